This is an optimization exercise on Yosys and OpenROAD, whose aim is small area and a short achievable clock period, not a production implementation. Function was checked by simulation only, so behaviour that the tests miss may differ from the original. Runs are listed by start time; runs that overlapped did not see each other's results, and the first one shown may already differ from the original design. Some runs may be left out. An edit can pass the tests and still lose a function that they never use. In runs 8 to 18 the design's own scripts or RTL, not TritonCTS, make the clock network. The clock input has no modelled driver; a real chip could not lean on it and would need a root buffer or a full tree.

<file path="flow/constraint.sdc">
create_clock -name core_clock -period 5.0 [get_ports {clk}]
set_input_delay 1.0000 -clock core_clock [delete_from_list [all_inputs] [get_ports {clk}]]
set_output_delay 1.0000 -clock core_clock [all_outputs]
set_load 0.01 [all_outputs]
</file>
<file path="flow/design.v">
module ram (clk,reset, writeEn,readEn,writeAddr,readAddr,dataIn,dataOut);
parameter packetwidth = 55;
parameter addressWidth = 4;
input clk;
input reset;
input writeEn;
input readEn;
input [addressWidth-1:0] writeAddr;
input [addressWidth-1:0] readAddr;
input [packetwidth-1:0] dataIn;
output [packetwidth-1:0] dataOut;
reg [packetwidth-1:0] ram[(1<<addressWidth)-1:0];
reg [packetwidth-1:0] dataOut;
wire [packetwidth-1:0] dataIn;
always @(posedge clk or negedge reset)
  begin
    if( !reset)
		begin
      dataOut 		<= 0;
		end
    else
      begin 
        if (writeEn)
            ram[writeAddr] <= dataIn;
        if (readEn)
            dataOut <= ram[readAddr];
      end
       end
endmodule
`timescale 1ns / 1ps
module FIFO ( clk, reset, reqUpStr , gntUpStr , full, PacketIn,
                         reqInCtr , gntInCtr , empty, PacketOut );
parameter packetwidth = 55;  
parameter addressWidth = 4; 
parameter fifoDepth =  ( ( 1 << addressWidth ) - 1 );  
input clk;
input reset;
input reqUpStr; 
input reqInCtr; 
input [packetwidth-1:0] PacketIn; 
output gntUpStr; 
output gntInCtr; 
output full; 
output empty; 
output [packetwidth-1:0] PacketOut; 
wire clk;
wire reset;
wire reqUpStr; 
reg  gntUpStr; 
wire reqInCtr; 
wire [packetwidth-1:0] PacketIn; 
wire [packetwidth-1:0] PacketOut; 
wire full; 
wire empty; 
reg writeEnable; 
reg readEnable; 
reg gntInCtr; 
reg [addressWidth-1:0] writeAddr; 
reg [addressWidth-1:0] readAddr; 
reg EnableGnt;
ram # (.packetwidth(packetwidth),.addressWidth(addressWidth)) fifoBuffer
(
.clk(clk),
.reset(reset),
.writeEn(writeEnable),
.readEn(readEnable),
.writeAddr(writeAddr),
.readAddr(readAddr),
.dataIn(PacketIn),
.dataOut(PacketOut)
);
always @(posedge clk or negedge reset)
  begin
    if( !reset) 
      begin 
        gntInCtr 	<= 0;
		gntUpStr	<= 0;
		readEnable	<= 0;
		writeEnable <= 0;
        writeAddr 	<= 0;
        readAddr 	<= 0;
		EnableGnt   <= 1;
      end
    else
      begin
			if ( !reqUpStr)
				EnableGnt <= 1;			
			if ( reqUpStr && ! full  && EnableGnt)
				begin
					gntUpStr 	<= 1;
					EnableGnt 	<= 0;
					writeEnable <= 1;
					writeAddr	<= writeAddr + 1'b1;
				end
			else
				begin
					gntUpStr 	<= 0;
					writeEnable <= 0;
				end
			if ( reqInCtr && ! empty )
				begin						
					gntInCtr		<= 1; 
					readEnable  <= 1;
					readAddr 	<= readAddr +1'b1;						
				end
			else 
				begin
					readEnable  <= 0;
					gntInCtr	<= 0;
				end
      end  
  end  
assign full = ( writeAddr == readAddr-1 ); 
assign empty = ( writeAddr == readAddr );
endmodule
`timescale 1ns / 1ps
module InputPortController ( clk, reset, req , gnt , empty , PacketIn,
                           PacketOut );
parameter routerNo  = 8;  
parameter packetwidth = 55; 
parameter Idle = 2'b00,
          Read = 2'b01,
          Route = 2'b10,
          Grant = 2'b11; 		 
input clk;
input reset;
input gnt; 
input empty; 
input [packetwidth-1:0] PacketIn; 
output req; 
output [packetwidth-1:0] PacketOut; 
wire clk;
wire reset;  
wire gnt; 
wire [packetwidth-1:0] PacketIn; 
wire [packetwidth-1:0] PacketOut; 
wire empty; 
reg req, EnableRoute; 
reg [packetwidth-1:0] dataBuf,Temp; 
reg [1:0] State;
always @(posedge clk or negedge reset)
  begin
    if( !reset)
      begin 
		  req 			<= 0;
        dataBuf 		<= 0;
		  Temp 			<= 0;
        State 			<= Idle;
      end
    else
      begin
        case (State) 
          Idle :
			 begin
				 if ( !empty )
					begin
					  State 	<= Read;
					  req 	<= 1;
					end
				else
					begin
						req 	<= 0;
						State <= Idle;
					end
			 end 
          Read : 
			 begin     
				if ( gnt )
					begin
						req <= 0;
						State <= Route;
					end 
				else
					begin
						req <= 0;
						State <= Read;
					end
			 end 
          Route : 
		   begin
            State <= Idle;
				dataBuf <= PacketIn;
           end
       endcase
      end  
  end  
assign PacketOut = dataBuf;
endmodule
`timescale 1ns / 1ps
module InputPort ( clk, reset, reqUpStr , gntUpStr , full, PacketIn, PacketOut );
parameter routerNo 		= 24;  
parameter packetwidth = 55;  
parameter datawidth=25;
parameter addressWidth = 4; 
parameter fifoDepth =  ( ( 1 << addressWidth ) - 1 );  
input clk;
input reset; 
input reqUpStr; 
input [packetwidth-1:0] PacketIn; 
output full;
output gntUpStr; 
output [packetwidth-1:0] PacketOut; 
wire clk;
wire reset;
wire reqUpStr , gntUpStr; 
wire full; 
wire [packetwidth-1:0] PacketIn; 
wire [packetwidth-1:0] PacketOut; 
wire emptyFifoInCntr, reqFifoInCntr, gntFifoInCntr;
wire [packetwidth-1:0] PacketFifoInCntr;
FIFO # (.packetwidth(packetwidth),.addressWidth(addressWidth),
        .fifoDepth(fifoDepth)) fifo
(
.clk(clk),
.reset(reset),
.reqUpStr(reqUpStr),
.gntUpStr(gntUpStr),
.full(full), 
.PacketIn(PacketIn),
.reqInCtr(reqFifoInCntr),
.gntInCtr(gntFifoInCntr),
.empty(emptyFifoInCntr),
.PacketOut(PacketFifoInCntr)
);
InputPortController # (.packetwidth(packetwidth)) InputPortController
(
.clk(clk),
.reset(reset),
.req(reqFifoInCntr),
.gnt(gntFifoInCntr),
.empty(emptyFifoInCntr),
.PacketIn(PacketFifoInCntr),
.PacketOut(PacketOut)
);
endmodule
`timescale 1ns / 1ps
module OutputController( clk, reset, reqDnStr, gntDnStr, full, 
PacketInPort_0, PacketInPort_1, PacketInPort_2 , PacketInPort_3,PacketInPort_4,PacketOut);
parameter routerNo  = 8;  
parameter packetwidth = 55; 
parameter datawidth=25;
parameter direction =3'b000;
parameter SEND_REQ=1'b0, 
				    WAIT_GRANT=1'b1;
input clk;
input reset;
input gntDnStr; 
input full; 
input [packetwidth-1:0] PacketInPort_0, PacketInPort_1, PacketInPort_2, PacketInPort_3,PacketInPort_4;
output reqDnStr; 
output [packetwidth-1:0] PacketOut; 
wire clk;
wire reset;
wire gntDnStr; 
wire full; 
wire [packetwidth-1:0] PacketInPort,PacketInPort_0, PacketInPort_1, PacketInPort_2, PacketInPort_3,PacketInPort_4;
reg  [packetwidth-1:0] PacketOut; 
reg reqDnStr; 
wire [packetwidth-1:0] DataBuff;
reg [1:0] STATE;
assign PacketInPort=PacketInPort_0|PacketInPort_1 | PacketInPort_2 | PacketInPort_3 | PacketInPort_4;
always @(posedge clk or negedge reset)
  begin
    if( !reset) 
      begin 
        reqDnStr  <= 0;
		  PacketOut  <= 0;
		  STATE		<= SEND_REQ;
      end
    else
	 begin
      case(STATE)
			SEND_REQ:
				begin
					if ( (! full) &(PacketInPort[datawidth+2:datawidth]==direction))
						begin
						STATE 		 <= WAIT_GRANT;
						reqDnStr  <= 1;
						PacketOut<= {3'b000,(PacketInPort[packetwidth-1:datawidth+3]),PacketInPort[datawidth-1:0]};
						end
					else if(full)
						begin
						STATE 		<= SEND_REQ;
						end 
				end
		    WAIT_GRANT:
				begin
				if ( gntDnStr )
					begin
					STATE 		<= SEND_REQ;
					reqDnStr 	<= 0;
					end
				else
					begin
					STATE 		<= WAIT_GRANT;
					end
				end
			endcase
		end 
  end  
endmodule
`timescale 1ns / 1ps
module Base_Router(  clk, reset,
							eastReqUpStr,  eastGntUpStr,  eastUpStrFull,  eastPacketIn,
							eastReqDnStr,  eastGntDnStr,  eastDnStrFull,  eastPacketOut,
							northReqUpStr, northGntUpStr, northUpStrFull, northPacketIn,
							northReqDnStr, northGntDnStr, northDnStrFull, northPacketOut,
							westReqUpStr,  westGntUpStr , westUpStrFull,  westPacketIn,
							westReqDnStr,  westGntDnStr,  westDnStrFull,  westPacketOut,
							southReqUpStr, southGntUpStr, southUpStrFull, southPacketIn,
							southReqDnStr, southGntDnStr, southDnStrFull, southPacketOut,
							localReqUpStr, localGntUpStr, localUpStrFull, localPacketIn,
							localReqDnStr, localGntDnStr, localDnStrFull, localPacketOut);
parameter routerID     	= 6'b000_000; 
parameter routerNo 		= 5'b00001;
parameter packetwidth = 55;
parameter datawidth=25;
parameter addressWidth 	= 4;
parameter fifoDepth 	= ((1 << addressWidth) - 1); 
input clk;
input reset;
input eastReqUpStr, northReqUpStr, westReqUpStr, southReqUpStr, localReqUpStr;
input eastDnStrFull,  northDnStrFull, westDnStrFull, southDnStrFull, localDnStrFull ;
input eastGntDnStr, northGntDnStr, westGntDnStr, southGntDnStr, localGntDnStr;
input [packetwidth-1:0] eastPacketIn, northPacketIn, westPacketIn, southPacketIn, localPacketIn;
output eastReqDnStr, northReqDnStr, westReqDnStr, southReqDnStr, localReqDnStr;  
output eastUpStrFull, northUpStrFull, westUpStrFull, southUpStrFull, localUpStrFull;
output eastGntUpStr, northGntUpStr, westGntUpStr, southGntUpStr, localGntUpStr;
output [packetwidth-1:0] eastPacketOut, northPacketOut, westPacketOut, southPacketOut, localPacketOut ;
wire clk;
wire reset;
wire eastReqUpStr, northReqUpStr, westReqUpStr, southReqUpStr, localReqUpStr;
wire eastDnStrFull,  northDnStrFull, westDnStrFull, southDnStrFull, localDnStrFull ;
wire eastGntDnStr, northGntDnStr, westGntDnStr, southGntDnStr, localGntDnStr; 
wire [packetwidth-1:0] eastPacketOut, northPacketOut, westPacketOut, southPacketOut, localPacketOut ;
wire eastReqDnStr, northReqDnStr, westReqDnStr, southReqDnStr, localReqDnStr; 
wire eastUpStrFull, northUpStrFull, westUpStrFull, southUpStrFull, localUpStrFull;
wire  eastGntUpStr,  northGntUpStr, westGntUpStr, southGntUpStr, localGntUpStr;
wire [packetwidth-1:0] eastPacketIn, northPacketIn, westPacketIn, southPacketIn, localPacketIn;
wire [packetwidth-1:0] eastPacket, northPacket, westPacket, southPacket, localPacket ;
InputPort  # (.routerNo(routerNo),.packetwidth(packetwidth),.datawidth(datawidth),.addressWidth(addressWidth) ,
                    .fifoDepth(fifoDepth)) eastInputController
(
.clk(clk),
.reset(reset),
.reqUpStr(eastReqUpStr),  
.gntUpStr(eastGntUpStr), 
.full(eastUpStrFull),  
.PacketIn(eastPacketIn),
.PacketOut(eastPacket)
);
OutputController # (.direction(3'b100),.routerNo(routerNo),.datawidth(datawidth),.packetwidth(packetwidth)) eastOutputController
( 
.clk(clk), 
.reset(reset), 
.reqDnStr(eastReqDnStr),
.gntDnStr(eastGntDnStr),   
.full(eastDnStrFull), 
.PacketInPort_4(localPacket), 
.PacketInPort_3(southPacket), 
.PacketInPort_2(westPacket), 
.PacketInPort_1(northPacket),
.PacketInPort_0(eastPacket), 
.PacketOut(eastPacketOut)
);     	
InputPort  # (.routerNo(routerNo),.packetwidth(packetwidth),.datawidth(datawidth),.addressWidth(addressWidth) ,
                    .fifoDepth(fifoDepth)) northInputController
(
.clk(clk),
.reset(reset),
.reqUpStr(northReqUpStr), 
.gntUpStr(northGntUpStr),
.full(northUpStrFull),  
.PacketIn(northPacketIn), 
.PacketOut(northPacket)
);
OutputController # (.direction(3'b111),.routerNo(routerNo),.datawidth(datawidth),.packetwidth(packetwidth)) northOutputController
( 
.clk(clk), 
.reset(reset), 
.reqDnStr(northReqDnStr), 
.gntDnStr(northGntDnStr), 
.full(northDnStrFull), 
.PacketInPort_4(localPacket), 
.PacketInPort_3(southPacket), 
.PacketInPort_2(westPacket), 
.PacketInPort_1(northPacket),
.PacketInPort_0(eastPacket), 
.PacketOut(northPacketOut)
);
InputPort  # (.routerNo(routerNo),.packetwidth(packetwidth),.datawidth(datawidth),.addressWidth(addressWidth) ,
                    .fifoDepth(fifoDepth)) westInputController
(
.clk(clk),
.reset(reset),
.reqUpStr(westReqUpStr), 
.gntUpStr(westGntUpStr),
.full(westUpStrFull), 
.PacketIn(westPacketIn), 
.PacketOut(westPacket)
);
OutputController # (.direction(3'b110),.routerNo(routerNo),.datawidth(datawidth),.packetwidth(packetwidth)) westOutputController
( 
.clk(clk), 
.reset(reset), 
.reqDnStr(westReqDnStr), 
.gntDnStr(westGntDnStr), 
.full(westDnStrFull), 
.PacketInPort_4(localPacket), 
.PacketInPort_3(southPacket), 
.PacketInPort_2(westPacket), 
.PacketInPort_1(northPacket),
.PacketInPort_0(eastPacket), 
.PacketOut(westPacketOut)
);
InputPort  # (.routerNo(routerNo),.packetwidth(packetwidth),.datawidth(datawidth),.addressWidth(addressWidth) ,
                    .fifoDepth(fifoDepth)) southInputController
(
.clk(clk),
.reset(reset),
.reqUpStr(southReqUpStr),
.gntUpStr(southGntUpStr), 
.full(southUpStrFull), 
.PacketIn(southPacketIn),
.PacketOut(southPacket)
);
OutputController # (.direction(3'b101),.routerNo(routerNo),.datawidth(datawidth),.packetwidth(packetwidth)) southOutputController
( 
.clk(clk), 
.reset(reset), 
.reqDnStr(southReqDnStr),  
.gntDnStr(southGntDnStr), 
.full(southDnStrFull), 
.PacketInPort_4(localPacket), 
.PacketInPort_3(southPacket), 
.PacketInPort_2(westPacket), 
.PacketInPort_1(northPacket),
.PacketInPort_0(eastPacket), 
.PacketOut(southPacketOut)
);
InputPort  # (.routerNo(routerNo),.packetwidth(packetwidth),.datawidth(datawidth),.addressWidth(addressWidth) ,
                    .fifoDepth(fifoDepth)) localInputController
(
.clk(clk),
.reset(reset),
.reqUpStr(localReqUpStr), 
.gntUpStr(localGntUpStr),
.full(localUpStrFull), 
.PacketIn(localPacketIn),
.PacketOut(localPacket) 
);
OutputController # (.direction(3'b000),.routerNo(routerNo),.datawidth(datawidth),.packetwidth(packetwidth)) localOutputController
( 
.clk(clk), 
.reset(reset), 
.reqDnStr(localReqDnStr),
.gntDnStr(localGntDnStr),  
.full(localDnStrFull), 
.PacketInPort_4(localPacket), 
.PacketInPort_3(southPacket), 
.PacketInPort_2(westPacket), 
.PacketInPort_1(northPacket),
.PacketInPort_0(eastPacket), 
.PacketOut(localPacketOut));
endmodule
</file>
<file path="flow/run.sh">
#!/bin/bash
# synth_recipe.tcl (not shown) runs the flow's synth.tcl, then flattens the netlist and writes it again
# the make line also repeats each setting of config.mk as NAME=value (left out here)
make -C /OpenROAD-flow-scripts/flow DESIGN_CONFIG=/design/flow/config.mk WORK_HOME=/design/flow/orfs CLKGATE_MAP_FILE= SYNTH_SCRIPT=/design/flow/synth_recipe.tcl finish
</file>
<file path="flow/config.mk">
export PLATFORM = sky130hd
export DESIGN_NAME = Base_Router
export DESIGN_NICKNAME = Base_Router
export VERILOG_FILES = /design/flow/design.v
export SDC_FILE = /design/flow/constraint.sdc
export NUM_CORES = 8
export LEC_CHECK = 0
export CAP_MARGIN = 20
export CORE_MARGIN = 2
export CORE_UTILIZATION = 40
export SLEW_MARGIN = 20
</file>
==> results of run 1 <==
layout make-up:
type | count | area [um2] | area share, %
Antenna cell | 81 | 202.7 | 0.08703
Clock buffer | 807 | 15780 | 6.776
Tap cell | 6655 | 8327 | 3.575
Clock inverter | 214 | 2132 | 0.9154
Sequential cell | 5290 | 154500 | 66.31
Timing Repair Buffer | 945 | 9630 | 4.135
Inverter | 64 | 240.2 | 0.1031
Multi-Input combinational cell | 5952 | 42140 | 18.09
through the flow:
| step | hold WS (ns) | setup WS, ns | std cells |
|---|---|---|---|
| 6_report | 0.4518 | 0.5977 | 20010 |
| 2_1_floorplan | 0.4389 | -0.8729 | 12190 |
| 3_3_place_gp | 0.4460 | 1.380 | 18900 |
| 3_5_place_dp | 0.4495 | 1.342 | 18910 |
| 5_1_grt | 0.4303 | 0.4488 | 19950 |
| 4_1_cts | 0.3726 | 0.5431 | 19930 |
cell families (layout without fill, tap and decap cells):
| logic type | count (synthesis) | after routing |
|---|---|---|
| AO/OA/AOI/OAI | 3346 | 3346 |
| XOR/XNOR | 64 | 64 |
| adder cells (fa/ha/maj) | 65 | 65 |
| buffers and inverters | 944 | 2030 |
| flip-flops | 5290 | 5290 |
| multiplexers | 761 | 761 |
| other | 1 | 96 |
| AND/OR/NAND/NOR | 1701 | 1701 |
how the worst min path moves through the flow:
stage / to / slack (ns) / cells after the start
2_1_floorplan: eastInputController.fifo.EnableGnt / 0.44 / 2
3_3_place_gp: westInputController.fifo.EnableGnt / 0.45 / 2
3_5_place_dp: localInputController.fifo.EnableGnt / 0.45 / 2
4_1_cts: westInputController.fifo.EnableGnt / 0.37 / 2
5_1_grt: localInputController.fifo.EnableGnt / 0.43 / 2
6_report: localInputController.fifo.EnableGnt / 0.45 / 2
cell usage after synthesis (313+ instances only):
cell and n:
sky130_fd_sc_hd__buf_2 320, sky130_fd_sc_hd__clkbuf_1 403, sky130_fd_sc_hd__nor2_1 313, sky130_fd_sc_hd__mux2_2 482, sky130_fd_sc_hd__nand2_1 711, sky130_fd_sc_hd__o21ai_0 518, sky130_fd_sc_hd__dfrtp_1 885, sky130_fd_sc_hd__a221oi_1 333
sky130_fd_sc_hd__a21oi_1 575, sky130_fd_sc_hd__o22ai_1 332, sky130_fd_sc_hd__a22oi_1 570, sky130_fd_sc_hd__edfxtp_1 4400
layer usage:
layer | vias up | part of all wire (%) | track usage [%]
met5 | - | 0.084 | 0
met4 | 86 | 4.2 | 10.18
met3 | 1134 | 12 | 7.556
met2 | 7065 | 45 | 39.00
met1 | 63160 | 39 | 35.40
li1 | 50200 | - | -
registers in the layout, summed over array words and instances, names as in the netlist, 880 cells and up:
name                                      flops
eastInputController.fifo.fifoBuffer.ram     880
localInputController.fifo.fifoBuffer.ram    880
northInputController.fifo.fifoBuffer.ram    880
southInputController.fifo.fifoBuffer.ram    880
westInputController.fifo.fifoBuffer.ram     880
==> flow_summary.json, run 1 <==
{
  "synth_top_cell_area_share_pct": 66.18,
  "worstPathCellList": "inv_1 > ha_1 > xnor2_1 > a22oi_1 > and3_1 > clkdlybuf4s50_1",
  "hp-class": "in2reg",
  "gate_count_post_synth": 12170,
  "crit_path_top_delay_cell": "sky130_fd_sc_hd__clkdlybuf4s50_1",
  "timing.final.setup_violations": 0,
  "start_kind": "flip-flop",
  "rrSetupSlack_ns": 1.55,
  "cts.clk_slew.worst_paths_ns": 0.06,
  "dp_hpwl_um": 408000,
  "count_of_boundary_i_o_pins": 582,
  "timing.fmax_mhz": 227.2,
  "post_synth_and_or_nand_nor_area_fraction_pct": 3.871,
  "root_buffer": "sky130_fd_sc_hd__clkbuf_16",
  "rsz_0062_raised_after_global_routing": "false",
  "post-route-period-util_pct": 88.05,
  "worst_path_dominant_cell_family": "buffers and inverters",
  "drt_iter0_drc": 17260,
  "timing.hold.worst.start": "localReqUpStr",
  "final_max_tran_viols": 0,
  "hold_violations": 0,
  "core_region_area_um2": 497400,
  "wire_length_of_the_first_global_routing_pass_um": 929600,
  "finalInstanceArea_um2": 232900,
  "compound_cell_area_share_of_the_yosys_netlist_pct": 11.73,
  "drt.antenna.violating_nets": 0,
  "layout-drive-gt1-share_pct": 14.18,
  "commonest_non_fill_non_tap_cells_in_the_layout": "sky130_fd_sc_hd__edfxtp_1, sky130_fd_sc_hd__dfrtp_1, sky130_fd_sc_hd__nand2_1",
  "gpl.final_weighted_congestion": 0.8211,
  "worst_setup_path_endpoint": "localUpStrFull",
  "yosysWarnings": 9,
  "main_combinational_cell_family_by_area_after_synthesis": "compound AO/OA/AOI/OAI gates",
  "post_cts_buffers": 0,
  "final_common_cell": "sky130_fd_sc_hd__edfxtp_1",
  "grt_use_total_pct": 25.88,
  "path_buf_inv": 2,
  "hold_buffers": 1,
  "yosys.area_share.adder_pct": 0.4074,
  "dieHeight_um": 710.5,
  "post_dp_cell_area_um2": 214800,
  "floorplan.initialDensity_pct": 40.13,
  "clock_insertion_delay_worst_skew_ns": 1.09,
  "nets": 13160,
  "grt_pass1_vias": 116100,
  "worst_pin_slew_ns": 1.227,
  "antenna_found_initial": 176,
  "grt_start_max_net_pins": 140,
  "setup-tns-final_ns": 0,
  "vias_per_cell": 6.080,
  "worst_r2r_path_depth": 8,
  "end_kind": "primary output",
  "worst_clock_skew_ns": 0.04767,
  "post_synth_mux_area_share_pct": 4.281,
  "postSynth.topFlopCell": "sky130_fd_sc_hd__edfxtp_1",
  "syn-cell-area_um2": 199600,
  "die_w_um": 710.5,
  "io_buffer_count": 566,
  "area_growth_syn_to_layout_pct": 16.67,
  "ys_types": 93,
  "synth_top_area_cell": "sky130_fd_sc_hd__edfxtp_1",
  "arrival_ns": 3.40,
  "ys_async_sr_fraction_pct": 16.82,
  "grt_overflow_total": 0,
  "synth-edff-count": 4400,
  "critical_path.startpoint": "localInputController.fifo.readAddr[0]",
  "final.min_clock_period_ns": 4.402,
  "route.vias.total": 121600,
  "std_cell_rows": 259,
  "ctsResizeCount": 0,
  "worst-path-max-fanout": 6,
  "synth_seq_cells": 5290,
  "cts_inserted_buffers": 554,
  "reported_max_cap_violation_count": 0,
  "cp_num_cells": 6,
  "yosysSeqAreaShare_pct": 77.34,
  "tritoncts_num_sinks": 5290,
  "htree_levels": 6,
  "tritoncts": "yes",
  "design.die.area_um2": 504800,
  "slew-limit-headroom_pct": 17.93,
  "n_fill_cell": 42230,
  "drt-wirelength-per-cell_um": 33.56,
  "drt-pass1-iter-count": 10,
  "crit_required_ns": 4.00,
  "fin_util_pct": 46.82,
  "crit_path_kind": "reg2out",
  "synth-xor-area-share_pct": 0.2808,
  "critical-path-max-stage-delay_ns": 0.64,
  "post-route-drc-count": 0,
  "synth_area_per_cell_um2": 16.40,
  "drt_wl_total_um": 671600,
  "cts_max_path_buffers": 4,
  "critical_path.reg2reg.startpoint": "northInputController.fifo.readAddr[1]",
  "synthTopCellsByArea": "sky130_fd_sc_hd__edfxtp_1, sky130_fd_sc_hd__dfrtp_1, sky130_fd_sc_hd__mux2_2",
  "run_status": "no timing/DRC/antenna violations",
  "reg2reg_to": "northInputController.fifo.fifoBuffer.dataOut[43]"
}
Power of run 1 is not shown: the default activity estimate is doubtful for this run.
==> run 2: changes to the inputs <==
==> flow/design.v (replaced) <==
module ram (clk, writeEn, writeAddr, readAddr, dataIn, dataOut);
parameter packetwidth = 55;
parameter addressWidth = 4;
input clk;
input writeEn;
input [addressWidth-1:0] writeAddr;
input [addressWidth-1:0] readAddr;
input [packetwidth-1:0] dataIn;
output [packetwidth-1:0] dataOut;
reg [packetwidth-1:0] mem [0:(1<<addressWidth)-1];
always @(posedge clk)
  if (writeEn)
    mem[writeAddr] <= dataIn;
assign dataOut = mem[readAddr];
endmodule
module FIFO (clk, reset, reqUpStr, gntUpStr, full, rdReq, rdGnt, empty, readAddr,
             PacketIn, PacketOut);
parameter packetwidth = 55;
parameter addressWidth = 4;
input clk;
input reset;
input reqUpStr;
output reg gntUpStr;           
output reg full;
input rdReq;
output rdGnt;
output empty;
output reg [addressWidth-1:0] readAddr;
input [packetwidth-1:0] PacketIn;
output [packetwidth-1:0] PacketOut;
reg [addressWidth-1:0] writeAddr;
reg EnableGnt;
wire wrGnt = reqUpStr & ~full & EnableGnt;
assign empty = (writeAddr == readAddr);
assign rdGnt = rdReq & ~empty;
wire [addressWidth-1:0] writeAddrNext = writeAddr + {{(addressWidth-1){1'b0}}, wrGnt};
wire [addressWidth-1:0] readAddrNext  = readAddr  + {{(addressWidth-1){1'b0}}, rdGnt};
wire fullNext = (readAddrNext != 0) &&
                (writeAddrNext == readAddrNext - {{(addressWidth-1){1'b0}}, 1'b1});
always @(posedge clk or negedge reset)
  if (!reset) begin
    gntUpStr  <= 1'b0;
    writeAddr <= 0;
    readAddr  <= 0;
    EnableGnt <= 1'b1;
    full      <= 1'b0;
  end else begin
    gntUpStr  <= wrGnt;
    writeAddr <= writeAddrNext;
    readAddr  <= readAddrNext;
    EnableGnt <= ~reqUpStr | (EnableGnt & ~wrGnt);
    full      <= fullNext;
  end
ram #(.packetwidth(packetwidth), .addressWidth(addressWidth)) fifoBuffer (
  .clk(clk), .writeEn(gntUpStr), .writeAddr(writeAddr), .readAddr(readAddr),
  .dataIn(PacketIn), .dataOut(PacketOut));
endmodule
module InputPortController (clk, reset, rdReq, rdGnt, empty, PacketIn, valid, PacketOut);
parameter packetwidth = 55;
input clk;
input reset;
output rdReq;
input rdGnt;
input empty;
input [packetwidth-1:0] PacketIn;
output reg valid;                      
output reg [packetwidth-1:0] PacketOut;
localparam IDLE = 3'd0, REQ = 3'd1, WAIT = 3'd2, ROUTE = 3'd3, STUCK = 3'd4;
reg [2:0] State;
assign rdReq = (State == REQ);
always @(posedge clk or negedge reset)
  if (!reset) begin
    State <= IDLE;
    valid <= 1'b0;
  end else begin
    case (State)
      IDLE:    if (!empty) State <= REQ;
      REQ:     State <= rdGnt ? WAIT : STUCK;
      WAIT:    State <= ROUTE;
      ROUTE:   begin State <= IDLE; valid <= 1'b1; end
      default: State <= STUCK;
    endcase
  end
always @(posedge clk)
  if (State == ROUTE)
    PacketOut <= PacketIn;
endmodule
module InputPort (clk, reset, reqUpStr, gntUpStr, full, PacketIn, PacketOut);
parameter packetwidth = 55;
parameter addressWidth = 4;
input clk;
input reset;
input reqUpStr;
output gntUpStr;
output full;
input [packetwidth-1:0] PacketIn;
output [packetwidth-1:0] PacketOut;    
wire rdReq, rdGnt, empty, valid;
wire [addressWidth-1:0] readAddr;
wire [packetwidth-1:0] ramOut, dataBuf;
FIFO #(.packetwidth(packetwidth), .addressWidth(addressWidth)) fifo (
  .clk(clk), .reset(reset), .reqUpStr(reqUpStr), .gntUpStr(gntUpStr), .full(full),
  .rdReq(rdReq), .rdGnt(rdGnt), .empty(empty), .readAddr(readAddr),
  .PacketIn(PacketIn), .PacketOut(ramOut));
InputPortController #(.packetwidth(packetwidth)) InputPortController (
  .clk(clk), .reset(reset), .rdReq(rdReq), .rdGnt(rdGnt), .empty(empty),
  .PacketIn(ramOut), .valid(valid), .PacketOut(dataBuf));
assign PacketOut = dataBuf & {packetwidth{valid}};
endmodule
module OutputController (clk, reset, reqDnStr, gntDnStr, full, PacketIn, PacketOut);
parameter packetwidth = 55;
parameter datawidth = 25;
parameter direction = 3'b000;
input clk;
input reset;
output reg reqDnStr;
input gntDnStr;
input full;
input [packetwidth-1:0] PacketIn;      
output [packetwidth-1:0] PacketOut;
reg [packetwidth-4:0] pkt;
wire load = ~reqDnStr & ~full & (PacketIn[datawidth+2:datawidth] == direction);
always @(posedge clk or negedge reset)
  if (!reset) begin
    reqDnStr <= 1'b0;
    pkt      <= 0;
  end else begin
    reqDnStr <= reqDnStr ? ~gntDnStr : load;
    if (load)
      pkt <= {PacketIn[packetwidth-1:datawidth+3], PacketIn[datawidth-1:0]};
  end
assign PacketOut = {3'b000, pkt};
endmodule
`timescale 1ns / 1ps
module Base_Router(  clk, reset,
							eastReqUpStr,  eastGntUpStr,  eastUpStrFull,  eastPacketIn,
							eastReqDnStr,  eastGntDnStr,  eastDnStrFull,  eastPacketOut,
							northReqUpStr, northGntUpStr, northUpStrFull, northPacketIn,
							northReqDnStr, northGntDnStr, northDnStrFull, northPacketOut,
							westReqUpStr,  westGntUpStr , westUpStrFull,  westPacketIn,
							westReqDnStr,  westGntDnStr,  westDnStrFull,  westPacketOut,
							southReqUpStr, southGntUpStr, southUpStrFull, southPacketIn,
							southReqDnStr, southGntDnStr, southDnStrFull, southPacketOut,
							localReqUpStr, localGntUpStr, localUpStrFull, localPacketIn,
							localReqDnStr, localGntDnStr, localDnStrFull, localPacketOut);
parameter routerID     	= 6'b000_000; 
parameter routerNo 		= 5'b00001;
parameter packetwidth = 55;
parameter datawidth=25;
parameter addressWidth 	= 4;
parameter fifoDepth 	= ((1 << addressWidth) - 1); 
input clk;
input reset;
input eastReqUpStr, northReqUpStr, westReqUpStr, southReqUpStr, localReqUpStr;
input eastDnStrFull,  northDnStrFull, westDnStrFull, southDnStrFull, localDnStrFull ;
input eastGntDnStr, northGntDnStr, westGntDnStr, southGntDnStr, localGntDnStr;
input [packetwidth-1:0] eastPacketIn, northPacketIn, westPacketIn, southPacketIn, localPacketIn;
output eastReqDnStr, northReqDnStr, westReqDnStr, southReqDnStr, localReqDnStr;  
output eastUpStrFull, northUpStrFull, westUpStrFull, southUpStrFull, localUpStrFull;
output eastGntUpStr, northGntUpStr, westGntUpStr, southGntUpStr, localGntUpStr;
output [packetwidth-1:0] eastPacketOut, northPacketOut, westPacketOut, southPacketOut, localPacketOut ;
wire [packetwidth-1:0] eastPacket, northPacket, westPacket, southPacket, localPacket;
wire [packetwidth-1:0] orPacket = eastPacket | northPacket | westPacket | southPacket | localPacket;
InputPort #(.packetwidth(packetwidth), .addressWidth(addressWidth)) eastInputController (
  .clk(clk), .reset(reset), .reqUpStr(eastReqUpStr), .gntUpStr(eastGntUpStr), .full(eastUpStrFull),
  .PacketIn(eastPacketIn), .PacketOut(eastPacket));
OutputController #(.direction(3'b100), .datawidth(datawidth), .packetwidth(packetwidth)) eastOutputController (
  .clk(clk), .reset(reset), .reqDnStr(eastReqDnStr), .gntDnStr(eastGntDnStr), .full(eastDnStrFull),
  .PacketIn(orPacket), .PacketOut(eastPacketOut));
InputPort #(.packetwidth(packetwidth), .addressWidth(addressWidth)) northInputController (
  .clk(clk), .reset(reset), .reqUpStr(northReqUpStr), .gntUpStr(northGntUpStr), .full(northUpStrFull),
  .PacketIn(northPacketIn), .PacketOut(northPacket));
OutputController #(.direction(3'b111), .datawidth(datawidth), .packetwidth(packetwidth)) northOutputController (
  .clk(clk), .reset(reset), .reqDnStr(northReqDnStr), .gntDnStr(northGntDnStr), .full(northDnStrFull),
  .PacketIn(orPacket), .PacketOut(northPacketOut));
InputPort #(.packetwidth(packetwidth), .addressWidth(addressWidth)) westInputController (
  .clk(clk), .reset(reset), .reqUpStr(westReqUpStr), .gntUpStr(westGntUpStr), .full(westUpStrFull),
  .PacketIn(westPacketIn), .PacketOut(westPacket));
OutputController #(.direction(3'b110), .datawidth(datawidth), .packetwidth(packetwidth)) westOutputController (
  .clk(clk), .reset(reset), .reqDnStr(westReqDnStr), .gntDnStr(westGntDnStr), .full(westDnStrFull),
  .PacketIn(orPacket), .PacketOut(westPacketOut));
InputPort #(.packetwidth(packetwidth), .addressWidth(addressWidth)) southInputController (
  .clk(clk), .reset(reset), .reqUpStr(southReqUpStr), .gntUpStr(southGntUpStr), .full(southUpStrFull),
  .PacketIn(southPacketIn), .PacketOut(southPacket));
OutputController #(.direction(3'b101), .datawidth(datawidth), .packetwidth(packetwidth)) southOutputController (
  .clk(clk), .reset(reset), .reqDnStr(southReqDnStr), .gntDnStr(southGntDnStr), .full(southDnStrFull),
  .PacketIn(orPacket), .PacketOut(southPacketOut));
InputPort #(.packetwidth(packetwidth), .addressWidth(addressWidth)) localInputController (
  .clk(clk), .reset(reset), .reqUpStr(localReqUpStr), .gntUpStr(localGntUpStr), .full(localUpStrFull),
  .PacketIn(localPacketIn), .PacketOut(localPacket));
OutputController #(.direction(3'b000), .datawidth(datawidth), .packetwidth(packetwidth)) localOutputController (
  .clk(clk), .reset(reset), .reqDnStr(localReqDnStr), .gntDnStr(localGntDnStr), .full(localDnStrFull),
  .PacketIn(orPacket), .PacketOut(localPacketOut));
endmodule
==> flow_summary.json, run 2 <==
{
  "run_status": "no timing/DRC/antenna violations",
  "hold_violations": 0,
  "syn-cell-area_um2": 190000,
  "seq_area_um2": 149000,
  "worst_clock_skew_ns": 0.03800,
  "clock_insertion_delay_worst_skew_ns": 1.06,
  "synth_top_cell_area_share_pct": 73.90,
  "synth_seq_cells": 5015,
  "n_fill_cell": 38490,
  "start_kind": "flip-flop",
  "final_common_cell": "sky130_fd_sc_hd__edfxtp_1",
  "worst-path-max-fanout": 28,
  "gpl.final_weighted_congestion": 0.8095,
  "worst_pin_slew_ns": 1.133,
  "post-route-period-util_pct": 70.44,
  "drt.antenna.violating_nets": 0,
  "detailed_routed_wire_length_on_met2_um": 247500,
  "routedLengthMet1_um": 210400,
  "tritoncts": "yes",
  "wire_length_of_the_first_global_routing_pass_um": 733800,
  "core_region_area_um2": 473900,
  "cts_max_path_buffers": 4,
  "timing.fmax_mhz": 283.9,
  "reported_max_cap_violation_count": 0,
  "post_dp_cell_area_um2": 204700,
  "final_max_tran_viols": 0,
  "ys_async_sr_fraction_pct": 6.780,
  "synthTopCellsByArea": "sky130_fd_sc_hd__edfxtp_1, sky130_fd_sc_hd__mux4_2, sky130_fd_sc_hd__dfrtp_1",
  "drt-pass1-iter-count": 7,
  "slew-limit-headroom_pct": 24.30,
  "grt_overflow_total": 0,
  "yosysSeqAreaShare_pct": 78.39,
  "finalInstanceArea_um2": 221600,
  "synthMostInstantiatedCell": "sky130_fd_sc_hd__edfxtp_1",
  "hold_path_depth": 2,
  "std_cell_rows": 253,
  "fin_hold_ws_ns": 0.4698,
  "drt_wl_total_um": 529700,
  "worst_hold_path.endpoint": "eastInputController.fifo.EnableGnt",
  "crit_path_top_delay_cell": "sky130_fd_sc_hd__dfrtp_4",
  "gate_count_post_synth": 8843,
  "hp-class": "reg2reg",
  "antenna_found_initial": 181,
  "rsz_0062_raised_after_global_routing": "false",
  "end_kind": "flip-flop",
  "worst_r2r_path_depth": 12,
  "tritoncts_num_sinks": 5015,
  "dp_hpwl_um": 303700,
  "timing.final.setup_violations": 0,
  "yosysWarnings": 8,
  "cts_inserted_buffers": 530,
  "ys_types": 50,
  "instances_no_fill": 16420,
  "drt-wirelength-per-cell_um": 32.25,
  "grt_use_total_pct": 21.56,
  "route.vias.total": 94500,
  "drt_iter0_drc": 11970,
  "design.die.area_um2": 480400,
  "top_layer_used": "met5",
  "cell_repeated_most_along_the_worst_path": "sky130_fd_sc_hd__ha_1",
  "nets": 10020,
  "grt_pass1_vias": 94950,
  "count_of_boundary_i_o_pins": 582,
  "crit_required_ns": 5.96,
  "synth_top_area_cell": "sky130_fd_sc_hd__edfxtp_1",
  "critical-path-max-stage-delay_ns": 0.81,
  "synth-edff-count": 4675,
  "setup-tns-final_ns": 0,
  "floorplan.initialDensity_pct": 40.09,
  "io_buffer_count": 566,
  "cts.clk_slew.worst_paths_ns": 0.07,
  "ctsResizeCount": 0,
  "dp_cells": 15410,
  "crit_path_kind": "reg2reg",
  "layout-drive-gt1-share_pct": 23.51,
  "synth_area_per_cell_um2": 21.48,
  "vias_per_cell": 5.754,
  "area_growth_syn_to_layout_pct": 16.64,
  "grt_start_max_net_pins": 141,
  "worstPathCellList": "xor2_1 > nor4_1 > nor4b_1 > ha_1 > ha_1 > inv_1 > ha_1 > xor2_1 > nand3_1 > o21ai_0 > a21oi_1 > a211oi_1",
  "postSynth.topFlopCell": "sky130_fd_sc_hd__edfxtp_1",
  "post-route-drc-count": 0,
  "multi_input_area_um2": 39620,
  "die_w_um": 693.1,
  "timing.hold.worst.start": "eastInputController.fifo.EnableGnt",
  "dieHeight_um": 693.1,
  "arrival_ns": 4.48,
  "met3WireLength_um": 54060,
  "rrSetupSlack_ns": 1.48,
  "commonest_non_fill_non_tap_cells_in_the_layout": "sky130_fd_sc_hd__edfxtp_1, sky130_fd_sc_hd__mux4_2, sky130_fd_sc_hd__clkdlybuf4s50_1",
  "final.min_clock_period_ns": 3.522,
  "htree_levels": 6,
  "critical_path.reg2reg.startpoint": "eastInputController.fifo.readAddr[0]",
  "root_buffer": "sky130_fd_sc_hd__clkbuf_16",
  "reg2reg_to": "eastInputController.fifo.full",
  "synth.cells.most_frequent": "sky130_fd_sc_hd__edfxtp_1, sky130_fd_sc_hd__mux4_2, sky130_fd_sc_hd__mux2i_1, sky130_fd_sc_hd__mux2_2, sky130_fd_sc_hd__o21ai_0"
}
## run 2: through the flow
step           setup WS [ns]  util, %
6_report               1.478    46.76
5_1_grt                1.201    46.74
4_1_cts                1.522    46.72
3_5_place_dp           1.541    43.21
3_3_place_gp           1.237    43.20
2_1_floorplan       0.008831        -
## run 2: timing repair
item	CTS	global route
hold buffers	1	0
buffers inserted	0	0
endpoints found under the hold margin	40	0
## run 2: layout make-up
| cell class | count | share of cell area (%) |
|---|---|---|
| diodes | 60 | 0.06776 |
| clock buffers | 716 | 6.563 |
| clock inverters | 233 | 0.9560 |
| inverters | 17 | 0.02880 |
| multi-input cells | 3337 | 17.88 |
| flip-flops and latches | 5015 | 67.24 |
| well taps | 6247 | 3.528 |
| repair buffers | 798 | 3.739 |
## run 2: worst max-delay path: cells and delay by family (launching register included)
kind	cells	cell delay, ns
adders and majority gates	3	0.85
DFF	1	0.81
and+or+nand+nor	3	0.73
AOI/OAI and AO/OA	3	0.57
xor gates and xnor gates	2	0.39
buffers and inverters	1	0.08
## run 2: worst max path at each step
stage / from / end / slack [ns] / depth (start not counted)
CTS: eastInputController.fifo.readAddr[0] / eastInputController.fifo.full / 1.52 / 12
detailed placement: eastInputController.fifo.readAddr[0] / eastInputController.fifo.full / 1.54 / 12
global route: eastInputController.fifo.readAddr[0] / eastInputController.fifo.full / 1.20 / 12
global placement: eastInputController.fifo.readAddr[2] / eastInputController.fifo.full / 1.24 / 12
floorplan: northInputController.fifo.writeAddr[2] / northInputController.fifo.fifoBuffer.mem[12][0] / 0.009 / 3
finish: eastInputController.fifo.readAddr[0] / eastInputController.fifo.full / 1.48 / 12
## run 2: cells by family (layout without fill, tap and decap cells)
kind of cell | count (synthesis) | in the layout | synth area share [%]
other | 1 | 75 | 0.001974
buffers and inverters | 505 | 1764 | 1.145
muxes | 1805 | 1805 | 15.55
AOI/OAI and AO/OA | 965 | 965 | 3.325
and+or+nand+nor | 457 | 457 | 1.081
adders and majority gates | 28 | 28 | 0.1844
xor gates and xnor gates | 67 | 67 | 0.3247
DFF | 5015 | 5015 | 78.39
## run 2: per-layer routing
metal	global-route usage, %	vias up
met2	33.72	4203
li1	-	38690
met4	6.963	108
met3	6.305	892
met5	0	-
met1	29.13	50610
Power of run 2 is not shown: the default activity estimate is doubtful for this run.
==> run 3: changes to the inputs <==
--- a/flow/design.v
+++ b/flow/design.v
@@ -1,17 +1,25 @@
-module ram (clk, writeEn, writeAddr, readAddr, dataIn, dataOut);
+module ram (clk, writeSel, readSel, dataIn, dataOut);
 parameter packetwidth = 55;
 parameter addressWidth = 4;
 input clk;
-input writeEn;
-input [addressWidth-1:0] writeAddr;
-input [addressWidth-1:0] readAddr;
+input [(1<<addressWidth)-1:0] writeSel;   
+input [(1<<addressWidth)-1:0] readSel;    
 input [packetwidth-1:0] dataIn;
 output [packetwidth-1:0] dataOut;
 reg [packetwidth-1:0] mem [0:(1<<addressWidth)-1];
-always @(posedge clk)
-  if (writeEn)
-    mem[writeAddr] <= dataIn;
-assign dataOut = mem[readAddr];
+integer j;
+always @(posedge clk)
+  for (j = 0; j < (1<<addressWidth); j = j + 1)
+    if (writeSel[j])
+      mem[j] <= dataIn;
+reg [packetwidth-1:0] rd;
+integer i;
+always @* begin
+  rd = {packetwidth{1'b0}};
+  for (i = 0; i < (1<<addressWidth); i = i + 1)
+    rd = rd | (mem[i] & {packetwidth{readSel[i]}});
+end
+assign dataOut = rd;
 endmodule
 module FIFO (clk, reset, reqUpStr, gntUpStr, full, rdReq, rdGnt, empty, readAddr,
              PacketIn, PacketOut);
@@ -24,19 +32,27 @@
 output reg full;
 input rdReq;
 output rdGnt;
-output empty;
+output reg empty;
 output reg [addressWidth-1:0] readAddr;
 input [packetwidth-1:0] PacketIn;
 output [packetwidth-1:0] PacketOut;
 reg [addressWidth-1:0] writeAddr;
 reg EnableGnt;
+reg [(1<<addressWidth)-1:0] readSel;    
+reg [(1<<addressWidth)-1:0] writeSel;
 wire wrGnt = reqUpStr & ~full & EnableGnt;
-assign empty = (writeAddr == readAddr);
 assign rdGnt = rdReq & ~empty;
-wire [addressWidth-1:0] writeAddrNext = writeAddr + {{(addressWidth-1){1'b0}}, wrGnt};
-wire [addressWidth-1:0] readAddrNext  = readAddr  + {{(addressWidth-1){1'b0}}, rdGnt};
-wire fullNext = (readAddrNext != 0) &&
-                (writeAddrNext == readAddrNext - {{(addressWidth-1){1'b0}}, 1'b1});
+wire [addressWidth-1:0] one = {{(addressWidth-1){1'b0}}, 1'b1};
+wire wEqRm1 = (writeAddr == readAddr - one);            
+wire wEqRm2 = (writeAddr == readAddr - one - one);      
+wire wEqRp1 = (writeAddr == readAddr + one);            
+wire fullNext  = wrGnt ? (rdGnt ? wEqRm1 : (wEqRm2 & (readAddr != 0)))
+                       : (rdGnt ? 1'b0 : full);
+wire emptyNext = wrGnt ? (rdGnt ? 1'b0 : wEqRm1)
+                       : (rdGnt ? wEqRp1 : empty);
+wire [addressWidth-1:0] writeAddrInc = writeAddr + one;
+always @(posedge clk)
+  writeSel <= {{((1<<addressWidth)-1){1'b0}}, wrGnt} << writeAddrInc;
 always @(posedge clk or negedge reset)
   if (!reset) begin
     gntUpStr  <= 1'b0;
@@ -44,18 +60,22 @@
     readAddr  <= 0;
     EnableGnt <= 1'b1;
     full      <= 1'b0;
+    empty     <= 1'b1;
+    readSel   <= {{((1<<addressWidth)-1){1'b0}}, 1'b1};
   end else begin
     gntUpStr  <= wrGnt;
-    writeAddr <= writeAddrNext;
-    readAddr  <= readAddrNext;
+    if (wrGnt) writeAddr <= writeAddrInc;
+    if (rdGnt) readAddr  <= readAddr + one;
+    if (rdGnt) readSel   <= {readSel[(1<<addressWidth)-2:0], readSel[(1<<addressWidth)-1]};
     EnableGnt <= ~reqUpStr | (EnableGnt & ~wrGnt);
     full      <= fullNext;
+    empty     <= emptyNext;
   end
 ram #(.packetwidth(packetwidth), .addressWidth(addressWidth)) fifoBuffer (
-  .clk(clk), .writeEn(gntUpStr), .writeAddr(writeAddr), .readAddr(readAddr),
+  .clk(clk), .writeSel(writeSel), .readSel(readSel),
   .dataIn(PacketIn), .dataOut(PacketOut));
 endmodule
-module InputPortController (clk, reset, rdReq, rdGnt, empty, PacketIn, valid, PacketOut);
+module InputPortController (clk, reset, rdReq, rdGnt, empty, PacketIn, valid, PacketOut, hopNext);
 parameter packetwidth = 55;
 input clk;
 input reset;
@@ -65,6 +85,8 @@
 input [packetwidth-1:0] PacketIn;
 output reg valid;                      
 output reg [packetwidth-1:0] PacketOut;
+output [2:0] hopNext;                  
+parameter datawidth = 25;
 localparam IDLE = 3'd0, REQ = 3'd1, WAIT = 3'd2, ROUTE = 3'd3, STUCK = 3'd4;
 reg [2:0] State;
 assign rdReq = (State == REQ);
@@ -84,8 +106,14 @@
 always @(posedge clk)
   if (State == ROUTE)
     PacketOut <= PacketIn;
-endmodule
-module InputPort (clk, reset, reqUpStr, gntUpStr, full, PacketIn, PacketOut);
+reg [2:0] hopPre;
+always @(posedge clk)
+  if (State == WAIT)
+    hopPre <= PacketIn[datawidth+2:datawidth];
+assign hopNext = (State == ROUTE) ? hopPre :
+                 (PacketOut[datawidth+2:datawidth] & {3{valid}});
+endmodule
+module InputPort (clk, reset, reqUpStr, gntUpStr, full, PacketIn, PacketOut, hopNext);
 parameter packetwidth = 55;
 parameter addressWidth = 4;
 input clk;
@@ -95,6 +123,7 @@
 output full;
 input [packetwidth-1:0] PacketIn;
 output [packetwidth-1:0] PacketOut;    
+output [2:0] hopNext;
 wire rdReq, rdGnt, empty, valid;
 wire [addressWidth-1:0] readAddr;
 wire [packetwidth-1:0] ramOut, dataBuf;
@@ -104,10 +133,10 @@
   .PacketIn(PacketIn), .PacketOut(ramOut));
 InputPortController #(.packetwidth(packetwidth)) InputPortController (
   .clk(clk), .reset(reset), .rdReq(rdReq), .rdGnt(rdGnt), .empty(empty),
-  .PacketIn(ramOut), .valid(valid), .PacketOut(dataBuf));
+  .PacketIn(ramOut), .valid(valid), .PacketOut(dataBuf), .hopNext(hopNext));
 assign PacketOut = dataBuf & {packetwidth{valid}};
 endmodule
-module OutputController (clk, reset, reqDnStr, gntDnStr, full, PacketIn, PacketOut);
+module OutputController (clk, reset, reqDnStr, gntDnStr, full, PacketIn, hopNext, PacketOut);
 parameter packetwidth = 55;
 parameter datawidth = 25;
 parameter direction = 3'b000;
@@ -117,14 +146,18 @@
 input gntDnStr;
 input full;
 input [packetwidth-1:0] PacketIn;      
+input [2:0] hopNext;                   
 output [packetwidth-1:0] PacketOut;
 reg [packetwidth-4:0] pkt;
-wire load = ~reqDnStr & ~full & (PacketIn[datawidth+2:datawidth] == direction);
+reg match;                             
+wire load = ~reqDnStr & ~full & match;
 always @(posedge clk or negedge reset)
   if (!reset) begin
     reqDnStr <= 1'b0;
     pkt      <= 0;
+    match    <= (direction == 3'b000);
   end else begin
+    match    <= (hopNext == direction);
     reqDnStr <= reqDnStr ? ~gntDnStr : load;
     if (load)
       pkt <= {PacketIn[packetwidth-1:datawidth+3], PacketIn[datawidth-1:0]};
@@ -161,34 +194,36 @@
 output [packetwidth-1:0] eastPacketOut, northPacketOut, westPacketOut, southPacketOut, localPacketOut ;
 wire [packetwidth-1:0] eastPacket, northPacket, westPacket, southPacket, localPacket;
 wire [packetwidth-1:0] orPacket = eastPacket | northPacket | westPacket | southPacket | localPacket;
+wire [2:0] eastHop, northHop, westHop, southHop, localHop;
+wire [2:0] orHopNext = eastHop | northHop | westHop | southHop | localHop;
 InputPort #(.packetwidth(packetwidth), .addressWidth(addressWidth)) eastInputController (
   .clk(clk), .reset(reset), .reqUpStr(eastReqUpStr), .gntUpStr(eastGntUpStr), .full(eastUpStrFull),
-  .PacketIn(eastPacketIn), .PacketOut(eastPacket));
+  .PacketIn(eastPacketIn), .PacketOut(eastPacket), .hopNext(eastHop));
 OutputController #(.direction(3'b100), .datawidth(datawidth), .packetwidth(packetwidth)) eastOutputController (
   .clk(clk), .reset(reset), .reqDnStr(eastReqDnStr), .gntDnStr(eastGntDnStr), .full(eastDnStrFull),
-  .PacketIn(orPacket), .PacketOut(eastPacketOut));
+  .PacketIn(orPacket), .hopNext(orHopNext), .PacketOut(eastPacketOut));
 InputPort #(.packetwidth(packetwidth), .addressWidth(addressWidth)) northInputController (
   .clk(clk), .reset(reset), .reqUpStr(northReqUpStr), .gntUpStr(northGntUpStr), .full(northUpStrFull),
-  .PacketIn(northPacketIn), .PacketOut(northPacket));
+  .PacketIn(northPacketIn), .PacketOut(northPacket), .hopNext(northHop));
 OutputController #(.direction(3'b111), .datawidth(datawidth), .packetwidth(packetwidth)) northOutputController (
   .clk(clk), .reset(reset), .reqDnStr(northReqDnStr), .gntDnStr(northGntDnStr), .full(northDnStrFull),
-  .PacketIn(orPacket), .PacketOut(northPacketOut));
+  .PacketIn(orPacket), .hopNext(orHopNext), .PacketOut(northPacketOut));
 InputPort #(.packetwidth(packetwidth), .addressWidth(addressWidth)) westInputController (
   .clk(clk), .reset(reset), .reqUpStr(westReqUpStr), .gntUpStr(westGntUpStr), .full(westUpStrFull),
-  .PacketIn(westPacketIn), .PacketOut(westPacket));
+  .PacketIn(westPacketIn), .PacketOut(westPacket), .hopNext(westHop));
 OutputController #(.direction(3'b110), .datawidth(datawidth), .packetwidth(packetwidth)) westOutputController (
   .clk(clk), .reset(reset), .reqDnStr(westReqDnStr), .gntDnStr(westGntDnStr), .full(westDnStrFull),
-  .PacketIn(orPacket), .PacketOut(westPacketOut));
+  .PacketIn(orPacket), .hopNext(orHopNext), .PacketOut(westPacketOut));
 InputPort #(.packetwidth(packetwidth), .addressWidth(addressWidth)) southInputController (
   .clk(clk), .reset(reset), .reqUpStr(southReqUpStr), .gntUpStr(southGntUpStr), .full(southUpStrFull),
-  .PacketIn(southPacketIn), .PacketOut(southPacket));
+  .PacketIn(southPacketIn), .PacketOut(southPacket), .hopNext(southHop));
 OutputController #(.direction(3'b101), .datawidth(datawidth), .packetwidth(packetwidth)) southOutputController (
   .clk(clk), .reset(reset), .reqDnStr(southReqDnStr), .gntDnStr(southGntDnStr), .full(southDnStrFull),
-  .PacketIn(orPacket), .PacketOut(southPacketOut));
+  .PacketIn(orPacket), .hopNext(orHopNext), .PacketOut(southPacketOut));
 InputPort #(.packetwidth(packetwidth), .addressWidth(addressWidth)) localInputController (
   .clk(clk), .reset(reset), .reqUpStr(localReqUpStr), .gntUpStr(localGntUpStr), .full(localUpStrFull),
-  .PacketIn(localPacketIn), .PacketOut(localPacket));
+  .PacketIn(localPacketIn), .PacketOut(localPacket), .hopNext(localHop));
 OutputController #(.direction(3'b000), .datawidth(datawidth), .packetwidth(packetwidth)) localOutputController (
   .clk(clk), .reset(reset), .reqDnStr(localReqDnStr), .gntDnStr(localGntDnStr), .full(localDnStrFull),
-  .PacketIn(orPacket), .PacketOut(localPacketOut));
-endmodule
+  .PacketIn(orPacket), .hopNext(orHopNext), .PacketOut(localPacketOut));
+endmodule
==> flow/flow/run.sh (new file) <==
#!/bin/bash
# Own layout flow: the standard ORFS flow (standard.sh), with
#  - output flip-flops pulled next to their output ports after global placement
#    (move_out_flops.tcl), so the clock-to-output paths are short;
#  - port buffers of a fixed type, free resizing, and timing repair aimed at the
#    worst paths only.
# Each stage's full output goes to log_<stage>.txt in the work folder.
set -uo pipefail
W=$(pwd)
F=$W/flow
ARGS=(
  "POST_GLOBAL_PLACE_TCL=$F/move_out_flops.tcl"
  "BUFFER_PORTS_ARGS=-buffer_cell sky130_fd_sc_hd__buf_2"
  "MATCH_CELL_FOOTPRINT=0"
)
for stage in synth floorplan place cts route finish; do
  echo "=== $stage $(date)"
  if ! bash standard.sh "${ARGS[@]}" $stage > "$W/log_$stage.txt" 2>&1; then
    echo "stage $stage failed"; tail -30 "$W/log_$stage.txt"; exit 1
  fi
done
ls -la out/
==> flow/flow/move_out_flops.tcl (new file) <==
# After global placement: pull each output port's buffer, the flip-flop driving it
# and that flip-flop's data-input gate next to the port, so the path from the
# flip-flop to the output is short. Detailed placement legalises afterwards.
set block [ord::get_db_block]
set die [$block getDieArea]
set W [$die xMax]; set H [$die yMax]
set um 1000
set moved 0
proc drv_of {net} {
  if {$net == "NULL"} { return "" }
  foreach it [$net getITerms] { if {[$it isOutputSignal]} { return [$it getInst] } }
  return ""
}
proc place_at {inst x y} {
  $inst setLocation [expr {int($x)}] [expr {int($y)}]
  $inst setPlacementStatus PLACED
}
foreach bt [$block getBTerms] {
  if {[$bt getIoType] != "OUTPUT"} continue
  set net [$bt getNet]
  set buf [drv_of $net]
  if {$buf == ""} continue
  if {[llength [$net getITerms]] != 1} continue
  set in ""
  foreach it [$buf getITerms] { if {[$it isInputSignal]} { set in [$it getNet] } }
  if {$in == ""} continue
  set ff [drv_of $in]
  if {$ff == ""} continue
  if {![string match "*df*" [[$ff getMaster] getName]]} continue
  set bb [$bt getBBox]
  set px [expr {([$bb xMin] + [$bb xMax]) / 2}]
  set py [expr {([$bb yMin] + [$bb yMax]) / 2}]
  # inward unit vector
  set dx 0; set dy 0
  if {$py <= 1000} { set dy 1 } elseif {$py >= $H - 1000} { set dy -1 } elseif {$px <= 1000} { set dx 1 } else { set dx -1 }
  place_at $buf [expr {$px + $dx*4*$um}] [expr {$py + $dy*4*$um}]
  place_at $ff  [expr {$px + $dx*10*$um}] [expr {$py + $dy*10*$um}]
  # the gate driving the flip-flop's D pin, if it drives only that pin
  foreach it [$ff getITerms] {
    if {[$it isInputSignal] && [[$it getMTerm] getName] == "D"} {
      set dn [$it getNet]
      set g [drv_of $dn]
      if {$g != "" && [llength [$dn getITerms]] == 2 && ![string match "*df*" [[$g getMaster] getName]]} {
        place_at $g [expr {$px + $dx*16*$um}] [expr {$py + $dy*16*$um}]
      }
    }
  }
  incr moved
}
puts "move_out_flops: moved $moved output flip-flops next to their ports"
==> flow/standard.sh (new file) <==
#!/bin/bash
# synth_recipe.tcl (not shown) runs the flow's synth.tcl, then flattens the netlist and writes it again
# the make line also repeats each setting of config.mk as NAME=value (left out here)
make -C /OpenROAD-flow-scripts/flow DESIGN_CONFIG=/design/flow/config.mk WORK_HOME=/design/flow/orfs CLKGATE_MAP_FILE= SYNTH_SCRIPT=/design/flow/synth_recipe.tcl "${@:-finish}"
--- a/flow/config.mk
+++ b/flow/config.mk
@@ -5,7 +5,12 @@
 export SDC_FILE = /design/flow/constraint.sdc
 export NUM_CORES = 8
 export LEC_CHECK = 0
+export ABC_AREA = 1
 export CAP_MARGIN = 20
 export CORE_MARGIN = 2
-export CORE_UTILIZATION = 40
+export CORE_UTILIZATION = 60
+export CTS_CLUSTER_DIAMETER = 80
+export CTS_CLUSTER_SIZE = 24
+export SETUP_SLACK_MARGIN = 2.8
 export SLEW_MARGIN = 20
+export TNS_END_PERCENT = 5
removed: flow/run.sh
==> flow_summary.json, run 3 <==
{
  "vias_per_cell": 6.674,
  "io_buffer_count": 566,
  "floorplan.initialDensity_pct": 60.41,
  "drt_wl_total_um": 639500,
  "worstPathCellList": "nand2_4 > buf_4 > nand2_1 > o21ai_0",
  "syn-cell-area_um2": 188700,
  "ys_types": 46,
  "wire_length_of_the_first_global_routing_pass_um": 866600,
  "start_kind": "flip-flop",
  "path_buf_inv": 1,
  "synth_area_per_cell_um2": 15.10,
  "slew-limit-headroom_pct": 15.06,
  "tritoncts": "yes",
  "post-route-period-util_pct": 56.31,
  "hold_buffers": 0,
  "crit_path_kind": "reg2reg",
  "std_cell_rows": 205,
  "gate_count_post_synth": 12500,
  "timing.final.setup_violations": 0,
  "reported_max_cap_violation_count": 0,
  "nets": 13460,
  "synth_top_cell_area_share_pct": 74.63,
  "synth.cells.most_frequent": "sky130_fd_sc_hd__edfxtp_1, sky130_fd_sc_hd__nand2_1, sky130_fd_sc_hd__a221oi_1, sky130_fd_sc_hd__nand3_1, sky130_fd_sc_hd__dfrtp_1",
  "rsz_0062_raised_after_global_routing": "true",
  "area_growth_syn_to_layout_pct": 9.519,
  "synth_top_area_cell": "sky130_fd_sc_hd__edfxtp_1",
  "route.vias.total": 117300,
  "core_region_area_um2": 312400,
  "worst_pin_slew_ns": 1.274,
  "end_kind": "flip-flop",
  "synthTopCellsByArea": "sky130_fd_sc_hd__edfxtp_1, sky130_fd_sc_hd__nand2_1, sky130_fd_sc_hd__dfrtp_1",
  "hp-class": "in2async",
  "setup-tns-final_ns": 0,
  "dieHeight_um": 564.8,
  "root_buffer": "sky130_fd_sc_hd__clkbuf_16",
  "final_max_tran_viols": 0,
  "grt_pass1_vias": 106400,
  "synth_seq_cells": 5200,
  "drt-pass1-iter-count": 13,
  "layout-drive-gt1-share_pct": 12.56,
  "grt_overflow_total": 0,
  "grt_start_max_net_pins": 106,
  "hold_violations": 0,
  "drt-wirelength-per-cell_um": 36.38,
  "cts_max_path_buffers": 4,
  "count_of_boundary_i_o_pins": 582,
  "timing.fmax_mhz": 355.2,
  "worst-path-max-fanout": 64,
  "commonest_non_fill_non_tap_cells_in_the_layout": "sky130_fd_sc_hd__edfxtp_1, sky130_fd_sc_hd__nand2_1, sky130_fd_sc_hd__a221oi_1",
  "drt.antenna.violating_nets": 0,
  "crit_path_top_delay_cell": "sky130_fd_sc_hd__dfstp_2",
  "tritoncts_num_sinks": 5200,
  "synth-edff-count": 4690,
  "cts.clk_slew.worst_paths_ns": 0.10,
  "yosysWarnings": 9,
  "final.min_clock_period_ns": 2.816,
  "critical-path-max-stage-delay_ns": 0.76,
  "post-route-drc-count": 0,
  "ys_async_sr_fraction_pct": 8.269,
  "yosysSeqAreaShare_pct": 81.19,
  "clock_insertion_delay_worst_skew_ns": 1.02,
  "drt_iter0_drc": 19290,
  "dp_hpwl_um": 377500,
  "die_w_um": 564.8,
  "grt_use_total_pct": 39.88,
  "htree_levels": 4,
  "worst_path_dominant_cell_family": "simple AND/OR/NAND/NOR gates",
  "antenna_found_initial": 254,
  "worst_clock_skew_ns": 0.07523,
  "run_status": "no timing/DRC/antenna violations",
  "postSynth.topFlopCell": "sky130_fd_sc_hd__edfxtp_1",
  "arrival_ns": 3.67,
  "design.die.area_um2": 319000,
  "synthMostInstantiatedCell": "sky130_fd_sc_hd__edfxtp_1",
  "cts_inserted_buffers": 241,
  "fin_hold_ws_ns": 0.02734,
  "final_common_cell": "sky130_fd_sc_hd__edfxtp_1",
  "crit_required_ns": 5.86
}
==> run 3: cell count changes after synthesis, sizes merged, moves of 431 or more <==
| cell | delta |
|---|---|
| a221oi | +494 |
| mux2 | -431 |
| mux2i | -500 |
| mux4 | -874 |
| nand2 | +3648 |
| nand3 | +494 |
==> run 3: worst paths after layout <==
kind                                                       startpoint                                             end  slack [ns]  cells after the start
worst max register to register            localOutputController.match                    localOutputController.pkt[7]        2.18                      4
worst min register to register  eastInputController.fifo.writeSel[10]  eastInputController.fifo.fifoBuffer.mem[10][7]        0.46                      0
worst min-delay path                                            reset            westInputController.fifo.readSel[13]        0.03                      1
min in group core_clock                                 localReqUpStr             localInputController.fifo.EnableGnt        0.15                      2
max in group asynchronous                                       reset                    westOutputController.pkt[48]        3.51                      2
worst max-delay path                      localOutputController.match                    localOutputController.pkt[7]        2.18                      4
==> run 3: layout make-up <==
class / instances / area (um2)
flip-flops and latches: 5200 / 153800
fillers: 21440 / 105700
multi-input cells: 6554 / 32950
repair buffers: 988 / 6925
clock buffers: 373 / 6621
well taps: 4140 / 5180
inverters: 153 / 603.1
diodes: 144 / 360.3
clock inverters: 21 / 240.2
repair inverters: 3 / 17.52
==> run 3: metrics by stage <==
stage	instance area [um2]	setup WS [ns]	util [%]	instances
floorplan	188800	2.499	-	12510
global placement	196800	2.152	62.99	16860
detailed placement	197100	1.604	63.10	16870
CTS	205600	2.362	65.82	17390
global route	206500	2.211	66.10	17500
finish	206700	2.184	66.16	17580
==> run 3: timing repair <==
| item | in CTS | in global routing |
|---|---|---|
| cloned | 1 | 5 |
| gates resized for setup | 180 | 52 |
| endpoints found under the setup margin | 900 | 947 |
| pin swaps | 3 | 5 |
| setup buffers | 126 | 30 |
==> run 3: per-layer routing <==
layer | wire length (um) | global-route usage (%) | share of wire (%)
met1 | 222700 | 51.84 | 35
met4 | 45930 | 24.94 | 7.2
met5 | 1046 | 0.9077 | 0.16
met3 | 86870 | 13.92 | 14
met2 | 283000 | 57.83 | 44
==> run 3: worst reg2reg max path, delay by kind of cell, from the launching register on <==
family	cells	cell delay (ns)
buffers and inverters	1	0.85
AOI/OAI and AO/OA	1	0.16
DFF	1	0.76
and+or+nand+nor	2	0.95
==> run 3: kinds of logic after synthesis <==
logic type / share of synthesized area [%]
flops: 81.19
simple gates: 11.09
compound gates: 5.597
buf+inv: 1.676
xor+xnor: 0.3056
fa+ha+maj: 0.1459
other cells: 0.001987
Power of run 3 is not shown: the default activity estimate is doubtful for this run.
==> run 4: changes to the inputs <==
--- a/flow/design.v
+++ b/flow/design.v
@@ -55,63 +55,65 @@
   writeSel <= {{((1<<addressWidth)-1){1'b0}}, wrGnt} << writeAddrInc;
 always @(posedge clk or negedge reset)
   if (!reset) begin
-    gntUpStr  <= 1'b0;
     writeAddr <= 0;
     readAddr  <= 0;
     EnableGnt <= 1'b1;
-    full      <= 1'b0;
     empty     <= 1'b1;
-    readSel   <= {{((1<<addressWidth)-1){1'b0}}, 1'b1};
-  end else begin
-    gntUpStr  <= wrGnt;
+    readSel   <= 0;
+  end else begin
     if (wrGnt) writeAddr <= writeAddrInc;
     if (rdGnt) readAddr  <= readAddr + one;
-    if (rdGnt) readSel   <= {readSel[(1<<addressWidth)-2:0], readSel[(1<<addressWidth)-1]};
+    if (rdGnt) readSel   <= {{((1<<addressWidth)-1){1'b0}}, 1'b1} << (readAddr + one);
     EnableGnt <= ~reqUpStr | (EnableGnt & ~wrGnt);
-    full      <= fullNext;
     empty     <= emptyNext;
+  end
+always @(posedge clk)
+  if (!reset) begin
+    gntUpStr <= 1'b0;
+    full     <= 1'b0;
+  end else begin
+    gntUpStr <= wrGnt;
+    full     <= fullNext;
   end
 ram #(.packetwidth(packetwidth), .addressWidth(addressWidth)) fifoBuffer (
   .clk(clk), .writeSel(writeSel), .readSel(readSel),
   .dataIn(PacketIn), .dataOut(PacketOut));
 endmodule
-module InputPortController (clk, reset, rdReq, rdGnt, empty, PacketIn, valid, PacketOut, hopNext);
-parameter packetwidth = 55;
+module InputPortController (clk, reset, rdReq, rdGnt, empty, PacketIn, PacketOut, hopNext);
+parameter packetwidth = 55;
+parameter datawidth = 25;
 input clk;
 input reset;
 output rdReq;
 input rdGnt;
 input empty;
 input [packetwidth-1:0] PacketIn;
-output reg valid;                      
 output reg [packetwidth-1:0] PacketOut;
 output [2:0] hopNext;                  
-parameter datawidth = 25;
-localparam IDLE = 3'd0, REQ = 3'd1, WAIT = 3'd2, ROUTE = 3'd3, STUCK = 3'd4;
-reg [2:0] State;
-assign rdReq = (State == REQ);
+reg sIdle, sReq, sWait, sRoute, sStuck;
+assign rdReq = sReq;
 always @(posedge clk or negedge reset)
   if (!reset) begin
-    State <= IDLE;
-    valid <= 1'b0;
-  end else begin
-    case (State)
-      IDLE:    if (!empty) State <= REQ;
-      REQ:     State <= rdGnt ? WAIT : STUCK;
-      WAIT:    State <= ROUTE;
-      ROUTE:   begin State <= IDLE; valid <= 1'b1; end
-      default: State <= STUCK;
-    endcase
-  end
-always @(posedge clk)
-  if (State == ROUTE)
+    sIdle  <= 1'b1;
+    sReq   <= 1'b0;
+    sWait  <= 1'b0;
+    sRoute <= 1'b0;
+    sStuck <= 1'b0;
+  end else begin
+    sIdle  <= (sIdle & empty) | sRoute;
+    sReq   <= sIdle & ~empty;
+    sWait  <= sReq & rdGnt;
+    sRoute <= sWait;
+    sStuck <= sStuck | (sReq & ~rdGnt);
+  end
+always @(posedge clk)
+  if (sRoute | ~reset)
     PacketOut <= PacketIn;
 reg [2:0] hopPre;
 always @(posedge clk)
-  if (State == WAIT)
+  if (sWait)
     hopPre <= PacketIn[datawidth+2:datawidth];
-assign hopNext = (State == ROUTE) ? hopPre :
-                 (PacketOut[datawidth+2:datawidth] & {3{valid}});
+assign hopNext = sRoute ? hopPre : PacketOut[datawidth+2:datawidth];
 endmodule
 module InputPort (clk, reset, reqUpStr, gntUpStr, full, PacketIn, PacketOut, hopNext);
 parameter packetwidth = 55;
@@ -124,7 +126,7 @@
 input [packetwidth-1:0] PacketIn;
 output [packetwidth-1:0] PacketOut;    
 output [2:0] hopNext;
-wire rdReq, rdGnt, empty, valid;
+wire rdReq, rdGnt, empty;
 wire [addressWidth-1:0] readAddr;
 wire [packetwidth-1:0] ramOut, dataBuf;
 FIFO #(.packetwidth(packetwidth), .addressWidth(addressWidth)) fifo (
@@ -133,8 +135,8 @@
   .PacketIn(PacketIn), .PacketOut(ramOut));
 InputPortController #(.packetwidth(packetwidth)) InputPortController (
   .clk(clk), .reset(reset), .rdReq(rdReq), .rdGnt(rdGnt), .empty(empty),
-  .PacketIn(ramOut), .valid(valid), .PacketOut(dataBuf), .hopNext(hopNext));
-assign PacketOut = dataBuf & {packetwidth{valid}};
+  .PacketIn(ramOut), .PacketOut(dataBuf), .hopNext(hopNext));
+assign PacketOut = dataBuf;
 endmodule
 module OutputController (clk, reset, reqDnStr, gntDnStr, full, PacketIn, hopNext, PacketOut);
 parameter packetwidth = 55;
@@ -152,12 +154,15 @@
 reg match;                             
 wire load = ~reqDnStr & ~full & match;
 always @(posedge clk or negedge reset)
+  if (!reset)
+    match <= (direction == 3'b000);
+  else
+    match <= (hopNext == direction);
+always @(posedge clk)
   if (!reset) begin
     reqDnStr <= 1'b0;
     pkt      <= 0;
-    match    <= (direction == 3'b000);
-  end else begin
-    match    <= (hopNext == direction);
+  end else begin
     reqDnStr <= reqDnStr ? ~gntDnStr : load;
     if (load)
       pkt <= {PacketIn[packetwidth-1:datawidth+3], PacketIn[datawidth-1:0]};
==> flow/config.mk (replaced) <==
export PLATFORM = sky130hd
export DESIGN_NAME = Base_Router
export DESIGN_NICKNAME = Base_Router
export VERILOG_FILES = /design/flow/design.v
export SDC_FILE = /design/flow/constraint.sdc
export NUM_CORES = 8
export LEC_CHECK = 0
export CAP_MARGIN = 20
export CORE_MARGIN = 2
export CORE_UTILIZATION = 60
export CTS_CLUSTER_DIAMETER = 80
export CTS_CLUSTER_SIZE = 24
export SETUP_SLACK_MARGIN = 2.45
export SLEW_MARGIN = 20
export TNS_END_PERCENT = 100
==> flow_summary.json, run 4 <==
{
  "run_status": "no timing/DRC/antenna violations",
  "count_of_boundary_i_o_pins": 582,
  "critical-path-max-stage-delay_ns": 0.88,
  "core_region_area_um2": 303300,
  "antenna_found_initial": 168,
  "layout-drive-gt1-share_pct": 14.52,
  "drt.antenna.violating_nets": 0,
  "seq_area_um2": 152600,
  "reg2reg_to": "westOutputController.pkt[36]",
  "routedLengthMet1_um": 218000,
  "timing.final.setup_violations": 0,
  "worst_setup_path_endpoint": "westOutputController.pkt[36]",
  "ys_types": 54,
  "tritoncts": "yes",
  "htree_levels": 4,
  "postSynth.topFlopCell": "sky130_fd_sc_hd__edfxtp_1",
  "synth_seq_cells": 5200,
  "std_cell_rows": 202,
  "drt_wl_total_um": 617000,
  "synth.cells.most_frequent": "sky130_fd_sc_hd__edfxtp_1, sky130_fd_sc_hd__a22o_1, sky130_fd_sc_hd__a221oi_1, sky130_fd_sc_hd__clkbuf_1, sky130_fd_sc_hd__nor2_1",
  "final_common_cell": "sky130_fd_sc_hd__edfxtp_1",
  "synthTopCellsByArea": "sky130_fd_sc_hd__edfxtp_1, sky130_fd_sc_hd__a22o_1, sky130_fd_sc_hd__a221oi_1",
  "grt_start_max_net_pins": 143,
  "drt_iter0_drc": 17500,
  "cts_max_path_buffers": 4,
  "reported_max_cap_violation_count": 0,
  "dp_hpwl_um": 364100,
  "route.vias.total": 106300,
  "floorplan.initialDensity_pct": 60.36,
  "worstPathCellList": "or4_1 > nor2_1 > a211oi_1",
  "top_layer_used": "met5",
  "fin_hold_ws_ns": 0.1773,
  "synth-edff-count": 4690,
  "detailed_routed_wire_length_on_met2_um": 281900,
  "grt_overflow_total": 0,
  "grt_pass1_vias": 98650,
  "crit_path_kind": "reg2reg",
  "dieHeight_um": 556.4,
  "timing.fmax_mhz": 370.3,
  "commonest_non_fill_non_tap_cells_in_the_layout": "sky130_fd_sc_hd__edfxtp_1, sky130_fd_sc_hd__a22o_1, sky130_fd_sc_hd__a221oi_1",
  "area_growth_syn_to_layout_pct": 9.206,
  "arrival_ns": 3.47,
  "design.die.area_um2": 309600,
  "synth_top_area_cell": "sky130_fd_sc_hd__edfxtp_1",
  "n_fill_cell": 20150,
  "crit_path_top_delay_cell": "sky130_fd_sc_hd__nor2_1",
  "io_buffer_count": 566,
  "met3WireLength_um": 81230,
  "nets": 10460,
  "vias_per_cell": 7.376,
  "grt_use_total_pct": 39.17,
  "synth_area_per_cell_um2": 19.04,
  "final_max_tran_viols": 0,
  "crit_required_ns": 5.77,
  "rsz_0062_raised_after_global_routing": "true",
  "root_buffer": "sky130_fd_sc_hd__clkbuf_16",
  "final.min_clock_period_ns": 2.700,
  "worst-path-max-fanout": 5,
  "gate_count_post_synth": 9618,
  "wire_length_of_the_first_global_routing_pass_um": 827500,
  "hold_violations": 0,
  "synth_top_cell_area_share_pct": 76.93,
  "drt-pass1-iter-count": 10,
  "worst_r2r_path_depth": 3,
  "syn-cell-area_um2": 183100,
  "clock_insertion_delay_worst_skew_ns": 0.99,
  "slew-limit-headroom_pct": 13.25,
  "drt-wirelength-per-cell_um": 42.81,
  "end_kind": "flip-flop",
  "multi_input_area_um2": 29010,
  "hp-class": "in2reg",
  "cts.clk_slew.worst_paths_ns": 0.09,
  "worst_clock_skew_ns": 0.04090,
  "rrSetupSlack_ns": 2.30,
  "die_w_um": 556.4,
  "start_kind": "flip-flop",
  "yosysSeqAreaShare_pct": 82.94,
  "yosysWarnings": 9,
  "ys_async_sr_fraction_pct": 2.981,
  "cts_inserted_buffers": 241,
  "worst_pin_slew_ns": 1.300,
  "post-route-period-util_pct": 54.00,
  "tritoncts_num_sinks": 5200,
  "post-route-drc-count": 0,
  "setup-tns-final_ns": 0,
  "synthMostInstantiatedCell": "sky130_fd_sc_hd__edfxtp_1"
}
[run 4: metrics by stage]
| step | utilization [%] | setup WS (ns) | cells | cell area, um2 |
|---|---|---|---|---|
| detailed placement | 62.98 | 1.368 | 13770 | 191000 |
| global route | 65.86 | 2.413 | 14340 | 199800 |
| CTS | 65.64 | 2.398 | 14270 | 199100 |
| global placement | 62.85 | 0.9770 | 13750 | 190600 |
| finish | 65.92 | 2.300 | 14410 | 199900 |
| floorplan | - | 2.839 | 9632 | 183100 |
[run 4: worst min path at each step]
stage | endpoint | start | depth (start not counted)
after floorplan | eastInputController.InputPortController.sRoute | eastInputController.InputPortController.sWait | 0
after global placement | westInputController.fifo.EnableGnt | westInputController.fifo.full | 2
after detailed placement | westInputController.fifo.EnableGnt | westInputController.fifo.full | 2
after CTS | eastInputController.fifo.readAddr[3] | reset | 1
after global routing | localInputController.fifo.EnableGnt | localReqUpStr | 2
final | southInputController.fifo.EnableGnt | southReqUpStr | 2
[run 4: kinds of logic after synthesis]
| kind of cell | share of synthesized area (%) |
|---|---|
| XOR/XNOR | 0.5440 |
| AND/OR/NAND/NOR | 2.690 |
| adder cells (fa/ha/maj) | 0.2597 |
| AO/OA/AOI/OAI | 12.11 |
| other | 0.002048 |
| buffers and inverters | 1.392 |
| flip-flops | 82.94 |
| multiplexers | 0.06698 |
[run 4: layer usage]
metal | vias up | global-route usage, %
met4 | 92 | 18.93
li1 | 41490 | -
met2 | 7618 | 59.07
met5 | - | 0.04688
met3 | 1502 | 12.05
met1 | 55600 | 52.37
[run 4: layout make-up]
cell class | instances | area share, %
diodes | 119 | 0.1489
clock buffers | 413 | 3.403
clock inverters | 13 | 0.07885
inverters | 26 | 0.05257
multi-input cells | 3779 | 14.51
flip-flops and latches | 5200 | 76.34
well taps | 3978 | 2.489
repair buffers | 885 | 2.982
[run 4: critical path, delay by kind of cell (launching register included)]
kind | cells | cell delay (ns)
simple gates | 2 | 1.54
compound gates | 1 | 0.28
flops | 1 | 0.65
[run 4: repair_timing]
| action | 4_1_cts | 5_1_grt |
|---|---|---|
| endpoints found under the hold margin | 0 | 19 |
| setup buffers | 67 | 21 |
| hold buffers | 0 | 5 |
| pin swaps | 17 | 16 |
| setup endpoints to repair | 155 | 58 |
| gates resized for setup | 224 | 40 |
Power of run 4 is not shown: the default activity estimate is doubtful for this run.
==> run 5: changes to the inputs <==
--- a/flow/design.v
+++ b/flow/design.v
@@ -29,7 +29,8 @@
 input reset;
 input reqUpStr;
 output reg gntUpStr;           
-output reg full;
+output reg full;               
+reg fullInt;                   
 input rdReq;
 output rdGnt;
 output reg empty;
@@ -40,14 +41,15 @@
 reg EnableGnt;
 reg [(1<<addressWidth)-1:0] readSel;    
 reg [(1<<addressWidth)-1:0] writeSel;
-wire wrGnt = reqUpStr & ~full & EnableGnt;
+wire wrGnt = reqUpStr & ~fullInt & EnableGnt;
 assign rdGnt = rdReq & ~empty;
 wire [addressWidth-1:0] one = {{(addressWidth-1){1'b0}}, 1'b1};
 wire wEqRm1 = (writeAddr == readAddr - one);            
 wire wEqRm2 = (writeAddr == readAddr - one - one);      
 wire wEqRp1 = (writeAddr == readAddr + one);            
-wire fullNext  = wrGnt ? (rdGnt ? wEqRm1 : (wEqRm2 & (readAddr != 0)))
-                       : (rdGnt ? 1'b0 : full);
+wire fullMove  = wrGnt ? (rdGnt ? wEqRm1 : (wEqRm2 & (readAddr != 0))) : 1'b0;
+wire fullNext  = fullMove | (~wrGnt & ~rdGnt & fullInt);
+wire fullNextOut = fullMove | (~wrGnt & ~rdGnt & full);    
 wire emptyNext = wrGnt ? (rdGnt ? 1'b0 : wEqRm1)
                        : (rdGnt ? wEqRp1 : empty);
 wire [addressWidth-1:0] writeAddrInc = writeAddr + one;
@@ -71,9 +73,11 @@
   if (!reset) begin
     gntUpStr <= 1'b0;
     full     <= 1'b0;
+    fullInt  <= 1'b0;
   end else begin
     gntUpStr <= wrGnt;
-    full     <= fullNext;
+    full     <= fullNextOut;
+    fullInt  <= fullNext;
   end
 ram #(.packetwidth(packetwidth), .addressWidth(addressWidth)) fifoBuffer (
   .clk(clk), .writeSel(writeSel), .readSel(readSel),
@@ -144,7 +148,7 @@
 parameter direction = 3'b000;
 input clk;
 input reset;
-output reg reqDnStr;
+output reg reqDnStr;                   
 input gntDnStr;
 input full;
 input [packetwidth-1:0] PacketIn;      
@@ -152,7 +156,8 @@
 output [packetwidth-1:0] PacketOut;
 reg [packetwidth-4:0] pkt;
 reg match;                             
-wire load = ~reqDnStr & ~full & match;
+reg waitGnt;                           
+wire load = ~waitGnt & ~full & match;
 always @(posedge clk or negedge reset)
   if (!reset)
     match <= (direction == 3'b000);
@@ -161,9 +166,11 @@
 always @(posedge clk)
   if (!reset) begin
     reqDnStr <= 1'b0;
+    waitGnt  <= 1'b0;
     pkt      <= 0;
   end else begin
     reqDnStr <= reqDnStr ? ~gntDnStr : load;
+    waitGnt  <= waitGnt ? ~gntDnStr : load;
     if (load)
       pkt <= {PacketIn[packetwidth-1:datawidth+3], PacketIn[datawidth-1:0]};
   end
--- a/flow/config.mk
+++ b/flow/config.mk
@@ -7,9 +7,9 @@
 export LEC_CHECK = 0
 export CAP_MARGIN = 20
 export CORE_MARGIN = 2
-export CORE_UTILIZATION = 60
+export CORE_UTILIZATION = 65
 export CTS_CLUSTER_DIAMETER = 80
 export CTS_CLUSTER_SIZE = 24
-export SETUP_SLACK_MARGIN = 2.45
+export SETUP_SLACK_MARGIN = 2.5
 export SLEW_MARGIN = 20
 export TNS_END_PERCENT = 100
==> flow_summary.json, run 5 <==
{
  "root_buffer": "sky130_fd_sc_hd__clkbuf_16",
  "rrSetupSlack_ns": 2.08,
  "grt_start_max_net_pins": 116,
  "drt-wirelength-per-cell_um": 40.86,
  "final.min_clock_period_ns": 2.919,
  "grt_use_total_pct": 40.09,
  "layout-drive-gt1-share_pct": 15.91,
  "antenna_found_initial": 197,
  "seq_area_um2": 152800,
  "worst_r2r_path_depth": 4,
  "dieHeight_um": 535.4,
  "final_max_tran_viols": 0,
  "worst_clock_skew_ns": 0.05030,
  "slew-limit-headroom_pct": 11.39,
  "synth_top_area_cell": "sky130_fd_sc_hd__edfxtp_1",
  "synth_area_per_cell_um2": 19.01,
  "std_cell_rows": 195,
  "critical_path.reg2reg.startpoint": "northOutputController.match",
  "drt-pass1-iter-count": 12,
  "ys_async_sr_fraction_pct": 2.975,
  "synthMostInstantiatedCell": "sky130_fd_sc_hd__edfxtp_1",
  "crit_path_kind": "reg2reg",
  "syn-cell-area_um2": 183500,
  "io_buffer_count": 566,
  "drt_iter0_drc": 17030,
  "design.die.area_um2": 286600,
  "reported_max_cap_violation_count": 0,
  "n_fill_cell": 17280,
  "multi_input_area_um2": 29230,
  "pre_cts_slack_ns": 1.787,
  "yosysWarnings": 9,
  "htree_levels": 4,
  "end_kind": "flip-flop",
  "timing.fmax_mhz": 342.6,
  "grt_pass1_vias": 98320,
  "fin_util_pct": 71.07,
  "route.vias.total": 106500,
  "final_common_cell": "sky130_fd_sc_hd__edfxtp_1",
  "ys_types": 55,
  "clock_insertion_delay_worst_skew_ns": 1.00,
  "floorplan.initialDensity_pct": 65.19,
  "gate_count_post_synth": 9657,
  "worst_pin_slew_ns": 1.329,
  "synth_seq_cells": 5210,
  "rsz_0062_raised_after_global_routing": "true",
  "tritoncts_num_sinks": 5210,
  "drt.antenna.violating_nets": 0,
  "reg2reg_to": "northOutputController.pkt[10]",
  "die_w_um": 535.4,
  "dp_hpwl_um": 331200,
  "synth-edff-count": 4690,
  "crit_required_ns": 5.84,
  "cts_inserted_buffers": 240,
  "grt_overflow_total": 0,
  "yosysSeqAreaShare_pct": 82.84,
  "core_region_area_um2": 281600,
  "critical_path.startpoint": "northOutputController.match",
  "wire_length_of_the_first_global_routing_pass_um": 790000,
  "cts.clk_slew.worst_paths_ns": 0.11,
  "timing.final.setup_violations": 0,
  "post-route-period-util_pct": 58.39,
  "dp_cells": 13580,
  "synth_top_cell_area_share_pct": 76.73,
  "synth.cells.most_frequent": "sky130_fd_sc_hd__edfxtp_1, sky130_fd_sc_hd__a22o_1, sky130_fd_sc_hd__a221oi_1, sky130_fd_sc_hd__clkbuf_1, sky130_fd_sc_hd__nor2_1",
  "arrival_ns": 3.76,
  "commonest_non_fill_non_tap_cells_in_the_layout": "sky130_fd_sc_hd__edfxtp_1, sky130_fd_sc_hd__a22o_1, sky130_fd_sc_hd__a221oi_1",
  "area_growth_syn_to_layout_pct": 9.021,
  "run_status": "no timing/DRC/antenna violations",
  "count_of_boundary_i_o_pins": 582,
  "tritoncts": "yes",
  "synthTopCellsByArea": "sky130_fd_sc_hd__edfxtp_1, sky130_fd_sc_hd__a22o_1, sky130_fd_sc_hd__a221oi_1",
  "hold_violations": 0,
  "hp-class": "in2async",
  "nets": 10510,
  "postSynth.topFlopCell": "sky130_fd_sc_hd__edfxtp_1",
  "worst-path-max-fanout": 105,
  "post-route-drc-count": 0,
  "instances_no_fill": 14200,
  "start_kind": "flip-flop",
  "setup-tns-final_ns": 0,
  "cts_max_path_buffers": 4,
  "drt_wl_total_um": 580400,
  "vias_per_cell": 7.497,
  "setup_ws_ns": 2.081
}
==> run 5: cell types whose count changed in the layout (fill, tap and decap cells not counted), moves of 24 or more <==
cell and change:
sky130_fd_sc_hd__nor2_2 -24, sky130_fd_sc_hd__dfxtp_1 -140, sky130_fd_sc_hd__clkbuf_1 -37, sky130_fd_sc_hd__nor2_1 +35
sky130_fd_sc_hd__buf_2 -82, sky130_fd_sc_hd__dfxtp_4 -56, sky130_fd_sc_hd__dfxtp_2 +206, sky130_fd_sc_hd__buf_4 +77
sky130_fd_sc_hd__buf_6 +42
==> run 5: timing repair <==
action | 4_1_cts | 5_1_grt
hold buffers | 0 | 0
pin swaps | 7 | 8
gates cloned | 2 | 0
buffers inserted | 49 | 52
setup endpoints to repair | 269 | 165
gates resized for setup | 279 | 121
==> run 5: critical path, stage by stage (launching register included) <==
cell and delay [ns]:
sky130_fd_sc_hd__dfrtp_1 0.49, sky130_fd_sc_hd__nor3b_2 0.32, sky130_fd_sc_hd__buf_12 0.26, sky130_fd_sc_hd__nor2_1 0.47, sky130_fd_sc_hd__a211oi_1 0.61
==> run 5: metrics by stage <==
step / instance area, um2 / hold WS [ns]
global placement: 191000 / 0.4170
detailed placement: 191100 / 0.4231
floorplan: 183600 / 0.3923
CTS: 198800 / 0.0002169
global route: 199900 / 0.02271
finish: 200100 / 0.02983
==> run 5: how the worst max path moves through the flow <==
stage,end,slack [ns]
after floorplan,flip-flop,2.10
after global placement,localOutputController.pkt[25],1.87
after detailed placement,northInputController.fifo.full,1.79
after CTS,westInputController.fifo.full,2.45
after global routing,northOutputController.pkt[10],2.03
final,northOutputController.pkt[10],2.08
==> run 5: final cells by class <==
type                       instances  share of cell area (%)
timing repair buffer             900                   3.066
multi-input combinational       3806                   14.61
tap                             3743                   2.340
sequential                      5210                   76.37
clock inverter                    13                 0.07628
clock buffer                     376                   3.330
inverter                          23                 0.04877
antenna                          133                  0.1663
==> run 5: per-layer routing <==
metal,wire length [um],track usage (%)
met1,199000,54.40
met2,265400,60.29
met3,78900,11.29
met4,36330,20.27
met5,831,0.6662
==> run 5: cells by family (layout without fill, tap and decap cells) <==
| kind of cell | Yosys count | after routing | share of synthesized area (%) |
|---|---|---|---|
| AOI/OAI and AO/OA | 2602 | 2602 | 12.13 |
| muxes | 20 | 20 | 0.1111 |
| and+or+nand+nor | 1017 | 1019 | 2.725 |
| other | 1 | 148 | 0.002043 |
| DFF | 5210 | 5210 | 82.84 |
| buffers and inverters | 657 | 1312 | 1.394 |
| adders and majority gates | 38 | 38 | 0.2590 |
| xor gates and xnor gates | 112 | 112 | 0.5426 |
Power of run 5 is not shown: the default activity estimate is doubtful for this run.
==> run 6: changes to the inputs <==
--- a/flow/config.mk
+++ b/flow/config.mk
@@ -5,11 +5,11 @@
 export SDC_FILE = /design/flow/constraint.sdc
 export NUM_CORES = 8
 export LEC_CHECK = 0
-export CAP_MARGIN = 20
+export CAP_MARGIN = 50
 export CORE_MARGIN = 2
 export CORE_UTILIZATION = 65
 export CTS_CLUSTER_DIAMETER = 80
 export CTS_CLUSTER_SIZE = 24
 export SETUP_SLACK_MARGIN = 2.5
-export SLEW_MARGIN = 20
+export SLEW_MARGIN = 50
 export TNS_END_PERCENT = 100
==> flow_summary.json, run 6 <==
{
  "grt_overflow_total": 0,
  "wire_length_of_the_first_global_routing_pass_um": 785200,
  "setup-tns-final_ns": 0,
  "synth_top_area_cell": "sky130_fd_sc_hd__edfxtp_1",
  "crit_required_ns": 5.56,
  "reported_max_cap_violation_count": 0,
  "end_kind": "flip-flop",
  "ys_types": 55,
  "critical-path-max-stage-delay_ns": 0.47,
  "yosysWarnings": 9,
  "cts_max_path_buffers": 4,
  "vias_per_cell": 7.458,
  "layout-drive-gt1-share_pct": 16.06,
  "final_common_cell": "sky130_fd_sc_hd__edfxtp_1",
  "std_cell_rows": 195,
  "start_kind": "flip-flop",
  "hold_violations": 0,
  "post-route-period-util_pct": 51.11,
  "timing.fmax_mhz": 391.3,
  "worst_pin_slew_ns": 0.8412,
  "drt_wl_total_um": 575000,
  "htree_levels": 4,
  "antenna_found_initial": 183,
  "final.min_clock_period_ns": 2.556,
  "rsz_0062_raised_after_global_routing": "true",
  "die_w_um": 535.4,
  "hp-class": "in2async",
  "area_growth_syn_to_layout_pct": 9.367,
  "post_dp_cell_area_um2": 192100,
  "path_buf_inv": 2,
  "dp_hpwl_um": 336700,
  "postSynth.topFlopCell": "sky130_fd_sc_hd__edfxtp_1",
  "tritoncts_num_sinks": 5210,
  "dieHeight_um": 535.4,
  "synth_area_per_cell_um2": 19.01,
  "nets": 10500,
  "cell_repeated_most_along_the_worst_path": "sky130_fd_sc_hd__buf_4",
  "slew-limit-headroom_pct": 43.86,
  "timing.final.setup_violations": 0,
  "finalInstanceArea_um2": 200700,
  "syn-cell-area_um2": 183500,
  "grt_start_max_net_pins": 116,
  "synth-edff-count": 4690,
  "cts.clk_slew.worst_paths_ns": 0.10,
  "gate_count_post_synth": 9657,
  "synth_top_cell_area_share_pct": 76.73,
  "crit_path_kind": "reg2reg",
  "synthTopCellsByArea": "sky130_fd_sc_hd__edfxtp_1, sky130_fd_sc_hd__a22o_1, sky130_fd_sc_hd__a221oi_1",
  "yosysSeqAreaShare_pct": 82.84,
  "final_max_tran_viols": 0,
  "tritoncts": "yes",
  "synth_seq_cells": 5210,
  "worst_clock_skew_ns": 0.03634,
  "post-route-drc-count": 0,
  "count_of_boundary_i_o_pins": 582,
  "run_status": "no timing/DRC/antenna violations",
  "worst-path-max-fanout": 37,
  "grt_pass1_vias": 98350,
  "design.die.area_um2": 286600,
  "ys_async_sr_fraction_pct": 2.975,
  "floorplan.initialDensity_pct": 65.19,
  "root_buffer": "sky130_fd_sc_hd__clkbuf_16",
  "cts_inserted_buffers": 240,
  "drt-pass1-iter-count": 11,
  "arrival_ns": 3.12,
  "synth.cells.most_frequent": "sky130_fd_sc_hd__edfxtp_1, sky130_fd_sc_hd__a22o_1, sky130_fd_sc_hd__a221oi_1, sky130_fd_sc_hd__clkbuf_1, sky130_fd_sc_hd__nor2_1",
  "rrSetupSlack_ns": 2.44,
  "drt.antenna.violating_nets": 0,
  "worst_path_dominant_cell_family": "buffers and inverters",
  "crit_path_top_delay_cell": "sky130_fd_sc_hd__dfrtp_2",
  "commonest_non_fill_non_tap_cells_in_the_layout": "sky130_fd_sc_hd__edfxtp_1, sky130_fd_sc_hd__a22o_1, sky130_fd_sc_hd__a221oi_1",
  "io_buffer_count": 566,
  "worstPathCellList": "buf_4 > buf_4 > a22o_1 > a221oi_1 > nand4_1",
  "clock_insertion_delay_worst_skew_ns": 0.98,
  "grt_use_total_pct": 39.74,
  "route.vias.total": 105900,
  "synthMostInstantiatedCell": "sky130_fd_sc_hd__edfxtp_1",
  "core_region_area_um2": 281600,
  "drt_iter0_drc": 17000,
  "drt-wirelength-per-cell_um": 40.49
}
-- run 6: cell counts after synthesis --
No cell type changed its count.
-- run 6: cell families after synthesis --
logic type,count (synthesis),synth area share (%)
and+or+nand+nor,1017,2.725
xor gates and xnor gates,112,0.5426
AOI/OAI and AO/OA,2602,12.13
adders and majority gates,38,0.2590
other,1,0.002043
buffers and inverters,657,1.394
DFF,5210,82.84
muxes,20,0.1111
-- run 6: through the flow --
step                setup WS (ns)  hold WS (ns)  utilization [%]  std cells
finish                      2.444        0.1407            71.30      14200
global route                2.447        0.1129            71.23      14130
CTS                         2.389      0.003906            70.96      14030
detailed placement          1.553        0.4268            68.21      13610
global placement            1.865        0.4170            67.82      13570
floorplan                   2.100        0.3923                -       9671
-- run 6: layout make-up --
type,count,area (um2)
Antenna cell,144,360.3
Clock buffer,378,6736
Clock inverter,10,125.1
Fill cell,17210,80820
Inverter,23,102.6
Multi-Input combinational cell,3804,29420
Sequential cell,5210,152900
Tap cell,3743,4683
Timing Repair Buffer,888,6446
-- run 6: what timing repair did --
item                                    CTS  global route
hold endpoints to repair                  0             7
hold buffers                              0             1
pin swaps                                 4             9
buffers inserted                         36            15
endpoints found under the setup margin  246            33
gates resized for setup                 293            16
-- run 6: per-layer routing --
metal | vias up | global-route usage (%) | share of wire, %
met2 | 7982 | 60.08 | 46
li1 | 41620 | - | -
met3 | 1628 | 10.69 | 13
met5 | - | 0.6163 | 0.16
met1 | 54560 | 54.08 | 35
met4 | 116 | 19.86 | 5.8
-- run 6: worst paths after layout --
path | start | end | cells past startpoint
min in group core_clock | southReqUpStr | southInputController.fifo.EnableGnt | 2
worst min-delay path | reset | westInputController.InputPortController.sIdle | 1
worst min register to register | localInputController.fifo.fullInt | localInputController.fifo.EnableGnt | 2
worst max register to register | northInputController.fifo.readSel[10] | flip-flop | 5
worst max-delay path | northInputController.fifo.readSel[10] | flip-flop | 5
max in group asynchronous | reset | westInputController.fifo.readSel[12] | 2
Power of run 6 is not shown: the default activity estimate is doubtful for this run.
==> run 7: changes to the inputs <==
==> flow/flow/run.sh (replaced) <==
#!/bin/bash
# Own layout flow: the standard ORFS flow (standard.sh), with
#  - output flip-flops (and the gates driving their D pins) placed in the rows
#    next to their output ports before global placement and held there while
#    the rest is placed (place_out_cells.tcl, unfix_out_cells.tcl), so the
#    clock-to-output paths are short;
#  - port buffers of a fixed type, free resizing, and timing repair aimed at the
#    worst paths only.
# Each stage's full output goes to log_<stage>.txt in the work folder.
set -uo pipefail
W=$(pwd)
F=$W/flow
ARGS=(
  "PRE_GLOBAL_PLACE_TCL=$F/place_out_cells.tcl"
  "POST_GLOBAL_PLACE_TCL=$F/unfix_out_cells.tcl"
  "BUFFER_PORTS_ARGS=-buffer_cell sky130_fd_sc_hd__buf_2"
  "MATCH_CELL_FOOTPRINT=0"
)
for stage in synth floorplan place cts route finish; do
  echo "=== $stage $(date)"
  if ! bash standard.sh "${ARGS[@]}" $stage > "$W/log_$stage.txt" 2>&1; then
    echo "stage $stage failed"; tail -30 "$W/log_$stage.txt"; exit 1
  fi
done
ls -la out/
==> flow/flow/place_out_cells.tcl (new file) <==
# Before global placement: put each output port's flip-flop, and the gate that
# drives its D pin, in a legal spot in the rows next to the port, and hold them
# there (FIXED) while the global placer places everything else around them.
# unfix_out_cells.tcl releases them afterwards so later steps may resize them.
namespace eval place_out {
set block [ord::get_db_block]
set die [$block getDieArea]
set W [$die xMax]; set H [$die yMax]

proc drv_iterm {net} {
  if {$net == "NULL"} { return "" }
  foreach it [$net getITerms] { if {[$it isOutputSignal]} { return $it } }
  return ""
}

# rows: y -> {x0 x1 sitew}
set rows {}
foreach row [$block getRows] {
  set bb [$row getBBox]
  lappend rows [list [$bb yMin] [$bb xMin] [$bb xMax] [[$row getSite] getWidth] [[$row getSite] getHeight]]
}
set rows [lsort -integer -index 0 $rows]
set nrows [llength $rows]
set rowH [lindex $rows 0 4]
set siteW [lindex $rows 0 3]
set coreX0 [lindex $rows 0 1]; set coreX1 [lindex $rows 0 2]
set coreY0 [lindex $rows 0 0]; set coreY1 [expr {[lindex $rows end 0] + $rowH}]

# occupied intervals per row index (fixed cells already there: tap cells)
array set occ {}
for {set r 0} {$r < $nrows} {incr r} { set occ($r) {} }
foreach inst [$block getInsts] {
  if {[$inst getPlacementStatus] != "FIRM" && [$inst getPlacementStatus] != "FIXED" && [$inst getPlacementStatus] != "LOCKED"} continue
  set bb [$inst getBBox]
  set r [expr {([$bb yMin] - $coreY0) / $rowH}]
  if {$r >= 0 && $r < $nrows} { lappend occ($r) [list [$bb xMin] [$bb xMax]] }
}
proc free_x {r x w} {
  # first x' >= x where [x', x'+w) hits no occupied interval of row r
  variable occ
  set moved 1
  while {$moved} {
    set moved 0
    foreach iv $occ($r) {
      lassign $iv a b
      if {$x < $b && [expr {$x + $w}] > $a} { set x $b; set moved 1 }
    }
  }
  return $x
}
proc snap {x} { variable coreX0; variable siteW; return [expr {$coreX0 + (($x - $coreX0 + $siteW - 1) / $siteW) * $siteW}] }

# collect output units: {side pos flop gate}
set units {}
foreach bt [$block getBTerms] {
  if {[$bt getIoType] != "OUTPUT"} continue
  set dit [drv_iterm [$bt getNet]]
  if {$dit == ""} continue
  set ff [$dit getInst]
  if {![string match "*df*" [[$ff getMaster] getName]]} continue
  set gate ""
  foreach it [$ff getITerms] {
    if {[$it isInputSignal] && [[$it getMTerm] getName] == "D"} {
      set g [drv_iterm [$it getNet]]
      if {$g != "" && [llength [[$it getNet] getITerms]] == 2} {
        set gi [$g getInst]
        if {![string match "*df*" [[$gi getMaster] getName]]} { set gate $gi }
      }
    }
  }
  set bb [$bt getBBox]
  set px [expr {([$bb xMin] + [$bb xMax]) / 2}]
  set py [expr {([$bb yMin] + [$bb yMax]) / 2}]
  if {$py <= [$die yMin] + 1000} { set side B; set pos $px } \
  elseif {$py >= $H - 1000} { set side T; set pos $px } \
  elseif {$px <= [$die xMin] + 1000} { set side L; set pos $py } \
  else { set side R; set pos $py }
  lappend units [list $side $pos $ff $gate]
}

proc unit_w {u} {
  set w [[[lindex $u 2] getMaster] getWidth]
  if {[lindex $u 3] != ""} { set w [expr {$w + [[[lindex $u 3] getMaster] getWidth]}] }
  return $w
}
proc put {u x y} {
  set ff [lindex $u 2]; set g [lindex $u 3]
  $ff setLocation $x $y; $ff setPlacementStatus FIRM
  if {$g != ""} { $g setLocation [expr {$x + [[$ff getMaster] getWidth]}] $y; $g setPlacementStatus FIRM }
}
proc add_occ {r a b} { variable occ; lappend occ($r) [list $a $b] }

set depth 3 ;# rows kept free next to the edge for the port buffers (horizontal sides)
set placed 0
foreach side {B T} {
  set us [lsort -integer -index 1 [lsearch -all -inline -index 0 $units $side]]
  if {$side == "B"} { set rlist {}; for {set k 1} {$k <= 8} {incr k} { lappend rlist $k } } \
  else { set rlist {}; for {set k 2} {$k <= 9} {incr k} { lappend rlist [expr {$nrows - $k}] } }
  foreach u $us {
    set w [unit_w $u]
    set want [snap [expr {[lindex $u 1] - $w / 2}]]
    set best ""; set bestc 1e18
    set k 0
    foreach r $rlist {
      set x [snap [free_x $r $want $w]]
      set x [snap [free_x $r $x $w]]
      if {$x + $w <= $coreX1} {
        set c [expr {abs($x - $want) + $k * 3000}]
        if {$c < $bestc} { set bestc $c; set best [list $r $x] }
      }
      incr k
    }
    if {$best == ""} continue
    lassign $best r x
    put $u $x [expr {$coreY0 + $r * $rowH}]
    add_occ $r $x [expr {$x + $w}]
    incr placed
  }
}
foreach side {L R} {
  set us [lsort -integer -index 1 [lsearch -all -inline -index 0 $units $side]]
  foreach u $us {
    set w [unit_w $u]
    set r0 [expr {([lindex $u 1] - $coreY0) / $rowH}]
    set best ""; set bestc 1e18
    for {set r [expr {$r0 - 4}]} {$r <= $r0 + 4} {incr r} {
      if {$r < 0 || $r >= $nrows} continue
      if {$side == "L"} {
        set x [snap [free_x $r [expr {$coreX0 + 4000}] $w]]
        set c [expr {($x - $coreX0) + abs($r - $r0) * $rowH}]
      } else {
        # from the right edge inwards
        set x [expr {[snap [expr {$coreX1 - 4000 - $w}]] - $siteW}]
        set guard 0
        while {[free_x $r $x $w] != $x && $guard < 400} { set x [expr {$x - $siteW}]; incr guard }
        set c [expr {($coreX1 - $x) + abs($r - $r0) * $rowH}]
      }
      if {$c < $bestc} { set bestc $c; set best [list $r $x] }
    }
    if {$best == ""} continue
    lassign $best r x
    put $u $x [expr {$coreY0 + $r * $rowH}]
    add_occ $r $x [expr {$x + $w}]
    incr placed
  }
}
puts "place_out_cells: fixed $placed of [llength $units] output flip-flops (and their D gates) next to their ports"

}
namespace delete place_out
==> flow/flow/unfix_out_cells.tcl (new file) <==
# Release the cells place_out_cells.tcl held in place during global placement.
set n 0
foreach inst [[ord::get_db_block] getInsts] {
  if {[$inst getPlacementStatus] == "FIRM" && ![string match "*tap*" [[$inst getMaster] getName]]} {
    $inst setPlacementStatus PLACED; incr n
  }
}
puts "unfix_out_cells: released $n cells"
removed: flow/flow/move_out_flops.tcl
==> flow_summary.json, run 7 <==
{
  "rsz_0062_raised_after_global_routing": "true",
  "area_growth_syn_to_layout_pct": 9.001,
  "grt_start_max_net_pins": 107,
  "die_w_um": 535.4,
  "drt_iter0_drc": 17170,
  "timing.hold.worst.start": "southReqUpStr",
  "post_synth_mux_area_share_pct": 0.1111,
  "yosysSeqAreaShare_pct": 82.84,
  "final_common_cell": "sky130_fd_sc_hd__edfxtp_1",
  "main_combinational_cell_family_by_area_after_synthesis": "compound AO/OA/AOI/OAI gates",
  "instances_no_fill": 14120,
  "synth_seq_cells": 5210,
  "tritoncts": "yes",
  "post_synth_and_or_nand_nor_area_fraction_pct": 2.725,
  "clock_insertion_delay_worst_skew_ns": 0.97,
  "ys_types": 55,
  "design.die.area_um2": 286600,
  "std_cell_rows": 195,
  "grt_pass1_vias": 96110,
  "synth_area_per_cell_um2": 19.01,
  "worst_hold_path.endpoint": "southInputController.fifo.EnableGnt",
  "core_region_area_um2": 281600,
  "synth.cells.most_frequent": "sky130_fd_sc_hd__edfxtp_1, sky130_fd_sc_hd__a22o_1, sky130_fd_sc_hd__a221oi_1, sky130_fd_sc_hd__clkbuf_1, sky130_fd_sc_hd__nor2_1",
  "worst-path-max-fanout": 23,
  "slew-limit-headroom_pct": 45.26,
  "ys_async_sr_fraction_pct": 2.975,
  "route.vias.total": 104500,
  "postSynth.topFlopCell": "sky130_fd_sc_hd__edfxtp_1",
  "cts_max_path_buffers": 4,
  "run_status": "no timing/DRC/antenna violations",
  "fin_hold_ws_ns": 0.1768,
  "hp-class": "in2reg",
  "synth_top_area_cell": "sky130_fd_sc_hd__edfxtp_1",
  "critical-path-max-stage-delay_ns": 0.66,
  "worst_r2r_path_depth": 4,
  "worst_pin_slew_ns": 0.8203,
  "yosysWarnings": 9,
  "rrSetupSlack_ns": 2.48,
  "drt-pass1-iter-count": 11,
  "yosys.area_share.adder_pct": 0.2590,
  "critical_path.reg2reg.startpoint": "southInputController.fifo.readSel[11]",
  "hold_path_depth": 2,
  "drt.antenna.violating_nets": 0,
  "floorplan.initialDensity_pct": 65.19,
  "cts.clk_slew.worst_paths_ns": 0.10,
  "synth-edff-count": 4690,
  "htree_levels": 4,
  "gate_count_post_synth": 9657,
  "post-route-drc-count": 0,
  "cts_inserted_buffers": 239,
  "vias_per_cell": 7.403,
  "synthTopCellsByArea": "sky130_fd_sc_hd__edfxtp_1, sky130_fd_sc_hd__a22o_1, sky130_fd_sc_hd__a221oi_1",
  "arrival_ns": 3.07,
  "hold_violations": 0,
  "antenna_found_initial": 169,
  "grt_use_total_pct": 38.98,
  "commonest_non_fill_non_tap_cells_in_the_layout": "sky130_fd_sc_hd__edfxtp_1, sky130_fd_sc_hd__a22o_1, sky130_fd_sc_hd__a221oi_1",
  "syn-cell-area_um2": 183500,
  "dieHeight_um": 535.4,
  "grt_overflow_total": 0,
  "start_kind": "flip-flop",
  "dp_cells": 13610,
  "reported_max_cap_violation_count": 0,
  "synth_top_cell_area_share_pct": 76.73,
  "synth-xor-area-share_pct": 0.5426,
  "final_max_tran_viols": 0,
  "timing.fmax_mhz": 396.8,
  "crit_path_top_delay_cell": "sky130_fd_sc_hd__dfrtp_2",
  "worstPathCellList": "buf_4 > a22o_1 > a221oi_1 > nand4_1",
  "worst_clock_skew_ns": 0.02662,
  "end_kind": "flip-flop",
  "crit_path_kind": "reg2reg",
  "tritoncts_num_sinks": 5210,
  "nets": 10450,
  "post-route-period-util_pct": 50.41,
  "dp_hpwl_um": 338200,
  "io_buffer_count": 566,
  "crit_required_ns": 5.55,
  "count_of_boundary_i_o_pins": 582,
  "root_buffer": "sky130_fd_sc_hd__clkbuf_16",
  "layout-drive-gt1-share_pct": 14.75,
  "final.min_clock_period_ns": 2.520,
  "timing.final.setup_violations": 0,
  "wire_length_of_the_first_global_routing_pass_um": 771500,
  "drt-wirelength-per-cell_um": 40.07,
  "drt_wl_total_um": 565800,
  "compound_cell_area_share_of_the_yosys_netlist_pct": 12.13,
  "synthMostInstantiatedCell": "sky130_fd_sc_hd__edfxtp_1",
  "setup-tns-final_ns": 0
}
## run 7: changes by cell type in the layout (fill, tap and decap cells not counted), sizes merged
cell and change:
clkinv +1, buf -45, bufinv -1, diode -31, clkbuf -2, inv -3
## run 7: metal layers
| layer | global-route usage, % | share of wire, % | up-vias |
|---|---|---|---|
| met2 | 59.30 | 46 | 7412 |
| met1 | 54.48 | 36 | 54270 |
| met4 | 16.66 | 4.9 | 130 |
| met5 | 1.399 | 0.24 | - |
| met3 | 9.660 | 13 | 1214 |
| li1 | - | - | 41500 |
## run 7: worst max-delay path by stage
stage                                          startpoint                            end  slack, ns  depth (start not counted)
finish              southInputController.fifo.readSel[11]                      flip-flop       2.48                          4
global route               westInputController.fifo.empty  westInputController.fifo.full       2.49                          5
CTS                         localOutputController.pkt[19]             localPacketOut[19]       2.47                          1
detailed placement                                  reset                      flip-flop       2.29                          5
global placement                                    reset                      flip-flop       2.04                          2
floorplan                                           reset                      flip-flop       2.10                          2
## run 7: kinds of logic (layout without fill, tap and decap cells)
logic type                 after synthesis  after routing
adders and majority gates               38             38
DFF                                   5210           5210
AOI/OAI and AO/OA                     2602           2602
buffers and inverters                  657           1249
xor gates and xnor gates               112            112
and+or+nand+nor                       1017           1017
muxes                                   20             20
other                                    1            128
## run 7: worst max-delay path: cells and delay by family, from the launching register on
| kind | cells | cell delay [ns] |
|---|---|---|
| AO/OA/AOI/OAI | 2 | 0.53 |
| buffers and inverters | 1 | 0.42 |
| AND/OR/NAND/NOR | 1 | 0.46 |
| flip-flops | 1 | 0.66 |
## run 7: repair_timing
item / 4_1_cts / 5_1_grt
pin swaps: 1 / 2
gates resized for setup: 373 / 18
setup endpoints to repair: 217 / 17
endpoints found under the hold margin: 13 / 0
gates cloned: 0 / 0
hold buffers: 1 / 0
buffers inserted: 10 / 1
## run 7: layout make-up
cell class	count	area (um2)
diodes	113	282.8
fillers	17330	81490
clock buffers	376	6644
clock inverters	7	58.81
well taps	3743	4683
flip-flops and latches	5210	152700
inverters	23	93.84
repair buffers	843	6329
multi-input cells	3804	29270
## run 7: through the flow
stage	instance area [um2]	worst slack [ns]	utilization [%]
6_report	200100	2.480	71.06
3_5_place_dp	192000	2.286	68.19
4_1_cts	199600	2.465	70.90
3_3_place_gp	191100	2.038	67.87
2_1_floorplan	183600	2.100	-
5_1_grt	199900	2.491	71.00
Power of run 7 is not shown: the default activity estimate is doubtful for this run.
==> run 8: changes to the inputs <==
--- a/flow/flow/run.sh
+++ b/flow/flow/run.sh
@@ -4,6 +4,8 @@
 #    next to their output ports before global placement and held there while
 #    the rest is placed (place_out_cells.tcl, unfix_out_cells.tcl), so the
 #    clock-to-output paths are short;
+#  - a balanced clock tree of inverters (clock_tree.tcl, via cts_hook.tcl) in
+#    place of TritonCTS, for a shorter clock insertion delay;
 #  - port buffers of a fixed type, free resizing, and timing repair aimed at the
 #    worst paths only.
 # Each stage's full output goes to log_<stage>.txt in the work folder.
@@ -13,6 +15,7 @@
 ARGS=(
   "PRE_GLOBAL_PLACE_TCL=$F/place_out_cells.tcl"
   "POST_GLOBAL_PLACE_TCL=$F/unfix_out_cells.tcl"
+  "PRE_CTS_TCL=$F/cts_hook.tcl"
   "BUFFER_PORTS_ARGS=-buffer_cell sky130_fd_sc_hd__buf_2"
   "MATCH_CELL_FOOTPRINT=0"
 )
==> flow/flow/clock_tree.tcl (new file) <==
# Clock tree of inverters, built level by level from the flip-flops up by
# recursive bisection (compact groups of equal size), with an even number of
# inverting levels so every flip-flop sees the rising clock edge. Replaces
# TritonCTS in the cts step (see cts_hook.tcl).
namespace eval ctree {
  # per level, from the leaves up: {master max_fanout}
  variable levels {
    {sky130_fd_sc_hd__inv_12 20}
    {sky130_fd_sc_hd__inv_16  8}
    {sky130_fd_sc_hd__inv_16  6}
    {sky130_fd_sc_hd__inv_16  8}
  }
  variable prefix ctree
}

proc ctree::bisect {items maxn} {
  if {[llength $items] <= $maxn} { return [list $items] }
  set xs [lmap it $items {lindex $it 0}]
  set ys [lmap it $items {lindex $it 1}]
  set dx [expr {[tcl::mathfunc::max {*}$xs] - [tcl::mathfunc::min {*}$xs]}]
  set dy [expr {[tcl::mathfunc::max {*}$ys] - [tcl::mathfunc::min {*}$ys]}]
  set idx [expr {$dx >= $dy ? 0 : 1}]
  set sorted [lsort -integer -index $idx $items]
  set n [llength $sorted]
  set groups [expr {($n + $maxn - 1) / $maxn}]
  set left [expr {int(round(double($n) * ($groups / 2) / $groups))}]
  if {$left < 1} { set left 1 }
  return [concat [ctree::bisect [lrange $sorted 0 [expr {$left - 1}]] $maxn] \
                 [ctree::bisect [lrange $sorted $left end] $maxn]]
}

proc ctree::centroid {grp} {
  set sx 0; set sy 0
  foreach it $grp { set sx [expr {$sx + [lindex $it 0]}]; set sy [expr {$sy + [lindex $it 1]}] }
  set n [llength $grp]
  return [list [expr {$sx / $n}] [expr {$sy / $n}]]
}

proc ctree::make_inv {block master name x y} {
  set inst [odb::dbInst_create $block $master $name]
  set w [$master getWidth]; set h [$master getHeight]
  $inst setLocation [expr {int($x - $w / 2)}] [expr {int($y - $h / 2)}]
  $inst setPlacementStatus PLACED
  set net [odb::dbNet_create $block "${name}_n"]
  $net setSigType CLOCK
  set out ""; set in ""
  foreach it [$inst getITerms] {
    if {[$it isOutputSignal]} { set out $it } elseif {[$it isInputSignal]} { set in $it }
  }
  $out connect $net
  return [list $inst $net $in]
}

proc ctree::build {clkname} {
  variable levels; variable prefix
  set db [ord::get_db]
  set block [ord::get_db_block]
  set clk [$block findNet $clkname]
  $clk setSigType CLOCK
  set items {}
  foreach it [$clk getITerms] {
    set bb [[$it getInst] getBBox]
    lappend items [list [expr {([$bb xMin] + [$bb xMax]) / 2}] [expr {([$bb yMin] + [$bb yMax]) / 2}] $it]
  }
  set nsinks [llength $items]
  foreach it $items { [lindex $it 2] disconnect }
  set lv 0
  set counts {}
  while {1} {
    if {$lv < [llength $levels]} { lassign [lindex $levels $lv] mname fo } else { lassign [lindex $levels end] mname fo }
    set master [$db findMaster $mname]
    set remaining_odd [expr {$lv % 2}]
    # the last level has a single inverter; stop when one group is left and the
    # number of levels built so far makes the polarity right
    set groups [ctree::bisect $items $fo]
    set next {}
    set k 0
    foreach grp $groups {
      lassign [ctree::centroid $grp] cx cy
      lassign [ctree::make_inv $block $master "${prefix}_${lv}_${k}" $cx $cy] inst net in
      foreach s $grp { [lindex $s 2] connect $net }
      lappend next [list $cx $cy $in]
      incr k
    }
    lappend counts $k
    incr lv
    set items $next
    if {[llength $items] == 1 && $lv % 2 == 0} break
  }
  [lindex $items 0 2] connect $clk
  puts "ctree: $nsinks sinks, $lv inverter levels, inverters per level (leaf first): $counts"
}
==> flow/flow/cts_hook.tcl (new file) <==
# PRE_CTS hook: build the clock tree with clock_tree.tcl instead of TritonCTS.
source [file join [file dirname [info script]] clock_tree.tcl]
if {[info commands ::ctree_tritoncts] == ""} { rename ::clock_tree_synthesis ::ctree_tritoncts }
proc ::clock_tree_synthesis {args} { ctree::build clk }
--- a/flow/config.mk
+++ b/flow/config.mk
@@ -8,8 +8,6 @@
 export CAP_MARGIN = 50
 export CORE_MARGIN = 2
 export CORE_UTILIZATION = 65
-export CTS_CLUSTER_DIAMETER = 80
-export CTS_CLUSTER_SIZE = 24
-export SETUP_SLACK_MARGIN = 2.5
+export SETUP_SLACK_MARGIN = 2.7
 export SLEW_MARGIN = 50
 export TNS_END_PERCENT = 100
==> flow_summary.json, run 8 <==
{
  "synth_top_area_cell": "sky130_fd_sc_hd__edfxtp_1",
  "crit_path_kind": "reg2reg",
  "drt_wl_total_um": 592900,
  "rrSetupSlack_ns": 2.63,
  "worst_clock_skew_ns": 0.08331,
  "worst_pin_slew_ns": 0.8032,
  "area_growth_syn_to_layout_pct": 8.866,
  "grt_use_total_pct": 40.40,
  "pre_cts_slack_ns": 1.836,
  "grt_pass1_vias": 97050,
  "dp_hpwl_um": 337500,
  "timing.final.setup_violations": 0,
  "commonest_non_fill_non_tap_cells_in_the_layout": "sky130_fd_sc_hd__edfxtp_1, sky130_fd_sc_hd__a22o_1, sky130_fd_sc_hd__a221oi_1",
  "synth_seq_cells": 5210,
  "floorplan.initialDensity_pct": 65.19,
  "cts.clk_slew.worst_paths_ns": 0.09,
  "final_common_cell": "sky130_fd_sc_hd__edfxtp_1",
  "post-route-period-util_pct": 47.41,
  "antenna_found_initial": 177,
  "vias_per_cell": 7.544,
  "final_max_tran_viols": 0,
  "count_of_boundary_i_o_pins": 582,
  "n_fill_cell": 17340,
  "grt_start_max_net_pins": 65,
  "synth-edff-count": 4690,
  "rsz_0062_raised_after_global_routing": "true",
  "final.min_clock_period_ns": 2.370,
  "io_buffer_count": 566,
  "setup-tns-final_ns": 0,
  "yosysWarnings": 9,
  "start_kind": "flip-flop",
  "arrival_ns": 2.64,
  "setup_ws_ns": 2.630,
  "ys_types": 55,
  "synth_area_per_cell_um2": 19.01,
  "syn-cell-area_um2": 183500,
  "run_status": "no timing/DRC/antenna violations",
  "synthTopCellsByArea": "sky130_fd_sc_hd__edfxtp_1, sky130_fd_sc_hd__a22o_1, sky130_fd_sc_hd__a221oi_1",
  "synthMostInstantiatedCell": "sky130_fd_sc_hd__edfxtp_1",
  "core_region_area_um2": 281600,
  "yosysSeqAreaShare_pct": 82.84,
  "std_cell_rows": 195,
  "ys_async_sr_fraction_pct": 2.975,
  "synth_top_cell_area_share_pct": 76.73,
  "end_kind": "flip-flop",
  "die_w_um": 535.4,
  "slew-limit-headroom_pct": 46.45,
  "reported_max_cap_violation_count": 0,
  "route.vias.total": 106900,
  "postSynth.topFlopCell": "sky130_fd_sc_hd__edfxtp_1",
  "grt_overflow_total": 0,
  "drt-wirelength-per-cell_um": 41.84,
  "design.die.area_um2": 286600,
  "hp-class": "in2async",
  "wire_length_of_the_first_global_routing_pass_um": 797100,
  "dieHeight_um": 535.4,
  "worst-path-max-fanout": 29,
  "hold_violations": 0,
  "hold_buffers": 0,
  "crit_required_ns": 5.27,
  "drt.antenna.violating_nets": 0,
  "multi_input_area_um2": 29400,
  "seq_area_um2": 152600,
  "nets": 10640,
  "critical_path.reg2reg.startpoint": "eastInputController.fifo.readSel[0]",
  "drt-pass1-iter-count": 7,
  "drt_iter0_drc": 17320,
  "clock_insertion_delay_worst_skew_ns": 0.69,
  "synth.cells.most_frequent": "sky130_fd_sc_hd__edfxtp_1, sky130_fd_sc_hd__a22o_1, sky130_fd_sc_hd__a221oi_1, sky130_fd_sc_hd__clkbuf_1, sky130_fd_sc_hd__nor2_1",
  "timing.fmax_mhz": 421.9,
  "post-route-drc-count": 0,
  "gate_count_post_synth": 9657,
  "layout-drive-gt1-share_pct": 15.08,
  "worst_r2r_path_depth": 4,
  "fin_hold_ws_ns": 0.2707
}
==> run 8: changes by cell type in the layout (fill, tap and decap cells not counted), sizes merged <==
cell	change
clkinv	-2
diode	+4
clkbuf	-363
inv	+301
and2	+3
nand2b	+1
bufinv	-2
dlygate4sd3	-1
buf	+112
==> run 8: repair_timing <==
action	CTS	global route
buffers inserted	72	53
cloned	24	0
pin swaps	32	19
gates resized for setup	146	37
setup endpoints to repair	607	57
==> run 8: cell families (layout without fill, tap and decap cells) <==
family          Yosys count  in the layout  synth area share (%)
flops                  5210           5210                 82.84
other cells               1            132              0.002043
fa+ha+maj                38             38                0.2590
buf+inv                 657           1294                 1.394
xor+xnor                112            112                0.5426
simple gates           1017           1021                 2.725
mux                      20             20                0.1111
compound gates         2602           2602                 12.13
==> run 8: critical path: stages, from the launching register on <==
cell	delay (ns)
sky130_fd_sc_hd__dfrtp_4	0.63
sky130_fd_sc_hd__buf_8	0.29
sky130_fd_sc_hd__a22o_1	0.26
sky130_fd_sc_hd__a221oi_1	0.31
sky130_fd_sc_hd__nand4_1	0.48
==> run 8: worst max path at each step <==
| stage | endpoint | startpoint | cells past startpoint | slack (ns) |
|---|---|---|---|---|
| 2_1_floorplan | flip-flop | reset | 2 | 2.61 |
| 6_report | flip-flop | eastInputController.fifo.readSel[0] | 4 | 2.63 |
| 4_1_cts | eastOutputController.pkt[16] | eastDnStrFull | 5 | 2.67 |
| 3_5_place_dp | localOutputController.pkt[47] | localDnStrFull | 6 | 1.84 |
| 3_3_place_gp | localOutputController.pkt[14] | localDnStrFull | 6 | 1.85 |
| 5_1_grt | flip-flop | northInputController.fifo.readSel[5] | 4 | 2.65 |
==> run 8: cell type report <==
type | instances | share of cell area, %
tap | 3743 | 2.344
timing repair inverter | 3 | 0.02880
sequential | 5210 | 76.36
antenna | 117 | 0.1465
inverter | 324 | 2.584
multi-input combinational | 3808 | 14.71
timing repair buffer | 967 | 3.828
==> run 8: routing by layer <==
metal  up-vias  track usage [%]  wire, um
met1     55270            55.50    205300
met4       122            20.40     35510
met2      8229            60.17    269200
met3      1401            11.23     81850
met5         -           0.7328      1016
li1      41890                -         -
==> run 8: per-stage QoR <==
stage,std cells,area [um2],utilization (%)
after CTS,14000,198800,70.60
after global placement,13580,191000,67.84
final,14170,199800,70.97
after detailed placement,13600,191900,68.17
after floorplan,9671,183600,-
after global routing,14120,199700,70.92
Power of run 8 is not shown: the default activity estimate is doubtful for this run.
==> run 9: changes to the inputs <==
--- a/flow/design.v
+++ b/flow/design.v
@@ -1,11 +1,14 @@
-module ram (clk, writeSel, readSel, dataIn, dataOut);
-parameter packetwidth = 55;
-parameter addressWidth = 4;
-input clk;
-input [(1<<addressWidth)-1:0] writeSel;   
-input [(1<<addressWidth)-1:0] readSel;    
+module ram (clk, writeSel, routeSel, readAddr, dataIn, dataOut, hopOut);
+parameter packetwidth = 55;
+parameter addressWidth = 4;
+parameter datawidth = 25;
+input clk;
+input [(1<<addressWidth)-1:0] writeSel;
+input [(1<<addressWidth)-1:0] routeSel;
+input [addressWidth-1:0] readAddr;
 input [packetwidth-1:0] dataIn;
 output [packetwidth-1:0] dataOut;
+output [2:0] hopOut;
 reg [packetwidth-1:0] mem [0:(1<<addressWidth)-1];
 integer j;
 always @(posedge clk)
@@ -17,12 +20,14 @@
 always @* begin
   rd = {packetwidth{1'b0}};
   for (i = 0; i < (1<<addressWidth); i = i + 1)
-    rd = rd | (mem[i] & {packetwidth{readSel[i]}});
+    rd = rd | (mem[i] & {packetwidth{routeSel[i]}});
 end
 assign dataOut = rd;
+wire [packetwidth-1:0] atRead = mem[readAddr];
+assign hopOut = atRead[datawidth+2:datawidth];
 endmodule
 module FIFO (clk, reset, reqUpStr, gntUpStr, full, rdReq, rdGnt, empty, readAddr,
-             PacketIn, PacketOut);
+             routeSel, PacketIn, PacketOut, hopOut);
 parameter packetwidth = 55;
 parameter addressWidth = 4;
 input clk;
@@ -35,11 +40,12 @@
 output rdGnt;
 output reg empty;
 output reg [addressWidth-1:0] readAddr;
+input [(1<<addressWidth)-1:0] routeSel;    
 input [packetwidth-1:0] PacketIn;
 output [packetwidth-1:0] PacketOut;
+output [2:0] hopOut;                      
 reg [addressWidth-1:0] writeAddr;
 reg EnableGnt;
-reg [(1<<addressWidth)-1:0] readSel;    
 reg [(1<<addressWidth)-1:0] writeSel;
 wire wrGnt = reqUpStr & ~fullInt & EnableGnt;
 assign rdGnt = rdReq & ~empty;
@@ -61,11 +67,9 @@
     readAddr  <= 0;
     EnableGnt <= 1'b1;
     empty     <= 1'b1;
-    readSel   <= 0;
   end else begin
     if (wrGnt) writeAddr <= writeAddrInc;
     if (rdGnt) readAddr  <= readAddr + one;
-    if (rdGnt) readSel   <= {{((1<<addressWidth)-1){1'b0}}, 1'b1} << (readAddr + one);
     EnableGnt <= ~reqUpStr | (EnableGnt & ~wrGnt);
     empty     <= emptyNext;
   end
@@ -80,43 +84,52 @@
     fullInt  <= fullNext;
   end
 ram #(.packetwidth(packetwidth), .addressWidth(addressWidth)) fifoBuffer (
-  .clk(clk), .writeSel(writeSel), .readSel(readSel),
-  .dataIn(PacketIn), .dataOut(PacketOut));
-endmodule
-module InputPortController (clk, reset, rdReq, rdGnt, empty, PacketIn, PacketOut, hopNext);
+  .clk(clk), .writeSel(writeSel), .routeSel(routeSel), .readAddr(readAddr),
+  .dataIn(PacketIn), .dataOut(PacketOut), .hopOut(hopOut));
+endmodule
+module InputPortController (clk, reset, rdReq, rdGnt, empty, readAddr, routeSel,
+                            hopIn, PacketIn, PacketOut, hopNext);
 parameter packetwidth = 55;
 parameter datawidth = 25;
+parameter addressWidth = 4;
 input clk;
 input reset;
 output rdReq;
 input rdGnt;
 input empty;
-input [packetwidth-1:0] PacketIn;
+input [addressWidth-1:0] readAddr;             
+output reg [(1<<addressWidth)-1:0] routeSel;   
+input [2:0] hopIn;                             
+input [packetwidth-1:0] PacketIn;              
 output reg [packetwidth-1:0] PacketOut;
-output [2:0] hopNext;                  
+output [2:0] hopNext;                          
 reg sIdle, sReq, sWait, sRoute, sStuck;
+reg keep;                                      
 assign rdReq = sReq;
 always @(posedge clk or negedge reset)
   if (!reset) begin
-    sIdle  <= 1'b1;
-    sReq   <= 1'b0;
-    sWait  <= 1'b0;
-    sRoute <= 1'b0;
-    sStuck <= 1'b0;
-  end else begin
-    sIdle  <= (sIdle & empty) | sRoute;
-    sReq   <= sIdle & ~empty;
-    sWait  <= sReq & rdGnt;
-    sRoute <= sWait;
-    sStuck <= sStuck | (sReq & ~rdGnt);
-  end
-always @(posedge clk)
-  if (sRoute | ~reset)
-    PacketOut <= PacketIn;
+    sIdle    <= 1'b1;
+    sReq     <= 1'b0;
+    sWait    <= 1'b0;
+    sRoute   <= 1'b0;
+    sStuck   <= 1'b0;
+    keep     <= 1'b0;
+    routeSel <= 0;
+  end else begin
+    sIdle    <= (sIdle & empty) | sRoute;
+    sReq     <= sIdle & ~empty;
+    sWait    <= sReq & rdGnt;
+    sRoute   <= sWait;
+    sStuck   <= sStuck | (sReq & ~rdGnt);
+    keep     <= ~sWait;
+    routeSel <= {{((1<<addressWidth)-1){1'b0}}, sWait} << readAddr;
+  end
+always @(posedge clk)
+  PacketOut <= PacketIn | (PacketOut & {packetwidth{keep}});
 reg [2:0] hopPre;
 always @(posedge clk)
   if (sWait)
-    hopPre <= PacketIn[datawidth+2:datawidth];
+    hopPre <= hopIn;
 assign hopNext = sRoute ? hopPre : PacketOut[datawidth+2:datawidth];
 endmodule
 module InputPort (clk, reset, reqUpStr, gntUpStr, full, PacketIn, PacketOut, hopNext);
@@ -131,14 +144,17 @@
 output [packetwidth-1:0] PacketOut;    
 output [2:0] hopNext;
 wire rdReq, rdGnt, empty;
+wire [(1<<addressWidth)-1:0] routeSel;
+wire [2:0] hopIn;
 wire [addressWidth-1:0] readAddr;
 wire [packetwidth-1:0] ramOut, dataBuf;
 FIFO #(.packetwidth(packetwidth), .addressWidth(addressWidth)) fifo (
   .clk(clk), .reset(reset), .reqUpStr(reqUpStr), .gntUpStr(gntUpStr), .full(full),
   .rdReq(rdReq), .rdGnt(rdGnt), .empty(empty), .readAddr(readAddr),
-  .PacketIn(PacketIn), .PacketOut(ramOut));
-InputPortController #(.packetwidth(packetwidth)) InputPortController (
+  .routeSel(routeSel), .PacketIn(PacketIn), .PacketOut(ramOut), .hopOut(hopIn));
+InputPortController #(.packetwidth(packetwidth), .addressWidth(addressWidth)) InputPortController (
   .clk(clk), .reset(reset), .rdReq(rdReq), .rdGnt(rdGnt), .empty(empty),
+  .readAddr(readAddr), .routeSel(routeSel), .hopIn(hopIn),
   .PacketIn(ramOut), .PacketOut(dataBuf), .hopNext(hopNext));
 assign PacketOut = dataBuf;
 endmodule
==> flow_summary.json, run 9 <==
{
  "worst_clock_skew_ns": 0.06878,
  "std_cell_rows": 195,
  "post-route-period-util_pct": 46.43,
  "synth_seq_cells": 5215,
  "synth-edff-count": 4415,
  "grt_start_max_net_pins": 99,
  "slew-limit-headroom_pct": 47.45,
  "commonest_non_fill_non_tap_cells_in_the_layout": "sky130_fd_sc_hd__edfxtp_1, sky130_fd_sc_hd__a22oi_1, sky130_fd_sc_hd__buf_2",
  "rrSetupSlack_ns": 2.68,
  "core_region_area_um2": 281800,
  "hp-class": "in2async",
  "wire_length_of_the_first_global_routing_pass_um": 812000,
  "synth.cells.most_frequent": "sky130_fd_sc_hd__edfxtp_1, sky130_fd_sc_hd__a22oi_1, sky130_fd_sc_hd__dfxtp_1, sky130_fd_sc_hd__a221oi_1, sky130_fd_sc_hd__nor2_1",
  "rsz_0062_raised_after_global_routing": "true",
  "synth_top_cell_area_share_pct": 72.13,
  "timing.fmax_mhz": 430.8,
  "antenna_found_initial": 168,
  "post-route-drc-count": 0,
  "nets": 11350,
  "io_buffer_count": 566,
  "ys_types": 63,
  "timing.final.setup_violations": 0,
  "floorplan.initialDensity_pct": 65.22,
  "final_max_tran_viols": 0,
  "die_w_um": 535.8,
  "worst_pin_slew_ns": 0.7871,
  "hold_buffers": 0,
  "drt-wirelength-per-cell_um": 40.00,
  "yosysSeqAreaShare_pct": 81.29,
  "yosysWarnings": 9,
  "grt_use_total_pct": 40.73,
  "synth_top_area_cell": "sky130_fd_sc_hd__edfxtp_1",
  "synth_area_per_cell_um2": 17.51,
  "setup-tns-final_ns": 0,
  "count_of_boundary_i_o_pins": 582,
  "hold_violations": 0,
  "end_kind": "flip-flop",
  "route.vias.total": 110700,
  "drt-pass1-iter-count": 9,
  "vias_per_cell": 7.448,
  "start_kind": "flip-flop",
  "dp_hpwl_um": 342700,
  "worst-path-max-fanout": 5,
  "worst_path_dominant_cell_family": "simple AND/OR/NAND/NOR gates",
  "synthMostInstantiatedCell": "sky130_fd_sc_hd__edfxtp_1",
  "arrival_ns": 2.80,
  "syn-cell-area_um2": 183800,
  "crit_path_kind": "reg2reg",
  "crit_path_top_delay_cell": "sky130_fd_sc_hd__or4_1",
  "crit_required_ns": 5.48,
  "dieHeight_um": 535.8,
  "critical-path-max-stage-delay_ns": 0.76,
  "design.die.area_um2": 287000,
  "final_common_cell": "sky130_fd_sc_hd__edfxtp_1",
  "clock_insertion_delay_worst_skew_ns": 0.68,
  "grt_pass1_vias": 103800,
  "postSynth.topFlopCell": "sky130_fd_sc_hd__edfxtp_1",
  "drt_iter0_drc": 19780,
  "drt_wl_total_um": 594500,
  "ys_async_sr_fraction_pct": 3.068,
  "cts.clk_slew.worst_paths_ns": 0.08,
  "path_buf_inv": 0,
  "post_dp_cell_area_um2": 192000,
  "reported_max_cap_violation_count": 0,
  "area_growth_syn_to_layout_pct": 8.044,
  "gate_count_post_synth": 10500,
  "run_status": "no timing/DRC/antenna violations",
  "final.min_clock_period_ns": 2.321,
  "worstPathCellList": "or4_1 > nor2_4 > a211oi_1",
  "layout-drive-gt1-share_pct": 13.50,
  "finalInstanceArea_um2": 198600,
  "grt_overflow_total": 0,
  "drt.antenna.violating_nets": 0,
  "synthTopCellsByArea": "sky130_fd_sc_hd__edfxtp_1, sky130_fd_sc_hd__dfxtp_1, sky130_fd_sc_hd__a22oi_1"
}
-- run 9: cell types whose count changed after synthesis, moves of 271 or more --
cell	delta
sky130_fd_sc_hd__a22oi_1	+1128
sky130_fd_sc_hd__a22o_1	-883
sky130_fd_sc_hd__a221oi_1	-541
sky130_fd_sc_hd__nand3_1	+314
sky130_fd_sc_hd__nand2_1	+302
sky130_fd_sc_hd__a222oi_1	+294
sky130_fd_sc_hd__dfxtp_1	+275
sky130_fd_sc_hd__edfxtp_1	-275
sky130_fd_sc_hd__nand4_1	-273
sky130_fd_sc_hd__and3_1	+271
-- run 9: cell families after synthesis --
group | Yosys count | synth area share, %
AOI/OAI and AO/OA | 2676 | 11.82
xor gates and xnor gates | 98 | 0.4711
adders and majority gates | 42 | 0.2859
buffers and inverters | 717 | 1.566
DFF | 5215 | 81.29
muxes | 36 | 0.2151
other | 1 | 0.002040
and+or+nand+nor | 1713 | 4.347
-- run 9: final timing paths --
kind	from	to	depth (start not counted)
max reg2reg	flip-flop	northOutputController.pkt[12]	3
min reg2reg	southInputController.fifo.fullInt	southInputController.fifo.EnableGnt	2
max in group asynchronous	reset	eastInputController.fifo.EnableGnt	4
min	reset	async pin	1
min in group core_clock	southInputController.fifo.fullInt	southInputController.fifo.EnableGnt	2
max	flip-flop	northOutputController.pkt[12]	3
-- run 9: area by class of cell --
class | instances | area, um2
inverter | 340 | 5230
timing repair inverter | 2 | 22.52
timing repair buffer | 879 | 6447
multi-input combinational | 4580 | 31990
fill | 17760 | 83220
sequential | 5215 | 150000
tap | 3743 | 4683
antenna | 103 | 257.7
-- run 9: timing repair --
action                     in CTS  in global routing
gates resized for setup        76                 27
setup endpoints to repair     304                 33
setup buffers                  23                 20
pin swaps                      13                  2
gates cloned                   21                  0
-- run 9: metrics by stage --
step / utilization (%) / hold WS, ns / worst slack [ns] / instances
2_1_floorplan: - / 0.4045 / 2.807 / 10510
4_1_cts: 70.23 / 0.4275 / 2.681 / 14730
5_1_grt: 70.41 / 0.1853 / 2.670 / 14790
6_report: 70.47 / 0.1939 / 2.679 / 14860
3_3_place_gp: 67.81 / 0.4219 / 1.224 / 14360
3_5_place_dp: 68.13 / 0.4251 / 1.875 / 14390
-- run 9: worst reg2reg max path, cell delays in order, from the launching register on --
cell	delay, ns
sky130_fd_sc_hd__dfxtp_1	0.58
sky130_fd_sc_hd__or4_1	0.77
sky130_fd_sc_hd__nor2_4	0.61
sky130_fd_sc_hd__a211oi_1	0.17
-- run 9: routing by layer --
metal	global-route usage (%)	wire (um)	up-vias
li1	-	-	44070
met1	56.16	205300	56340
met2	60.20	262900	8705
met3	11.41	87510	1462
met4	20.73	38010	114
met5	0.3331	784	-
Power of run 9 is not shown: the default activity estimate is doubtful for this run.
==> run 10: changes to the inputs <==
--- a/flow/flow/clock_tree.tcl
+++ b/flow/flow/clock_tree.tcl
@@ -6,11 +6,12 @@
   # per level, from the leaves up: {master max_fanout}
   variable levels {
     {sky130_fd_sc_hd__inv_12 20}
-    {sky130_fd_sc_hd__inv_16  8}
-    {sky130_fd_sc_hd__inv_16  6}
-    {sky130_fd_sc_hd__inv_16  8}
+    {sky130_fd_sc_hd__inv_12  6}
+    {sky130_fd_sc_hd__inv_16  5}
+    {sky130_fd_sc_hd__inv_16 12}
   }
   variable prefix ctree
+  variable use_bbox 1
 }
 
 proc ctree::bisect {items maxn} {
@@ -27,6 +28,13 @@
   if {$left < 1} { set left 1 }
   return [concat [ctree::bisect [lrange $sorted 0 [expr {$left - 1}]] $maxn] \
                  [ctree::bisect [lrange $sorted $left end] $maxn]]
+}
+
+proc ctree::bboxcenter {grp} {
+  set xs [lmap it $grp {lindex $it 0}]
+  set ys [lmap it $grp {lindex $it 1}]
+  return [list [expr {([tcl::mathfunc::min {*}$xs] + [tcl::mathfunc::max {*}$xs]) / 2}] \
+               [expr {([tcl::mathfunc::min {*}$ys] + [tcl::mathfunc::max {*}$ys]) / 2}]]
 }
 
 proc ctree::centroid {grp} {
@@ -76,7 +84,7 @@
     set next {}
     set k 0
     foreach grp $groups {
-      lassign [ctree::centroid $grp] cx cy
+      if {$lv == 0 || !$ctree::use_bbox} { lassign [ctree::centroid $grp] cx cy } else { lassign [ctree::bboxcenter $grp] cx cy }
       lassign [ctree::make_inv $block $master "${prefix}_${lv}_${k}" $cx $cy] inst net in
       foreach s $grp { [lindex $s 2] connect $net }
       lappend next [list $cx $cy $in]
--- a/flow/config.mk
+++ b/flow/config.mk
@@ -8,6 +8,6 @@
 export CAP_MARGIN = 50
 export CORE_MARGIN = 2
 export CORE_UTILIZATION = 65
-export SETUP_SLACK_MARGIN = 2.7
+export SETUP_SLACK_MARGIN = 2.8
 export SLEW_MARGIN = 50
 export TNS_END_PERCENT = 100
==> flow_summary.json, run 10 <==
{
  "drt-pass1-iter-count": 9,
  "final_max_tran_viols": 0,
  "rrSetupSlack_ns": 2.71,
  "synthMostInstantiatedCell": "sky130_fd_sc_hd__edfxtp_1",
  "post-route-drc-count": 0,
  "fin_hold_ws_ns": 0.1569,
  "hp-class": "in2async",
  "nets": 11430,
  "grt_overflow_total": 0,
  "slew-limit-headroom_pct": 45.17,
  "syn-cell-area_um2": 183800,
  "worstPathCellList": "or4_1 > nor2_2 > a211oi_1",
  "timing.fmax_mhz": 436.5,
  "clock_insertion_delay_worst_skew_ns": 0.67,
  "yosysSeqAreaShare_pct": 81.29,
  "io_buffer_count": 566,
  "commonest_non_fill_non_tap_cells_in_the_layout": "sky130_fd_sc_hd__edfxtp_1, sky130_fd_sc_hd__a22oi_1, sky130_fd_sc_hd__a221oi_1",
  "dp_hpwl_um": 342700,
  "antenna_found_initial": 170,
  "fin_util_pct": 71.26,
  "final.min_clock_period_ns": 2.291,
  "reported_max_cap_violation_count": 0,
  "worst_clock_skew_ns": 0.06849,
  "drt_wl_total_um": 612500,
  "worst_pin_slew_ns": 0.8213,
  "synth.cells.most_frequent": "sky130_fd_sc_hd__edfxtp_1, sky130_fd_sc_hd__a22oi_1, sky130_fd_sc_hd__dfxtp_1, sky130_fd_sc_hd__a221oi_1, sky130_fd_sc_hd__nor2_1",
  "synth_area_per_cell_um2": 17.51,
  "gate_count_post_synth": 10500,
  "arrival_ns": 2.79,
  "drt_iter0_drc": 20470,
  "end_kind": "flip-flop",
  "ys_types": 63,
  "n_fill_cell": 17460,
  "grt_use_total_pct": 41.99,
  "grt_pass1_vias": 105200,
  "critical-path-max-stage-delay_ns": 0.85,
  "ys_async_sr_fraction_pct": 3.068,
  "dieHeight_um": 535.8,
  "worst-path-max-fanout": 5,
  "count_of_boundary_i_o_pins": 582,
  "crit_required_ns": 5.50,
  "yosysWarnings": 9,
  "synth_top_cell_area_share_pct": 72.13,
  "synth_seq_cells": 5215,
  "core_region_area_um2": 281800,
  "vias_per_cell": 7.504,
  "std_cell_rows": 195,
  "synth_top_area_cell": "sky130_fd_sc_hd__edfxtp_1",
  "run_status": "no timing/DRC/antenna violations",
  "layout-drive-gt1-share_pct": 15.64,
  "crit_path_kind": "reg2reg",
  "area_growth_syn_to_layout_pct": 9.250,
  "start_kind": "flip-flop",
  "timing.final.setup_violations": 0,
  "drt.antenna.violating_nets": 0,
  "crit_path_top_delay_cell": "sky130_fd_sc_hd__or4_1",
  "final_common_cell": "sky130_fd_sc_hd__edfxtp_1",
  "wire_length_of_the_first_global_routing_pass_um": 833100,
  "synth-edff-count": 4415,
  "route.vias.total": 112200,
  "cts.clk_slew.worst_paths_ns": 0.08,
  "design.die.area_um2": 287000,
  "grt_start_max_net_pins": 99,
  "hold_buffers": 0,
  "post-route-period-util_pct": 45.82,
  "synthTopCellsByArea": "sky130_fd_sc_hd__edfxtp_1, sky130_fd_sc_hd__dfxtp_1, sky130_fd_sc_hd__a22oi_1",
  "postSynth.topFlopCell": "sky130_fd_sc_hd__edfxtp_1",
  "rsz_0062_raised_after_global_routing": "true",
  "drt-wirelength-per-cell_um": 40.96,
  "hold_violations": 0,
  "die_w_um": 535.8,
  "setup-tns-final_ns": 0,
  "floorplan.initialDensity_pct": 65.22
}
run 10: cell counts after synthesis:
Identical to the previous run, type by type.
run 10: logic make-up (layout without fill, tap and decap cells):
logic type / Yosys count / count (layout) / synth area share, %
flops: 5215 / 5215 / 81.29
other cells: 1 / 129 / 0.002040
simple gates: 1713 / 1713 / 4.347
buf+inv: 717 / 1303 / 1.566
mux: 36 / 36 / 0.2151
compound gates: 2676 / 2676 / 11.82
fa+ha+maj: 42 / 42 / 0.2859
xor+xnor: 98 / 98 / 0.4711
run 10: routing by layer:
layer | up-vias | global-route usage [%] | part of all wire, %
met5 | - | 0.7162 | 0.17
met4 | 126 | 23.32 | 6.9
met3 | 1595 | 13.43 | 15
met2 | 9212 | 61.39 | 44
met1 | 57020 | 56.43 | 34
li1 | 44270 | - | -
run 10: what timing repair did:
action | 4_1_cts | 5_1_grt
setup endpoints to repair | 366 | 146
buffers inserted | 43 | 35
gates cloned | 55 | 0
pin swaps | 133 | 3
gates resized for setup | 299 | 108
hold endpoints to repair | 0 | 0
run 10: through the flow:
stage,worst slack [ns],instances,area [um2]
3_3_place_gp,1.224,14360,191100
2_1_floorplan,2.807,10510,183900
5_1_grt,2.746,14870,200600
6_report,2.709,14960,200800
3_5_place_dp,1.875,14390,192000
4_1_cts,2.692,14800,199800
run 10: worst paths after layout:
| check | cells past startpoint | from | end |
|---|---|---|---|
| max | 3 | flip-flop | eastOutputController.pkt[44] |
| max reg2reg | 3 | flip-flop | eastOutputController.pkt[44] |
| min | 1 | reset | async pin |
| min in group core_clock | 2 | southInputController.fifo.fullInt | southInputController.fifo.EnableGnt |
| min reg2reg | 2 | southInputController.fifo.fullInt | southInputController.fifo.EnableGnt |
| max in group asynchronous | 4 | reset | eastInputController.InputPortController.sIdle |
run 10: worst max-delay path: cells and delay by family (launching register included):
family / cells / cell delay, ns
AOI/OAI and AO/OA: 1 / 0.21
DFF: 1 / 0.57
and+or+nand+nor: 2 / 1.32
run 10: cell type report:
type / count / area (um2) / area share, %
Antenna cell: 114 / 285.3 / 0.1421
Multi-Input combinational cell: 4580 / 32640 / 16.25
Tap cell: 3743 / 4683 / 2.332
Sequential cell: 5215 / 150000 / 74.70
Inverter: 354 / 5356 / 2.668
Timing Repair Buffer: 947 / 7810 / 3.889
Timing Repair inverter: 2 / 22.52 / 0.01122
Power of run 10 is not shown: the default activity estimate is doubtful for this run.
==> run 11: changes to the inputs <==
--- a/flow/flow/run.sh
+++ b/flow/flow/run.sh
@@ -6,8 +6,8 @@
 #    clock-to-output paths are short;
 #  - a balanced clock tree of inverters (clock_tree.tcl, via cts_hook.tcl) in
 #    place of TritonCTS, for a shorter clock insertion delay;
-#  - port buffers of a fixed type, free resizing, and timing repair aimed at the
-#    worst paths only.
+#  - port buffers of a fixed type, free resizing, and timing repair by resizing
+#    and buffering only (no gate cloning or load splitting).
 # Each stage's full output goes to log_<stage>.txt in the work folder.
 set -uo pipefail
 W=$(pwd)
@@ -18,6 +18,7 @@
   "PRE_CTS_TCL=$F/cts_hook.tcl"
   "BUFFER_PORTS_ARGS=-buffer_cell sky130_fd_sc_hd__buf_2"
   "MATCH_CELL_FOOTPRINT=0"
+  "SETUP_MOVE_SEQUENCE=unbuffer,sizeup,swap,buffer"
 )
 for stage in synth floorplan place cts route finish; do
   echo "=== $stage $(date)"
--- a/flow/config.mk
+++ b/flow/config.mk
@@ -8,6 +8,6 @@
 export CAP_MARGIN = 50
 export CORE_MARGIN = 2
 export CORE_UTILIZATION = 65
-export SETUP_SLACK_MARGIN = 2.8
+export SETUP_SLACK_MARGIN = 2.9
 export SLEW_MARGIN = 50
 export TNS_END_PERCENT = 100
==> flow_summary.json, run 11 <==
{
  "run_status": "no timing/DRC/antenna violations",
  "count_of_boundary_i_o_pins": 582,
  "drt-pass1-iter-count": 10,
  "n_fill_cell": 17320,
  "post-route-drc-count": 0,
  "wire_length_of_the_first_global_routing_pass_um": 799500,
  "rrSetupSlack_ns": 2.79,
  "synth-edff-count": 4415,
  "drt-wirelength-per-cell_um": 39.80,
  "drt.antenna.violating_nets": 0,
  "grt_start_max_net_pins": 107,
  "route.vias.total": 111600,
  "worst_r2r_path_depth": 3,
  "worst-path-max-fanout": 5,
  "synth_top_area_cell": "sky130_fd_sc_hd__edfxtp_1",
  "slew-limit-headroom_pct": 46.01,
  "hp-class": "in2async",
  "ys_types": 63,
  "grt_overflow_total": 0,
  "post-route-period-util_pct": 44.26,
  "design.die.area_um2": 287000,
  "core_region_area_um2": 281800,
  "final_common_cell": "sky130_fd_sc_hd__edfxtp_1",
  "layout-drive-gt1-share_pct": 18.01,
  "worst_pin_slew_ns": 0.8088,
  "hold_violations": 0,
  "drt_iter0_drc": 19290,
  "grt_pass1_vias": 102800,
  "synthMostInstantiatedCell": "sky130_fd_sc_hd__edfxtp_1",
  "yosysSeqAreaShare_pct": 81.29,
  "multi_input_area_um2": 32770,
  "drt_wl_total_um": 594700,
  "vias_per_cell": 7.469,
  "timing.final.setup_violations": 0,
  "crit_required_ns": 5.47,
  "fin_util_pct": 71.51,
  "grt_use_total_pct": 40.02,
  "synth_seq_cells": 5215,
  "commonest_non_fill_non_tap_cells_in_the_layout": "sky130_fd_sc_hd__edfxtp_1, sky130_fd_sc_hd__a22oi_1, sky130_fd_sc_hd__a221oi_1",
  "arrival_ns": 2.68,
  "ys_async_sr_fraction_pct": 3.068,
  "dieHeight_um": 535.8,
  "end_kind": "flip-flop",
  "start_kind": "flip-flop",
  "crit_path_kind": "reg2reg",
  "syn-cell-area_um2": 183800,
  "synth.cells.most_frequent": "sky130_fd_sc_hd__edfxtp_1, sky130_fd_sc_hd__a22oi_1, sky130_fd_sc_hd__dfxtp_1, sky130_fd_sc_hd__a221oi_1, sky130_fd_sc_hd__nor2_1",
  "reg2reg_to": "southOutputController.pkt[44]",
  "nets": 11440,
  "synth_area_per_cell_um2": 17.51,
  "critical-path-max-stage-delay_ns": 0.78,
  "worstPathCellList": "or4_1 > nor2_2 > a211oi_1",
  "postSynth.topFlopCell": "sky130_fd_sc_hd__edfxtp_1",
  "std_cell_rows": 195,
  "dp_hpwl_um": 339900,
  "synthTopCellsByArea": "sky130_fd_sc_hd__edfxtp_1, sky130_fd_sc_hd__dfxtp_1, sky130_fd_sc_hd__a22oi_1",
  "yosysWarnings": 9,
  "rsz_0062_raised_after_global_routing": "true",
  "final_max_tran_viols": 0,
  "cts.clk_slew.worst_paths_ns": 0.08,
  "synth_top_cell_area_share_pct": 72.13,
  "floorplan.initialDensity_pct": 65.22,
  "area_growth_syn_to_layout_pct": 9.643,
  "crit_path_top_delay_cell": "sky130_fd_sc_hd__or4_1",
  "worst_setup_path_endpoint": "southOutputController.pkt[44]",
  "die_w_um": 535.8,
  "reported_max_cap_violation_count": 0,
  "instances_no_fill": 14940,
  "io_buffer_count": 566,
  "worst_clock_skew_ns": 0.08463,
  "timing.fmax_mhz": 451.9,
  "gate_count_post_synth": 10500,
  "dp_cells": 14400,
  "setup-tns-final_ns": 0,
  "final.min_clock_period_ns": 2.213,
  "seq_area_um2": 150300,
  "clock_insertion_delay_worst_skew_ns": 0.65,
  "antenna_found_initial": 161
}
-- run 11: cell counts after synthesis --
No cell type changed its count.
-- run 11: per-stage QoR --
step	hold slack, ns	worst slack (ns)	area [um2]
after floorplan	0.4045	2.864	183900
after global placement	0.4179	1.356	191100
after detailed placement	0.4257	2.234	192000
after CTS	0.4280	2.558	198500
after global routing	0.2395	2.814	201300
final	0.2345	2.787	201500
-- run 11: cells by family after synthesis --
| kind of cell | count (synthesis) | synth area share [%] |
|---|---|---|
| mux | 36 | 0.2151 |
| xor+xnor | 98 | 0.4711 |
| buf+inv | 717 | 1.566 |
| compound gates | 2676 | 11.82 |
| other cells | 1 | 0.002040 |
| flops | 5215 | 81.29 |
| fa+ha+maj | 42 | 0.2859 |
| simple gates | 1713 | 4.347 |
-- run 11: worst min-delay path by stage --
stage | slack (ns) | endpoint | depth (start not counted) | from
2_1_floorplan | 0.40 | localInputController.fifo.EnableGnt | 2 | localInputController.fifo.fullInt
3_3_place_gp | 0.42 | eastInputController.fifo.EnableGnt | 2 | eastInputController.fifo.fullInt
3_5_place_dp | 0.43 | northInputController.fifo.EnableGnt | 2 | northInputController.fifo.fullInt
4_1_cts | 0.43 | localInputController.fifo.EnableGnt | 2 | localInputController.fifo.fullInt
5_1_grt | 0.24 | southInputController.fifo.writeAddr[0] | 1 | reset
6_report | 0.23 | southInputController.fifo.writeAddr[0] | 1 | reset
-- run 11: worst max-delay path, delay by kind of cell, from the launching register on --
kind               cells  cell delay (ns)
and+or+nand+nor        2             1.23
DFF                    1             0.58
AOI/OAI and AO/OA      1             0.22
-- run 11: what timing repair did --
item,CTS,global route
hold buffers,0,0
buffers inserted,27,95
pin swaps,146,18
gates resized for setup,293,671
endpoints found under the setup margin,427,427
-- run 11: area by class of cell --
cell class	instances	area share [%]
repair buffers	950	4.057
well taps	3743	2.324
flip-flops and latches	5215	74.58
diodes	100	0.1242
inverters	354	2.653
multi-input cells	4580	16.26
-- run 11: per-layer routing --
layer	track usage (%)	vias up	share of wire, %
met4	17.90	110	5.9
met5	0.4664	-	0.14
met2	58.96	8888	44
li1	-	44230	-
met3	10.97	1523	15
met1	56.59	56850	35
Power of run 11 is not shown: the default activity estimate is doubtful for this run.
==> run 12: changes to the inputs <==
--- a/flow/config.mk
+++ b/flow/config.mk
@@ -8,6 +8,6 @@
 export CAP_MARGIN = 50
 export CORE_MARGIN = 2
 export CORE_UTILIZATION = 65
-export SETUP_SLACK_MARGIN = 2.9
+export SETUP_SLACK_MARGIN = 3.0
 export SLEW_MARGIN = 50
 export TNS_END_PERCENT = 100
==> flow_summary.json, run 12 <==
{
  "main_combinational_cell_family_by_area_after_synthesis": "compound AO/OA/AOI/OAI gates",
  "dp_hpwl_um": 333300,
  "floorplan.initialDensity_pct": 65.22,
  "design.die.area_um2": 287000,
  "vias_per_cell": 7.458,
  "synthTopCellsByArea": "sky130_fd_sc_hd__edfxtp_1, sky130_fd_sc_hd__dfxtp_1, sky130_fd_sc_hd__a22oi_1",
  "cts.clk_slew.worst_paths_ns": 0.09,
  "yosysWarnings": 9,
  "commonest_non_fill_non_tap_cells_in_the_layout": "sky130_fd_sc_hd__edfxtp_1, sky130_fd_sc_hd__a22oi_1, sky130_fd_sc_hd__a221oi_1",
  "worst_clock_skew_ns": 0.06893,
  "worst-path-max-fanout": 67,
  "core_region_area_um2": 281800,
  "hold_violations": 0,
  "drt-wirelength-per-cell_um": 39.28,
  "crit_path_top_delay_cell": "sky130_fd_sc_hd__dfstp_2",
  "route.vias.total": 111600,
  "final_common_cell": "sky130_fd_sc_hd__edfxtp_1",
  "compound_cell_area_share_of_the_yosys_netlist_pct": 11.82,
  "critical-path-max-stage-delay_ns": 0.60,
  "grt_use_total_pct": 39.57,
  "synth.cells.most_frequent": "sky130_fd_sc_hd__edfxtp_1, sky130_fd_sc_hd__a22oi_1, sky130_fd_sc_hd__dfxtp_1, sky130_fd_sc_hd__a221oi_1, sky130_fd_sc_hd__nor2_1",
  "synth-xor-area-share_pct": 0.4711,
  "io_buffer_count": 566,
  "drt_wl_total_um": 587700,
  "n_fill_cell": 17170,
  "dieHeight_um": 535.8,
  "std_cell_rows": 195,
  "reported_max_cap_violation_count": 0,
  "antenna_found_initial": 154,
  "final.min_clock_period_ns": 2.310,
  "die_w_um": 535.8,
  "synth_top_cell_area_share_pct": 72.13,
  "rsz_0062_raised_after_global_routing": "true",
  "final_max_tran_viols": 0,
  "start_kind": "flip-flop",
  "yosys.area_share.adder_pct": 0.2859,
  "synthMostInstantiatedCell": "sky130_fd_sc_hd__edfxtp_1",
  "post-route-period-util_pct": 46.20,
  "setup-tns-final_ns": 0,
  "instances_no_fill": 14960,
  "crit_required_ns": 5.54,
  "synth_top_area_cell": "sky130_fd_sc_hd__edfxtp_1",
  "drt_iter0_drc": 19310,
  "critical_path.reg2reg.startpoint": "localOutputController.match",
  "end_kind": "flip-flop",
  "reg2reg_to": "localOutputController.pkt[40]",
  "crit_path_kind": "reg2reg",
  "post_synth_mux_area_share_pct": 0.2151,
  "post_synth_and_or_nand_nor_area_fraction_pct": 4.347,
  "rrSetupSlack_ns": 2.69,
  "area_growth_syn_to_layout_pct": 10.39,
  "grt_overflow_total": 0,
  "syn-cell-area_um2": 183800,
  "clock_insertion_delay_worst_skew_ns": 0.65,
  "hold_buffers": 0,
  "count_of_boundary_i_o_pins": 582,
  "arrival_ns": 2.85,
  "run_status": "no timing/DRC/antenna violations",
  "post-route-drc-count": 0,
  "hp-class": "in2async",
  "dp_cells": 14380,
  "drt.antenna.violating_nets": 0,
  "worst_r2r_path_depth": 4,
  "timing.fmax_mhz": 432.9,
  "ys_async_sr_fraction_pct": 3.068,
  "synth_area_per_cell_um2": 17.51,
  "worstPathCellList": "and2_4 > buf_16 > nor2_2 > a211oi_2",
  "grt_pass1_vias": 103500,
  "gate_count_post_synth": 10500,
  "timing.final.setup_violations": 0,
  "layout-drive-gt1-share_pct": 18.34,
  "synth_seq_cells": 5215,
  "drt-pass1-iter-count": 10,
  "grt_start_max_net_pins": 112,
  "yosysSeqAreaShare_pct": 81.29,
  "postSynth.topFlopCell": "sky130_fd_sc_hd__edfxtp_1",
  "slew-limit-headroom_pct": 45.26,
  "nets": 11440,
  "ys_types": 63,
  "wire_length_of_the_first_global_routing_pass_um": 793700,
  "worst_pin_slew_ns": 0.8180,
  "synth-edff-count": 4415
}
-- run 12: cell counts after synthesis --
Identical to the previous run, type by type.
-- run 12: area by class of cell --
| class | instances | area, um2 | area share [%] |
|---|---|---|---|
| diodes | 113 | 282.8 | 0.1394 |
| flip-flops and latches | 5215 | 150300 | 74.09 |
| multi-input cells | 4580 | 33110 | 16.32 |
| repair buffers | 959 | 9129 | 4.499 |
| inverters | 354 | 5360 | 2.642 |
| well taps | 3743 | 4683 | 2.308 |
-- run 12: cells by family (layout without fill, tap and decap cells) --
family / Yosys count / after routing
xor+xnor: 98 / 98
fa+ha+maj: 42 / 42
buf+inv: 717 / 1313
flops: 5215 / 5215
simple gates: 1713 / 1713
mux: 36 / 36
other cells: 1 / 128
compound gates: 2676 / 2676
-- run 12: how the worst max path moves through the flow --
stage	start	endpoint	slack [ns]	cells past startpoint
CTS	localDnStrFull	localOutputController.pkt[46]	2.42	5
global placement	northInputController.InputPortController.sRoute	northOutputController.match	1.56	5
finish	localOutputController.match	localOutputController.pkt[40]	2.69	4
floorplan	northInputController.fifo.readAddr[0]	northInputController.InputPortController.hopPre[1]	2.94	9
global route	localOutputController.match	localOutputController.pkt[0]	2.70	4
detailed placement	reset	eastOutputController.pkt[40]	1.63	4
-- run 12: repair_timing --
item | CTS | global route
setup endpoints to repair | 568 | 603
setup buffers | 40 | 106
resized for setup | 235 | 953
hold endpoints to repair | 0 | 0
pin swaps | 88 | 55
-- run 12: worst max-delay path: cells and delay by family (launching register included) --
kind	cells	cell delay [ns]
AND/OR/NAND/NOR	2	0.66
flip-flops	1	0.60
buffers and inverters	1	0.43
AO/OA/AOI/OAI	1	0.24
-- run 12: through the flow --
stage	setup slack, ns	cell area [um2]	hold slack, ns	util (%)
after detailed placement	1.629	192000	0.4330	68.14
after global placement	1.558	191000	0.4278	67.78
after global routing	2.703	202700	0.2750	71.93
after CTS	2.422	198400	0.4427	70.41
final	2.690	202900	0.2477	72.00
after floorplan	2.935	184000	0.4045	-
-- run 12: routing by layer --
| metal | global-route usage, % | wire [um] | part of all wire, % |
|---|---|---|---|
| met4 | 15.00 | 28910 | 4.9 |
| met2 | 59.61 | 267300 | 45 |
| met5 | 0.1999 | 816 | 0.14 |
| met1 | 56.36 | 206600 | 35 |
| met3 | 10.21 | 84140 | 14 |
Power of run 12 is not shown: the default activity estimate is doubtful for this run.
==> run 13: changes to the inputs <==
--- a/flow/config.mk
+++ b/flow/config.mk
@@ -7,7 +7,7 @@
 export LEC_CHECK = 0
 export CAP_MARGIN = 50
 export CORE_MARGIN = 2
-export CORE_UTILIZATION = 65
-export SETUP_SLACK_MARGIN = 3.0
+export CORE_UTILIZATION = 72
+export SETUP_SLACK_MARGIN = 2.9
 export SLEW_MARGIN = 50
 export TNS_END_PERCENT = 100
==> flow_summary.json, run 13 <==
{
  "drt.antenna.violating_nets": 0,
  "arrival_ns": 2.85,
  "synth_top_area_cell": "sky130_fd_sc_hd__edfxtp_1",
  "worst_clock_skew_ns": 0.06170,
  "run_status": "no timing/DRC/antenna violations",
  "syn-cell-area_um2": 183800,
  "synth_seq_cells": 5215,
  "worst-path-max-fanout": 5,
  "final_common_cell": "sky130_fd_sc_hd__edfxtp_1",
  "drt_iter0_drc": 21700,
  "ys_async_sr_fraction_pct": 3.068,
  "commonest_non_fill_non_tap_cells_in_the_layout": "sky130_fd_sc_hd__edfxtp_1, sky130_fd_sc_hd__a22oi_1, sky130_fd_sc_hd__a221oi_1",
  "cts.clk_slew.worst_paths_ns": 0.08,
  "std_cell_rows": 185,
  "synth-edff-count": 4415,
  "crit_required_ns": 5.47,
  "start_kind": "flip-flop",
  "end_kind": "flip-flop",
  "final_max_tran_viols": 0,
  "timing.final.setup_violations": 0,
  "grt_start_max_net_pins": 144,
  "synth_top_cell_area_share_pct": 72.13,
  "antenna_found_initial": 175,
  "grt_overflow_total": 0,
  "synth.cells.most_frequent": "sky130_fd_sc_hd__edfxtp_1, sky130_fd_sc_hd__a22oi_1, sky130_fd_sc_hd__dfxtp_1, sky130_fd_sc_hd__a221oi_1, sky130_fd_sc_hd__nor2_1",
  "vias_per_cell": 7.725,
  "die_w_um": 509.3,
  "dp_hpwl_um": 331600,
  "finalInstanceArea_um2": 200700,
  "worst_pin_slew_ns": 0.8851,
  "layout-drive-gt1-share_pct": 17.09,
  "rsz_0062_raised_after_global_routing": "true",
  "n_fill_cell": 13180,
  "nets": 11400,
  "hold_buffers": 0,
  "drt-wirelength-per-cell_um": 39.51,
  "ys_types": 63,
  "crit_path_kind": "reg2reg",
  "slew-limit-headroom_pct": 40.78,
  "fin_hold_ws_ns": 0.1899,
  "post_dp_cell_area_um2": 191600,
  "crit_path_top_delay_cell": "sky130_fd_sc_hd__or4_1",
  "route.vias.total": 112500,
  "floorplan.initialDensity_pct": 72.38,
  "clock_insertion_delay_worst_skew_ns": 0.64,
  "hp-class": "in2async",
  "reported_max_cap_violation_count": 0,
  "timing.fmax_mhz": 421.0,
  "count_of_boundary_i_o_pins": 582,
  "final.min_clock_period_ns": 2.375,
  "post-route-period-util_pct": 47.50,
  "postSynth.topFlopCell": "sky130_fd_sc_hd__edfxtp_1",
  "critical-path-max-stage-delay_ns": 0.75,
  "drt_wl_total_um": 575600,
  "post-route-drc-count": 0,
  "dp_cells": 14020,
  "yosysSeqAreaShare_pct": 81.29,
  "area_growth_syn_to_layout_pct": 9.200,
  "synthTopCellsByArea": "sky130_fd_sc_hd__edfxtp_1, sky130_fd_sc_hd__dfxtp_1, sky130_fd_sc_hd__a22oi_1",
  "synth_area_per_cell_um2": 17.51,
  "yosysWarnings": 9,
  "hold_violations": 0,
  "dieHeight_um": 509.3,
  "wire_length_of_the_first_global_routing_pass_um": 780900,
  "drt-pass1-iter-count": 8,
  "grt_use_total_pct": 43.11,
  "grt_pass1_vias": 104300,
  "instances_no_fill": 14570,
  "synthMostInstantiatedCell": "sky130_fd_sc_hd__edfxtp_1",
  "io_buffer_count": 566,
  "fin_util_pct": 79.04,
  "core_region_area_um2": 253900,
  "gate_count_post_synth": 10500,
  "design.die.area_um2": 259300,
  "worstPathCellList": "or4_1 > nor2_1 > a211oi_1"
}
## run 13: final timing paths
check | from | endpoint | slack, ns | cells past startpoint
worst max-delay path | flip-flop | eastOutputController.pkt[40] | 2.62 | 3
worst min-delay path | reset | southInputController.fifo.writeAddr[2] | 0.19 | 1
worst max register to register | flip-flop | eastOutputController.pkt[40] | 2.62 | 3
worst min register to register | localInputController.fifo.fullInt | localInputController.fifo.EnableGnt | 0.44 | 2
max in group asynchronous | reset | async pin | 3.28 | 4
min in group core_clock | localInputController.fifo.fullInt | localInputController.fifo.EnableGnt | 0.44 | 2
## run 13: what timing repair did
action / 4_1_cts / 5_1_grt
hold endpoints to repair: 0 / 0
setup endpoints to repair: 426 / 412
pin swaps: 62 / 13
resized for setup: 149 / 705
setup buffers: 23 / 75
## run 13: metal layers
layer / vias to the layer above / GRT usage [%] / part of all wire, %
met5: - / 0.1645 / 0.13
met4: 110 / 22.49 / 6.9
met3: 1836 / 13.12 / 16
met2: 10440 / 63.26 / 44
met1: 55980 / 59.35 / 32
li1: 44160 / - / -
## run 13: layout make-up
type	instances	area, um2	area share [%]
flip-flops and latches	5215	150300	74.89
repair buffers	918	8064	4.018
multi-input cells	4580	32420	16.15
well taps	3366	4212	2.098
inverters	354	5368	2.674
diodes	134	335.3	0.1671
## run 13: stage by stage
stage / TNS (ns) / worst slack, ns
finish: 0 / 2.625
global route: 0 / 2.756
CTS: 0 / 2.622
detailed placement: 0 / 2.161
global placement: -0.9683 / -0.2323
floorplan: 0 / 2.864
## run 13: cells by family (layout without fill, tap and decap cells)
kind of cell               count (synthesis)  after routing  share of synthesized area (%)
adders and majority gates                 42             42                         0.2859
DFF                                     5215           5215                          81.29
AOI/OAI and AO/OA                       2676           2676                          11.82
xor gates and xnor gates                  98             98                         0.4711
and+or+nand+nor                         1713           1713                          4.347
other                                      1            149                       0.002040
muxes                                     36             36                         0.2151
buffers and inverters                    717           1272                          1.566
## run 13: worst max-delay path, delay by kind of cell (launching register included)
family	cells	cell delay, ns
AO/OA/AOI/OAI	1	0.22
flip-flops	1	0.51
AND/OR/NAND/NOR	2	1.48
Power of run 13 is not shown: the default activity estimate is doubtful for this run.
==> run 14: changes to the inputs <==
--- a/flow/design.v
+++ b/flow/design.v
@@ -33,7 +33,7 @@
 input clk;
 input reset;
 input reqUpStr;
-output reg gntUpStr;           
+output reg gntUpStr;
 output reg full;               
 reg fullInt;                   
 input rdReq;
@@ -46,30 +46,34 @@
 output [2:0] hopOut;                      
 reg [addressWidth-1:0] writeAddr;
 reg EnableGnt;
-reg [(1<<addressWidth)-1:0] writeSel;
 wire wrGnt = reqUpStr & ~fullInt & EnableGnt;
 assign rdGnt = rdReq & ~empty;
 wire [addressWidth-1:0] one = {{(addressWidth-1){1'b0}}, 1'b1};
-wire wEqRm1 = (writeAddr == readAddr - one);            
-wire wEqRm2 = (writeAddr == readAddr - one - one);      
-wire wEqRp1 = (writeAddr == readAddr + one);            
+reg [addressWidth-1:0] count;
+wire wEqRm1 = (count == {addressWidth{1'b1}});                      
+wire wEqRm2 = (count == {{(addressWidth-1){1'b1}}, 1'b0});          
+wire wEqRp1 = (count == one);                                      
 wire fullMove  = wrGnt ? (rdGnt ? wEqRm1 : (wEqRm2 & (readAddr != 0))) : 1'b0;
 wire fullNext  = fullMove | (~wrGnt & ~rdGnt & fullInt);
 wire fullNextOut = fullMove | (~wrGnt & ~rdGnt & full);    
 wire emptyNext = wrGnt ? (rdGnt ? 1'b0 : wEqRm1)
                        : (rdGnt ? wEqRp1 : empty);
 wire [addressWidth-1:0] writeAddrInc = writeAddr + one;
-always @(posedge clk)
-  writeSel <= {{((1<<addressWidth)-1){1'b0}}, wrGnt} << writeAddrInc;
+reg wrEn;
+always @(posedge clk)
+  wrEn <= wrGnt;
+wire [(1<<addressWidth)-1:0] writeSel = {{((1<<addressWidth)-1){1'b0}}, wrEn} << writeAddr;
 always @(posedge clk or negedge reset)
   if (!reset) begin
     writeAddr <= 0;
     readAddr  <= 0;
+    count     <= 0;
     EnableGnt <= 1'b1;
     empty     <= 1'b1;
   end else begin
     if (wrGnt) writeAddr <= writeAddrInc;
     if (rdGnt) readAddr  <= readAddr + one;
+    if (wrGnt != rdGnt) count <= wrGnt ? count + one : count - one;
     EnableGnt <= ~reqUpStr | (EnableGnt & ~wrGnt);
     empty     <= emptyNext;
   end
--- a/flow/config.mk
+++ b/flow/config.mk
@@ -7,7 +7,7 @@
 export LEC_CHECK = 0
 export CAP_MARGIN = 50
 export CORE_MARGIN = 2
-export CORE_UTILIZATION = 72
+export CORE_UTILIZATION = 65
 export SETUP_SLACK_MARGIN = 2.9
 export SLEW_MARGIN = 50
 export TNS_END_PERCENT = 100
==> flow_summary.json, run 14 <==
{
  "run_status": "no timing/DRC/antenna violations",
  "synth-xor-area-share_pct": 0.2388,
  "grt_overflow_total": 0,
  "synthTopCellsByArea": "sky130_fd_sc_hd__edfxtp_1, sky130_fd_sc_hd__dfxtp_1, sky130_fd_sc_hd__a22oi_1",
  "clock_insertion_delay_worst_skew_ns": 0.65,
  "postSynth.topFlopCell": "sky130_fd_sc_hd__edfxtp_1",
  "crit_path_kind": "reg2reg",
  "synth_top_area_cell": "sky130_fd_sc_hd__edfxtp_1",
  "count_of_boundary_i_o_pins": 582,
  "timing.fmax_mhz": 451.7,
  "yosysWarnings": 9,
  "grt_pass1_vias": 102700,
  "drt-pass1-iter-count": 10,
  "ys_async_sr_fraction_pct": 3.488,
  "post-route-period-util_pct": 44.27,
  "antenna_found_initial": 183,
  "worst_pin_slew_ns": 0.8315,
  "fin_util_pct": 72.15,
  "worst_clock_skew_ns": 0.05371,
  "floorplan.initialDensity_pct": 65.13,
  "syn-cell-area_um2": 183400,
  "multi_input_area_um2": 33630,
  "pre_cts_slack_ns": 2.112,
  "synth_top_cell_area_share_pct": 72.30,
  "dieHeight_um": 535.2,
  "drt-wirelength-per-cell_um": 39.39,
  "nets": 11460,
  "seq_area_um2": 149000,
  "post_synth_and_or_nand_nor_area_fraction_pct": 4.412,
  "cts.clk_slew.worst_paths_ns": 0.08,
  "start_kind": "flip-flop",
  "area_growth_syn_to_layout_pct": 10.78,
  "hold_violations": 0,
  "dp_hpwl_um": 359100,
  "drt.antenna.violating_nets": 0,
  "final_common_cell": "sky130_fd_sc_hd__edfxtp_1",
  "main_combinational_cell_family_by_area_after_synthesis": "compound AO/OA/AOI/OAI gates",
  "crit_required_ns": 5.50,
  "layout-drive-gt1-share_pct": 18.79,
  "wire_length_of_the_first_global_routing_pass_um": 802700,
  "route.vias.total": 110700,
  "die_w_um": 535.2,
  "setup_ws_ns": 2.786,
  "rsz_0062_raised_after_global_routing": "true",
  "yosysSeqAreaShare_pct": 80.93,
  "hold_buffers": 0,
  "drt_iter0_drc": 19630,
  "synth_area_per_cell_um2": 17.61,
  "worst-path-max-fanout": 5,
  "drt_wl_total_um": 589700,
  "setup-tns-final_ns": 0,
  "synth-edff-count": 4415,
  "yosys.area_share.adder_pct": 0.3411,
  "grt_start_max_net_pins": 123,
  "compound_cell_area_share_of_the_yosys_netlist_pct": 12.22,
  "design.die.area_um2": 286400,
  "vias_per_cell": 7.394,
  "commonest_non_fill_non_tap_cells_in_the_layout": "sky130_fd_sc_hd__edfxtp_1, sky130_fd_sc_hd__a22oi_1, sky130_fd_sc_hd__nand2_1",
  "std_cell_rows": 195,
  "end_kind": "flip-flop",
  "slew-limit-headroom_pct": 44.49,
  "grt_use_total_pct": 40.18,
  "dp_cells": 14430,
  "synth_seq_cells": 5160,
  "reported_max_cap_violation_count": 0,
  "post_synth_mux_area_share_pct": 0.2190,
  "n_fill_cell": 17190,
  "synth.cells.most_frequent": "sky130_fd_sc_hd__edfxtp_1, sky130_fd_sc_hd__a22oi_1, sky130_fd_sc_hd__nand2_1, sky130_fd_sc_hd__dfxtp_1, sky130_fd_sc_hd__a221oi_1",
  "io_buffer_count": 566,
  "final.min_clock_period_ns": 2.214,
  "core_region_area_um2": 281600,
  "ys_types": 73,
  "timing.final.setup_violations": 0,
  "post-route-drc-count": 0,
  "gate_count_post_synth": 10410,
  "instances_no_fill": 14970,
  "hp-class": "in2async",
  "arrival_ns": 2.71,
  "synthMostInstantiatedCell": "sky130_fd_sc_hd__edfxtp_1",
  "final_max_tran_viols": 0
}
run 14: cell count changes after synthesis, sizes merged, moves of 75 or more:
cell,previous run,this run
nor2,532,219
o211a,0,260
a211oi,266,11
nand2,411,649
dfxtp,640,565
run 14: layout make-up:
type	count	area share (%)
Inverter	374	2.633
Multi-Input combinational cell	4525	16.55
Antenna cell	110	0.1355
Sequential cell	5160	73.35
Tap cell	3743	2.305
Timing Repair Buffer	1056	5.022
run 14: metrics by stage:
stage	hold WS, ns	cell area [um2]
floorplan	0.3913	184100
global placement	0.4005	192000
detailed placement	0.4108	193400
CTS	0.4058	200100
global route	0.2477	203000
finish	0.2382	203100
run 14: layer usage:
metal / share of wire (%) / GRT usage (%) / vias up
met2: 46 / 61.33 / 8561
met4: 5.9 / 20.10 / 86
met3: 13 / 9.389 / 1415
met5: 0.10 / 0 / -
met1: 35 / 55.14 / 56480
li1: - / - / 44130
run 14: path summary, 6_finish.rpt:
| kind | slack [ns] | from | end | cells after the start |
|---|---|---|---|---|
| max | 2.79 | flip-flop | westOutputController.pkt[28] | 4 |
| min | 0.24 | reset | async pin | 1 |
| max reg2reg | 2.79 | flip-flop | westOutputController.pkt[28] | 4 |
| min reg2reg | 0.42 | localInputController.fifo.fullInt | localInputController.fifo.EnableGnt | 2 |
| max in group asynchronous | 3.50 | reset | async pin | 3 |
| min in group core_clock | 0.42 | localInputController.fifo.fullInt | localInputController.fifo.EnableGnt | 2 |
run 14: worst max-delay path, stage by stage, from the launching register on:
cell and delay [ns]:
sky130_fd_sc_hd__dfxtp_1 0.49, sky130_fd_sc_hd__or4_1 0.65, sky130_fd_sc_hd__nor2_4 0.58, sky130_fd_sc_hd__nand2_1 0.15, sky130_fd_sc_hd__o211a_1 0.18
run 14: kinds of logic after synthesis:
group	count (synthesis)
AND/OR/NAND/NOR	1690
flip-flops	5160
adder cells (fa/ha/maj)	50
AO/OA/AOI/OAI	2681
XOR/XNOR	50
other	1
multiplexers	39
buffers and inverters	741
run 14: what timing repair did:
action	4_1_cts	5_1_grt
pin swaps	127	15
setup endpoints to repair	3454	1825
endpoints found under the hold margin	0	0
setup buffers	80	33
resized for setup	279	777
Power of run 14 is not shown: the default activity estimate is doubtful for this run.
==> run 15: changes to the inputs <==
--- a/flow/config.mk
+++ b/flow/config.mk
@@ -8,6 +8,6 @@
 export CAP_MARGIN = 50
 export CORE_MARGIN = 2
 export CORE_UTILIZATION = 65
-export SETUP_SLACK_MARGIN = 2.9
+export SETUP_SLACK_MARGIN = 2.8
 export SLEW_MARGIN = 50
 export TNS_END_PERCENT = 100
==> flow_summary.json, run 15 <==
{
  "run_status": "no timing/DRC/antenna violations",
  "timing.final.setup_violations": 0,
  "dp_hpwl_um": 359100,
  "final_max_tran_viols": 0,
  "worst_pin_slew_ns": 0.8155,
  "drt-wirelength-per-cell_um": 39.01,
  "yosysSeqAreaShare_pct": 80.93,
  "worst_setup_path_endpoint": "westOutputController.pkt[13]",
  "antenna_found_initial": 168,
  "reg2reg_to": "westOutputController.pkt[13]",
  "worst_path_dominant_cell_family": "simple AND/OR/NAND/NOR gates",
  "clock_insertion_delay_worst_skew_ns": 0.65,
  "die_w_um": 535.2,
  "met1_usage_pct": 55.17,
  "drt_wl_total_um": 583100,
  "worst-path-max-fanout": 5,
  "synth-edff-count": 4415,
  "crit_required_ns": 5.52,
  "gr-max-usage-layer": "met2",
  "synth.cells.most_frequent": "sky130_fd_sc_hd__edfxtp_1, sky130_fd_sc_hd__a22oi_1, sky130_fd_sc_hd__nand2_1, sky130_fd_sc_hd__dfxtp_1, sky130_fd_sc_hd__a221oi_1",
  "multi_input_area_um2": 33220,
  "post-route-period-util_pct": 44.06,
  "yosysWarnings": 9,
  "setup-tns-final_ns": 0,
  "rsz_0062_raised_after_global_routing": "true",
  "ys_async_sr_fraction_pct": 3.488,
  "worst_r2r_path_depth": 5,
  "slew-limit-headroom_pct": 45.63,
  "io_buffer_count": 566,
  "reported_max_cap_violation_count": 0,
  "grt_start_max_net_pins": 123,
  "final.min_clock_period_ns": 2.203,
  "hold_violations": 0,
  "drt.antenna.violating_nets": 0,
  "synth_top_area_cell": "sky130_fd_sc_hd__edfxtp_1",
  "worstPathCellList": "or4_1 > nor2_1 > buf_4 > nand2_1 > o211a_1",
  "core_region_area_um2": 281600,
  "grt_use_total_pct": 40.11,
  "synthTopCellsByArea": "sky130_fd_sc_hd__edfxtp_1, sky130_fd_sc_hd__dfxtp_1, sky130_fd_sc_hd__a22oi_1",
  "commonest_non_fill_non_tap_cells_in_the_layout": "sky130_fd_sc_hd__edfxtp_1, sky130_fd_sc_hd__a22oi_1, sky130_fd_sc_hd__nand2_1",
  "route.vias.total": 109500,
  "std_cell_rows": 195,
  "syn-cell-area_um2": 183400,
  "synth_top_cell_area_share_pct": 72.30,
  "wire_length_of_the_first_global_routing_pass_um": 801200,
  "dieHeight_um": 535.2,
  "cp_num_cells": 5,
  "synthMostInstantiatedCell": "sky130_fd_sc_hd__edfxtp_1",
  "vias_per_cell": 7.327,
  "gate_count_post_synth": 10410,
  "floorplan.initialDensity_pct": 65.13,
  "drt-pass1-iter-count": 7,
  "postSynth.topFlopCell": "sky130_fd_sc_hd__edfxtp_1",
  "hp-class": "in2async",
  "post-route-drc-count": 0,
  "critical-path-max-stage-delay_ns": 0.82,
  "n_fill_cell": 17510,
  "synth_seq_cells": 5160,
  "rrSetupSlack_ns": 2.80,
  "timing.fmax_mhz": 453.9,
  "start_kind": "flip-flop",
  "end_kind": "flip-flop",
  "crit_path_kind": "reg2reg",
  "crit_path_top_delay_cell": "sky130_fd_sc_hd__or4_1",
  "worst_clock_skew_ns": 0.05796,
  "grt_pass1_vias": 102500,
  "count_of_boundary_i_o_pins": 582,
  "cts.clk_slew.worst_paths_ns": 0.08,
  "final_common_cell": "sky130_fd_sc_hd__edfxtp_1",
  "drt_iter0_drc": 18970,
  "synth_area_per_cell_um2": 17.61,
  "layout-drive-gt1-share_pct": 15.62,
  "design.die.area_um2": 286400,
  "grt_overflow_total": 0,
  "global_route.usage.met3_pct": 9.256,
  "global_route.usage.met2_pct": 60.77,
  "ys_types": 73,
  "nets": 11440,
  "area_growth_syn_to_layout_pct": 9.295,
  "seq_area_um2": 148700,
  "path_buf_inv": 1,
  "arrival_ns": 2.72
}
[run 15: cell counts after synthesis]
No cell type changed its count.
[run 15: how the worst min path moves through the flow]
stage,slack [ns],endpoint,from
final,0.23,async pin,reset
after global routing,0.23,async pin,reset
after detailed placement,0.41,localInputController.fifo.EnableGnt,localInputController.fifo.fullInt
after global placement,0.40,northInputController.fifo.EnableGnt,northInputController.fifo.fullInt
after CTS,0.41,localInputController.fifo.EnableGnt,localInputController.fifo.fullInt
after floorplan,0.39,localInputController.fifo.EnableGnt,localInputController.fifo.fullInt
[run 15: through the flow]
stage / setup WS, ns / instances / util [%] / instance area, um2 / hold slack [ns]
2_1_floorplan: 2.313 / 10430 / - / 184100 / 0.3913
3_3_place_gp: 1.687 / 14360 / 68.19 / 192000 / 0.4005
3_5_place_dp: 2.112 / 14430 / 68.69 / 193400 / 0.4108
4_1_cts: 2.579 / 14790 / 70.86 / 199500 / 0.4058
5_1_grt: 2.719 / 14880 / 71.12 / 200300 / 0.2312
6_report: 2.797 / 14950 / 71.19 / 200400 / 0.2294
[run 15: logic make-up after synthesis]
kind of cell	count (synthesis)	synth area share [%]
other	1	0.002045
adder cells (fa/ha/maj)	50	0.3411
multiplexers	39	0.2190
flip-flops	5160	80.93
buffers and inverters	741	1.638
XOR/XNOR	50	0.2388
AND/OR/NAND/NOR	1690	4.412
AO/OA/AOI/OAI	2681	12.22
[run 15: final cells by class]
class,count,area share (%)
inverter,374,2.667
multi-input combinational,4525,16.57
tap,3743,2.337
timing repair buffer,1034,4.113
antenna,112,0.1398
sequential,5160,74.17
[run 15: per-layer routing]
layer / share of wire, % / up-vias / wire length (um)
met5: 0.075 / - / 438
met4: 6.2 / 66 / 36230
met3: 13 / 1290 / 76230
met2: 46 / 8268 / 265800
met1: 35 / 55810 / 204400
li1: - / 44090 / -
[run 15: repair_timing]
| item | in CTS | in global routing |
|---|---|---|
| hold buffers | 0 | 0 |
| buffers inserted | 52 | 37 |
| gates resized for setup | 176 | 75 |
| endpoints found under the setup margin | 2512 | 703 |
| cloned | 0 | 0 |
| pin swaps | 77 | 8 |
[run 15: worst register-to-register path, delay by kind of cell, from the launching register on]
kind / cells / cell delay, ns
AO/OA/AOI/OAI: 1 / 0.13
buffers and inverters: 1 / 0.30
flip-flops: 1 / 0.49
AND/OR/NAND/NOR: 3 / 1.16
Power of run 15 is not shown: the default activity estimate is doubtful for this run.
==> run 16: changes to the inputs <==
--- a/flow/config.mk
+++ b/flow/config.mk
@@ -8,6 +8,7 @@
 export CAP_MARGIN = 50
 export CORE_MARGIN = 2
 export CORE_UTILIZATION = 65
+export PLACE_DENSITY = 0.85
 export SETUP_SLACK_MARGIN = 2.8
 export SLEW_MARGIN = 50
 export TNS_END_PERCENT = 100
==> flow_summary.json, run 16 <==
{
  "slew-limit-headroom_pct": 34.61,
  "worst_clock_skew_ns": 0.07268,
  "wire_length_of_the_first_global_routing_pass_um": 822000,
  "dieHeight_um": 535.2,
  "ys_types": 73,
  "route.vias.total": 117000,
  "io_buffer_count": 566,
  "die_w_um": 535.2,
  "yosysSeqAreaShare_pct": 80.93,
  "drt_wl_total_um": 602300,
  "synth.cells.most_frequent": "sky130_fd_sc_hd__edfxtp_1, sky130_fd_sc_hd__a22oi_1, sky130_fd_sc_hd__nand2_1, sky130_fd_sc_hd__dfxtp_1, sky130_fd_sc_hd__a221oi_1",
  "grt_overflow_total": 0,
  "postSynth.topFlopCell": "sky130_fd_sc_hd__edfxtp_1",
  "critical-path-max-stage-delay_ns": 0.74,
  "drt.antenna.violating_nets": 0,
  "commonest_non_fill_non_tap_cells_in_the_layout": "sky130_fd_sc_hd__edfxtp_1, sky130_fd_sc_hd__a22oi_1, sky130_fd_sc_hd__a221oi_1",
  "synthMostInstantiatedCell": "sky130_fd_sc_hd__edfxtp_1",
  "post-route-drc-count": 0,
  "cp_num_cells": 4,
  "nets": 11440,
  "clock_insertion_delay_worst_skew_ns": 0.67,
  "timing.final.setup_violations": 0,
  "gate_count_post_synth": 10410,
  "floorplan.initialDensity_pct": 65.13,
  "synth-edff-count": 4415,
  "worst_pin_slew_ns": 0.9809,
  "area_growth_syn_to_layout_pct": 9.609,
  "drt-wirelength-per-cell_um": 40.22,
  "timing.fmax_mhz": 438.1,
  "synth_seq_cells": 5160,
  "run_status": "no timing/DRC/antenna violations",
  "count_of_boundary_i_o_pins": 582,
  "design.die.area_um2": 286400,
  "worst_r2r_path_depth": 4,
  "antenna_found_initial": 189,
  "synth_top_area_cell": "sky130_fd_sc_hd__edfxtp_1",
  "grt_start_max_net_pins": 113,
  "crit_path_top_delay_cell": "sky130_fd_sc_hd__or4_1",
  "synth_top_cell_area_share_pct": 72.30,
  "final_max_tran_viols": 0,
  "rsz_0062_raised_after_global_routing": "true",
  "reg2reg_to": "eastOutputController.pkt[51]",
  "drt_iter0_drc": 26880,
  "arrival_ns": 2.84,
  "crit_path_kind": "reg2reg",
  "cts.clk_slew.worst_paths_ns": 0.08,
  "vias_per_cell": 7.810,
  "grt_pass1_vias": 110600,
  "yosysWarnings": 9,
  "dp_cells": 14420,
  "worst-path-max-fanout": 5,
  "worst_path_dominant_cell_family": "simple AND/OR/NAND/NOR gates",
  "final.min_clock_period_ns": 2.283,
  "ys_async_sr_fraction_pct": 3.488,
  "drt-pass1-iter-count": 11,
  "start_kind": "flip-flop",
  "instances_no_fill": 14980,
  "post_dp_cell_area_um2": 193300,
  "hold_violations": 0,
  "worst_setup_path_endpoint": "eastOutputController.pkt[51]",
  "hp-class": "in2async",
  "core_region_area_um2": 281600,
  "synthTopCellsByArea": "sky130_fd_sc_hd__edfxtp_1, sky130_fd_sc_hd__dfxtp_1, sky130_fd_sc_hd__a22oi_1",
  "worstPathCellList": "or4_1 > nor2_1 > nand2_1 > o211a_1",
  "std_cell_rows": 195,
  "layout-drive-gt1-share_pct": 16.52,
  "crit_required_ns": 5.55,
  "post-route-period-util_pct": 45.65,
  "rrSetupSlack_ns": 2.72,
  "reported_max_cap_violation_count": 0,
  "hold_buffers": 0,
  "syn-cell-area_um2": 183400,
  "n_fill_cell": 15340,
  "synth_area_per_cell_um2": 17.61,
  "end_kind": "flip-flop",
  "finalInstanceArea_um2": 201000,
  "setup-tns-final_ns": 0,
  "final_common_cell": "sky130_fd_sc_hd__edfxtp_1",
  "grt_use_total_pct": 40.63,
  "path_buf_inv": 0,
  "dp_hpwl_um": 362400
}
-- run 16: cell counts after synthesis --
Identical to the previous run, type by type.
-- run 16: what timing repair did --
item                        CTS  global route
setup buffers                72            23
resized for setup           254           144
pin swaps                   120             9
setup endpoints to repair  2716           955
-- run 16: cell type report --
class                      instances  area [um2]  area share, %
inverter                         374        5348          2.660
timing repair buffer            1034        8175          4.067
antenna                          141       352.8         0.1755
sequential                      5160      148700          73.99
tap                             3743        4683          2.330
multi-input combinational       4525       33730          16.78
-- run 16: worst min path at each step --
stage / from / endpoint / slack, ns
2_1_floorplan: localInputController.fifo.fullInt / localInputController.fifo.EnableGnt / 0.39
3_3_place_gp: northInputController.fifo.fullInt / northInputController.fifo.EnableGnt / 0.40
3_5_place_dp: eastInputController.fifo.fullInt / eastInputController.fifo.EnableGnt / 0.41
4_1_cts: eastInputController.fifo.fullInt / eastInputController.fifo.EnableGnt / 0.41
5_1_grt: reset / westInputController.fifo.count[2] / 0.24
6_report: reset / localInputController.fifo.writeAddr[3] / 0.26
-- run 16: metrics by stage --
step           hold WS (ns)  setup WS, ns  util (%)
3_5_place_dp         0.4087         2.135     68.65
5_1_grt              0.2428         2.770     71.32
3_3_place_gp         0.4010         2.122     68.11
4_1_cts              0.4133         2.563     70.98
2_1_floorplan        0.3913         2.313         -
6_report             0.2570         2.717     71.39
-- run 16: layer usage --
layer / up-vias / track usage (%) / part of all wire [%]
met5: - / 0.6995 / 0.16
met4: 110 / 30.39 / 9.0
met3: 2736 / 15.35 / 19
met2: 13780 / 58.65 / 43
met1: 56220 / 50.23 / 29
li1: 44140 / - / -
-- run 16: cell families (layout without fill, tap and decap cells) --
family                     after synthesis  in the layout  synth area share (%)
AOI/OAI and AO/OA                     2681           2681                 12.22
xor gates and xnor gates                50             50                0.2388
adders and majority gates               50             50                0.3411
buffers and inverters                  741           1408                 1.638
DFF                                   5160           5160                 80.93
muxes                                   39             39                0.2190
other                                    1            156              0.002045
and+or+nand+nor                       1690           1690                 4.412
Power of run 16 is not shown: the default activity estimate is doubtful for this run.
==> run 17: changes to the inputs <==
--- a/flow/flow/clock_tree.tcl
+++ b/flow/flow/clock_tree.tcl
@@ -5,8 +5,8 @@
 namespace eval ctree {
   # per level, from the leaves up: {master max_fanout}
   variable levels {
-    {sky130_fd_sc_hd__inv_12 20}
-    {sky130_fd_sc_hd__inv_12  6}
+    {sky130_fd_sc_hd__inv_8  16}
+    {sky130_fd_sc_hd__inv_12  8}
     {sky130_fd_sc_hd__inv_16  5}
     {sky130_fd_sc_hd__inv_16 12}
   }
--- a/flow/config.mk
+++ b/flow/config.mk
@@ -8,7 +8,6 @@
 export CAP_MARGIN = 50
 export CORE_MARGIN = 2
 export CORE_UTILIZATION = 65
-export PLACE_DENSITY = 0.85
 export SETUP_SLACK_MARGIN = 2.8
 export SLEW_MARGIN = 50
 export TNS_END_PERCENT = 100
==> flow_summary.json, run 17 <==
{
  "dieHeight_um": 535.2,
  "postSynth.topFlopCell": "sky130_fd_sc_hd__edfxtp_1",
  "dp_hpwl_um": 359100,
  "core_region_area_um2": 281600,
  "drt_wl_total_um": 583600,
  "grt_use_total_pct": 40.20,
  "end_kind": "flip-flop",
  "grt_pass1_vias": 103000,
  "wire_length_of_the_first_global_routing_pass_um": 803300,
  "final_common_cell": "sky130_fd_sc_hd__edfxtp_1",
  "route.vias.total": 109900,
  "critical-path-max-stage-delay_ns": 0.64,
  "start_kind": "flip-flop",
  "instances_no_fill": 15000,
  "synth_area_per_cell_um2": 17.61,
  "hold_violations": 0,
  "arrival_ns": 2.81,
  "worst_clock_skew_ns": 0.09162,
  "ys_types": 73,
  "yosysSeqAreaShare_pct": 80.93,
  "crit_path_kind": "reg2reg",
  "run_status": "no timing/DRC/antenna violations",
  "crit_required_ns": 5.54,
  "grt_overflow_total": 0,
  "worstPathCellList": "or4_1 > nor2_1 > nand2_1 > o211a_1",
  "synth-edff-count": 4415,
  "synth.cells.most_frequent": "sky130_fd_sc_hd__edfxtp_1, sky130_fd_sc_hd__a22oi_1, sky130_fd_sc_hd__nand2_1, sky130_fd_sc_hd__dfxtp_1, sky130_fd_sc_hd__a221oi_1",
  "floorplan.initialDensity_pct": 65.13,
  "final.min_clock_period_ns": 2.267,
  "antenna_found_initial": 175,
  "clock_insertion_delay_worst_skew_ns": 0.66,
  "synthTopCellsByArea": "sky130_fd_sc_hd__edfxtp_1, sky130_fd_sc_hd__dfxtp_1, sky130_fd_sc_hd__a22oi_1",
  "synth_top_area_cell": "sky130_fd_sc_hd__edfxtp_1",
  "drt.antenna.violating_nets": 0,
  "cts.clk_slew.worst_paths_ns": 0.09,
  "final_max_tran_viols": 0,
  "drt-pass1-iter-count": 9,
  "rsz_0062_raised_after_global_routing": "true",
  "post-route-period-util_pct": 45.35,
  "setup-tns-final_ns": 0,
  "area_growth_syn_to_layout_pct": 8.950,
  "slew-limit-headroom_pct": 47.01,
  "dp_cells": 14430,
  "syn-cell-area_um2": 183400,
  "vias_per_cell": 7.324,
  "drt-wirelength-per-cell_um": 38.90,
  "reported_max_cap_violation_count": 0,
  "worst-path-max-fanout": 5,
  "hp-class": "in2async",
  "grt_start_max_net_pins": 123,
  "timing.fmax_mhz": 441.1,
  "gate_count_post_synth": 10410,
  "commonest_non_fill_non_tap_cells_in_the_layout": "sky130_fd_sc_hd__edfxtp_1, sky130_fd_sc_hd__a22oi_1, sky130_fd_sc_hd__nand2_1",
  "nets": 11500,
  "crit_path_top_delay_cell": "sky130_fd_sc_hd__or4_1",
  "layout-drive-gt1-share_pct": 16.11,
  "ys_async_sr_fraction_pct": 3.488,
  "std_cell_rows": 195,
  "synth_top_cell_area_share_pct": 72.30,
  "design.die.area_um2": 286400,
  "count_of_boundary_i_o_pins": 582,
  "synth_seq_cells": 5160,
  "timing.final.setup_violations": 0,
  "drt_iter0_drc": 18880,
  "yosysWarnings": 9,
  "worst_pin_slew_ns": 0.7794,
  "die_w_um": 535.2,
  "io_buffer_count": 566,
  "synthMostInstantiatedCell": "sky130_fd_sc_hd__edfxtp_1",
  "post-route-drc-count": 0
}
==> run 17: cell counts after synthesis <==
No cell type changed its count.
==> run 17: logic make-up (layout without fill, tap and decap cells) <==
kind of cell,Yosys count,after routing,share of synthesized area [%]
buffers and inverters,741,1472,1.638
other,1,117,0.002045
multiplexers,39,39,0.2190
AO/OA/AOI/OAI,2681,2681,12.22
AND/OR/NAND/NOR,1690,1690,4.412
XOR/XNOR,50,50,0.2388
adder cells (fa/ha/maj),50,50,0.3411
flip-flops,5160,5160,80.93
==> run 17: routing by layer <==
metal / vias up / share of wire [%] / global-route usage [%] / wire length, um
met5: - / 0.083 / 0 / 484
met4: 80 / 6.2 / 21.26 / 36280
met3: 1313 / 13 / 9.144 / 76620
met2: 8246 / 46 / 60.85 / 266300
met1: 55980 / 35 / 55.35 / 203900
li1: 44260 / - / - / -
==> run 17: final timing paths <==
| kind | from | end | slack [ns] | cells past startpoint |
|---|---|---|---|---|
| worst max-delay path | flip-flop | southOutputController.pkt[2] | 2.73 | 4 |
| min in group core_clock | localInputController.fifo.fifoBuffer.mem[15][37] | flip-flop | 0.40 | 2 |
| max in group asynchronous | reset | async pin | 3.47 | 3 |
| worst max register to register | flip-flop | southOutputController.pkt[2] | 2.73 | 4 |
| worst min-delay path | reset | async pin | 0.25 | 1 |
| worst min register to register | localInputController.fifo.fifoBuffer.mem[15][37] | flip-flop | 0.40 | 2 |
==> run 17: metrics by stage <==
| step | area [um2] | setup slack (ns) | hold slack (ns) | util, % |
|---|---|---|---|---|
| floorplan | 184100 | 2.313 | 0.3913 | - |
| global placement | 192000 | 1.687 | 0.4005 | 68.19 |
| detailed placement | 193400 | 2.112 | 0.4108 | 68.69 |
| CTS | 198900 | 2.571 | 0.4058 | 70.65 |
| global route | 199600 | 2.678 | 0.2449 | 70.91 |
| finish | 199800 | 2.733 | 0.2457 | 70.96 |
==> run 17: what timing repair did <==
item                        CTS  global route
gates cloned                  0             0
pin swaps                    80            11
resized for setup           179            73
setup endpoints to repair  2515           666
setup buffers                52            40
hold buffers                  0             0
==> run 17: critical path, delay by kind of cell (launching register included) <==
kind / cells / cell delay [ns]
flops: 1 / 0.58
compound gates: 1 / 0.17
simple gates: 3 / 1.42
==> run 17: final cells by class <==
class | count | area [um2]
diodes | 102 | 255.2
fillers | 17680 | 81760
inverters | 437 | 4755
multi-input cells | 4525 | 33240
flip-flops and latches | 5160 | 148600
well taps | 3743 | 4683
repair buffers | 1035 | 8212
Power of run 17 is not shown: the default activity estimate is doubtful for this run.
==> run 18: changes to the inputs <==
--- a/flow/flow/clock_tree.tcl
+++ b/flow/flow/clock_tree.tcl
@@ -5,8 +5,8 @@
 namespace eval ctree {
   # per level, from the leaves up: {master max_fanout}
   variable levels {
-    {sky130_fd_sc_hd__inv_8  16}
-    {sky130_fd_sc_hd__inv_12  8}
+    {sky130_fd_sc_hd__inv_12 20}
+    {sky130_fd_sc_hd__inv_12  6}
     {sky130_fd_sc_hd__inv_16  5}
     {sky130_fd_sc_hd__inv_16 12}
   }
--- a/flow/config.mk
+++ b/flow/config.mk
@@ -5,9 +5,9 @@
 export SDC_FILE = /design/flow/constraint.sdc
 export NUM_CORES = 8
 export LEC_CHECK = 0
-export CAP_MARGIN = 50
+export CAP_MARGIN = 40
 export CORE_MARGIN = 2
 export CORE_UTILIZATION = 65
 export SETUP_SLACK_MARGIN = 2.8
-export SLEW_MARGIN = 50
+export SLEW_MARGIN = 40
 export TNS_END_PERCENT = 100
==> flow_summary.json, run 18 <==
{
  "rsz_0062_raised_after_global_routing": "false",
  "n_fill_cell": 17600,
  "synth-edff-count": 4415,
  "synth.cells.most_frequent": "sky130_fd_sc_hd__edfxtp_1, sky130_fd_sc_hd__a22oi_1, sky130_fd_sc_hd__nand2_1, sky130_fd_sc_hd__dfxtp_1, sky130_fd_sc_hd__a221oi_1",
  "drt.antenna.violating_nets": 0,
  "post-route-drc-count": 0,
  "final.min_clock_period_ns": 2.240,
  "floorplan.initialDensity_pct": 65.13,
  "grt_overflow_total": 0,
  "worst_r2r_path_depth": 4,
  "std_cell_rows": 195,
  "final_common_cell": "sky130_fd_sc_hd__edfxtp_1",
  "final_max_tran_viols": 0,
  "grt_use_total_pct": 40.27,
  "reg2reg_to": "localOutputController.pkt[2]",
  "worst-path-max-fanout": 5,
  "timing.final.setup_violations": 0,
  "vias_per_cell": 7.345,
  "synth_top_cell_area_share_pct": 72.30,
  "end_kind": "flip-flop",
  "ys_async_sr_fraction_pct": 3.488,
  "count_of_boundary_i_o_pins": 582,
  "wire_length_of_the_first_global_routing_pass_um": 804100,
  "dp_hpwl_um": 358300,
  "worst_clock_skew_ns": 0.07374,
  "post-route-period-util_pct": 44.79,
  "synthMostInstantiatedCell": "sky130_fd_sc_hd__edfxtp_1",
  "syn-cell-area_um2": 183400,
  "ys_types": 73,
  "synth_top_area_cell": "sky130_fd_sc_hd__edfxtp_1",
  "die_w_um": 535.2,
  "grt_pass1_vias": 102800,
  "reported_max_cap_violation_count": 0,
  "drt-pass1-iter-count": 9,
  "drt_iter0_drc": 19020,
  "crit_required_ns": 5.54,
  "clock_insertion_delay_worst_skew_ns": 0.67,
  "grt_start_max_net_pins": 123,
  "drt_wl_total_um": 584800,
  "core_region_area_um2": 281600,
  "yosysWarnings": 9,
  "crit_path_kind": "reg2reg",
  "commonest_non_fill_non_tap_cells_in_the_layout": "sky130_fd_sc_hd__edfxtp_1, sky130_fd_sc_hd__a22oi_1, sky130_fd_sc_hd__nand2_1",
  "hp-class": "in2async",
  "synth_seq_cells": 5160,
  "start_kind": "flip-flop",
  "design.die.area_um2": 286400,
  "synthTopCellsByArea": "sky130_fd_sc_hd__edfxtp_1, sky130_fd_sc_hd__dfxtp_1, sky130_fd_sc_hd__a22oi_1",
  "dieHeight_um": 535.2,
  "arrival_ns": 2.78,
  "area_growth_syn_to_layout_pct": 9.190,
  "slew-limit-headroom_pct": 36.93,
  "synth_area_per_cell_um2": 17.61,
  "layout-drive-gt1-share_pct": 15.33,
  "postSynth.topFlopCell": "sky130_fd_sc_hd__edfxtp_1",
  "hold_buffers": 0,
  "critical-path-max-stage-delay_ns": 0.62,
  "cts.clk_slew.worst_paths_ns": 0.08,
  "drt-wirelength-per-cell_um": 39.16,
  "worstPathCellList": "or4_1 > nor2_1 > nand2_1 > o211a_1",
  "gate_count_post_synth": 10410,
  "hold_violations": 0,
  "worst_pin_slew_ns": 0.9447,
  "antenna_found_initial": 175,
  "yosysSeqAreaShare_pct": 80.93,
  "nets": 11420,
  "rrSetupSlack_ns": 2.76,
  "timing.fmax_mhz": 446.5,
  "route.vias.total": 109700,
  "crit_path_top_delay_cell": "sky130_fd_sc_hd__or4_1",
  "run_status": "no timing/DRC/antenna violations",
  "setup-tns-final_ns": 0,
  "io_buffer_count": 566
}
-- run 18: worst max-delay path: cells and delay by family (launching register included) --
kind            cells  cell delay, ns
compound gates      1            0.17
simple gates        3            1.35
flops               1            0.58
-- run 18: timing repair --
item / in CTS / in global routing
setup endpoints to repair: 3057 / 1408
endpoints found under the hold margin: 0 / 0
resized for setup: 175 / 112
buffers inserted: 84 / 17
pin swaps: 78 / 6
-- run 18: cells by family after synthesis --
group	count (synthesis)	share of synthesized area [%]
compound gates	2681	12.22
xor+xnor	50	0.2388
fa+ha+maj	50	0.3411
buf+inv	741	1.638
flops	5160	80.93
mux	39	0.2190
other cells	1	0.002045
simple gates	1690	4.412
-- run 18: worst max-delay path by stage --
stage	from	to	slack (ns)	cells past startpoint
after floorplan	eastInputController.fifo.writeAddr[3]	eastInputController.fifo.fifoBuffer.mem[0][0]	2.31	2
final	flip-flop	localOutputController.pkt[2]	2.76	4
after global placement	localInputController.InputPortController.sRoute	localOutputController.match	1.69	4
after detailed placement	eastDnStrFull	eastOutputController.pkt[31]	2.14	6
after global routing	flip-flop	flip-flop	2.80	7
after CTS	reset	localOutputController.pkt[40]	2.58	4
-- run 18: cell type report --
| cell class | count | area [um2] | area share [%] |
|---|---|---|---|
| antenna | 108 | 270.3 | 0.1350 |
| inverter | 374 | 5348 | 2.671 |
| tap | 3743 | 4683 | 2.339 |
| sequential | 5160 | 148600 | 74.22 |
| multi-input combinational | 4525 | 33220 | 16.59 |
| timing repair buffer | 1021 | 8089 | 4.040 |
-- run 18: layer usage --
metal  vias to the layer above  part of all wire, %  global-route usage, %
met4                        82                  6.2                  21.02
met2                      8241                   46                  61.04
met3                      1331                   13                  9.402
met1                     55880                   35                  55.32
met5                         -                0.090                      0
li1                      44130                    -                      -
-- run 18: per-stage QoR --
stage	worst slack [ns]	instance area [um2]	instances	util, %	hold slack [ns]
floorplan	2.313	184100	10430	-	0.3913
global placement	1.687	192000	14360	68.19	0.4005
detailed placement	2.142	193100	14410	68.59	0.4104
CTS	2.582	199500	14810	70.86	0.4162
global route	2.795	200100	14870	71.06	0.2369
finish	2.760	200200	14930	71.12	0.2529
Power of run 18 is not shown: the default activity estimate is doubtful for this run.

-- re-timing with driven ports --
How much do the figures lean on ideal ports? The routed layouts below were timed once more, with nothing changed but the port constraints. Step 1 assumes that a clkbuf_16 drives the clock port and a buf_2 every other input. Step 2 moves the port delays by t, midway between the first and last clock arrival at a register: inputs arrive t later, outputs are due t later. That takes back most of the time a late clock gives input paths. a / b / c = no drivers / after step 1 / after step 2; a / b = the first two.
run | t, ns | setup WS [ns] | hold slack, ns | clock arrival spread, ns | worst slew at a driven data input, ns | pins driven straight from the clock port
run 1 | 1.195 | 0.598 / 0.471 / 0.662 | 0.452 / 0.359 / 0.458 | 0.063 / 0.063 | 0.31 | 1
run 2 | 1.169 | 1.478 / 1.478 / 1.436 | 0.470 / 0.368 / 0.470 | 0.040 / 0.040 | 0.32 | 1
run 3 | 1.104 | 2.184 / 2.184 / 1.531 | 0.027 / 0.017 / 0.463 | 0.082 / 0.082 | 0.39 | 1
run 4 | 1.078 | 2.300 / 2.300 / 1.917 | 0.177 / 0.091 / 0.460 | 0.051 / 0.051 | 0.39 | 1
run 5 | 1.089 | 2.081 / 2.081 / 1.404 | 0.030 / -0.033 / 0.439 | 0.054 / 0.054 | 0.40 | 1
run 6 | 1.069 | 2.444 / 2.355 / 1.622 | 0.141 / 0.090 / 0.442 | 0.040 / 0.039 | 0.32 | 1
run 7 | 1.071 | 2.480 / 2.369 / 1.641 | 0.177 / 0.076 / 0.433 | 0.032 / 0.032 | 0.26 | 1
run 8 | 0.788 | 2.630 / 2.552 / 2.520 | 0.271 / 0.219 / 0.428 | 0.098 / 0.098 | 0.31 | 1
run 9 | 0.796 | 2.679 / 2.594 / 2.351 | 0.194 / 0.329 / 0.440 | 0.088 / 0.087 | 0.31 | 1
run 10 | 0.774 | 2.709 / 2.606 / 2.456 | 0.157 / 0.328 / 0.446 | 0.087 / 0.087 | 0.31 | 1
run 11 | 0.766 | 2.787 / 2.692 / 2.233 | 0.235 / 0.174 / 0.429 | 0.099 / 0.099 | 0.34 | 1
run 12 | 0.762 | 2.690 / 2.683 / 2.125 | 0.248 / 0.197 / 0.455 | 0.075 / 0.075 | 0.33 | 1
run 13 | 0.758 | 2.625 / 2.625 / 2.169 | 0.190 / 0.135 / 0.440 | 0.069 / 0.069 | 0.29 | 1
run 14 | 0.775 | 2.786 / 2.676 / 2.410 | 0.238 / 0.185 / 0.417 | 0.062 / 0.062 | 0.26 | 1
run 15 | 0.774 | 2.797 / 2.658 / 2.468 | 0.229 / 0.174 / 0.415 | 0.063 / 0.063 | 0.28 | 1
run 16 | 0.770 | 2.717 / 2.623 / 2.330 | 0.257 / 0.203 / 0.432 | 0.077 / 0.077 | 0.37 | 1
run 17 | 0.753 | 2.733 / 2.660 / 2.454 | 0.246 / 0.199 / 0.398 | 0.094 / 0.094 | 0.30 | 1
run 18 | 0.780 | 2.760 / 2.643 / 2.410 | 0.253 / 0.200 / 0.421 | 0.075 / 0.075 | 0.26 | 1
After both steps every run listed still meets setup and hold. The setup slack of run 7, which loses most, moves by -0.111 ns with the drivers and by -0.839 ns with both steps.
